Background: an optimization exercise with open tools, aiming at small area, a short achievable clock period and few clock cycles. Do not read the settings as production practice.
RTL that was checked went through simulation tests only; none was proved equivalent to the original.
The runs stand in the order in which they began. Some may have run side by side, so a run need not build on the results above it, and the first need not be the original design.
Some runs may be left out. An edit can pass the tests and still lose a function that they never use.
For runs 2 to 9 and 11, only the layout was checked, not whether the RTL still works.
Power is estimated from default activity; no workload was simulated.

`design/flow/design.v`:
```
module half_adder(a,b,s,c); 
  input a,b;
  output s,c;
  xor x1(s,a,b);
  and a1(c,a,b);
endmodule
module full_adder(a,b,cin,cout,sum);
  input a,b,cin;
  output sum,cout;
  wire x,y,z;
  half_adder h1(.a(a),.b(b),.s(x),.c(y));
  half_adder h2(.a(x),.b(cin),.s(sum),.c(z));
  or o1(cout,y,z);
endmodule
module add32(
	input [31:0]A,
	input [31:0]B,
	input c_in,
	output c_out,
	output [31:0]R);
	wire [31:0]c;
	full_adder fa31(A[0],B[0],c_in,c[0],R[0]);
	full_adder fa30(A[1],B[1],c[0],c[1],R[1]);
	full_adder fa29(A[2],B[2],c[1],c[2],R[2]);
	full_adder fa28(A[3],B[3],c[2],c[3],R[3]);
	full_adder fa27(A[4],B[4],c[3],c[4],R[4]);
	full_adder fa26(A[5],B[5],c[4],c[5],R[5]);
	full_adder fa25(A[6],B[6],c[5],c[6],R[6]);
	full_adder fa24(A[7],B[7],c[6],c[7],R[7]);
	full_adder fa23(A[8],B[8],c[7],c[8],R[8]);
	full_adder fa22(A[9],B[9],c[8],c[9],R[9]);
	full_adder fa21(A[10],B[10],c[9],c[10],R[10]);
	full_adder fa20(A[11],B[11],c[10],c[11],R[11]);
	full_adder fa19(A[12],B[12],c[11],c[12],R[12]);
	full_adder fa18(A[13],B[13],c[12],c[13],R[13]);
	full_adder fa17(A[14],B[14],c[13],c[14],R[14]);
	full_adder fa16(A[15],B[15],c[14],c[15],R[15]);
	full_adder fa15(A[16],B[16],c[15],c[16],R[16]);
	full_adder fa14(A[17],B[17],c[16],c[17],R[17]);
	full_adder fa13(A[18],B[18],c[17],c[18],R[18]);
	full_adder fa12(A[19],B[19],c[18],c[19],R[19]);
	full_adder fa11(A[20],B[20],c[19],c[20],R[20]);
	full_adder fa10(A[21],B[21],c[20],c[21],R[21]);
	full_adder fa9(A[22],B[22],c[21],c[22],R[22]);
	full_adder fa8(A[23],B[23],c[22],c[23],R[23]);
	full_adder fa7(A[24],B[24],c[23],c[24],R[24]);
	full_adder fa6(A[25],B[25],c[24],c[25],R[25]);
	full_adder fa5(A[26],B[26],c[25],c[26],R[26]);
	full_adder fa4(A[27],B[27],c[26],c[27],R[27]);
	full_adder fa3(A[28],B[28],c[27],c[28],R[28]);
	full_adder fa2(A[29],B[29],c[28],c[29],R[29]);
	full_adder fa1(A[30],B[30],c[29],c[30],R[30]);
	full_adder fa0(A[31],B[31],c[30],c_out,R[31]);
endmodule
module sub32(A, B, R);
	input [31:0] A;
	input [31:0] B;
	output [31:0] R;
	wire [31:0]notB;
	wire [31:0]compB;
	wire tCout,tCout2;
	localparam zero = 1'b0;
	not not31(notB[31],B[31]);
	not not30(notB[30],B[30]);
	not not29(notB[29],B[29]);
	not not28(notB[28],B[28]);
	not not27(notB[27],B[27]);
	not not26(notB[26],B[26]);
	not not25(notB[25],B[25]);
	not not24(notB[24],B[24]);
	not not23(notB[23],B[23]);
	not not22(notB[22],B[22]);
	not not21(notB[21],B[21]);
	not not20(notB[20],B[20]);
	not not19(notB[19],B[19]);
	not not18(notB[18],B[18]);
	not not17(notB[17],B[17]);
	not not16(notB[16],B[16]);
	not not15(notB[15],B[15]);
	not not14(notB[14],B[14]);
	not not13(notB[13],B[13]);
	not not12(notB[12],B[12]);
	not not11(notB[11],B[11]);
	not not10(notB[10],B[10]);
	not not9(notB[9],B[9]);
	not not8(notB[8],B[8]);
	not not7(notB[7],B[7]);
	not not6(notB[6],B[6]);
	not not5(notB[5],B[5]);
	not not4(notB[4],B[4]);
	not not3(notB[3],B[3]);
	not not2(notB[2],B[2]);
	not not1(notB[1],B[1]);
	not not0(notB[0],B[0]);
	add32 compp1(notB,32'b1,zero,tCout,compB);
	add32 result(A,compB,zero,tCout2,R);
endmodule
module and32 (a, b, out);
input [31:0] a;
input [31:0] b;
output [31:0] out;
and and_0(out[0], b[0], a[0]);
and and_1(out[1], b[1], a[1]);
and and_2(out[2], b[2], a[2]);
and and_3(out[3], b[3], a[3]);
and and_4(out[4], b[4], a[4]);
and and_5(out[5], b[5], a[5]);
and and_6(out[6], b[6], a[6]);
and and_7(out[7], b[7], a[7]);
and and_8(out[8], b[8], a[8]);
and and_9(out[9], b[9], a[9]);
and and_10(out[10], b[10], a[10]);
and and_11(out[11], b[11], a[11]);
and and_12(out[12], b[12], a[12]);
and and_13(out[13], b[13], a[13]);
and and_14(out[14], b[14], a[14]);
and and_15(out[15], b[15], a[15]);
and and_16(out[16], b[16], a[16]);
and and_17(out[17], b[17], a[17]);
and and_18(out[18], b[18], a[18]);
and and_19(out[19], b[19], a[19]);
and and_20(out[20], b[20], a[20]);
and and_21(out[21], b[21], a[21]);
and and_22(out[22], b[22], a[22]);
and and_23(out[23], b[23], a[23]);
and and_24(out[24], b[24], a[24]);
and and_25(out[25], b[25], a[25]);
and and_26(out[26], b[26], a[26]);
and and_27(out[27], b[27], a[27]);
and and_28(out[28], b[28], a[28]);
and and_29(out[29], b[29], a[29]);
and and_30(out[30], b[30], a[30]);
and and_31(out[31], b[31], a[31]);
endmodule
module or32(a, b, out);
input [31:0] a;
input [31:0] b;
output [31:0] out;
or or_0(out[0], b[0], a[0]);
or or_1(out[1], b[1], a[1]);
or or_2(out[2], b[2], a[2]);
or or_3(out[3], b[3], a[3]);
or or_4(out[4], b[4], a[4]);
or or_5(out[5], b[5], a[5]);
or or_6(out[6], b[6], a[6]);
or or_7(out[7], b[7], a[7]);
or or_8(out[8], b[8], a[8]);
or or_9(out[9], b[9], a[9]);
or or_10(out[10], b[10], a[10]);
or or_11(out[11], b[11], a[11]);
or or_12(out[12], b[12], a[12]);
or or_13(out[13], b[13], a[13]);
or or_14(out[14], b[14], a[14]);
or or_15(out[15], b[15], a[15]);
or or_16(out[16], b[16], a[16]);
or or_17(out[17], b[17], a[17]);
or or_18(out[18], b[18], a[18]);
or or_19(out[19], b[19], a[19]);
or or_20(out[20], b[20], a[20]);
or or_21(out[21], b[21], a[21]);
or or_22(out[22], b[22], a[22]);
or or_23(out[23], b[23], a[23]);
or or_24(out[24], b[24], a[24]);
or or_25(out[25], b[25], a[25]);
or or_26(out[26], b[26], a[26]);
or or_27(out[27], b[27], a[27]);
or or_28(out[28], b[28], a[28]);
or or_29(out[29], b[29], a[29]);
or or_30(out[30], b[30], a[30]);
or or_31(out[31], b[31], a[31]);
endmodule
module xor32 (a, b, out);
input [31:0] a;
input [31:0] b;
output [31:0] out;
xor xor_0(out[0], b[0], a[0]);
xor xor_1(out[1], b[1], a[1]);
xor xor_2(out[2], b[2], a[2]);
xor xor_3(out[3], b[3], a[3]);
xor xor_4(out[4], b[4], a[4]);
xor xor_5(out[5], b[5], a[5]);
xor xor_6(out[6], b[6], a[6]);
xor xor_7(out[7], b[7], a[7]);
xor xor_8(out[8], b[8], a[8]);
xor xor_9(out[9], b[9], a[9]);
xor xor_10(out[10], b[10], a[10]);
xor xor_11(out[11], b[11], a[11]);
xor xor_12(out[12], b[12], a[12]);
xor xor_13(out[13], b[13], a[13]);
xor xor_14(out[14], b[14], a[14]);
xor xor_15(out[15], b[15], a[15]);
xor xor_16(out[16], b[16], a[16]);
xor xor_17(out[17], b[17], a[17]);
xor xor_18(out[18], b[18], a[18]);
xor xor_19(out[19], b[19], a[19]);
xor xor_20(out[20], b[20], a[20]);
xor xor_21(out[21], b[21], a[21]);
xor xor_22(out[22], b[22], a[22]);
xor xor_23(out[23], b[23], a[23]);
xor xor_24(out[24], b[24], a[24]);
xor xor_25(out[25], b[25], a[25]);
xor xor_26(out[26], b[26], a[26]);
xor xor_27(out[27], b[27], a[27]);
xor xor_28(out[28], b[28], a[28]);
xor xor_29(out[29], b[29], a[29]);
xor xor_30(out[30], b[30], a[30]);
xor xor_31(out[31], b[31], a[31]);
endmodule
module nor32(a, b, out);
input [31:0] a;
input [31:0] b;
output [31:0] out;
nor nor_0(out[0], b[0], a[0]);
nor nor_1(out[1], b[1], a[1]);
nor nor_2(out[2], b[2], a[2]);
nor nor_3(out[3], b[3], a[3]);
nor nor_4(out[4], b[4], a[4]);
nor nor_5(out[5], b[5], a[5]);
nor nor_6(out[6], b[6], a[6]);
nor nor_7(out[7], b[7], a[7]);
nor nor_8(out[8], b[8], a[8]);
nor nor_9(out[9], b[9], a[9]);
nor nor_10(out[10], b[10], a[10]);
nor nor_11(out[11], b[11], a[11]);
nor nor_12(out[12], b[12], a[12]);
nor nor_13(out[13], b[13], a[13]);
nor nor_14(out[14], b[14], a[14]);
nor nor_15(out[15], b[15], a[15]);
nor nor_16(out[16], b[16], a[16]);
nor nor_17(out[17], b[17], a[17]);
nor nor_18(out[18], b[18], a[18]);
nor nor_19(out[19], b[19], a[19]);
nor nor_20(out[20], b[20], a[20]);
nor nor_21(out[21], b[21], a[21]);
nor nor_22(out[22], b[22], a[22]);
nor nor_23(out[23], b[23], a[23]);
nor nor_24(out[24], b[24], a[24]);
nor nor_25(out[25], b[25], a[25]);
nor nor_26(out[26], b[26], a[26]);
nor nor_27(out[27], b[27], a[27]);
nor nor_28(out[28], b[28], a[28]);
nor nor_29(out[29], b[29], a[29]);
nor nor_30(out[30], b[30], a[30]);
nor nor_31(out[31], b[31], a[31]);
endmodule
module lessthan32 (a, b, out);
input [31:0] a;
input [31:0] b;
output [31:0] out;
wire [31:0] sub1_w;
localparam one = 1'b1;
sub32 sub_1(a, b, sub1_w);
and and_1(out[0], sub1_w[31], one);
assign out[31:1] = 31'b0;
endmodule
module mux8x1(a, b, c, d, e, f, g, h, S,out);
	input a, b, c, d, e, f, g, h;
	input [2:0] S;
	output out;
	wire sNot0;
	wire sNot1;
	wire sNot2;
	wire w1;
	wire w2;
	wire w3;
	wire w4;
	wire w5;
	wire w6;
	wire w7;
	wire w8;
	not (sNot2,S[2]);
	not (sNot1,S[1]);
	not (sNot0,S[0]);
	and (w1,sNot2,sNot1,sNot0,a);
	and (w2,S[2],sNot1,sNot0,b);
	and (w3,sNot2,S[1],sNot0,c);
	and (w4,S[2],S[1],sNot0,d);
	and (w5,sNot2,sNot1,S[0],e);
	and (w6,S[2],sNot1,S[0],f);
	and (w7,sNot2,S[1],S[0],g);
	and (w8,S[2],S[1],S[0],h);
	or (out,w1,w2,w3,w4,w5,w6,w7,w8);
endmodule
module mod_cu(
    input clk,
    input reset,
    input start,
    input less_than_B,   
    output reg save_A,   
    output reg subtract,  
    output reg done       
);
localparam [1:0] 
    first_s = 2'b00,
    secod_s = 2'b01,
    third_s = 2'b10,
    final_s = 2'b11;
reg [1:0] state;
always @(posedge clk or posedge reset) begin
    if (reset)
        state <= first_s;
    else begin
        case (state)
            first_s: state <= start ? secod_s : first_s;
            secod_s: state <= third_s;
            third_s: state <= less_than_B ? final_s : third_s;
            final_s: state <= first_s;
        endcase
    end
end
always @(*) begin
    save_A = (state == secod_s);
    subtract = (state == third_s) && !less_than_B;
    done = (state == final_s);
end
endmodule
module mod_dp(
    input clk,
    input [31:0] A,
    input [31:0] B,
    input save_A,        
    input subtract,      
    output reg [31:0] result,
    output less_than_B   
);
reg [31:0] TEMP;
always @(posedge clk) begin
    if (save_A) begin
        TEMP <= A;
    end
    else if (subtract) begin
        TEMP <= TEMP - B;
    end
end
assign less_than_B = TEMP < B;
always @(posedge clk) begin
    if (less_than_B) begin
        result <= TEMP;
    end
end
endmodule
module mod(
    input clk,
    input reset,
    input start,
    input [31:0] A,
    input [31:0] B,
    output [31:0] result,
    output done
);
wire save_A, subtract, less_than_B;
mod_cu control_unit(.clk(clk),.reset(reset),.start(start),.less_than_B(less_than_B),.save_A(save_A),.subtract(subtract),.done(done));
mod_dp datapath(.clk(clk),.A(A),.B(B),.save_A(save_A),.subtract(subtract),.result(result),.less_than_B(less_than_B));
endmodule
module alu32(clk,reset,start,a, b, aluop,out,done);
input wire clk;
input wire reset;
input wire start;
input [31:0] a;
input [31:0] b;
input [2:0] aluop;
output [31:0] out;
output wire done;
wire [31:0] w1, w2, w3, w4, w5, w6, w7, w8;
wire cout;
and32 op1(a,b,w1);
or32  op2(a,b,w2);
xor32 op3(a,b,w3);
nor32 op4(a,b,w4);
lessthan32 op5(a,b,w5);
add32 op6(a,b,1'b0,cout,w6);
sub32 op7(a,b,w7);
mod   op8(clk,reset,start,a,b,w8,done);
mux8x1 mux31(w1[31],w2[31],w3[31],w4[31],w5[31],w6[31],w7[31],w8[31],aluop,out[31]);
mux8x1 mux30(w1[30],w2[30],w3[30],w4[30],w5[30],w6[30],w7[30],w8[30],aluop,out[30]);
mux8x1 mux29(w1[29],w2[29],w3[29],w4[29],w5[29],w6[29],w7[29],w8[29],aluop,out[29]);
mux8x1 mux28(w1[28],w2[28],w3[28],w4[28],w5[28],w6[28],w7[28],w8[28],aluop,out[28]);
mux8x1 mux27(w1[27],w2[27],w3[27],w4[27],w5[27],w6[27],w7[27],w8[27],aluop,out[27]);
mux8x1 mux26(w1[26],w2[26],w3[26],w4[26],w5[26],w6[26],w7[26],w8[26],aluop,out[26]);
mux8x1 mux25(w1[25],w2[25],w3[25],w4[25],w5[25],w6[25],w7[25],w8[25],aluop,out[25]);
mux8x1 mux24(w1[24],w2[24],w3[24],w4[24],w5[24],w6[24],w7[24],w8[24],aluop,out[24]);
mux8x1 mux23(w1[23],w2[23],w3[23],w4[23],w5[23],w6[23],w7[23],w8[23],aluop,out[23]);
mux8x1 mux22(w1[22],w2[22],w3[22],w4[22],w5[22],w6[22],w7[22],w8[22],aluop,out[22]);
mux8x1 mux21(w1[21],w2[21],w3[21],w4[21],w5[21],w6[21],w7[21],w8[21],aluop,out[21]);
mux8x1 mux20(w1[20],w2[20],w3[20],w4[20],w5[20],w6[20],w7[20],w8[20],aluop,out[20]);
mux8x1 mux19(w1[19],w2[19],w3[19],w4[19],w5[19],w6[19],w7[19],w8[19],aluop,out[19]);
mux8x1 mux18(w1[18],w2[18],w3[18],w4[18],w5[18],w6[18],w7[18],w8[18],aluop,out[18]);
mux8x1 mux17(w1[17],w2[17],w3[17],w4[17],w5[17],w6[17],w7[17],w8[17],aluop,out[17]);
mux8x1 mux16(w1[16],w2[16],w3[16],w4[16],w5[16],w6[16],w7[16],w8[16],aluop,out[16]);
mux8x1 mux15(w1[15],w2[15],w3[15],w4[15],w5[15],w6[15],w7[15],w8[15],aluop,out[15]);
mux8x1 mux14(w1[14],w2[14],w3[14],w4[14],w5[14],w6[14],w7[14],w8[14],aluop,out[14]);
mux8x1 mux13(w1[13],w2[13],w3[13],w4[13],w5[13],w6[13],w7[13],w8[13],aluop,out[13]);
mux8x1 mux12(w1[12],w2[12],w3[12],w4[12],w5[12],w6[12],w7[12],w8[12],aluop,out[12]);
mux8x1 mux11(w1[11],w2[11],w3[11],w4[11],w5[11],w6[11],w7[11],w8[11],aluop,out[11]);
mux8x1 mux10(w1[10],w2[10],w3[10],w4[10],w5[10],w6[10],w7[10],w8[10],aluop,out[10]);
mux8x1 mux9(w1[9],w2[9],w3[9],w4[9],w5[9],w6[9],w7[9],w8[9],aluop,out[9]);
mux8x1 mux8(w1[8],w2[8],w3[8],w4[8],w5[8],w6[8],w7[8],w8[8],aluop,out[8]);
mux8x1 mux7(w1[7],w2[7],w3[7],w4[7],w5[7],w6[7],w7[7],w8[7],aluop,out[7]);
mux8x1 mux6(w1[6],w2[6],w3[6],w4[6],w5[6],w6[6],w7[6],w8[6],aluop,out[6]);
mux8x1 mux5(w1[5],w2[5],w3[5],w4[5],w5[5],w6[5],w7[5],w8[5],aluop,out[5]);
mux8x1 mux4(w1[4],w2[4],w3[4],w4[4],w5[4],w6[4],w7[4],w8[4],aluop,out[4]);
mux8x1 mux3(w1[3],w2[3],w3[3],w4[3],w5[3],w6[3],w7[3],w8[3],aluop,out[3]);
mux8x1 mux2(w1[2],w2[2],w3[2],w4[2],w5[2],w6[2],w7[2],w8[2],aluop,out[2]);
mux8x1 mux1(w1[1],w2[1],w3[1],w4[1],w5[1],w6[1],w7[1],w8[1],aluop,out[1]);
mux8x1 mux0(w1[0],w2[0],w3[0],w4[0],w5[0],w6[0],w7[0],w8[0],aluop,out[0]);
endmodule
```
`design/flow/run.sh`:
```
#!/bin/bash
# synth_recipe.tcl (not shown) runs the flow's synth.tcl, then flattens the netlist and writes it again
# the make line also repeats each setting of config.mk as NAME=value (left out here)
make -C /OpenROAD-flow-scripts/flow DESIGN_CONFIG=/design/flow/config.mk WORK_HOME=/design/flow/orfs CLKGATE_MAP_FILE= SYNTH_SCRIPT=/design/flow/synth_recipe.tcl finish
```
`design/flow/config.mk`:
```
export PLATFORM = sky130hd
export DESIGN_NAME = alu32
export DESIGN_NICKNAME = alu32
export VERILOG_FILES = /design/flow/design.v
export SDC_FILE = /design/flow/constraint.sdc
export NUM_CORES = 4
export LEC_CHECK = 0
export CAP_MARGIN = 20
export CORE_MARGIN = 2
export CORE_UTILIZATION = 40
export SLEW_MARGIN = 20
```
`design/flow/constraint.sdc`:
```
create_clock -name core_clock -period 23.0 [get_ports {clk}]
set_input_delay 4.6000 -clock core_clock [delete_from_list [all_inputs] [get_ports {clk}]]
set_output_delay 4.6000 -clock core_clock [all_outputs]
set_load 0.01 [all_outputs]
```
==> impl_metrics.env, run 1 <==
export IMPL_async_flop_share_pct=3.03
export IMPL_fin_cells=1313
export IMPL_drt_initial_drc_count=339
export IMPL_gr_total_overflow=0
export IMPL_hold_viol_final=0
export IMPL_multiInputGateArea_um2=6260
export IMPL_track_usage_pct=19.1
export IMPL_die_w_um=154
export IMPL_fin_crit_sh_pct=98.0
export IMPL_die_y_um=154
export IMPL_ys_seq_elements=66
export IMPL_status="no timing/DRC/antenna violations"
export IMPL_whs_ps=452
export IMPL_ys_flop_type="edfxtp_1"
export IMPL_cts_root_buf="clkbuf_16"
export IMPL_vdd_drop_max_uv=46.6
export IMPL_ys_seq_area_share_pct=22.1
export IMPL_whs_path_depth=0
export IMPL_crit_top_cell="fa_1"
export IMPL_drc=0
export IMPL_start_util_pct=40.8
export IMPL_antenna_found_initial=0
export IMPL_synth_area_leader_cell="edfxtp_1"
export IMPL_area_delta_synth_final_pct=15.3
export IMPL_grt_busiest_layer="met2"
export IMPL_grt_util_met2_pct=30.4
export IMPL_cts_sinks=66
export IMPL_numCtsBuffers=9
export IMPL_yosysUniqueCellTypes=61
export IMPL_crit_type="in -> out"
export IMPL_htree_levels=3
export IMPL_finalNetCount=1290
export IMPL_clockBufferDepth=2
export IMPL_boundaryPins=103
export IMPL_fmax_mhz=44.4
export IMPL_die_area_um2=23600
export IMPL_synthTopCellsByCount="130 x ha_1, 99 x nand2_1, 87 x inv_1"
export IMPL_cp_slowest_stage_delay_ps=500
export IMPL_reg2reg_to="op8.datapath.result[1]"
export IMPL_grt_pass1_wl_um=36600
export IMPL_critical_path_top_delay_family="adder cells"
export IMPL_hpwl_um=16700
export IMPL_place_gp_congestion=0.850
export IMPL_placed_cell_area_um2=9980
export IMPL_seq_area_um2=1970
export IMPL_start_kind="primary input"
export IMPL_wl_per_cell_um=16.7
export IMPL_clock_skew_ps=7.61
export IMPL_timing_final_ws_setup_ps=455
export IMPL_grt_pass1_vias=7002
export IMPL_port_buffers=102
export IMPL_rows=54
export IMPL_met1_usage_pct=27.4
export IMPL_drv_slew=0
export IMPL_core_um2=21900
export IMPL_hold_start="op8.datapath.TEMP[30]"
export IMPL_grt_max_degree=90
export IMPL_synth_fp_nets=1244
export IMPL_vias_per_cell=5.36
export IMPL_vias=7040
export IMPL_n_fill_cell=2151
export IMPL_post_synth_top_area_fraction_pct=21.5
export IMPL_r2r_start="op8.datapath.TEMP[0]"
export IMPL_placedCellCount=1297
export IMPL_synth_area_um2=8940
export IMPL_relSlewSlack_pct=41.2
export IMPL_yosys_top_cells_area="edfxtp_1 21%, ha_1 18%, fa_1 14%"
export IMPL_syn_area_per_cell_um2=9.10
export IMPL_total_power_uw=940
export IMPL_rrSetupSlack_ps=19180
export IMPL_insertion_delay_ps=330
export IMPL_r2r_cells=12
export IMPL_dr_pass1_iters=5
export IMPL_cts_tree="built"
export IMPL_synth_edf_count=64
export IMPL_leakage_nw=4.43
export IMPL_setup_viol=0
export IMPL_insertedDiodeCount=0
export IMPL_postSynthCellCount=983
export IMPL_cp_buffers_inverters=5
export IMPL_detailedPlace_worstSlack_ps=-475
export IMPL_end_kind="primary output"
export IMPL_hold_path_end="op8.datapath.result[30]"
export IMPL_yosysMostFrequentCell="ha_1"
export IMPL_clk_pin_slew_worst_paths_ps=50
export IMPL_drive_above_1_share_pct=6.49
export IMPL_grt_use_met3_pct=2.65
export IMPL_crit_path_max_fanout=2
export IMPL_wirelength_um=22000
export IMPL_antenna_left=0
export IMPL_ys_warn_count=2
export IMPL_maxCapViolCount=0
export IMPL_power_density_nw_per_um2=91.2
export IMPL_required_ps=18400
export IMPL_design_area_um2=10300
export IMPL_arrival_ps=17940
export IMPL_rsz0062_at_grt="no"
export IMPL_fin_crit_ps=22540
export IMPL_min_path_type="reg -> reg"
export IMPL_cp_slowest_cell="clkdlybuf4s50_1"
export IMPL_worstMarginPinSlew_ps=883
[cell type report]
class / instances / share of cell area, %
repair buffers: 118 / 10.9
clock inverters: 4 / 0.425
well taps: 280 / 3.40
flip-flops and latches: 66 / 19.1
inverters: 87 / 3.17
clock buffers: 11 / 2.26
multi-input cells: 747 / 60.7
[what timing repair did]
| action | in CTS | in global routing |
|---|---|---|
| endpoints found under the setup margin | 3 | 4 |
| gates resized for setup | 9 | 15 |
| pin swaps | 2 | 2 |
| setup buffers | 0 | 1 |
| hold buffers | 0 | 0 |
| cloned | 0 | 0 |
[layer usage]
metal / vias to the layer above / part of all wire, %
met5: - / 0
met2: 127 / 45
met4: 0 / 2.0
met3: 22 / 3.6
li1: 3521 / -
met1: 3370 / 49
[worst max path at each step]
stage / from / to / slack (ps) / cells past startpoint
global route: a[0] / out[30] / 2 / 39
detailed placement: b[0] / out[31] / -470 / 41
CTS: b[0] / out[31] / 30 / 41
finish: b[1] / out[31] / 460 / 41
global placement: b[0] / out[31] / -360 / 41
floorplan: b[0] / out[31] / 1250 / 40
[placed cells by master (no fill, tap or decap), types with 3 or more instances in the layout]
cell / netlist / layout
a211oi_1: 22 / 22
a21o_1: 18 / 17
a21oi_1: 70 / 70
a22oi_1: 24 / 24
a31oi_1: 8 / 8
and3_1: 6 / 6
buf_4: 32 / 17
clkbuf_16: 0 / 9
clkdlybuf4s50_1: 0 / 95
edfxtp_1: 64 / 64
fa_1: 61 / 45
fa_2: 0 / 16
ha_1: 130 / 128
inv_1: 87 / 87
mux2_2: 5 / 5
mux2i_1: 11 / 11
nand2_1: 99 / 99
nand2b_1: 6 / 6
nand3_1: 19 / 19
nand4_1: 3 / 3
nor2_1: 35 / 35
nor2b_1: 22 / 21
nor3_1: 5 / 5
nor3b_1: 4 / 4
o2111ai_1: 3 / 3
o211ai_1: 11 / 11
o21ai_0: 80 / 79
o21bai_1: 6 / 6
o22a_1: 4 / 4
o31ai_1: 10 / 10
xnor2_1: 22 / 22
xor2_1: 32 / 32
[where the power goes]
part	internal, mW	switching, mW
registers	0.246	0.0278
clock network	0.0826	0.0504
logic	0.217	0.316
total	0.545	0.394
[worst reg2reg max path, stage by stage (launching register included)]
cell,delay [ps]
edfxtp_1,380
inv_1,70
ha_1,210
fa_1,280
nor2b_4,50
o2111ai_1,290
a31oi_1,180
a211oi_2,410
o211ai_2,220
a31o_1,250
a21o_1,250
inv_1,490
buf_4,400
[logic make-up (layout without fill, tap and decap cells)]
family | count (synthesis) | in the layout | share of synthesized area (%)
compound gates | 282 | 282 | 20.0
flops | 66 | 66 | 22.1
xor+xnor | 54 | 54 | 5.29
simple gates | 204 | 204 | 10.4
mux | 16 | 16 | 1.86
fa+ha+maj | 191 | 191 | 31.8
buf+inv | 170 | 220 | 8.52
[sequential cells by signal, indices dropped and copies added (netlist names)]
signal and flops:
op8.datapath.TEMP 32, op8.control_unit.state 2, op8.datapath.result 32
[through the flow]
step	TNS, ps	utilization, %
2_1_floorplan	0	-
3_3_place_gp	-493	45.6
3_5_place_dp	-714	45.6
4_1_cts	0	46.9
5_1_grt	0	47.1
6_report	0	47.1
Testbench counts, summed over its fixed seeds: cycles 493,847.
==> run 2: changes to the inputs <==
--- a/design/flow/design.v
+++ b/design/flow/design.v
@@ -339,7 +339,7 @@
     end
 end
 endmodule
-module mod(
+module mod #(parameter M = 3) (
     input clk,
     input reset,
     input start,
@@ -348,9 +348,54 @@
     output [31:0] result,
     output done
 );
-wire save_A, subtract, less_than_B;
-mod_cu control_unit(.clk(clk),.reset(reset),.start(start),.less_than_B(less_than_B),.save_A(save_A),.subtract(subtract),.done(done));
-mod_dp datapath(.clk(clk),.A(A),.B(B),.save_A(save_A),.subtract(subtract),.result(result),.less_than_B(less_than_B));
+function [5:0] clz32(input [31:0] v);
+    integer i;
+    reg found;
+    begin
+        clz32 = 6'd32;
+        found = 1'b0;
+        for (i = 31; i >= 0; i = i - 1)
+            if (!found && v[i]) begin
+                clz32 = 31 - i;
+                found = 1'b1;
+            end
+    end
+endfunction
+reg busy;
+reg [4:0] k;
+reg [31:0] R;
+wire [5:0] lza = clz32(A);
+wire [5:0] lzb = clz32(B);
+wire [6:0] kd = {1'b0, lzb} - {1'b0, lza};
+wire [4:0] k0 = kd[6] ? 5'd0 : (kd[5] ? 5'd31 : kd[4:0]);
+wire [4:0] kin = busy ? k : k0;
+wire [31:0] rin = busy ? R : A;
+wire [31:0] X = B << kin;
+reg [31:0] r [0:M];
+reg [32:0] t [0:M-1];
+integer j;
+always @(*) begin
+    r[0] = rin;
+    for (j = 0; j < M; j = j + 1) begin
+        t[j] = {1'b0, r[j]} - {1'b0, X >> j};
+        r[j+1] = (kin >= j && !t[j][32]) ? t[j][31:0] : r[j];
+    end
+end
+wire last = kin < M;
+assign done = busy && last;
+assign result = r[M];
+always @(posedge clk or posedge reset) begin
+    if (reset)
+        busy <= 1'b0;
+    else if (busy)
+        busy <= !last;
+    else
+        busy <= start;
+end
+always @(posedge clk) begin
+    R <= r[M];
+    k <= last ? 5'd0 : kin - M;
+end
 endmodule
 module alu32(clk,reset,start,a, b, aluop,out,done);
 input wire clk;
@@ -359,48 +404,23 @@
 input [31:0] a;
 input [31:0] b;
 input [2:0] aluop;
-output [31:0] out;
+output reg [31:0] out;
 output wire done;
-wire [31:0] w1, w2, w3, w4, w5, w6, w7, w8;
-wire cout;
-and32 op1(a,b,w1);
-or32  op2(a,b,w2);
-xor32 op3(a,b,w3);
-nor32 op4(a,b,w4);
-lessthan32 op5(a,b,w5);
-add32 op6(a,b,1'b0,cout,w6);
-sub32 op7(a,b,w7);
-mod   op8(clk,reset,start,a,b,w8,done);
-mux8x1 mux31(w1[31],w2[31],w3[31],w4[31],w5[31],w6[31],w7[31],w8[31],aluop,out[31]);
-mux8x1 mux30(w1[30],w2[30],w3[30],w4[30],w5[30],w6[30],w7[30],w8[30],aluop,out[30]);
-mux8x1 mux29(w1[29],w2[29],w3[29],w4[29],w5[29],w6[29],w7[29],w8[29],aluop,out[29]);
-mux8x1 mux28(w1[28],w2[28],w3[28],w4[28],w5[28],w6[28],w7[28],w8[28],aluop,out[28]);
-mux8x1 mux27(w1[27],w2[27],w3[27],w4[27],w5[27],w6[27],w7[27],w8[27],aluop,out[27]);
-mux8x1 mux26(w1[26],w2[26],w3[26],w4[26],w5[26],w6[26],w7[26],w8[26],aluop,out[26]);
-mux8x1 mux25(w1[25],w2[25],w3[25],w4[25],w5[25],w6[25],w7[25],w8[25],aluop,out[25]);
-mux8x1 mux24(w1[24],w2[24],w3[24],w4[24],w5[24],w6[24],w7[24],w8[24],aluop,out[24]);
-mux8x1 mux23(w1[23],w2[23],w3[23],w4[23],w5[23],w6[23],w7[23],w8[23],aluop,out[23]);
-mux8x1 mux22(w1[22],w2[22],w3[22],w4[22],w5[22],w6[22],w7[22],w8[22],aluop,out[22]);
-mux8x1 mux21(w1[21],w2[21],w3[21],w4[21],w5[21],w6[21],w7[21],w8[21],aluop,out[21]);
-mux8x1 mux20(w1[20],w2[20],w3[20],w4[20],w5[20],w6[20],w7[20],w8[20],aluop,out[20]);
-mux8x1 mux19(w1[19],w2[19],w3[19],w4[19],w5[19],w6[19],w7[19],w8[19],aluop,out[19]);
-mux8x1 mux18(w1[18],w2[18],w3[18],w4[18],w5[18],w6[18],w7[18],w8[18],aluop,out[18]);
-mux8x1 mux17(w1[17],w2[17],w3[17],w4[17],w5[17],w6[17],w7[17],w8[17],aluop,out[17]);
-mux8x1 mux16(w1[16],w2[16],w3[16],w4[16],w5[16],w6[16],w7[16],w8[16],aluop,out[16]);
-mux8x1 mux15(w1[15],w2[15],w3[15],w4[15],w5[15],w6[15],w7[15],w8[15],aluop,out[15]);
-mux8x1 mux14(w1[14],w2[14],w3[14],w4[14],w5[14],w6[14],w7[14],w8[14],aluop,out[14]);
-mux8x1 mux13(w1[13],w2[13],w3[13],w4[13],w5[13],w6[13],w7[13],w8[13],aluop,out[13]);
-mux8x1 mux12(w1[12],w2[12],w3[12],w4[12],w5[12],w6[12],w7[12],w8[12],aluop,out[12]);
-mux8x1 mux11(w1[11],w2[11],w3[11],w4[11],w5[11],w6[11],w7[11],w8[11],aluop,out[11]);
-mux8x1 mux10(w1[10],w2[10],w3[10],w4[10],w5[10],w6[10],w7[10],w8[10],aluop,out[10]);
-mux8x1 mux9(w1[9],w2[9],w3[9],w4[9],w5[9],w6[9],w7[9],w8[9],aluop,out[9]);
-mux8x1 mux8(w1[8],w2[8],w3[8],w4[8],w5[8],w6[8],w7[8],w8[8],aluop,out[8]);
-mux8x1 mux7(w1[7],w2[7],w3[7],w4[7],w5[7],w6[7],w7[7],w8[7],aluop,out[7]);
-mux8x1 mux6(w1[6],w2[6],w3[6],w4[6],w5[6],w6[6],w7[6],w8[6],aluop,out[6]);
-mux8x1 mux5(w1[5],w2[5],w3[5],w4[5],w5[5],w6[5],w7[5],w8[5],aluop,out[5]);
-mux8x1 mux4(w1[4],w2[4],w3[4],w4[4],w5[4],w6[4],w7[4],w8[4],aluop,out[4]);
-mux8x1 mux3(w1[3],w2[3],w3[3],w4[3],w5[3],w6[3],w7[3],w8[3],aluop,out[3]);
-mux8x1 mux2(w1[2],w2[2],w3[2],w4[2],w5[2],w6[2],w7[2],w8[2],aluop,out[2]);
-mux8x1 mux1(w1[1],w2[1],w3[1],w4[1],w5[1],w6[1],w7[1],w8[1],aluop,out[1]);
-mux8x1 mux0(w1[0],w2[0],w3[0],w4[0],w5[0],w6[0],w7[0],w8[0],aluop,out[0]);
+wire [31:0] modres;
+wire sub = ~(aluop[2] & ~aluop[1]);
+wire [32:0] sum33 = {a, 1'b1} + {b ^ {32{sub}}, sub};
+wire [31:0] sum = sum33[32:1];
+mod op8(.clk(clk), .reset(reset), .start(start), .A(a), .B(b), .result(modres), .done(done));
+always @(*) begin
+    case (aluop)
+        3'b000: out = a & b;
+        3'b100: out = a | b;
+        3'b010: out = a ^ b;
+        3'b110: out = ~(a | b);
+        3'b001: out = {31'b0, sum[31]};
+        3'b101: out = sum;
+        3'b011: out = sum;
+        default: out = modres;
+    endcase
+end
 endmodule
==> run 2 against run 1 <==
Net effect: die area up 54%; sequential share of layout area down 15 points; still clean; highest routed layer is now met5; synthesized cell count up 100%; utilization up 3.6 points; via count up 130%; synthesized area up 56%.
==> impl_metrics.env, run 2 <==
export IMPL_synthTopCellsByCount="211 x nor2_1, 203 x a21oi_1, 197 x ha_1"
export IMPL_vias_per_cell=6.05
export IMPL_crit_type="in -> out"
export IMPL_arrival_ps=17900
export IMPL_hold_viol_final=0
export IMPL_cts_sinks=38
export IMPL_required_ps=18400
export IMPL_clock_skew_ps=6.49
export IMPL_post_synth_top_area_fraction_pct=17.7
export IMPL_yosys_top_cells_area="ha_1 18%, a21oi_1 7.3%, xnor2_1 6.7%"
export IMPL_die_area_um2=36400
export IMPL_fmax_mhz=44.4
export IMPL_dr_pass1_iters=6
export IMPL_final_cell_mix="208 x nor2_1, 191 x ha_1, 183 x buf_4"
export IMPL_clockBufferDepth=2
export IMPL_yosysMostFrequentCell="nor2_1"
export IMPL_min_path_type="reg -> reg"
export IMPL_htree_levels=2
export IMPL_setup_viol=0
export IMPL_gr_total_overflow=0
export IMPL_port_buffers=102
export IMPL_synth_area_um2=14000
export IMPL_status="no timing/DRC/antenna violations"
export IMPL_antenna_found_initial=1
export IMPL_async_flop_share_pct=2.63
export IMPL_whs_ps=816
export IMPL_die_y_um=191
export IMPL_cp_slowest_cell="clkdlybuf4s50_1"
export IMPL_finalNetCount=2455
export IMPL_rows=68
export IMPL_placed_cell_area_um2=16600
export IMPL_fin_crit_sh_pct=97.8
export IMPL_ys_flop_type="dfxtp_1"
export IMPL_wirelength_um=56900
export IMPL_hpwl_um=46500
export IMPL_grt_pass1_wl_um=86400
export IMPL_ys_warn_count=4
export IMPL_boundaryPins=103
export IMPL_die_w_um=191
export IMPL_clk_pin_slew_worst_paths_ps=70
export IMPL_numCtsBuffers=5
export IMPL_layout_commonest_cell="nor2_1"
export IMPL_design_area_um2=17500
export IMPL_synth_edf_count=0
export IMPL_place_gp_congestion=1.01
export IMPL_regMostFlops="op8.R"
export IMPL_worstMarginPinSlew_ps=978
export IMPL_end_kind="primary output"
export IMPL_postSynthCellCount=1969
export IMPL_cts_hold_fix_buffers=0
export IMPL_crit_path_max_fanout=26
export IMPL_relSlewSlack_pct=34.2
export IMPL_cp_slowest_stage_delay_ps=530
export IMPL_largest_reg_flops=32
export IMPL_area_delta_synth_final_pct=25.1
export IMPL_yosysUniqueCellTypes=82
export IMPL_top_regs="op8.R: 32 flops, op8.k: 5 flops, op8.busy: 1 flops"
export IMPL_maxCapViolCount=0
export IMPL_vias=16000
export IMPL_core_um2=34500
export IMPL_synth_fp_nets=2240
export IMPL_ys_seq_elements=38
export IMPL_antenna_left=0
export IMPL_ys_seq_area_share_pct=5.49
export IMPL_fin_crit_ps=22500
export IMPL_cts_tree="built"
export IMPL_drv_slew=0
export IMPL_drive_above_1_share_pct=17.2
export IMPL_start_util_pct=40.5
export IMPL_wl_per_cell_um=21.6
export IMPL_track_usage_pct=30.5
export IMPL_grt_pass1_vias=15400
export IMPL_synth_area_leader_cell="ha_1"
export IMPL_drt_initial_drc_count=1479
export IMPL_start_kind="primary input"
export IMPL_syn_area_per_cell_um2=7.09
export IMPL_grt_max_degree=75
export IMPL_drc=0
export IMPL_cts_root_buf="clkbuf_16"
export IMPL_insertion_delay_ps=300
[run 2: timing repair]
item | CTS | global route
pin swaps | 1 | 17
buffers inserted | 2 | 13
endpoints found under the setup margin | 32 | 32
resized for setup | 17 | 96
cloned | 0 | 3
[run 2: area by class of cell]
cell class / instances / area, µm²
sequential: 38 / 767
antenna: 1 / 2.50
clock inverter: 3 / 68.8
timing repair buffer: 297 / 2610
multi-input combinational: 1727 / 12900
fill: 3441 / 17000
tap: 455 / 569
clock buffer: 5 / 125
inverter: 115 / 432
[run 2: kinds of logic (layout without fill, tap and decap cells)]
logic type	count (synthesis)	after routing	synth area share, %
compound gates	676	676	31.6
xor+xnor	142	142	8.91
fa+ha+maj	203	203	18.4
buf+inv	204	420	5.75
flops	38	38	5.49
mux	150	150	11.8
other cells	0	1	0
simple gates	556	556	18.1
[run 2: path summary, 6_finish.rpt]
path	from	endpoint	slack, ps	depth (start not counted)
setup / recovery	a[28]	out[19]	500	62
hold / removal	op8.k[2]	op8.k[0]	820	3
setup reg to reg	op8.busy	op8.R[13]	12350	48
hold reg to reg	op8.k[2]	op8.k[0]	820	3
max in group asynchronous	reset	op8.busy	18470	2
min in group asynchronous	reset	op8.busy	4430	2
[run 2: layer usage]
| metal | vias to the layer above | GRT usage [%] | routed length, µm |
|---|---|---|---|
| met5 | - | 0 | 13 |
| met4 | 2 | 10.5 | 1940 |
| met3 | 108 | 2.54 | 3730 |
| met2 | 687 | 49.0 | 25300 |
| met1 | 7549 | 42.4 | 25900 |
| li1 | 7635 | - | - |
[run 2: critical path: cells and delay by family]
family | cells | cell delay (ps)
buffers and inverters | 13 | 2750
adders and majority gates | 5 | 1600
muxes | 5 | 1180
and+or+nand+nor | 15 | 2750
AOI/OAI and AO/OA | 24 | 4980
[run 2: stage by stage]
step	worst slack [ps]	utilization (%)	cells	TNS [ps]
floorplan	1180	-	1969	0
global placement	-668	48.2	2614	-17770
detailed placement	-813	48.2	2614	-20790
CTS	16.6	49.1	2624	0
global route	-39.3	50.7	2640	-125
finish	496	50.7	2641	0
Power of run 2 is left out: the tool's default activity adds up to more than one toggle a clock period on the data nets, which glitch-free logic cannot reach.
==> run 3: changes to the inputs <==
--- a/design/flow/design.v
+++ b/design/flow/design.v
@@ -361,27 +361,47 @@
             end
     end
 endfunction
+function [32:0] bksub(input [31:0] r, input [31:0] d);
+    reg [31:0] g0, p0, g, p;
+    integer i, l;
+    begin
+        g0 = r & ~d;
+        p0 = r ^ ~d;
+        g = g0;
+        p = p0;
+        g[0] = g0[0] | p0[0];
+        for (l = 1; l < 32; l = l * 2)
+            for (i = 2*l-1; i < 32; i = i + 2*l) begin
+                g[i] = g[i] | (p[i] & g[i-l]);
+                p[i] = p[i] & p[i-l];
+            end
+        for (l = 8; l >= 1; l = l / 2)
+            for (i = 3*l-1; i < 32; i = i + 2*l) begin
+                g[i] = g[i] | (p[i] & g[i-l]);
+                p[i] = p[i] & p[i-l];
+            end
+        bksub = {g[31], p0 ^ {g[30:0], 1'b1}};
+    end
+endfunction
 reg busy;
-reg [4:0] k;
+reg signed [5:0] kt;
 reg [31:0] R;
+reg [31:0] X;
 wire [5:0] lza = clz32(A);
 wire [5:0] lzb = clz32(B);
 wire [6:0] kd = {1'b0, lzb} - {1'b0, lza};
 wire [4:0] k0 = kd[6] ? 5'd0 : (kd[5] ? 5'd31 : kd[4:0]);
-wire [4:0] kin = busy ? k : k0;
-wire [31:0] rin = busy ? R : A;
-wire [31:0] X = B << kin;
 reg [31:0] r [0:M];
 reg [32:0] t [0:M-1];
 integer j;
 always @(*) begin
-    r[0] = rin;
+    r[0] = R;
     for (j = 0; j < M; j = j + 1) begin
-        t[j] = {1'b0, r[j]} - {1'b0, X >> j};
-        r[j+1] = (kin >= j && !t[j][32]) ? t[j][31:0] : r[j];
+        t[j] = bksub(r[j], X >> j);
+        r[j+1] = (kt >= j && t[j][32]) ? t[j][31:0] : r[j];
     end
 end
-wire last = kin < M;
+wire last = kt < M;
 assign done = busy && last;
 assign result = r[M];
 always @(posedge clk or posedge reset) begin
@@ -393,8 +413,15 @@
         busy <= start;
 end
 always @(posedge clk) begin
-    R <= r[M];
-    k <= last ? 5'd0 : kin - M;
+    if (!busy) begin
+        R <= A;
+        X <= B << k0;
+        kt <= {1'b0, k0};
+    end else begin
+        R <= r[M];
+        X <= X >> M;
+        kt <= kt - M;
+    end
 end
 endmodule
 module alu32(clk,reset,start,a, b, aluop,out,done);
@@ -408,8 +435,27 @@
 output wire done;
 wire [31:0] modres;
 wire sub = ~(aluop[2] & ~aluop[1]);
-wire [32:0] sum33 = {a, 1'b1} + {b ^ {32{sub}}, sub};
-wire [31:0] sum = sum33[32:1];
+wire [31:0] bx = b ^ {32{sub}};
+wire [31:0] g0 = a & bx;
+wire [31:0] p0 = a ^ bx;
+reg [31:0] g, p;
+integer i, l;
+always @(*) begin
+    g = g0;
+    p = p0;
+    g[0] = g0[0] | (p0[0] & sub);
+    for (l = 1; l < 32; l = l * 2)
+        for (i = 2*l-1; i < 32; i = i + 2*l) begin
+            g[i] = g[i] | (p[i] & g[i-l]);
+            p[i] = p[i] & p[i-l];
+        end
+    for (l = 8; l >= 1; l = l / 2)
+        for (i = 3*l-1; i < 32; i = i + 2*l) begin
+            g[i] = g[i] | (p[i] & g[i-l]);
+            p[i] = p[i] & p[i-l];
+        end
+end
+wire [31:0] sum = p0 ^ {g[30:0], sub};
 mod op8(.clk(clk), .reset(reset), .start(start), .A(a), .B(b), .result(modres), .done(done));
 always @(*) begin
     case (aluop)
--- a/design/flow/config.mk
+++ b/design/flow/config.mk
@@ -5,6 +5,7 @@
 export SDC_FILE = /design/flow/constraint.sdc
 export NUM_CORES = 4
 export LEC_CHECK = 0
+export ABC_AREA = 1
 export CAP_MARGIN = 20
 export CORE_MARGIN = 2
 export CORE_UTILIZATION = 40
==> run 3 against run 2 <==
Net effect: clock skew up 10 ps; die area down 2.5%; routed wire length down 11%; register-to-register slack better by 1300 ps; utilization down 5.0 points; global-route usage down 2.1 points; via count down 11%; flip-flop and latch count up 33; clock-buffer cell count up 4; non-clock buffer count down 178; critical path depth down 36; sequential share of layout area up 4.9 points; largest cell class unchanged.
==> impl_metrics.env, run 3 <==
export IMPL_whs_ps=513
export IMPL_drive_above_1_share_pct=4.87
export IMPL_die_y_um=188
export IMPL_start_util_pct=40.6
export IMPL_cts_tree="built"
export IMPL_yosysMostFrequentCell="nand2_1"
export IMPL_end_kind="primary output"
export IMPL_cp_slowest_stage_delay_ps=500
export IMPL_cts_sinks=71
export IMPL_yosys_top_cells_area="ha_1 18%, nand2_1 14%, dfxtp_1 10%"
export IMPL_grt_pass1_wl_um=78100
export IMPL_start_kind="primary input"
export IMPL_arrival_ps=10580
export IMPL_design_area_um2=15300
export IMPL_rsz0062_at_grt="no"
export IMPL_clockBufferDepth=2
export IMPL_place_gp_congestion=0.916
export IMPL_drv_slew=0
export IMPL_hpwl_um=40100
export IMPL_grt_busiest_layer="met2"
export IMPL_placed_cell_area_um2=15000
export IMPL_hold_start="op8.kt[4]"
export IMPL_r2r_start="op8.R[0]"
export IMPL_timing_final_ws_setup_ps=7820
export IMPL_post_synth_top_area_fraction_pct=17.8
export IMPL_layout_commonest_cell="nand2_1"
export IMPL_area_delta_synth_final_pct=12.5
export IMPL_dr_pass1_iters=7
export IMPL_critical_path_top_delay_family="compound AO/OA/AOI/OAI gates"
export IMPL_clock_skew_ps=16.5
export IMPL_core_um2=33500
export IMPL_cp_slowest_cell="clkdlybuf4s50_1"
export IMPL_vias_per_cell=5.59
export IMPL_post_cts_resized=0
export IMPL_antenna_found_initial=0
export IMPL_status="no timing/DRC/antenna violations"
export IMPL_n_fill_cell=3488
export IMPL_grt_util_met2_pct=47.4
export IMPL_clk_pin_slew_worst_paths_ps=60
export IMPL_insertion_delay_ps=350
export IMPL_relSlewSlack_pct=26.4
export IMPL_met1_usage_pct=37.9
export IMPL_synth_edf_count=0
export IMPL_multiInputGateArea_um2=10800
export IMPL_startpoint="aluop[2]"
export IMPL_ys_warn_count=4
export IMPL_top_regs="op8.R: 32 flops, op8.X: 32 flops, op8.kt: 6 flops"
export IMPL_grt_use_met3_pct=2.83
export IMPL_syn_area_per_cell_um2=6.69
export IMPL_fin_crit_sh_pct=66.0
export IMPL_cp_buffers_inverters=6
export IMPL_maxCapViolCount=0
export IMPL_finalNetCount=2418
export IMPL_synthTopCellsByCount="495 x nand2_1, 269 x inv_1, 194 x ha_1"
export IMPL_detailedPlace_worstSlack_ps=7760
export IMPL_track_usage_pct=28.4
export IMPL_seq_area_um2=1430
export IMPL_rows=67
export IMPL_cts_root_buf="clkbuf_16"
export IMPL_drc=0
export IMPL_vias=14200
export IMPL_boundaryPins=103
export IMPL_cts_hold_fix_buffers=0
export IMPL_synth_fp_nets=2363
export IMPL_async_flop_share_pct=1.41
export IMPL_hold_viol_final=0
export IMPL_port_buffers=102
export IMPL_grt_pass1_vias=13800
export IMPL_drt_initial_drc_count=1149
export IMPL_insertedDiodeCount=0
export IMPL_synth_area_leader_cell="ha_1"
export IMPL_required_ps=18400
export IMPL_crit_type="in -> out"
export IMPL_die_w_um=188
export IMPL_wirelength_um=50400
export IMPL_yosysUniqueCellTypes=60
export IMPL_synth_area_um2=13600
export IMPL_ys_flop_type="dfxtp_1"
export IMPL_ys_seq_elements=71
export IMPL_antenna_left=0
export IMPL_final_cell_mix="495 x nand2_1, 269 x inv_1, 194 x ha_1"
export IMPL_postSynthCellCount=2035
export IMPL_worstMarginPinSlew_ps=1100
export IMPL_htree_levels=3
export IMPL_fin_crit_ps=15180
export IMPL_grt_max_degree=64
export IMPL_setup_tns_ps=0
export IMPL_min_path_type="reg -> reg"
export IMPL_gr_total_overflow=0
export IMPL_die_area_um2=35500
export IMPL_ys_seq_area_share_pct=10.5
export IMPL_cts_setup_buffers=0
export IMPL_setup_viol=0
export IMPL_numCtsBuffers=9
export IMPL_crit_path_max_fanout=13
export IMPL_wl_per_cell_um=19.8
export IMPL_fmax_mhz=65.9
## run 3: layout make-up
cell class / count / share of cell area, %
multi-input cells: 1611 / 70.7
flip-flops and latches: 71 / 9.32
repair buffers: 119 / 7.58
inverters: 278 / 6.82
well taps: 448 / 3.66
clock buffers: 9 / 1.47
clock inverters: 7 / 0.474
## run 3: through the flow
stage | util (%) | instances
finish | 45.7 | 2543
global route | 45.7 | 2543
CTS | 45.7 | 2543
global placement | 44.7 | 2526
floorplan | - | 2035
detailed placement | 44.8 | 2527
## run 3: final timing paths
kind / slack, ps / cells after the start / end
worst min register to register: 510 / 2 / op8.kt[4]
worst max register to register: 13670 / 55 / op8.R[15]
max in group asynchronous: 18510 / 2 / op8.busy
min in group asynchronous: 4390 / 2 / op8.busy
worst max-delay path: 7820 / 26 / out[0]
worst min-delay path: 510 / 2 / op8.kt[4]
## run 3: per-layer routing
layer	share of wire, %	wire (µm)
met1	45	22700
met2	46	23000
met3	6.1	3080
met4	3.4	1700
met5	0	0
## run 3: logic make-up (layout without fill, tap and decap cells)
group	count (synthesis)	count (layout)	synth area share [%]
flip-flops	71	71	10.5
multiplexers	7	7	0.515
XOR/XNOR	84	84	5.46
AO/OA/AOI/OAI	429	429	19.3
adder cells (fa/ha/maj)	258	258	27.3
AND/OR/NAND/NOR	833	833	26.7
buffers and inverters	353	413	10.3
## run 3: tightest hold or removal path, delay by kind of cell, from the launching register on
kind / cells / cell delay, ps
AO/OA/AOI/OAI: 2 / 150
flip-flops: 1 / 310
Power of run 3 is left out for the same reason.
==> run 4: changes to the inputs <==
--- a/design/flow/design.v
+++ b/design/flow/design.v
@@ -349,16 +349,18 @@
     output done
 );
 function [5:0] clz32(input [31:0] v);
-    integer i;
-    reg found;
+    reg [31:0] x;
+    reg [5:0] n;
     begin
-        clz32 = 6'd32;
-        found = 1'b0;
-        for (i = 31; i >= 0; i = i - 1)
-            if (!found && v[i]) begin
-                clz32 = 31 - i;
-                found = 1'b1;
-            end
+        n = 6'd0;
+        x = v;
+        if (x[31:16] == 16'b0) begin n[4] = 1'b1; x = {x[15:0], 16'b0}; end
+        if (x[31:24] == 8'b0) begin n[3] = 1'b1; x = {x[23:0], 8'b0}; end
+        if (x[31:28] == 4'b0) begin n[2] = 1'b1; x = {x[27:0], 4'b0}; end
+        if (x[31:30] == 2'b0) begin n[1] = 1'b1; x = {x[29:0], 2'b0}; end
+        if (!x[31]) n[0] = 1'b1;
+        if (!x[31] && !x[30]) n = 6'd32;
+        clz32 = n;
     end
 endfunction
 function [32:0] bksub(input [31:0] r, input [31:0] d);
==> run 4 against run 3 <==
Net effect: sequential share of layout area hardly changed; flip-flop and latch count stayed put; register-to-register slack better by 30 ps; via count is 0.65% lower; routed wire length is 3.4% lower; die area is 0.14% lower; hold slack worse by 4.0 ps; clock skew is 10 ps lower; global-route usage is 0.74 points lower; first-iteration DRC count is 3.5% lower; synthesized cell count is 1.9% higher; critical path type unchanged.
==> impl_metrics.env, run 4 <==
export IMPL_r2r_cells=48
export IMPL_ys_warn_count=4
export IMPL_relSlewSlack_pct=39.9
export IMPL_yosysMostFrequentCell="nand2_1"
export IMPL_fin_crit_sh_pct=64.5
export IMPL_hold_start="op8.X[22]"
export IMPL_yosysUniqueCellTypes=55
export IMPL_start_util_pct=40.6
export IMPL_status="no timing/DRC/antenna violations"
export IMPL_rsz0062_at_grt="no"
export IMPL_grt_pass1_vias=13600
export IMPL_htree_levels=3
export IMPL_maxCapViolCount=0
export IMPL_die_area_um2=35500
export IMPL_die_y_um=188
export IMPL_syn_area_per_cell_um2=6.55
export IMPL_fin_crit_ps=14830
export IMPL_cts_sinks=71
export IMPL_wl_per_cell_um=18.9
export IMPL_setup_tns_ps=0
export IMPL_insertedDiodeCount=0
export IMPL_gr_total_overflow=0
export IMPL_hpwl_um=39600
export IMPL_rrSetupSlack_ps=13700
export IMPL_vias=14100
export IMPL_synth_area_um2=13600
export IMPL_ys_seq_elements=71
export IMPL_worstMarginPinSlew_ps=879
export IMPL_post_cts_resized=0
export IMPL_grt_pass1_wl_um=76500
export IMPL_yosys_top_cells_area="ha_1 18%, nand2_1 14%, dfxtp_1 10%"
export IMPL_area_delta_synth_final_pct=12.6
export IMPL_layout_commonest_cell="nand2_1"
export IMPL_synth_edf_count=0
export IMPL_cts_tree="built"
export IMPL_finalNetCount=2454
export IMPL_whs_path_depth=2
export IMPL_clock_skew_ps=6.05
export IMPL_crit_path_max_fanout=13
export IMPL_fmax_mhz=67.4
export IMPL_die_w_um=188
export IMPL_arrival_ps=10230
export IMPL_design_area_um2=15300
export IMPL_end_kind="primary output"
export IMPL_final_cell_mix="520 x nand2_1, 291 x inv_1, 194 x ha_1"
export IMPL_setup_viol=0
export IMPL_start_kind="primary input"
export IMPL_antenna_left=0
export IMPL_drv_slew=0
export IMPL_hold_viol_final=0
export IMPL_post_synth_top_area_fraction_pct=17.9
export IMPL_top_regs="op8.R: 32 flops, op8.X: 32 flops, op8.kt: 6 flops"
export IMPL_antenna_found_initial=0
export IMPL_track_usage_pct=27.6
export IMPL_vias_per_cell=5.48
export IMPL_cts_hold_fix_buffers=0
export IMPL_synth_area_leader_cell="ha_1"
export IMPL_hold_path_end="op8.X[19]"
export IMPL_async_flop_share_pct=1.41
export IMPL_min_path_type="reg -> reg"
export IMPL_dr_pass1_iters=5
export IMPL_crit_type="in -> out"
export IMPL_required_ps=18400
export IMPL_drt_initial_drc_count=1109
export IMPL_synth_fp_nets=2401
export IMPL_port_buffers=102
export IMPL_reg2reg_to="op8.R[21]"
export IMPL_cts_root_buf="clkbuf_16"
export IMPL_postSynthCellCount=2073
export IMPL_numCtsBuffers=9
export IMPL_boundaryPins=103
export IMPL_r2r_start="op8.R[0]"
export IMPL_synthTopCellsByCount="520 x nand2_1, 291 x inv_1, 194 x ha_1"
export IMPL_grt_max_degree=64
export IMPL_place_gp_congestion=0.954
export IMPL_drc=0
export IMPL_drive_above_1_share_pct=4.50
export IMPL_core_um2=33400
export IMPL_placed_cell_area_um2=15000
export IMPL_insertion_delay_ps=350
export IMPL_clockBufferDepth=2
export IMPL_wirelength_um=48700
export IMPL_clk_pin_slew_worst_paths_ps=60
export IMPL_ys_seq_area_share_pct=10.5
export IMPL_ys_flop_type="dfxtp_1"
export IMPL_rows=67
export IMPL_cts_setup_buffers=0
## run 4: area by class of cell
cell class                 instances  area [µm²]
multi-input combinational       1624       10700
sequential                        71        1430
timing repair buffer             120        1180
clock buffer                       9         225
fill                            3461       18200
tap                              448         561
inverter                         300        1130
clock inverter                     7        73.8
## run 4: cell families after synthesis
logic type | count (synthesis) | share of synthesized area [%]
and+or+nand+nor | 874 | 27.3
DFF | 71 | 10.5
adders and majority gates | 258 | 27.3
buffers and inverters | 378 | 10.9
xor gates and xnor gates | 85 | 5.48
AOI/OAI and AO/OA | 404 | 18.3
muxes | 3 | 0.221
## run 4: per-stage QoR
stage / utilization (%) / worst slack [ps] / hold WS [ps] / cells
3_3_place_gp: 44.7 / 7750 / 477 / 2561
3_5_place_dp: 44.7 / 7610 / 495 / 2561
5_1_grt: 45.7 / 7300 / 523 / 2579
6_report: 45.7 / 8170 / 509 / 2579
4_1_cts: 45.6 / 7590 / 511 / 2577
2_1_floorplan: - / 9990 / 453 / 2073
## run 4: worst max-delay path by stage
stage | startpoint | end | slack [ps] | cells past startpoint
finish | aluop[2] | out[0] | 8170 | 24
global placement | aluop[2] | out[0] | 7750 | 24
detailed placement | aluop[2] | out[0] | 7610 | 24
CTS | aluop[2] | out[0] | 7590 | 24
global route | op8.R[0] | out[19] | 7300 | 52
floorplan | aluop[2] | out[0] | 9990 | 23
## run 4: worst max-delay path, cell delays in order
cell	delay (ps)
clkdlybuf4s50_1	520
inv_1	110
nor2_4	420
o21ai_0	200
fa_1	460
a31oi_1	290
inv_1	100
a221o_1	360
nand2_1	90
a21oi_1	60
nor2_1	170
o21ai_0	300
nand3_1	170
nand2_1	80
nand2_1	70
nand2_1	90
nand3_1	90
nand2_1	70
fa_1	410
xnor2_1	190
xor2_1	520
a311oi_1	190
nand2_1	110
clkdlybuf4s50_1	550
## run 4: per-layer routing
metal / GRT usage (%) / vias to the layer above / share of wire (%)
met2: 44.2 / 484 / 44
met5: 0 / - / 0
met3: 2.44 / 92 / 5.9
met4: 11.0 / 0 / 4.0
li1: - / 6963 / -
met1: 38.4 / 6586 / 46
Power of run 4 is left out for the same reason.
==> run 5: changes to the inputs <==
==> design/flow/flow/run.sh (new file) <==
#!/bin/bash
set -euo pipefail
bash standard.sh SETUP_SLACK_MARGIN=10 finish > standard.log 2>&1
==> design/flow/standard.sh (new file) <==
#!/bin/bash
# synth_recipe.tcl (not shown) runs the flow's synth.tcl, then flattens the netlist and writes it again
# the make line also repeats each setting of config.mk as NAME=value (left out here)
make -C /OpenROAD-flow-scripts/flow DESIGN_CONFIG=/design/flow/config.mk WORK_HOME=/design/flow/orfs CLKGATE_MAP_FILE= SYNTH_SCRIPT=/design/flow/synth_recipe.tcl "${@:-finish}"
removed: design/flow/run.sh
==> run 5 against run 4 <==
Net effect: still clean on timing, DRC and antenna; final cell count grew 1.7%; utilization grew 2.5 points; register-to-register slack better by 1800 ps; synthesized area unchanged; clock-buffer cell count did not move; highest routed layer is now met5.
==> impl_metrics.env, run 5 <==
export IMPL_die_y_um=188
export IMPL_hpwl_um=39400
export IMPL_ys_flop_type="dfxtp_1"
export IMPL_ys_warn_count=4
export IMPL_setup_viol=0
export IMPL_syn_area_per_cell_um2=6.55
export IMPL_status="no timing/DRC/antenna violations"
export IMPL_yosys_top_cells_area="ha_1 18%, nand2_1 14%, dfxtp_1 10%"
export IMPL_min_path_type="reg -> reg"
export IMPL_synth_xor_area_share_pct=5.48
export IMPL_track_usage_pct=28.3
export IMPL_start_util_pct=40.6
export IMPL_die_w_um=188
export IMPL_insertedDiodeCount=0
export IMPL_antenna_found_initial=1
export IMPL_synth_compound_area_share_pct=18.3
export IMPL_drt_initial_drc_count=1348
export IMPL_drc=0
export IMPL_yosys_area_share_adder_pct=27.3
export IMPL_wl_per_cell_um=19.6
export IMPL_multiInputGateArea_um2=11200
export IMPL_clk_pin_slew_worst_paths_ps=60
export IMPL_final_cell_mix="508 x nand2_1, 278 x inv_1, 193 x ha_1"
export IMPL_core_um2=33400
export IMPL_arrival_ps=8350
export IMPL_rows=67
export IMPL_yosysMostFrequentCell="nand2_1"
export IMPL_grt_max_degree=61
export IMPL_synthTopCellsByCount="520 x nand2_1, 291 x inv_1, 194 x ha_1"
export IMPL_required_ps=18400
export IMPL_ys_seq_elements=71
export IMPL_vias=14600
export IMPL_port_buffers=102
export IMPL_setup_tns_ps=0
export IMPL_place_gp_congestion=0.956
export IMPL_maxCapViolCount=0
export IMPL_drv_slew=0
export IMPL_fin_crit_ps=12950
export IMPL_hold_viol_final=0
export IMPL_crit_type="in -> out"
export IMPL_async_flop_share_pct=1.41
export IMPL_vias_per_cell=5.56
export IMPL_seq_area_um2=1430
export IMPL_end_kind="primary output"
export IMPL_timing_final_ws_setup_ps=10050
export IMPL_clockBufferDepth=2
export IMPL_cts_root_buf="clkbuf_16"
export IMPL_ys_seq_area_share_pct=10.5
export IMPL_drive_above_1_share_pct=9.84
export IMPL_layout_commonest_cell="nand2_1"
export IMPL_top_regs="op8.R: 32 flops, op8.X: 32 flops, op8.kt: 6 flops"
export IMPL_htree_levels=3
export IMPL_gr_total_overflow=0
export IMPL_relSlewSlack_pct=34.4
export IMPL_rsz0062_at_grt="yes"
export IMPL_die_area_um2=35500
export IMPL_detailedPlace_worstSlack_ps=7700
export IMPL_rrSetupSlack_ps=15530
export IMPL_synth_mux_area_share_pct=0.221
export IMPL_synth_top_family_by_area="simple AND/OR/NAND/NOR gates"
export IMPL_fmax_mhz=77.2
export IMPL_synth_area_um2=13600
export IMPL_area_delta_synth_final_pct=18.8
export IMPL_start_kind="primary input"
export IMPL_worstMarginPinSlew_ps=977
export IMPL_synth_area_leader_cell="ha_1"
export IMPL_grt_pass1_vias=13800
export IMPL_crit_path_max_fanout=4
export IMPL_synth_fp_nets=2401
export IMPL_dr_pass1_iters=8
export IMPL_cts_tree="built"
export IMPL_synthSimpleGateAreaFrac_pct=27.3
export IMPL_yosysUniqueCellTypes=55
export IMPL_post_synth_top_area_fraction_pct=17.9
export IMPL_numCtsBuffers=9
export IMPL_synth_edf_count=0
export IMPL_finalNetCount=2497
export IMPL_boundaryPins=103
export IMPL_grt_pass1_wl_um=78100
export IMPL_antenna_left=0
export IMPL_clock_skew_ps=7.96
export IMPL_n_fill_cell=3414
export IMPL_fin_crit_sh_pct=56.3
export IMPL_wirelength_um=51300
export IMPL_postSynthCellCount=2073
export IMPL_insertion_delay_ps=350
export IMPL_whs_ps=512
export IMPL_cts_sinks=71
## run 5: cell counts after synthesis
Identical to the previous run, type by type.
## run 5: cells by family after synthesis
kind of cell	after synthesis
and+or+nand+nor	874
DFF	71
adders and majority gates	258
xor gates and xnor gates	85
buffers and inverters	378
muxes	3
AOI/OAI and AO/OA	404
## run 5: layer usage
metal  global-route usage, %  share of wire (%)  routed length, µm  vias to the layer above
li1                        -                  -                  -                     7052
met1                    38.1                 43              22200                     6846
met2                    45.9                 45              23300                      578
met3                    3.17                7.0               3600                       97
met4                    12.3                4.3               2210                        2
met5                       0              0.023                 12                        -
## run 5: layout make-up
class,instances,area share (%)
flip-flops and latches,71,8.84
well taps,448,3.47
clock inverters,7,0.744
repair buffers,157,9.42
clock buffers,9,1.40
multi-input cells,1630,69.1
inverters,300,7.02
## run 5: stage by stage
step,std cells,utilization (%),area [µm²]
final,2622,48.3,16100
after global placement,2561,44.7,15000
after floorplan,2073,-,13600
after CTS,2606,47.1,15700
after detailed placement,2561,44.7,15000
after global routing,2622,48.3,16100
## run 5: critical path: stages
cell and delay (ps):
clkdlybuf4s15_1 260, inv_2 110, xor2_1 200, fa_2 400, a31oi_4 200, inv_2 60, a221o_1 360, nand2_2 100
a21oi_2 70, nor2_4 130, o21ai_4 100, buf_4 160, a21oi_2 200, o31ai_2 110, fa_1 380, or2_2 310
a311oi_2 310, nand2_1 120, buf_2 160
## run 5: worst paths after layout
kind	cells past startpoint	start	end
max reg2reg	53	op8.R[0]	op8.R[21]
min reg2reg	2	op8.X[22]	op8.X[19]
min	2	op8.X[22]	op8.X[19]
min in group asynchronous	2	reset	op8.busy
max	19	b[1]	out[23]
max in group asynchronous	2	reset	op8.busy
## run 5: repair_timing
item	4_1_cts	5_1_grt
resized for setup	98	82
pin swaps	27	29
gates cloned	4	2
hold buffers	0	0
setup endpoints to repair	32	32
buffers inserted	25	13
endpoints found under the hold margin	0	0
Power of run 5 is left out for the same reason.
==> run 6: changes to the inputs <==
--- a/design/flow/design.v
+++ b/design/flow/design.v
@@ -436,7 +436,7 @@
 output reg [31:0] out;
 output wire done;
 wire [31:0] modres;
-wire sub = ~(aluop[2] & ~aluop[1]);
+wire sub = ~aluop[2];
 wire [31:0] bx = b ^ {32{sub}};
 wire [31:0] g0 = a & bx;
 wire [31:0] p0 = a ^ bx;
==> design/flow/flow/run.sh (replaced) <==
#!/bin/bash
set -euo pipefail
bash standard.sh SETUP_SLACK_MARGIN=12 finish > standard.log 2>&1
==> run 6 against run 5 <==
Net effect: still clean on timing, DRC and antenna; synthesized cell count increased by 1.8%; worst setup slack got worse by 77 ps; sequential share of layout area decreased by 1.5 points; final area increased by 21%; utilization increased by 9.9 points; hold slack got worse by 3.9 ps; maximum frequency decreased by 0.59%; global-route usage increased by 3.1 points; critical path depth increased by 7; clock skew increased by 5.7 ps; routed wire length increased by 19%.
==> impl_metrics.env, run 6 <==
export IMPL_synth_area_um2=13800
export IMPL_n_fill_cell=3110
export IMPL_yosys_top_cells_area="ha_1 18%, nand2_1 14%, dfxtp_1 10%"
export IMPL_drv_slew=0
export IMPL_startpoint="aluop[2]"
export IMPL_synth_area_leader_cell="ha_1"
export IMPL_whs_path_depth=2
export IMPL_grt_max_degree=63
export IMPL_top_regs="op8.R: 32 flops, op8.X: 32 flops, op8.kt: 6 flops"
export IMPL_htree_levels=3
export IMPL_setup_tns_ps=0
export IMPL_boundaryPins=103
export IMPL_wirelength_um=61000
export IMPL_gr_total_overflow=0
export IMPL_crit_top_cell="buf_6"
export IMPL_min_path_type="reg -> reg"
export IMPL_cts_root_buf="clkbuf_16"
export IMPL_fin_crit_ps=13030
export IMPL_clock_skew_ps=13.6
export IMPL_cp_slowest_stage_delay_ps=450
export IMPL_start_kind="primary input"
export IMPL_required_ps=18400
export IMPL_die_w_um=190
export IMPL_yosysUniqueCellTypes=55
export IMPL_r2r_cells=98
export IMPL_wl_per_cell_um=21.6
export IMPL_r2r_start="op8.X[2]"
export IMPL_crit_type="in -> out"
export IMPL_die_y_um=190
export IMPL_status="no timing/DRC/antenna violations"
export IMPL_end_kind="primary output"
export IMPL_reg2reg_to="op8.R[5]"
export IMPL_setup_viol=0
export IMPL_rsz0062_at_grt="yes"
export IMPL_area_delta_synth_final_pct=42.1
export IMPL_rrSetupSlack_ps=11520
export IMPL_synth_edf_count=0
export IMPL_place_gp_congestion=1.01
export IMPL_insertion_delay_ps=360
export IMPL_yosysMostFrequentCell="nand2_1"
export IMPL_port_buffers=102
export IMPL_ys_seq_elements=71
export IMPL_ys_warn_count=4
export IMPL_cts_hold_fix_buffers=0
export IMPL_synthTopCellsByCount="505 x nand2_1, 302 x inv_1, 200 x nand3_1"
export IMPL_maxCapViolCount=0
export IMPL_core_um2=33700
export IMPL_start_util_pct=40.9
export IMPL_die_area_um2=36000
export IMPL_vias_per_cell=5.76
export IMPL_dr_pass1_iters=8
export IMPL_postSynthCellCount=2111
export IMPL_numCtsBuffers=9
export IMPL_crit_end="out[7]"
export IMPL_worstMarginPinSlew_ps=822
export IMPL_insertedDiodeCount=0
export IMPL_arrival_ps=8430
export IMPL_antenna_found_initial=1
export IMPL_multiInputGateArea_um2=12900
export IMPL_cts_tree="built"
export IMPL_antenna_left=0
export IMPL_crit_path_max_fanout=4
export IMPL_hold_viol_final=0
export IMPL_cp_slowest_cell="a2111oi_4"
export IMPL_fin_crit_sh_pct=56.6
export IMPL_track_usage_pct=31.4
export IMPL_clk_pin_slew_worst_paths_ps=70
export IMPL_fmax_mhz=76.8
export IMPL_ys_seq_area_share_pct=10.3
export IMPL_synth_fp_nets=2439
export IMPL_relSlewSlack_pct=45.0
export IMPL_post_synth_top_area_fraction_pct=17.6
export IMPL_rows=67
export IMPL_hpwl_um=41100
export IMPL_drc=0
export IMPL_clockBufferDepth=2
export IMPL_hold_start="op8.kt[4]"
export IMPL_seq_area_um2=1440
export IMPL_final_cell_mix="449 x nand2_1, 262 x inv_1, 189 x nand3_1"
export IMPL_ys_flop_type="dfxtp_1"
export IMPL_syn_area_per_cell_um2=6.53
export IMPL_finalNetCount=2696
export IMPL_async_flop_share_pct=1.41
export IMPL_drt_initial_drc_count=1604
export IMPL_grt_pass1_wl_um=87200
export IMPL_grt_pass1_vias=15300
export IMPL_layout_commonest_cell="nand2_1"
export IMPL_vias=16300
export IMPL_cts_sinks=71
export IMPL_drive_above_1_share_pct=27.7
run 6: logic make-up (layout without fill, tap and decap cells):
| group | after synthesis | in the layout | share of synthesized area (%) |
|---|---|---|---|
| AND/OR/NAND/NOR | 895 | 903 | 28.1 |
| AO/OA/AOI/OAI | 403 | 403 | 17.8 |
| buffers and inverters | 396 | 650 | 11.3 |
| adder cells (fa/ha/maj) | 258 | 258 | 26.9 |
| XOR/XNOR | 85 | 85 | 5.40 |
| flip-flops | 71 | 71 | 10.3 |
| multiplexers | 3 | 3 | 0.218 |
run 6: cell type report:
type	instances	share of cell area (%)
Inverter	314	6.22
Clock buffer	9	1.15
Timing Repair Buffer	320	16.4
Tap cell	448	2.86
Sequential cell	71	7.36
Clock inverter	7	0.370
Multi-Input combinational cell	1652	65.6
run 6: critical path: cells and delay by family:
family          cells  cell delay (ps)
fa+ha+maj           2              740
buf+inv            17             1760
compound gates      4              900
xor+xnor            1              180
simple gates        2              220
run 6: worst min path at each step:
stage | end | slack [ps]
final | op8.kt[4] | 510
after global routing | op8.kt[4] | 550
after CTS | op8.kt[4] | 500
after detailed placement | op8.kt[4] | 490
after floorplan | op8.X[19] | 450
after global placement | op8.kt[4] | 490
run 6: repair_timing:
item	CTS	global route
endpoints found under the setup margin	60	65
pin swaps	81	135
resized for setup	384	359
setup buffers	121	72
gates cloned	11	2
run 6: through the flow:
step | hold slack (ps) | utilization (%) | area, µm² | setup WS (ps) | std cells
final | 508 | 58.1 | 19600 | 9970 | 2821
after global routing | 545 | 58.1 | 19600 | 9890 | 2821
after CTS | 503 | 52.1 | 17600 | 10000 | 2746
after detailed placement | 493 | 45.1 | 15200 | 8770 | 2598
after global placement | 495 | 45.1 | 15200 | 8820 | 2598
after floorplan | 453 | - | 13900 | 10420 | 2111
run 6: per-layer routing:
metal | vias up | share of wire, % | track usage (%)
li1 | 7496 | - | -
met1 | 7727 | 39 | 40.3
met2 | 807 | 46 | 52.5
met3 | 223 | 7.5 | 3.39
met4 | 2 | 6.6 | 15.6
met5 | - | 0.016 | 0
Power of run 6 is left out for the same reason.
==> run 7: changes to the inputs <==
==> design/flow/flow/run.sh (replaced) <==
#!/bin/bash
set -euo pipefail
bash standard.sh SETUP_SLACK_MARGIN=11 finish > standard.log 2>&1
==> run 7 against run 6 <==
Net effect: routed wire length shrank 3.7%; clock skew increased by 2.2 ps; global-route usage fell by 0.44 points; largest cell class unchanged; synthesized area did not move; utilization is 2.6 points lower; still clean; highest routed layer unchanged; worst setup slack better by 370 ps; final area down 4.5%.
==> impl_metrics.env, run 7 <==
export IMPL_path_cells="buf_2, xnor2_1, ha_4, a21o_1, a221o_1, nand2_1, a21oi_2, nor2_2, o21ai_2, nand3_1, nand2_2, nand2_2, nand2_2, nand3_2, nand2_2, fa_2, xor2_2, xnor2_2, buf_6, nor2_1, a2111oi_2, nand2_1, buf_2"
export IMPL_r2r_start="op8.R[0]"
export IMPL_cp_buffers_inverters=3
export IMPL_placedCellCount=2599
export IMPL_grt_pass1_wl_um=85700
export IMPL_port_buffers=102
export IMPL_antenna_left=0
export IMPL_wl_per_cell_um=21.0
export IMPL_clk_pin_slew_worst_paths_ps=60
export IMPL_die_y_um=190
export IMPL_arrival_ps=8060
export IMPL_critical_path_top_delay_family="compound AO/OA/AOI/OAI gates"
export IMPL_hold_start="op8.kt[4]"
export IMPL_ys_warn_count=4
export IMPL_drive_above_1_share_pct=24.6
export IMPL_rows=67
export IMPL_fin_crit_sh_pct=55.0
export IMPL_crit_path_max_fanout=4
export IMPL_status="no timing/DRC/antenna violations"
export IMPL_synth_fp_nets=2439
export IMPL_startpoint="b[5]"
export IMPL_postSynthCellCount=2111
export IMPL_ys_seq_elements=71
export IMPL_wirelength_um=58700
export IMPL_vias_per_cell=5.71
export IMPL_worstMarginPinSlew_ps=998
export IMPL_ys_flop_type="dfxtp_1"
export IMPL_rrSetupSlack_ps=11080
export IMPL_required_ps=18400
export IMPL_cp_slowest_cell="fa_2"
export IMPL_synth_edf_count=0
export IMPL_cp_slowest_stage_delay_ps=370
export IMPL_boundaryPins=103
export IMPL_dr_pass1_iters=6
export IMPL_htree_levels=3
export IMPL_drv_slew=0
export IMPL_crit_top_cell="nand2_2"
export IMPL_post_synth_top_area_fraction_pct=17.6
export IMPL_insertedDiodeCount=0
export IMPL_syn_area_per_cell_um2=6.53
export IMPL_crit_type="in -> out"
export IMPL_area_delta_synth_final_pct=35.8
export IMPL_ys_seq_area_share_pct=10.3
export IMPL_cts_tree="built"
export IMPL_finalNetCount=2665
export IMPL_place_gp_congestion=0.963
export IMPL_drt_initial_drc_count=1540
export IMPL_vias=15900
export IMPL_synth_area_leader_cell="ha_1"
export IMPL_yosys_top_cells_area="ha_1 18%, nand2_1 14%, dfxtp_1 10%"
export IMPL_core_um2=33700
export IMPL_fin_crit_ps=12660
export IMPL_relSlewSlack_pct=33.4
export IMPL_die_area_um2=36000
export IMPL_track_usage_pct=31.0
export IMPL_grt_max_degree=63
export IMPL_insertion_delay_ps=370
export IMPL_grt_pass1_vias=14900
export IMPL_hpwl_um=41000
export IMPL_timing_final_ws_setup_ps=10340
export IMPL_setup_tns_ps=0
export IMPL_top_regs="op8.R: 32 flops, op8.X: 32 flops, op8.kt: 6 flops"
export IMPL_fin_cells=2790
export IMPL_setup_viol=0
export IMPL_cts_sinks=71
export IMPL_cts_root_buf="clkbuf_16"
export IMPL_synth_area_um2=13800
export IMPL_clockBufferDepth=2
export IMPL_gr_total_overflow=0
export IMPL_yosysUniqueCellTypes=55
export IMPL_start_kind="primary input"
export IMPL_synthTopCellsByCount="505 x nand2_1, 302 x inv_1, 200 x nand3_1"
export IMPL_rsz0062_at_grt="yes"
export IMPL_fmax_mhz=79.0
export IMPL_final_cell_mix="439 x nand2_1, 280 x inv_1, 183 x nand3_1"
export IMPL_maxCapViolCount=0
export IMPL_end_kind="primary output"
export IMPL_yosysMostFrequentCell="nand2_1"
export IMPL_hold_viol_final=0
export IMPL_async_flop_share_pct=1.41
export IMPL_die_w_um=190
export IMPL_layout_commonest_cell="nand2_1"
export IMPL_antenna_found_initial=1
export IMPL_detailedPlace_worstSlack_ps=8420
export IMPL_drc=0
export IMPL_start_util_pct=40.9
export IMPL_numCtsBuffers=9
export IMPL_min_path_type="reg -> reg"
export IMPL_clock_skew_ps=15.9
## run 7: cell counts after synthesis
No cell type changed its count.
## run 7: timing repair
action | in CTS | in global routing
resized for setup | 341 | 294
pin swaps | 60 | 119
setup endpoints to repair | 32 | 35
hold buffers | 0 | 0
buffers inserted | 107 | 57
cloned | 10 | 1
## run 7: per-layer routing
metal | part of all wire [%] | GRT usage [%] | vias up
met5 | 0.020 | 0 | -
met4 | 5.6 | 14.8 | 2
met3 | 7.1 | 2.86 | 185
met2 | 46 | 50.8 | 764
met1 | 41 | 41.0 | 7546
li1 | - | - | 7429
## run 7: worst paths after layout
| kind | to | depth (start not counted) |
|---|---|---|
| setup / recovery | out[31] | 23 |
| hold / removal | op8.kt[4] | 2 |
| setup reg to reg | op8.R[13] | 95 |
| hold reg to reg | op8.kt[4] | 2 |
| max in group asynchronous | op8.busy | 2 |
| min in group asynchronous | op8.busy | 2 |
## run 7: logic make-up after synthesis
kind of cell | count (synthesis) | share of synthesized area (%)
buffers and inverters | 396 | 11.3
AND/OR/NAND/NOR | 895 | 28.1
adder cells (fa/ha/maj) | 258 | 26.9
XOR/XNOR | 85 | 5.40
multiplexers | 3 | 0.218
AO/OA/AOI/OAI | 403 | 17.8
flip-flops | 71 | 10.3
## run 7: layout make-up
cell class,instances,area (µm²)
flip-flops and latches,71,1430
clock buffers,9,225
well taps,448,561
inverters,314,1200
clock inverters,7,72.6
fillers,3143,15000
multi-input cells,1647,12400
repair buffers,294,2880
## run 7: worst min-delay path, stage by stage (launching register included)
cell	delay, ps
dfxtp_1	310
o21ai_0	70
a31oi_1	80
## run 7: through the flow
step | util [%] | hold slack (ps) | instance area (µm²)
finish | 55.6 | 506 | 18700
CTS | 51.1 | 511 | 17200
detailed placement | 45.1 | 502 | 15200
global route | 55.6 | 529 | 18700
global placement | 45.1 | 491 | 15200
floorplan | - | 453 | 13900
Power of run 7 is left out for the same reason.
==> run 8: changes to the inputs <==
--- a/design/flow/design.v
+++ b/design/flow/design.v
@@ -404,6 +404,7 @@
     end
 end
 wire last = kt < M;
+wire [4:0] kn = busy ? kt[4:0] - M : k0;
 assign done = busy && last;
 assign result = r[M];
 always @(posedge clk or posedge reset) begin
@@ -417,13 +418,12 @@
 always @(posedge clk) begin
     if (!busy) begin
         R <= A;
-        X <= B << k0;
         kt <= {1'b0, k0};
     end else begin
         R <= r[M];
-        X <= X >> M;
         kt <= kt - M;
     end
+    X <= B << kn;
 end
 endmodule
 module alu32(clk,reset,start,a, b, aluop,out,done);
==> design/flow/flow/run.sh (replaced) <==
#!/bin/bash
set -euo pipefail
bash standard.sh "BUFFER_PORTS_ARGS=-buffer_cell sky130_fd_sc_hd__buf_1" SETUP_SLACK_MARGIN=10 finish > standard.log 2>&1
==> run 8 against run 7 <==
Net effect: routed wire length shrank 14%; maximum frequency shrank 1.6%; still clean; first-iteration DRC count shrank 27%; die area shrank 1.6%; via count shrank 10%; critical path depth shrank 3; global-route usage shrank 3.0 points; non-clock buffer count shrank 153; register-to-register slack gained 4500 ps.
==> impl_metrics.env, run 8 <==
export IMPL_die_area_um2=35400
export IMPL_hpwl_um=39400
export IMPL_n_fill_cell=3475
export IMPL_ys_warn_count=4
export IMPL_rows=67
export IMPL_min_path_type="reg -> reg"
export IMPL_antenna_left=0
export IMPL_crit_type="in -> out"
export IMPL_synthTopCellsByCount="500 x nand2_1, 301 x inv_1, 194 x ha_1"
export IMPL_cts_root_buf="clkbuf_16"
export IMPL_setup_viol=0
export IMPL_rsz0062_at_grt="yes"
export IMPL_placedCellCount=2555
export IMPL_reg2reg_to="op8.R[10]"
export IMPL_drc=0
export IMPL_ys_seq_elements=71
export IMPL_start_kind="primary input"
export IMPL_area_delta_synth_final_pct=11.9
export IMPL_status="no timing/DRC/antenna violations"
export IMPL_clockBufferDepth=2
export IMPL_cts_tree="built"
export IMPL_whs_ps=656
export IMPL_synth_fp_nets=2401
export IMPL_layout_commonest_cell="nand2_1"
export IMPL_end_kind="primary output"
export IMPL_finalNetCount=2472
export IMPL_fmax_mhz=77.7
export IMPL_utilization_pct=45.4
export IMPL_required_ps=18400
export IMPL_cp_slowest_cell="fa_1"
export IMPL_grt_pass1_vias=13600
export IMPL_ys_flop_type="dfxtp_1"
export IMPL_fin_crit_ps=12870
export IMPL_antenna_found_initial=0
export IMPL_track_usage_pct=28.0
export IMPL_yosysMostFrequentCell="nand2_1"
export IMPL_port_buffers=102
export IMPL_arrival_ps=8270
export IMPL_rrSetupSlack_ps=15540
export IMPL_synth_edf_count=0
export IMPL_setup_tns_ps=0
export IMPL_post_synth_top_area_fraction_pct=17.9
export IMPL_async_flop_share_pct=1.41
export IMPL_clock_skew_ps=9.58
export IMPL_numCtsBuffers=9
export IMPL_cts_hold_fix_buffers=0
export IMPL_crit_top_cell="nand2_1"
export IMPL_syn_area_per_cell_um2=6.54
export IMPL_worstMarginPinSlew_ps=1130
export IMPL_relSlewSlack_pct=22.8
export IMPL_r2r_cells=52
export IMPL_yosysUniqueCellTypes=56
export IMPL_cp_slowest_stage_delay_ps=420
export IMPL_grt_pass1_wl_um=77300
export IMPL_place_gp_congestion=0.943
export IMPL_final_cell_mix="489 x nand2_1, 299 x inv_1, 194 x ha_1"
export IMPL_start_util_pct=40.5
export IMPL_r2r_start="op8.R[0]"
export IMPL_vias=14300
export IMPL_top_regs="op8.R: 32 flops, op8.X: 32 flops, op8.kt: 6 flops"
export IMPL_die_y_um=188
export IMPL_dr_pass1_iters=5
export IMPL_clk_pin_slew_worst_paths_ps=60
export IMPL_whs_path_depth=2
export IMPL_yosys_top_cells_area="ha_1 18%, nand2_1 14%, dfxtp_1 10%"
export IMPL_hold_viol_final=0
export IMPL_synth_area_leader_cell="ha_1"
export IMPL_vias_per_cell=5.51
export IMPL_htree_levels=3
export IMPL_insertedDiodeCount=0
export IMPL_crit_path_max_fanout=6
export IMPL_gr_total_overflow=0
export IMPL_postSynthCellCount=2073
export IMPL_die_w_um=188
export IMPL_wirelength_um=50500
export IMPL_hold_start="op8.kt[5]"
export IMPL_boundaryPins=103
export IMPL_ys_seq_area_share_pct=10.5
export IMPL_drt_initial_drc_count=1120
export IMPL_cts_sinks=71
export IMPL_insertion_delay_ps=350
export IMPL_fin_cells=2597
export IMPL_path_cells="clkbuf_16, xnor2_2, ha_1, nand2_1, nand2_1, a31oi_4, inv_2, a221o_1, nand2_1, a21oi_1, nor2_2, o21ai_2, buf_4, a21oi_1, o31ai_1, fa_1, or2_2, a311oi_2, nand2_1, buf_1"
export IMPL_fin_crit_sh_pct=55.9
export IMPL_drive_above_1_share_pct=8.70
export IMPL_grt_max_degree=64
export IMPL_maxCapViolCount=0
export IMPL_drv_slew=0
export IMPL_wl_per_cell_um=19.5
export IMPL_hold_path_end="op8.kt[5]"
export IMPL_synth_area_um2=13600
export IMPL_core_um2=33400
## run 8: final cells by class
type	count	area, µm²	area share [%]
tap	448	561	3.69
timing repair buffer	141	823	5.43
clock inverter	7	62.6	0.412
clock buffer	9	225	1.48
multi-input combinational	1613	10900	72.0
inverter	308	1160	7.62
sequential	71	1430	9.40
## run 8: logic make-up after synthesis
| family | synth area share, % |
|---|---|
| flops | 10.5 |
| compound gates | 18.0 |
| mux | 0.148 |
| fa+ha+maj | 27.4 |
| simple gates | 27.2 |
| buf+inv | 11.3 |
| xor+xnor | 5.55 |
## run 8: worst max path at each step
stage / start / endpoint / cells past startpoint
after global routing: op8.R[0] / out[23] / 44
after CTS: aluop[2] / out[0] / 24
after detailed placement: aluop[2] / out[0] / 23
after floorplan: aluop[2] / out[0] / 23
after global placement: aluop[2] / out[0] / 23
final: aluop[2] / out[23] / 20
## run 8: what timing repair did
| action | 4_1_cts | 5_1_grt |
|---|---|---|
| hold endpoints to repair | 0 | 0 |
| endpoints found under the setup margin | 32 | 32 |
| setup buffers | 13 | 7 |
| gates cloned | 3 | 3 |
| resized for setup | 42 | 52 |
| pin swaps | 17 | 20 |
## run 8: metrics by stage
step                cell area, µm²  worst slack, ps
global route                 15200             9950
global placement             14300             8110
CTS                          14900            10010
finish                       15200            10130
floorplan                    13600            10010
detailed placement           14300             7880
## run 8: metal layers
layer | vias to the layer above | share of wire (%) | GRT usage [%]
met1 | 6755 | 46 | 38.9
met4 | 0 | 3.0 | 8.60
met2 | 514 | 45 | 45.9
li1 | 6965 | - | -
met3 | 78 | 5.7 | 2.30
met5 | - | 0 | 0
## run 8: worst max-delay path, delay by kind of cell
family | cells | cell delay (ps)
AND/OR/NAND/NOR | 6 | 840
AO/OA/AOI/OAI | 7 | 1450
adder cells (fa/ha/maj) | 2 | 720
buffers and inverters | 4 | 510
XOR/XNOR | 1 | 130
Power of run 8 is left out for the same reason.
==> run 9: changes to the inputs <==
==> design/flow/flow/run.sh (replaced) <==
#!/bin/bash
set -euo pipefail
bash standard.sh "BUFFER_PORTS_ARGS=-buffer_cell sky130_fd_sc_hd__buf_2" SETUP_SLACK_MARGIN=10 finish > standard.log 2>&1
==> run 9 against run 8 <==
Net effect: worst setup slack worse by 73 ps; routed wire length is 0.42% higher; via count up 1.1%; critical path depth up 4; register-to-register slack got worse by 110 ps; still clean; non-clock buffer count up 20; final cell count up 0.69%; hold slack better by 8.9 ps; critical endpoint is now out[6]; synthesized cell count stayed put; first-iteration DRC count increased by 12%; flip-flop and latch count unchanged.
==> impl_metrics.env, run 9 <==
export IMPL_status="no timing/DRC/antenna violations"
export IMPL_arrival_ps=8340
export IMPL_relSlewSlack_pct=25.1
export IMPL_dr_pass1_iters=5
export IMPL_drt_initial_drc_count=1252
export IMPL_ys_seq_area_share_pct=10.5
export IMPL_synthTopCellsByCount="500 x nand2_1, 301 x inv_1, 194 x ha_1"
export IMPL_area_delta_synth_final_pct=14.9
export IMPL_die_y_um=188
export IMPL_drv_slew=0
export IMPL_port_buffers=102
export IMPL_die_w_um=188
export IMPL_cts_tree="built"
export IMPL_top_regs="op8.R: 32 flops, op8.X: 32 flops, op8.kt: 6 flops"
export IMPL_die_area_um2=35400
export IMPL_clockBufferDepth=2
export IMPL_wirelength_um=50700
export IMPL_gr_total_overflow=0
export IMPL_insertedDiodeCount=0
export IMPL_yosysMostFrequentCell="nand2_1"
export IMPL_track_usage_pct=28.1
export IMPL_drc=0
export IMPL_critical_path_top_delay_family="buffers and inverters"
export IMPL_drive_above_1_share_pct=14.0
export IMPL_vias_per_cell=5.53
export IMPL_yosys_top_cells_area="ha_1 18%, nand2_1 14%, dfxtp_1 10%"
export IMPL_setup_viol=0
export IMPL_grt_pass1_vias=13900
export IMPL_cts_hold_fix_buffers=0
export IMPL_seq_area_um2=1430
export IMPL_path_cells="buf_4, nand2_2, o21ai_2, fa_2, a31oi_4, inv_2, buf_4, buf_4, buf_4, buf_4, buf_4, buf_4, buf_4, buf_4, buf_4, buf_4, buf_4, buf_4, buf_4, a31o_2, fa_2, a211oi_2, nand2_1, buf_2"
export IMPL_start_kind="primary input"
export IMPL_crit_path_max_fanout=7
export IMPL_synth_fp_nets=2401
export IMPL_timing_final_ws_setup_ps=10060
export IMPL_place_gp_congestion=0.995
export IMPL_detailedPlace_worstSlack_ps=7930
export IMPL_n_fill_cell=3483
export IMPL_core_um2=33400
export IMPL_boundaryPins=103
export IMPL_ys_flop_type="dfxtp_1"
export IMPL_ys_seq_elements=71
export IMPL_synth_edf_count=0
export IMPL_rows=67
export IMPL_grt_pass1_wl_um=78100
export IMPL_worstMarginPinSlew_ps=1120
export IMPL_setup_tns_ps=0
export IMPL_fin_crit_ps=12940
export IMPL_required_ps=18400
export IMPL_syn_area_per_cell_um2=6.54
export IMPL_htree_levels=3
export IMPL_wl_per_cell_um=19.4
export IMPL_cts_sinks=71
export IMPL_yosysUniqueCellTypes=56
export IMPL_rsz0062_at_grt="yes"
export IMPL_crit_type="in -> out"
export IMPL_clk_pin_slew_worst_paths_ps=60
export IMPL_antenna_found_initial=0
export IMPL_async_flop_share_pct=1.41
export IMPL_numCtsBuffers=9
export IMPL_cp_slowest_stage_delay_ps=460
export IMPL_fmax_mhz=77.3
export IMPL_maxCapViolCount=0
export IMPL_cts_root_buf="clkbuf_16"
export IMPL_hpwl_um=39200
export IMPL_cp_buffers_inverters=16
export IMPL_post_synth_top_area_fraction_pct=17.9
export IMPL_antenna_left=0
export IMPL_start_util_pct=40.5
export IMPL_r2r_start="op8.X[3]"
export IMPL_placedCellCount=2555
export IMPL_synth_area_leader_cell="ha_1"
export IMPL_hold_viol_final=0
export IMPL_fin_crit_sh_pct=56.3
export IMPL_startpoint="b[0]"
export IMPL_layout_commonest_cell="nand2_1"
export IMPL_insertion_delay_ps=360
export IMPL_final_cell_mix="485 x nand2_1, 300 x inv_1, 192 x ha_1"
export IMPL_fin_cells=2615
export IMPL_end_kind="primary output"
export IMPL_crit_top_cell="buf_4"
export IMPL_grt_max_degree=64
export IMPL_finalNetCount=2490
export IMPL_cp_slowest_cell="fa_2"
export IMPL_synth_area_um2=13600
export IMPL_vias=14500
export IMPL_min_path_type="reg -> reg"
export IMPL_hold_start="op8.kt[5]"
export IMPL_clock_skew_ps=11.8
export IMPL_multiInputGateArea_um2=11000
export IMPL_ys_warn_count=4
export IMPL_postSynthCellCount=2073
-- run 9: cell counts after synthesis --
No cell type changed its count.
-- run 9: logic make-up after synthesis --
logic type      share of synthesized area [%]
fa+ha+maj                                27.4
compound gates                           18.0
xor+xnor                                 5.55
simple gates                             27.2
flops                                    10.5
mux                                     0.148
buf+inv                                  11.3
-- run 9: worst min-delay path: stages, from the launching register on --
cell	delay, ps
dfxtp_1	330
inv_1	200
a21oi_1	90
-- run 9: final timing paths --
path                              to  slack [ps]  cells after the start
setup / recovery              out[6]       10060                     24
hold / removal             op8.kt[5]         660                      2
setup reg to reg           op8.R[29]       15430                     51
hold reg to reg            op8.kt[5]         660                      2
max in group asynchronous   op8.busy       18840                      2
min in group asynchronous   op8.busy        4070                      2
-- run 9: layer usage --
metal  track usage (%)  vias up  share of wire, %
li1                  -     6999                 -
met1              39.4     6828                45
met2              45.6      564                45
met3              2.92       77               6.7
met4              8.27        0               2.9
met5                 0        -                 0
-- run 9: final cells by class --
class	count	area share [%]
clock buffer	9	1.45
sequential	71	9.17
inverter	308	7.42
clock inverter	7	0.546
multi-input combinational	1611	70.4
tap	448	3.60
timing repair buffer	161	7.41
-- run 9: repair_timing --
| action | CTS | global route |
|---|---|---|
| pin swaps | 22 | 24 |
| endpoints found under the setup margin | 32 | 32 |
| gates resized for setup | 49 | 45 |
| buffers inserted | 25 | 12 |
| cloned | 3 | 4 |
-- run 9: stage by stage --
stage          hold slack (ps)  cell area [µm²]  utilization, %
2_1_floorplan              529            13600               -
5_1_grt                    709            15600            46.6
3_5_place_dp               614            14400            43.1
3_3_place_gp               602            14400            43.1
4_1_cts                    625            15200            45.4
6_report                   665            15600            46.6
Power of run 9 is left out for the same reason.
==> run 10: changes to the inputs <==
--- a/design/flow/design.v
+++ b/design/flow/design.v
@@ -348,19 +348,30 @@
     output [31:0] result,
     output done
 );
-function [5:0] clz32(input [31:0] v);
-    reg [31:0] x;
-    reg [5:0] n;
+function [4:0] clz32(input [31:0] v);
+    reg [15:0] c1; reg [15:0] v1;
+    reg [15:0] c2; reg [7:0] v2;
+    reg [11:0] c3; reg [3:0] v3;
+    reg [7:0] c4; reg [1:0] v4;
+    integer i;
     begin
-        n = 6'd0;
-        x = v;
-        if (x[31:16] == 16'b0) begin n[4] = 1'b1; x = {x[15:0], 16'b0}; end
-        if (x[31:24] == 8'b0) begin n[3] = 1'b1; x = {x[23:0], 8'b0}; end
-        if (x[31:28] == 4'b0) begin n[2] = 1'b1; x = {x[27:0], 4'b0}; end
-        if (x[31:30] == 2'b0) begin n[1] = 1'b1; x = {x[29:0], 2'b0}; end
-        if (!x[31]) n[0] = 1'b1;
-        if (!x[31] && !x[30]) n = 6'd32;
-        clz32 = n;
+        for (i = 0; i < 16; i = i + 1) begin
+            v1[i] = v[2*i+1] | v[2*i];
+            c1[i] = ~v[2*i+1];
+        end
+        for (i = 0; i < 8; i = i + 1) begin
+            v2[i] = v1[2*i+1] | v1[2*i];
+            c2[2*i+1 -: 2] = v1[2*i+1] ? {1'b0, c1[2*i+1]} : {1'b1, c1[2*i]};
+        end
+        for (i = 0; i < 4; i = i + 1) begin
+            v3[i] = v2[2*i+1] | v2[2*i];
+            c3[3*i+2 -: 3] = v2[2*i+1] ? {1'b0, c2[4*i+3 -: 2]} : {1'b1, c2[4*i+1 -: 2]};
+        end
+        for (i = 0; i < 2; i = i + 1) begin
+            v4[i] = v3[2*i+1] | v3[2*i];
+            c4[4*i+3 -: 4] = v3[2*i+1] ? {1'b0, c3[6*i+5 -: 3]} : {1'b1, c3[6*i+2 -: 3]};
+        end
+        clz32 = v4[1] ? {1'b0, c4[7:4]} : {1'b1, c4[3:0]};
     end
 endfunction
 function [32:0] bksub(input [31:0] r, input [31:0] d);
@@ -389,10 +400,10 @@
 reg signed [5:0] kt;
 reg [31:0] R;
 reg [31:0] X;
-wire [5:0] lza = clz32(A);
-wire [5:0] lzb = clz32(B);
-wire [6:0] kd = {1'b0, lzb} - {1'b0, lza};
-wire [4:0] k0 = kd[6] ? 5'd0 : (kd[5] ? 5'd31 : kd[4:0]);
+wire [4:0] lza = clz32(A);
+wire [4:0] lzb = clz32(B);
+wire [5:0] kd = {1'b0, lzb} - {1'b0, lza};
+wire [4:0] k0 = kd[5] ? 5'd0 : kd[4:0];
 reg [31:0] r [0:M];
 reg [32:0] t [0:M-1];
 integer j;
==> design/flow/flow/run.sh (replaced) <==
#!/bin/bash
set -euo pipefail
bash standard.sh "BUFFER_PORTS_ARGS=-buffer_cell sky130_fd_sc_hd__buf_1" SETUP_SLACK_MARGIN=11 finish > standard.log 2>&1
==> run 10 against run 9 <==
Net effect: synthesized cell count fell by 2.4%; maximum frequency is 1.9% higher; still clean on timing, DRC and antenna; flip-flop and latch count unchanged; non-clock buffer count grew 19; via count down 3.8%; critical endpoint is now out[23]; routed wire length fell by 11%; clock-buffer cell count is 1 higher.
==> impl_metrics.env, run 10 <==
export IMPL_numCtsBuffers=9
export IMPL_final_cell_mix="468 x nand2_1, 304 x inv_1, 189 x ha_1"
export IMPL_cts_tree="built"
export IMPL_rows=66
export IMPL_grt_max_degree=66
export IMPL_start_kind="primary input"
export IMPL_area_delta_synth_final_pct=21.6
export IMPL_fin_crit_ps=12700
export IMPL_syn_area_per_cell_um2=6.53
export IMPL_met1_usage_pct=35.2
export IMPL_clockBufferDepth=2
export IMPL_ys_seq_elements=71
export IMPL_die_area_um2=34500
export IMPL_placed_cell_area_um2=14000
export IMPL_fin_crit_sh_pct=55.2
export IMPL_setup_tns_ps=0
export IMPL_relSlewSlack_pct=34.3
export IMPL_drv_slew=0
export IMPL_layout_commonest_cell="nand2_1"
export IMPL_die_y_um=186
export IMPL_synthTopCellsByCount="509 x nand2_1, 312 x inv_1, 193 x ha_1"
export IMPL_finalNetCount=2470
export IMPL_crit_type="in -> out"
export IMPL_ys_flop_type="dfxtp_1"
export IMPL_async_flop_share_pct=1.41
export IMPL_vias=13900
export IMPL_placedCellCount=2507
export IMPL_rsz0062_at_grt="yes"
export IMPL_port_buffers=102
export IMPL_drive_above_1_share_pct=14.9
export IMPL_vias_per_cell=5.37
export IMPL_crit_path_max_fanout=4
export IMPL_ys_seq_area_share_pct=10.8
export IMPL_fmax_mhz=78.8
export IMPL_grt_pass1_vias=12900
export IMPL_grt_busiest_layer="met2"
export IMPL_cts_sinks=71
export IMPL_synth_area_leader_cell="ha_1"
export IMPL_synth_area_um2=13200
export IMPL_end_kind="primary output"
export IMPL_grt_util_met2_pct=42.1
export IMPL_min_path_type="reg -> reg"
export IMPL_drt_initial_drc_count=979
export IMPL_place_gp_congestion=0.915
export IMPL_ys_warn_count=4
export IMPL_arrival_ps=8100
export IMPL_synth_fp_nets=2350
export IMPL_design_area_um2=16100
export IMPL_setup_viol=0
export IMPL_yosys_top_cells_area="ha_1 18%, nand2_1 14%, dfxtp_1 11%"
export IMPL_antenna_left=0
export IMPL_synth_edf_count=0
export IMPL_grt_pass1_wl_um=68600
export IMPL_dr_pass1_iters=7
export IMPL_start_util_pct=40.6
export IMPL_yosysMostFrequentCell="nand2_1"
export IMPL_cts_root_buf="clkbuf_16"
export IMPL_top_regs="op8.R: 32 flops, op8.X: 32 flops, op8.kt: 6 flops"
export IMPL_clock_skew_ps=9.30
export IMPL_status="no timing/DRC/antenna violations"
export IMPL_required_ps=18400
export IMPL_hpwl_um=33700
export IMPL_core_um2=32500
export IMPL_die_w_um=186
export IMPL_track_usage_pct=25.4
export IMPL_yosysUniqueCellTypes=56
export IMPL_htree_levels=3
export IMPL_maxCapViolCount=0
export IMPL_post_synth_top_area_fraction_pct=18.3
export IMPL_hold_viol_final=0
export IMPL_antenna_found_initial=0
export IMPL_worstMarginPinSlew_ps=986
export IMPL_grt_use_met3_pct=1.94
export IMPL_clk_pin_slew_worst_paths_ps=60
export IMPL_postSynthCellCount=2023
export IMPL_insertion_delay_ps=350
export IMPL_drc=0
export IMPL_insertedDiodeCount=0
export IMPL_wirelength_um=45100
export IMPL_wl_per_cell_um=17.4
export IMPL_n_fill_cell=3296
export IMPL_fin_cells=2590
export IMPL_boundaryPins=103
export IMPL_gr_total_overflow=0
[run 10: cell count changes in the layout (fill, tap and decap cells not counted), sizes merged, moves of 7 or more]
cell / change
a221oi: +8
o211ai: -8
or2: -15
o21a: +11
nand3: -38
clkbuf: +7
nand2: +7
buf: +13
[run 10: path summary, 6_finish.rpt]
| kind | start | end | slack, ps | cells after the start |
|---|---|---|---|---|
| setup / recovery | aluop[2] | out[23] | 10300 | 21 |
| hold / removal | op8.kt[5] | op8.kt[5] | 680 | 2 |
| setup reg to reg | op8.R[0] | op8.R[29] | 16080 | 48 |
| hold reg to reg | op8.kt[5] | op8.kt[5] | 680 | 2 |
| max in group asynchronous | reset | op8.busy | 18860 | 2 |
| min in group asynchronous | reset | op8.busy | 4050 | 2 |
[run 10: cell type report]
| type | count | area (µm²) | share of cell area, % |
|---|---|---|---|
| clock inverters | 6 | 93.8 | 0.584 |
| well taps | 442 | 553 | 3.44 |
| clock buffers | 10 | 229 | 1.42 |
| flip-flops and latches | 71 | 1430 | 8.89 |
| repair buffers | 180 | 1230 | 7.65 |
| inverters | 318 | 1210 | 7.51 |
| multi-input cells | 1563 | 11300 | 70.5 |
[run 10: worst max-delay path, cell delays in order]
cell       delay (ps)
clkbuf_16         140
buf_16            140
xnor2_2           140
fa_2              390
a31oi_4           190
o21a_1            200
nor2_2             60
nand2_1            70
nand3_2            90
nand2_2           100
nand3_4            80
a21oi_4           210
buf_4             140
buf_6              80
buf_6              90
o21ai_2            60
fa_2              390
or2_4             240
a311oi_4          380
nand2_1           140
buf_2             170
[run 10: stage by stage]
step,hold WS (ps),util [%],worst slack [ps]
3_5_place_dp,639,43.2,9300
5_1_grt,728,49.4,10170
4_1_cts,660,47.1,10390
2_1_floorplan,511,-,10650
6_report,684,49.4,10300
3_3_place_gp,629,43.2,9380
[run 10: routing by layer]
layer	vias to the layer above	routed length, µm
met5	-	0
met4	0	1430
met3	77	2530
met2	449	20800
met1	6511	20300
li1	6884	-
[run 10: kinds of logic (layout without fill, tap and decap cells)]
group / Yosys count / count (layout) / synth area share, %
simple gates: 804 / 812 / 25.4
compound gates: 408 / 408 / 18.5
buf+inv: 397 / 514 / 11.6
fa+ha+maj: 257 / 257 / 28.0
xor+xnor: 84 / 84 / 5.57
flops: 71 / 71 / 10.8
mux: 2 / 2 / 0.151
[run 10: repair_timing]
| action | in CTS | in global routing |
|---|---|---|
| gates resized for setup | 138 | 129 |
| cloned | 7 | 5 |
| pin swaps | 53 | 66 |
| hold buffers | 0 | 0 |
| buffers inserted | 30 | 25 |
| setup endpoints to repair | 32 | 32 |
Testbench counts for the RTL of run 10, summed over its fixed seeds: cycles 4,027.
Power of run 10 is left out for the same reason.
==> run 11: changes to the inputs <==
--- a/design/flow/design.v
+++ b/design/flow/design.v
@@ -470,16 +470,11 @@
 end
 wire [31:0] sum = p0 ^ {g[30:0], sub};
 mod op8(.clk(clk), .reset(reset), .start(start), .A(a), .B(b), .result(modres), .done(done));
-always @(*) begin
-    case (aluop)
-        3'b000: out = a & b;
-        3'b100: out = a | b;
-        3'b010: out = a ^ b;
-        3'b110: out = ~(a | b);
-        3'b001: out = {31'b0, sum[31]};
-        3'b101: out = sum;
-        3'b011: out = sum;
-        default: out = modres;
-    endcase
-end
+wire sumsel = aluop[0] & (aluop[2] ^ aluop[1]);
+wire sltsel = aluop[0] & ~aluop[2] & ~aluop[1];
+wire [31:0] logic_ab = aluop[1] ? (aluop[2] ? ~(a | b) : a ^ b)
+                                : (aluop[2] ? a | b : a & b);
+wire [31:0] other = aluop[0] ? ((aluop[2] & aluop[1]) ? modres : 32'b0) : logic_ab;
+wire [31:0] sumbits = {{32{sumsel}} & sum} | {31'b0, sltsel & sum[31]};
+always @(*) out = other | sumbits;
 endmodule
==> design/flow/flow/run.sh (replaced) <==
#!/bin/bash
set -euo pipefail
bash standard.sh "BUFFER_PORTS_ARGS=-buffer_cell sky130_fd_sc_hd__buf_1" SETUP_SLACK_MARGIN=10 finish > standard.log 2>&1
==> run 11 against run 10 <==
Net effect: utilization fell by 4.1 points; via count grew 0.93%; die area increased by 1.9%; routed wire length is 1.0% lower; hold slack worse by 21 ps; register-to-register slack got worse by 430 ps; clock skew is essentially flat; worst setup slack worse by 170 ps; critical endpoint is now out[0].
==> impl_metrics.env, run 11 <==
export IMPL_track_usage_pct=24.6
export IMPL_ys_seq_elements=71
export IMPL_antenna_left=0
export IMPL_wirelength_um=44600
export IMPL_start_kind="primary input"
export IMPL_status="no timing/DRC/antenna violations"
export IMPL_synth_fp_nets=2414
export IMPL_rrSetupSlack_ps=15650
export IMPL_cts_sinks=71
export IMPL_fmax_mhz=77.7
export IMPL_die_area_um2=35200
export IMPL_synth_area_um2=13500
export IMPL_ys_flop_type="dfxtp_1"
export IMPL_design_area_um2=15100
export IMPL_rows=67
export IMPL_vias_per_cell=5.39
export IMPL_postSynthCellCount=2086
export IMPL_yosysMostFrequentCell="nand2_1"
export IMPL_ys_warn_count=4
export IMPL_cts_tree="built"
export IMPL_die_y_um=188
export IMPL_setup_viol=0
export IMPL_area_delta_synth_final_pct=12.2
export IMPL_start_util_pct=40.4
export IMPL_crit_path_max_fanout=8
export IMPL_synthTopCellsByCount="547 x nand2_1, 298 x inv_1, 194 x ha_1, 194 x nand3_1, 179 x o21ai_0"
export IMPL_placed_cell_area_um2=14200
export IMPL_port_buffers=102
export IMPL_ys_seq_area_share_pct=10.6
export IMPL_relSlewSlack_pct=36.5
export IMPL_cts_root_buf="clkbuf_16"
export IMPL_grt_max_degree=67
export IMPL_cp_buffers_inverters=5
export IMPL_post_synth_top_area_fraction_pct=18.0
export IMPL_vias=14100
export IMPL_fin_crit_sh_pct=55.9
export IMPL_core_um2=33400
export IMPL_setup_tns_ps=0
export IMPL_min_path_type="reg -> reg"
export IMPL_final_cell_mix="536 x nand2_1, 295 x inv_1, 192 x nand3_1"
export IMPL_maxCapViolCount=0
export IMPL_worstMarginPinSlew_ps=951
export IMPL_cp_slowest_cell="a221o_1"
export IMPL_yosysUniqueCellTypes=52
export IMPL_cp_slowest_stage_delay_ps=390
export IMPL_cts_hold_fix_buffers=0
export IMPL_required_ps=18400
export IMPL_drv_slew=0
export IMPL_path_cells="clkbuf_16, buf_12, xnor2_2, ha_1, nand2_1, inv_1, a221o_1, a21oi_2, nand3b_1, o21ai_2, nand2_1, nand2_2, nand2_2, nand2_4, nand2_2, nand2_2, fa_2, xnor2_2, xnor2_1, inv_1, nor4_4, a221oi_2, nand2_1, buf_2"
export IMPL_fin_crit_ps=12860
export IMPL_clock_skew_ps=9.13
export IMPL_antenna_found_initial=0
export IMPL_dr_pass1_iters=6
export IMPL_clk_pin_slew_worst_paths_ps=60
export IMPL_utilization_pct=45.3
export IMPL_syn_area_per_cell_um2=6.46
export IMPL_synth_area_leader_cell="ha_1"
export IMPL_insertedDiodeCount=0
export IMPL_drc=0
export IMPL_hpwl_um=34200
export IMPL_boundaryPins=103
export IMPL_rsz0062_at_grt="yes"
export IMPL_yosys_top_cells_area="ha_1 18%, nand2_1 15%, dfxtp_1 10%"
export IMPL_grt_pass1_wl_um=69800
export IMPL_gr_total_overflow=0
export IMPL_end_kind="primary output"
export IMPL_insertion_delay_ps=350
export IMPL_critical_path_top_delay_family="simple AND/OR/NAND/NOR gates"
export IMPL_wl_per_cell_um=17.1
export IMPL_numCtsBuffers=9
export IMPL_drt_initial_drc_count=900
export IMPL_die_w_um=188
export IMPL_hold_viol_final=0
export IMPL_arrival_ps=8260
export IMPL_drive_above_1_share_pct=7.28
export IMPL_async_flop_share_pct=1.41
export IMPL_grt_pass1_vias=13300
export IMPL_crit_type="in -> out"
export IMPL_layout_commonest_cell="nand2_1"
export IMPL_whs_ps=662
export IMPL_htree_levels=3
export IMPL_synth_edf_count=0
export IMPL_place_gp_congestion=0.955
export IMPL_top_regs="op8.R: 32 flops, op8.X: 32 flops, op8.kt: 6 flops"
export IMPL_finalNetCount=2480
export IMPL_crit_top_cell="nand2_2"
export IMPL_clockBufferDepth=2
-- run 11: changes by cell type in the layout (fill, tap and decap cells not counted), moves of 18 or more --
cell and delta:
buf_2 -18, nand3_1 +73, buf_4 -33, o21ai_0 +25, nand2_1 +68, nand2_2 -20
buf_1 +21
-- run 11: worst paths after layout --
check / from / end / depth (start not counted)
max: aluop[2] / out[0] / 24
min in group asynchronous: reset / op8.busy / 2
max in group asynchronous: reset / op8.busy / 2
min: op8.kt[4] / op8.kt[5] / 3
min reg2reg: op8.kt[4] / op8.kt[5] / 3
max reg2reg: op8.X[7] / op8.R[29] / 44
-- run 11: worst min-delay path, cell delays in order (launching register included) --
cell	delay (ps)
dfxtp_1	360
nor2_1	90
o21ai_0	100
a21oi_1	70
-- run 11: cells by family after synthesis --
group | after synthesis | synth area share (%)
mux | 4 | 0.297
simple gates | 904 | 28.5
compound gates | 378 | 16.5
flops | 71 | 10.6
buf+inv | 392 | 11.4
fa+ha+maj | 258 | 27.5
xor+xnor | 79 | 5.14
-- run 11: per-layer routing --
| metal | vias to the layer above | track usage (%) | wire length, µm |
|---|---|---|---|
| li1 | 6950 | - | - |
| met1 | 6559 | 34.6 | 20600 |
| met2 | 462 | 40.7 | 20600 |
| met3 | 79 | 1.46 | 2220 |
| met4 | 0 | 7.12 | 1220 |
| met5 | - | 0 | 0 |
-- run 11: layout make-up --
cell class	count	area (µm²)
timing repair buffer	139	798
clock inverter	6	51.3
clock buffer	10	239
sequential	71	1430
fill	3557	18200
tap	448	561
multi-input combinational	1628	10900
inverter	303	1140
-- run 11: repair_timing --
item                                   4_1_cts  5_1_grt
resized for setup                           26       55
buffers inserted                             7       11
pin swaps                                   12       21
setup endpoints to repair                   32       32
endpoints found under the hold margin        0        0
cloned                                       4        4
-- run 11: metrics by stage --
step           worst slack, ps  cells
2_1_floorplan            10020   2086
3_3_place_gp              8840   2563
3_5_place_dp              8780   2563
4_1_cts                   9940   2590
5_1_grt                   9920   2605
6_report                 10140   2605
Power of run 11 is left out for the same reason.
==> run 12: changes to the inputs <==
--- a/design/flow/design.v
+++ b/design/flow/design.v
@@ -448,33 +448,19 @@
 output wire done;
 wire [31:0] modres;
 wire sub = ~aluop[2];
-wire [31:0] bx = b ^ {32{sub}};
-wire [31:0] g0 = a & bx;
-wire [31:0] p0 = a ^ bx;
-reg [31:0] g, p;
-integer i, l;
+wire [32:0] sum33 = {a, 1'b1} + {b ^ {32{sub}}, sub};
+wire [31:0] sum = sum33[32:1];
+mod op8(.clk(clk), .reset(reset), .start(start), .A(a), .B(b), .result(modres), .done(done));
 always @(*) begin
-    g = g0;
-    p = p0;
-    g[0] = g0[0] | (p0[0] & sub);
-    for (l = 1; l < 32; l = l * 2)
-        for (i = 2*l-1; i < 32; i = i + 2*l) begin
-            g[i] = g[i] | (p[i] & g[i-l]);
-            p[i] = p[i] & p[i-l];
-        end
-    for (l = 8; l >= 1; l = l / 2)
-        for (i = 3*l-1; i < 32; i = i + 2*l) begin
-            g[i] = g[i] | (p[i] & g[i-l]);
-            p[i] = p[i] & p[i-l];
-        end
+    case (aluop)
+        3'b000: out = a & b;
+        3'b100: out = a | b;
+        3'b010: out = a ^ b;
+        3'b110: out = ~(a | b);
+        3'b001: out = {31'b0, sum[31]};
+        3'b101: out = sum;
+        3'b011: out = sum;
+        default: out = modres;
+    endcase
 end
-wire [31:0] sum = p0 ^ {g[30:0], sub};
-mod op8(.clk(clk), .reset(reset), .start(start), .A(a), .B(b), .result(modres), .done(done));
-wire sumsel = aluop[0] & (aluop[2] ^ aluop[1]);
-wire sltsel = aluop[0] & ~aluop[2] & ~aluop[1];
-wire [31:0] logic_ab = aluop[1] ? (aluop[2] ? ~(a | b) : a ^ b)
-                                : (aluop[2] ? a | b : a & b);
-wire [31:0] other = aluop[0] ? ((aluop[2] & aluop[1]) ? modres : 32'b0) : logic_ab;
-wire [31:0] sumbits = {{32{sumsel}} & sum} | {31'b0, sltsel & sum[31]};
-always @(*) out = other | sumbits;
 endmodule
==> run 12 against run 11 <==
Net effect: final area down 1.1%; still clean on timing, DRC and antenna; routed wire length grew 6.9%; utilization fell by 0.63 points; critical path type unchanged; synthesized cell count up 2.6%; via count rose by 3.7%; non-clock buffer count down 6; global-route usage grew 1.9 points.
==> impl_metrics.env, run 12 <==
export IMPL_vias_per_cell=5.47
export IMPL_vias=14600
export IMPL_drive_above_1_share_pct=5.15
export IMPL_clk_pin_slew_worst_paths_ps=60
export IMPL_cts_hold_fix_buffers=0
export IMPL_synth_xor_area_share_pct=5.87
export IMPL_track_usage_pct=26.5
export IMPL_maxCapViolCount=0
export IMPL_port_buffers=102
export IMPL_start_kind="primary input"
export IMPL_syn_area_per_cell_um2=6.34
export IMPL_clock_skew_ps=6.52
export IMPL_insertion_delay_ps=340
export IMPL_antenna_found_initial=0
export IMPL_numCtsBuffers=9
export IMPL_wirelength_um=47700
export IMPL_grt_pass1_wl_um=74600
export IMPL_setup_viol=0
export IMPL_wl_per_cell_um=17.9
export IMPL_r2r_start="op8.X[12]"
export IMPL_yosys_area_share_adder_pct=25.1
export IMPL_clockBufferDepth=2
export IMPL_setup_tns_ps=0
export IMPL_finalNetCount=2523
export IMPL_r2r_cells=49
export IMPL_cts_sinks=71
export IMPL_crit_path_max_fanout=39
export IMPL_post_synth_top_area_fraction_pct=18.1
export IMPL_rows=67
export IMPL_fmax_mhz=78.9
export IMPL_arrival_ps=8070
export IMPL_place_gp_congestion=0.974
export IMPL_fin_crit_sh_pct=55.1
export IMPL_final_cell_mix="515 x nand2_1, 297 x inv_1, 212 x nand3_1"
export IMPL_required_ps=18400
export IMPL_ys_seq_elements=71
export IMPL_hold_viol_final=0
export IMPL_antenna_left=0
export IMPL_synth_area_um2=13600
export IMPL_postSynthCellCount=2140
export IMPL_reg2reg_to="op8.R[9]"
export IMPL_gr_total_overflow=0
export IMPL_n_fill_cell=3610
export IMPL_drc=0
export IMPL_synthSimpleGateAreaFrac_pct=28.7
export IMPL_synth_fp_nets=2454
export IMPL_hpwl_um=37600
export IMPL_dr_pass1_iters=8
export IMPL_relSlewSlack_pct=20.6
export IMPL_worstMarginPinSlew_ps=1190
export IMPL_ys_seq_area_share_pct=10.5
export IMPL_crit_type="in -> out"
export IMPL_top_regs="op8.R: 32 flops, op8.X: 32 flops, op8.kt: 6 flops"
export IMPL_area_delta_synth_final_pct=10.1
export IMPL_synth_mux_area_share_pct=0.221
export IMPL_boundaryPins=103
export IMPL_yosysMostFrequentCell="nand2_1"
export IMPL_htree_levels=3
export IMPL_yosys_top_cells_area="ha_1 18%, nand2_1 14%, dfxtp_1 10%"
export IMPL_start_util_pct=40.6
export IMPL_synth_area_leader_cell="ha_1"
export IMPL_core_um2=33400
export IMPL_drv_slew=0
export IMPL_cts_tree="built"
export IMPL_layout_commonest_cell="nand2_1"
export IMPL_cts_root_buf="clkbuf_16"
export IMPL_die_area_um2=35400
export IMPL_drt_initial_drc_count=1354
export IMPL_whs_ps=664
export IMPL_end_kind="primary output"
export IMPL_ys_warn_count=4
export IMPL_grt_max_degree=65
export IMPL_grt_pass1_vias=13800
export IMPL_async_flop_share_pct=1.41
export IMPL_fin_crit_ps=12670
export IMPL_die_w_um=188
export IMPL_die_y_um=188
export IMPL_insertedDiodeCount=0
export IMPL_status="no timing/DRC/antenna violations"
export IMPL_yosysUniqueCellTypes=58
export IMPL_rrSetupSlack_ps=15560
export IMPL_synth_top_family_by_area="simple AND/OR/NAND/NOR gates"
export IMPL_synthTopCellsByCount="521 x nand2_1, 299 x inv_1, 212 x nand3_1"
export IMPL_synth_compound_area_share_pct=18.4
export IMPL_ys_flop_type="dfxtp_1"
export IMPL_rsz0062_at_grt="no"
export IMPL_crit_end="out[24]"
export IMPL_startpoint="aluop[2]"
export IMPL_synth_edf_count=0
export IMPL_min_path_type="reg -> reg"
==> run 12: cell types whose count changed after synthesis, sizes merged, moves of 14 or more <==
cell / delta
nand2: -25
o211ai: -19
a21oi: +42
nand3: +19
a32o: -14
a31oi: +16
nor2: +27
fa: -16
==> run 12: worst min-delay path by stage <==
stage	startpoint	to	slack (ps)	cells past startpoint
after global placement	op8.kt[4]	op8.kt[5]	630	3
after detailed placement	op8.kt[4]	op8.kt[5]	660	3
final	op8.kt[4]	op8.kt[5]	660	3
after CTS	op8.kt[4]	op8.kt[5]	660	3
after global routing	op8.kt[4]	op8.kt[5]	750	3
after floorplan	op8.kt[5]	op8.kt[5]	530	2
==> run 12: area by class of cell <==
type	instances	area [µm²]	area share (%)
sequential	71	1430	9.54
tap	448	561	3.75
timing repair inverter	1	7.51	0.0502
inverter	308	1160	7.76
clock buffer	12	236	1.58
timing repair buffer	133	674	4.51
multi-input combinational	1685	10800	72.5
clock inverter	4	47.5	0.318
==> run 12: worst max-delay path, cell delays in order <==
cell	delay, ps
clkbuf_2	90
buf_8	320
xnor2_1	170
ha_1	300
a21oi_1	160
nand2_1	100
a21oi_1	270
o21ai_1	160
a21oi_1	230
inv_1	60
nand2_1	60
nand2_1	130
a21boi_1	260
o21ai_0	210
nand2_1	130
nand3b_1	80
nand3_1	90
nand2_1	70
nor2_1	270
nand2_1	130
buf_1	140
==> run 12: kinds of logic after synthesis <==
logic type / after synthesis
flops: 71
simple gates: 916
fa+ha+maj: 244
buf+inv: 388
compound gates: 427
mux: 3
xor+xnor: 91
==> run 12: through the flow <==
stage | instance area (µm²) | std cells | util, % | setup WS [ps]
floorplan | 13600 | 2140 | - | 10910
detailed placement | 14300 | 2627 | 42.9 | 9020
global route | 14900 | 2662 | 44.7 | 10010
global placement | 14300 | 2627 | 42.9 | 9170
finish | 14900 | 2662 | 44.7 | 10330
CTS | 14800 | 2653 | 44.1 | 10070
==> run 12: what timing repair did <==
item | in CTS | in global routing
setup buffers | 7 | 6
gates resized for setup | 7 | 25
cloned | 3 | 3
endpoints found under the setup margin | 32 | 32
pin swaps | 3 | 7
==> run 12: routing by layer <==
layer | part of all wire, % | track usage (%) | vias up | routed length, µm
li1 | - | - | 7224 | -
met1 | 45 | 36.9 | 6742 | 21700
met2 | 45 | 42.8 | 497 | 21300
met3 | 5.8 | 1.73 | 101 | 2760
met4 | 4.0 | 10.7 | 0 | 1920
met5 | 0 | 0 | - | 0
Testbench counts for the RTL of run 12, summed over its fixed seeds: cycles 4,027.
Power of run 12 is left out for the same reason.
==> run 13: changes to the inputs <==
--- a/design/flow/design.v
+++ b/design/flow/design.v
@@ -448,8 +448,27 @@
 output wire done;
 wire [31:0] modres;
 wire sub = ~aluop[2];
-wire [32:0] sum33 = {a, 1'b1} + {b ^ {32{sub}}, sub};
-wire [31:0] sum = sum33[32:1];
+wire [31:0] bx = b ^ {32{sub}};
+wire [31:0] g0 = a & bx;
+wire [31:0] p0 = a ^ bx;
+reg [31:0] g, p;
+integer i, l;
+always @(*) begin
+    g = g0;
+    p = p0;
+    g[0] = g0[0] | (p0[0] & sub);
+    for (l = 1; l < 32; l = l * 2)
+        for (i = 2*l-1; i < 32; i = i + 2*l) begin
+            g[i] = g[i] | (p[i] & g[i-l]);
+            p[i] = p[i] & p[i-l];
+        end
+    for (l = 8; l >= 1; l = l / 2)
+        for (i = 3*l-1; i < 32; i = i + 2*l) begin
+            g[i] = g[i] | (p[i] & g[i-l]);
+            p[i] = p[i] & p[i-l];
+        end
+end
+wire [31:0] sum = p0 ^ {g[30:0], sub};
 mod op8(.clk(clk), .reset(reset), .start(start), .A(a), .B(b), .result(modres), .done(done));
 always @(*) begin
     case (aluop)
==> run 13 against run 12 <==
Net effect: final cell count down 4.5%; final area down 1.3%; register-to-register slack about the same; first-iteration DRC count down 32%; critical path type unchanged; critical endpoint is now out[23]; largest cell class unchanged.
==> impl_metrics.env, run 13 <==
export IMPL_syn_area_per_cell_um2=6.53
export IMPL_wirelength_um=42400
export IMPL_rsz0062_at_grt="no"
export IMPL_yosysMostFrequentCell="nand2_1"
export IMPL_status="no timing/DRC/antenna violations"
export IMPL_vias_per_cell=5.29
export IMPL_fin_crit_ps=12830
export IMPL_relSlewSlack_pct=31.7
export IMPL_die_w_um=186
export IMPL_cts_tree="built"
export IMPL_cts_hold_fix_buffers=0
export IMPL_startpoint="aluop[2]"
export IMPL_clock_skew_ps=11.6
export IMPL_final_cell_mix="503 x nand2_1, 310 x inv_1, 192 x ha_1"
export IMPL_n_fill_cell=3498
export IMPL_drc=0
export IMPL_min_path_type="reg -> reg"
export IMPL_synth_edf_count=0
export IMPL_rows=66
export IMPL_vias=13400
export IMPL_worstMarginPinSlew_ps=999
export IMPL_cts_sinks=71
export IMPL_ys_flop_type="dfxtp_1"
export IMPL_yosys_top_cells_area="ha_1 18%, nand2_1 14%, dfxtp_1 11%"
export IMPL_start_util_pct=40.6
export IMPL_top_regs="op8.R: 32 flops, op8.X: 32 flops, op8.kt: 6 flops"
export IMPL_async_flop_share_pct=1.41
export IMPL_yosysUniqueCellTypes=56
export IMPL_clk_pin_slew_worst_paths_ps=70
export IMPL_grt_pass1_vias=12700
export IMPL_setup_tns_ps=0
export IMPL_hold_viol_final=0
export IMPL_die_y_um=186
export IMPL_antenna_found_initial=1
export IMPL_dr_pass1_iters=7
export IMPL_fmax_mhz=77.9
export IMPL_end_kind="primary output"
export IMPL_synthTopCellsByCount="509 x nand2_1, 312 x inv_1, 193 x ha_1"
export IMPL_gr_total_overflow=0
export IMPL_die_area_um2=34500
export IMPL_port_buffers=102
export IMPL_synth_area_leader_cell="ha_1"
export IMPL_drt_initial_drc_count=926
export IMPL_setup_viol=0
export IMPL_wl_per_cell_um=16.7
export IMPL_drive_above_1_share_pct=6.29
export IMPL_place_gp_congestion=0.901
export IMPL_post_synth_top_area_fraction_pct=18.3
export IMPL_ys_warn_count=4
export IMPL_r2r_start="op8.R[0]"
export IMPL_crit_type="in -> out"
export IMPL_core_um2=32500
export IMPL_required_ps=18400
export IMPL_finalNetCount=2421
export IMPL_start_kind="primary input"
export IMPL_track_usage_pct=25.1
export IMPL_synth_area_um2=13200
export IMPL_grt_max_degree=66
export IMPL_area_delta_synth_final_pct=11.6
export IMPL_fin_crit_sh_pct=55.8
export IMPL_ys_seq_elements=71
export IMPL_synth_fp_nets=2350
export IMPL_ys_seq_area_share_pct=10.8
export IMPL_grt_pass1_wl_um=67600
export IMPL_clockBufferDepth=2
export IMPL_insertion_delay_ps=360
export IMPL_antenna_left=0
export IMPL_r2r_cells=54
export IMPL_hpwl_um=34000
export IMPL_postSynthCellCount=2023
export IMPL_boundaryPins=103
export IMPL_htree_levels=3
export IMPL_drv_slew=0
export IMPL_hold_start="op8.busy"
export IMPL_arrival_ps=8230
export IMPL_layout_commonest_cell="nand2_1"
export IMPL_whs_path_depth=3
export IMPL_maxCapViolCount=0
export IMPL_crit_path_max_fanout=9
export IMPL_insertedDiodeCount=0
export IMPL_numCtsBuffers=9
export IMPL_cts_root_buf="clkbuf_16"
[run 13: timing repair]
action,4_1_cts,5_1_grt
pin swaps,7,6
resized for setup,24,33
cloned,3,0
endpoints found under the setup margin,32,32
setup buffers,11,3
endpoints found under the hold margin,0,0
[run 13: final cells by class]
type	instances	area, µm²	share of cell area [%]
clock inverters	7	77.6	0.526
flip-flops and latches	71	1430	9.67
multi-input cells	1557	10600	71.5
repair buffers	137	724	4.91
inverters	318	1200	8.11
well taps	442	553	3.75
clock buffers	9	225	1.53
[run 13: per-layer routing]
metal  global-route usage (%)  vias to the layer above  part of all wire, %
li1                         -                     6758                    -
met1                     34.8                     6281                   47
met2                     41.1                      342                   46
met3                     2.21                       53                  5.1
met4                     7.69                        0                  2.3
met5                        0                        -                    0
[run 13: worst paths after layout]
check / to / slack [ps]
setup reg to reg: op8.R[31] / 15550
max in group asynchronous: op8.busy / 18870
min in group asynchronous: op8.busy / 4040
hold reg to reg: op8.busy / 660
hold / removal: op8.busy / 660
setup / recovery: out[23] / 10170
[run 13: critical path: stages]
cell	delay (ps)
clkbuf_2	150
buf_12	170
xnor2_1	120
ha_1	320
nand2_1	80
nand2_1	80
a31oi_4	210
o21a_1	180
nor2_1	60
nand2_1	60
nand3_1	100
nand2_1	100
nand3_2	120
a21oi_4	200
buf_4	150
o21ai_0	100
fa_1	430
or2_2	330
a311oi_4	350
nand2_1	150
buf_1	150
[run 13: logic make-up after synthesis]
family / count (synthesis) / share of synthesized area [%]
buf+inv: 397 / 11.6
simple gates: 804 / 25.4
mux: 2 / 0.151
compound gates: 408 / 18.5
flops: 71 / 10.8
fa+ha+maj: 257 / 28.0
xor+xnor: 84 / 5.57
[run 13: through the flow]
| stage | hold WS (ps) | std cells | cell area, µm² | setup WS [ps] | util (%) |
|---|---|---|---|---|---|
| 2_1_floorplan | 511 | 2023 | 13200 | 10010 | - |
| 3_3_place_gp | 636 | 2508 | 14000 | 8870 | 43.0 |
| 3_5_place_dp | 650 | 2508 | 14000 | 8790 | 43.0 |
| 4_1_cts | 664 | 2538 | 14600 | 10020 | 44.8 |
| 5_1_grt | 693 | 2541 | 14800 | 9970 | 45.4 |
| 6_report | 664 | 2541 | 14800 | 10170 | 45.4 |
Testbench counts for the RTL of run 13, summed over its fixed seeds: cycles 4,027.
Power of run 13 is left out for the same reason.
==> run 14: changes to the inputs <==
==> design/flow/flow/run.sh (replaced) <==
#!/bin/bash
set -euo pipefail
bash standard.sh "BUFFER_PORTS_ARGS=-buffer_cell sky130_fd_sc_hd__buf_1" SETUP_SLACK_MARGIN=9 finish > standard.log 2>&1
==> run 14 against run 13 <==
Net effect: synthesized cell count did not move; worst setup slack got worse by 720 ps; first-iteration DRC count rose by 2.3%; critical endpoint is now out[31]; still clean; synthesized area did not move; maximum frequency fell by 5.3%; utilization fell by 0.98 points; critical path depth rose by 4; global-route usage fell by 0.59 points; final area fell by 2.2%.
==> impl_metrics.env, run 14 <==
export IMPL_maxCapViolCount=0
export IMPL_die_w_um=186
export IMPL_cts_tree="built"
export IMPL_fmax_mhz=73.8
export IMPL_crit_type="in -> out"
export IMPL_crit_path_max_fanout=37
export IMPL_timing_final_ws_setup_ps=9450
export IMPL_setup_tns_ps=0
export IMPL_hpwl_um=34100
export IMPL_clk_pin_slew_worst_paths_ps=70
export IMPL_gr_total_overflow=0
export IMPL_start_kind="primary input"
export IMPL_place_gp_congestion=0.901
export IMPL_wirelength_um=42400
export IMPL_fin_crit_ps=13550
export IMPL_n_fill_cell=3506
export IMPL_yosysMostFrequentCell="nand2_1"
export IMPL_synth_area_um2=13200
export IMPL_yosysUniqueCellTypes=56
export IMPL_fin_crit_sh_pct=58.9
export IMPL_wl_per_cell_um=16.7
export IMPL_worstMarginPinSlew_ps=997
export IMPL_setup_viol=0
export IMPL_required_ps=18400
export IMPL_async_flop_share_pct=1.41
export IMPL_cts_hold_fix_buffers=0
export IMPL_drive_above_1_share_pct=4.54
export IMPL_vias_per_cell=5.34
export IMPL_track_usage_pct=24.5
export IMPL_ys_seq_elements=71
export IMPL_antenna_left=0
export IMPL_ys_flop_type="dfxtp_1"
export IMPL_drc=0
export IMPL_core_um2=32500
export IMPL_die_y_um=186
export IMPL_clockBufferDepth=2
export IMPL_utilization_pct=44.4
export IMPL_rows=66
export IMPL_grt_pass1_vias=12500
export IMPL_numCtsBuffers=9
export IMPL_area_delta_synth_final_pct=9.23
export IMPL_grt_pass1_wl_um=66500
export IMPL_rsz0062_at_grt="no"
export IMPL_arrival_ps=8950
export IMPL_synthTopCellsByCount="509 x nand2_1, 312 x inv_1, 193 x ha_1"
export IMPL_cts_sinks=71
export IMPL_grt_max_degree=66
export IMPL_hold_viol_final=0
export IMPL_synth_fp_nets=2350
export IMPL_yosys_top_cells_area="ha_1 18%, nand2_1 14%, dfxtp_1 11%"
export IMPL_postSynthCellCount=2023
export IMPL_final_cell_mix="509 x nand2_1, 311 x inv_1, 193 x ha_1"
export IMPL_cts_root_buf="clkbuf_16"
export IMPL_min_path_type="reg -> reg"
export IMPL_synth_edf_count=0
export IMPL_layout_commonest_cell="nand2_1"
export IMPL_status="no timing/DRC/antenna violations"
export IMPL_start_util_pct=40.6
export IMPL_vias=13500
export IMPL_clock_skew_ps=9.62
export IMPL_insertion_delay_ps=350
export IMPL_finalNetCount=2415
export IMPL_drt_initial_drc_count=947
export IMPL_boundaryPins=103
export IMPL_synth_area_leader_cell="ha_1"
export IMPL_port_buffers=102
export IMPL_drv_slew=0
export IMPL_post_synth_top_area_fraction_pct=18.3
export IMPL_end_kind="primary output"
export IMPL_dr_pass1_iters=6
export IMPL_die_area_um2=34500
export IMPL_relSlewSlack_pct=31.8
export IMPL_syn_area_per_cell_um2=6.53
export IMPL_detailedPlace_worstSlack_ps=8860
export IMPL_ys_seq_area_share_pct=10.8
export IMPL_ys_warn_count=4
export IMPL_antenna_found_initial=1
export IMPL_htree_levels=3
export IMPL_top_regs="op8.R: 32 flops, op8.X: 32 flops, op8.kt: 6 flops"
==> run 14: changes by cell type in the layout (fill, tap and decap cells not counted), sizes merged <==
cell,previous run,this run
bufbuf,1,0
diode,0,1
buf,133,129
clkinvlp,2,3
inv,319,317
clkbuf,12,11
==> run 14: stage by stage <==
stage | hold WS (ps) | instances | instance area [µm²]
floorplan | 511 | 2023 | 13200
global placement | 628 | 2509 | 14000
detailed placement | 633 | 2509 | 14000
CTS | 644 | 2524 | 14300
global route | 723 | 2534 | 14400
finish | 659 | 2535 | 14400
==> run 14: metal layers <==
metal	part of all wire [%]	vias up	wire [µm]	global-route usage, %
met4	2.5	0	1060	6.39
met3	5.7	66	2430	2.93
met2	45	395	19200	39.6
met1	47	6314	19800	34.3
met5	0	-	0	0
li1	-	6751	-	-
==> run 14: cells by family after synthesis <==
| logic type | after synthesis | synth area share (%) |
|---|---|---|
| xor+xnor | 84 | 5.57 |
| buf+inv | 397 | 11.6 |
| compound gates | 408 | 18.5 |
| simple gates | 804 | 25.4 |
| flops | 71 | 10.8 |
| mux | 2 | 0.151 |
| fa+ha+maj | 257 | 28.0 |
==> run 14: cell type report <==
type | instances | area [µm²] | area share, %
well taps | 442 | 553 | 3.83
flip-flops and latches | 71 | 1430 | 9.88
clock inverters | 6 | 71.3 | 0.494
inverters | 318 | 1200 | 8.29
clock buffers | 9 | 225 | 1.56
diodes | 1 | 2.50 | 0.0173
repair buffers | 131 | 608 | 4.21
multi-input cells | 1557 | 10400 | 71.7
==> run 14: worst paths after layout <==
path,start,end,slack [ps],cells after the start
setup / recovery,aluop[2],out[31],9450,25
hold / removal,op8.kt[5],op8.kt[5],660,2
setup reg to reg,op8.R[0],op8.R[22],14760,50
hold reg to reg,op8.kt[5],op8.kt[5],660,2
max in group asynchronous,reset,op8.busy,18870,2
min in group asynchronous,reset,op8.busy,4040,2
==> run 14: repair_timing <==
action | in CTS | in global routing
setup endpoints to repair | 2 | 32
gates resized for setup | 1 | 9
cloned | 0 | 2
buffers inserted | 0 | 8
pin swaps | 0 | 2
==> run 14: worst max-delay path, stage by stage <==
cell       delay, ps
clkbuf_2          80
clkbuf_8         350
o21ai_0          180
fa_1             490
a31oi_2          330
o21a_1           210
nor2_1            70
nand2_1           50
nand3_1          100
nand2_1           80
nand3_1          120
a21oi_2          250
o221ai_1         200
inv_1            130
o21ai_0          160
nand2_1          100
nand2_1           70
fa_1             410
xnor2_1          170
xnor2_2          350
nand2_1           90
o2111ai_1        100
inv_1             70
nand2_1           60
buf_1            140
Power of run 14 is left out for the same reason.
==> run 15: changes to the inputs <==
==> design/flow/flow/run.sh (replaced) <==
#!/bin/bash
set -euo pipefail
bash standard.sh "BUFFER_PORTS_ARGS=-buffer_cell sky130_fd_sc_hd__buf_1" SETUP_SLACK_MARGIN=10 finish > standard.log 2>&1
--- a/design/flow/config.mk
+++ b/design/flow/config.mk
@@ -9,4 +9,5 @@
 export CAP_MARGIN = 20
 export CORE_MARGIN = 2
 export CORE_UTILIZATION = 40
+export CTS_BUF_LIST = sky130_fd_sc_hd__clkbuf_4 sky130_fd_sc_hd__clkbuf_8
 export SLEW_MARGIN = 20
==> run 15 against run 14 <==
Net effect: still clean; critical path depth is 4 lower; first-iteration DRC count is 2.7% lower; final cell count is 0.28% higher; final area is 1.7% higher; via count is 0.60% lower; non-clock buffer count is 7 higher; worst setup slack better by 710 ps; maximum frequency is 5.5% higher; highest routed layer unchanged.
==> impl_metrics.env, run 15 <==
export IMPL_status="no timing/DRC/antenna violations"
export IMPL_cts_tree="built"
export IMPL_core_um2=32500
export IMPL_die_w_um=186
export IMPL_async_flop_share_pct=1.41
export IMPL_fmax_mhz=77.9
export IMPL_clk_pin_slew_worst_paths_ps=90
export IMPL_hold_viol_final=0
export IMPL_layout_commonest_cell="nand2_1"
export IMPL_yosys_top_cells_area="ha_1 18%, nand2_1 14%, dfxtp_1 11%"
export IMPL_antenna_left=0
export IMPL_crit_path_max_fanout=9
export IMPL_drive_above_1_share_pct=6.43
export IMPL_drv_slew=0
export IMPL_yosysMostFrequentCell="nand2_1"
export IMPL_area_delta_synth_final_pct=11.0
export IMPL_dr_pass1_iters=5
export IMPL_wirelength_um=42500
export IMPL_ys_flop_type="dfxtp_1"
export IMPL_ys_warn_count=4
export IMPL_synth_area_um2=13200
export IMPL_cts_hold_fix_buffers=0
export IMPL_port_buffers=102
export IMPL_die_area_um2=34500
export IMPL_crit_type="in -> out"
export IMPL_arrival_ps=8240
export IMPL_setup_viol=0
export IMPL_grt_max_degree=66
export IMPL_cts_sinks=71
export IMPL_insertion_delay_ps=370
export IMPL_htree_levels=3
export IMPL_numCtsBuffers=9
export IMPL_synth_fp_nets=2350
export IMPL_track_usage_pct=25.0
export IMPL_gr_total_overflow=0
export IMPL_hpwl_um=34000
export IMPL_top_regs="op8.R: 32 flops, op8.X: 32 flops, op8.kt: 6 flops"
export IMPL_finalNetCount=2422
export IMPL_required_ps=18400
export IMPL_setup_tns_ps=0
export IMPL_final_cell_mix="503 x nand2_1, 310 x inv_1, 191 x ha_1"
export IMPL_place_gp_congestion=0.901
export IMPL_synth_edf_count=0
export IMPL_end_kind="primary output"
export IMPL_wl_per_cell_um=16.7
export IMPL_start_kind="primary input"
export IMPL_fin_crit_ps=12840
export IMPL_grt_pass1_vias=12700
export IMPL_start_util_pct=40.6
export IMPL_min_path_type="reg -> reg"
export IMPL_vias_per_cell=5.29
export IMPL_boundaryPins=103
export IMPL_postSynthCellCount=2023
export IMPL_cts_root_buf="clkbuf_8"
export IMPL_synth_area_leader_cell="ha_1"
export IMPL_n_fill_cell=3508
export IMPL_antenna_found_initial=1
export IMPL_rsz0062_at_grt="no"
export IMPL_synthTopCellsByCount="509 x nand2_1, 312 x inv_1, 193 x ha_1"
export IMPL_worstMarginPinSlew_ps=997
export IMPL_insertedDiodeCount=0
export IMPL_yosysUniqueCellTypes=56
export IMPL_ys_seq_area_share_pct=10.8
export IMPL_vias=13400
export IMPL_maxCapViolCount=0
export IMPL_ys_seq_elements=71
export IMPL_utilization_pct=45.1
export IMPL_post_synth_top_area_fraction_pct=18.3
export IMPL_relSlewSlack_pct=31.8
export IMPL_rows=66
export IMPL_die_y_um=186
export IMPL_syn_area_per_cell_um2=6.53
export IMPL_clockBufferDepth=2
export IMPL_drc=0
export IMPL_drt_initial_drc_count=921
export IMPL_grt_pass1_wl_um=67600
export IMPL_fin_crit_sh_pct=55.8
export IMPL_clock_skew_ps=15.1
[run 15: cell counts after synthesis]
Identical to the previous run, type by type.
[run 15: layout make-up]
class | instances | area [µm²] | area share [%]
multi-input cells | 1557 | 10600 | 72.0
flip-flops and latches | 71 | 1430 | 9.72
inverters | 318 | 1200 | 8.16
repair buffers | 138 | 732 | 4.99
well taps | 442 | 553 | 3.77
clock buffers | 9 | 124 | 0.844
clock inverters | 7 | 77.6 | 0.529
[run 15: path summary, 6_finish.rpt]
kind | from | endpoint | slack [ps] | cells past startpoint
min | op8.kt[4] | op8.kt[5] | 670 | 3
min reg2reg | op8.kt[4] | op8.kt[5] | 670 | 3
max reg2reg | op8.R[0] | op8.R[29] | 15560 | 45
min in group asynchronous | reset | op8.busy | 4020 | 2
max in group asynchronous | reset | op8.busy | 18900 | 2
max | aluop[2] | out[23] | 10160 | 21
[run 15: cells by family after synthesis]
| logic type | after synthesis | share of synthesized area (%) |
|---|---|---|
| compound gates | 408 | 18.5 |
| xor+xnor | 84 | 5.57 |
| fa+ha+maj | 257 | 28.0 |
| buf+inv | 397 | 11.6 |
| flops | 71 | 10.8 |
| mux | 2 | 0.151 |
| simple gates | 804 | 25.4 |
[run 15: through the flow]
| step | cell area (µm²) | instances | setup WS, ps | hold slack, ps |
|---|---|---|---|---|
| CTS | 14500 | 2538 | 10000 | 667 |
| global route | 14700 | 2542 | 9970 | 700 |
| detailed placement | 14000 | 2508 | 8790 | 650 |
| floorplan | 13200 | 2023 | 10010 | 511 |
| finish | 14700 | 2542 | 10160 | 669 |
| global placement | 14000 | 2508 | 8870 | 636 |
[run 15: timing repair]
item                                    4_1_cts  5_1_grt
cloned                                        3        0
buffers inserted                             11        4
resized for setup                            24       35
pin swaps                                     7        7
endpoints found under the setup margin       32       32
[run 15: worst max-delay path, stage by stage]
cell	delay, ps
clkbuf_2	160
buf_12	180
xnor2_1	120
ha_1	320
nand2_1	80
nand2_1	90
a31oi_4	210
o21a_1	180
nor2_1	60
nand2_1	60
nand3_1	100
nand2_1	100
nand3_2	120
a21oi_4	200
buf_4	150
o21ai_0	100
fa_1	430
or2_2	330
a311oi_4	350
nand2_1	150
buf_1	150
[run 15: metal layers]
metal / track usage, % / wire length [µm] / up-vias
met3: 2.02 / 2320 / 51
met2: 41.2 / 19500 / 342
met5: 0 / 0 / -
li1: - / - / 6759
met4: 7.24 / 935 / 0
met1: 34.8 / 19700 / 6293
Power of run 15 is left out for the same reason.
==> run 16: changes to the inputs <==
==> design/flow/config.mk (replaced) <==
export PLATFORM = sky130hd
export DESIGN_NAME = alu32
export DESIGN_NICKNAME = alu32
export VERILOG_FILES = /design/flow/design.v
export SDC_FILE = /design/flow/constraint.sdc
export NUM_CORES = 4
export LEC_CHECK = 0
export ABC_AREA = 1
export CAP_MARGIN = 0
export CORE_MARGIN = 2
export CORE_UTILIZATION = 40
export SLEW_MARGIN = 0
==> run 16 against run 15 <==
Net effect: routed wire length shrank 0.14%; flip-flop and latch count stayed put; first-iteration DRC count up 0.54%; non-clock buffer count shrank 1; via count hardly changed; clock-buffer cell count is the same; critical path depth is the same; die area did not move; synthesized cell count stayed put; still clean on timing, DRC and antenna.
==> impl_metrics.env, run 16 <==
export IMPL_status="no timing/DRC/antenna violations"
export IMPL_rows=66
export IMPL_yosysMostFrequentCell="nand2_1"
export IMPL_rsz0062_at_grt="no"
export IMPL_final_cell_mix="503 x nand2_1, 310 x inv_1, 192 x ha_1"
export IMPL_synth_compound_area_share_pct=18.5
export IMPL_vias_per_cell=5.29
export IMPL_ys_warn_count=4
export IMPL_post_synth_top_area_fraction_pct=18.3
export IMPL_syn_area_per_cell_um2=6.53
export IMPL_drc=0
export IMPL_detailedPlace_worstSlack_ps=8790
export IMPL_cts_tree="built"
export IMPL_synth_area_um2=13200
export IMPL_synth_area_leader_cell="ha_1"
export IMPL_yosysUniqueCellTypes=56
export IMPL_end_kind="primary output"
export IMPL_antenna_left=0
export IMPL_synthTopCellsByCount="509 x nand2_1, 312 x inv_1, 193 x ha_1"
export IMPL_timing_final_ws_setup_ps=10170
export IMPL_place_gp_congestion=0.901
export IMPL_setup_tns_ps=0
export IMPL_cts_root_buf="clkbuf_16"
export IMPL_insertedDiodeCount=0
export IMPL_ys_seq_area_share_pct=10.8
export IMPL_cts_hold_fix_buffers=0
export IMPL_wirelength_um=42400
export IMPL_grt_pass1_wl_um=67600
export IMPL_crit_type="in -> out"
export IMPL_postSynthCellCount=2023
export IMPL_finalNetCount=2421
export IMPL_yosys_area_share_adder_pct=28.0
export IMPL_track_usage_pct=25.1
export IMPL_drv_slew=0
export IMPL_crit_path_max_fanout=9
export IMPL_vias=13400
export IMPL_die_area_um2=34500
export IMPL_cts_sinks=71
export IMPL_yosys_top_cells_area="ha_1 18%, nand2_1 14%, dfxtp_1 11%"
export IMPL_ys_seq_elements=71
export IMPL_maxCapViolCount=0
export IMPL_relSlewSlack_pct=31.7
export IMPL_boundaryPins=103
export IMPL_grt_pass1_vias=12700
export IMPL_layout_commonest_cell="nand2_1"
export IMPL_area_delta_synth_final_pct=11.6
export IMPL_hpwl_um=34000
export IMPL_synth_fp_nets=2350
export IMPL_fmax_mhz=77.9
export IMPL_core_um2=32500
export IMPL_worstMarginPinSlew_ps=999
export IMPL_start_kind="primary input"
export IMPL_whs_ps=664
export IMPL_drive_above_1_share_pct=6.29
export IMPL_ys_flop_type="dfxtp_1"
export IMPL_synthSimpleGateAreaFrac_pct=25.4
export IMPL_port_buffers=102
export IMPL_grt_max_degree=66
export IMPL_wl_per_cell_um=16.7
export IMPL_die_y_um=186
export IMPL_synth_xor_area_share_pct=5.57
export IMPL_synth_top_family_by_area="adder cells"
export IMPL_n_fill_cell=3498
export IMPL_insertion_delay_ps=360
export IMPL_fin_crit_ps=12830
export IMPL_antenna_found_initial=1
export IMPL_numCtsBuffers=9
export IMPL_clk_pin_slew_worst_paths_ps=70
export IMPL_hold_viol_final=0
export IMPL_synth_mux_area_share_pct=0.151
export IMPL_fin_crit_sh_pct=55.8
export IMPL_setup_viol=0
export IMPL_gr_total_overflow=0
export IMPL_clockBufferDepth=2
export IMPL_clock_skew_ps=11.6
export IMPL_arrival_ps=8230
export IMPL_required_ps=18400
export IMPL_htree_levels=3
export IMPL_top_regs="op8.R: 32 flops, op8.X: 32 flops, op8.kt: 6 flops"
export IMPL_synth_edf_count=0
export IMPL_die_w_um=186
export IMPL_drt_initial_drc_count=926
export IMPL_async_flop_share_pct=1.41
export IMPL_dr_pass1_iters=7
export IMPL_start_util_pct=40.6
export IMPL_min_path_type="reg -> reg"
run 16: cell count changes in the layout (fill, tap and decap cells not counted):
cell | previous run | this run
buf_4 | 31 | 30
clkbuf_16 | 0 | 9
clkbuf_8 | 9 | 0
fa_1 | 60 | 61
fa_2 | 4 | 3
ha_1 | 191 | 192
ha_4 | 2 | 1
run 16: what timing repair did:
item,CTS,global route
setup endpoints to repair,32,32
pin swaps,7,6
resized for setup,24,34
cloned,3,0
setup buffers,11,3
run 16: metrics by stage:
| step | util [%] | std cells | instance area, µm² |
|---|---|---|---|
| CTS | 44.8 | 2538 | 14600 |
| finish | 45.4 | 2541 | 14800 |
| global placement | 43.0 | 2508 | 14000 |
| global route | 45.4 | 2541 | 14800 |
| floorplan | - | 2023 | 13200 |
| detailed placement | 43.0 | 2508 | 14000 |
run 16: final timing paths:
kind	start	endpoint	slack, ps	cells after the start
setup reg to reg	op8.R[0]	op8.R[31]	15550	54
hold / removal	op8.busy	op8.busy	660	3
hold reg to reg	op8.busy	op8.busy	660	3
max in group asynchronous	reset	op8.busy	18870	2
min in group asynchronous	reset	op8.busy	4040	2
setup / recovery	aluop[2]	out[23]	10170	21
run 16: cell families after synthesis:
kind of cell             Yosys count
AO/OA/AOI/OAI                    408
XOR/XNOR                          84
adder cells (fa/ha/maj)          257
buffers and inverters            397
flip-flops                        71
multiplexers                       2
AND/OR/NAND/NOR                  804
run 16: critical path, cell delays in order:
cell	delay [ps]
clkbuf_2	150
buf_12	170
xnor2_1	120
ha_1	320
nand2_1	80
nand2_1	80
a31oi_4	210
o21a_1	180
nor2_1	60
nand2_1	60
nand3_1	100
nand2_1	100
nand3_2	120
a21oi_4	200
buf_4	150
o21ai_0	100
fa_1	430
or2_2	330
a311oi_4	350
nand2_1	150
buf_1	150
run 16: layer usage:
layer	vias to the layer above	routed length [µm]	track usage, %
li1	6758	-	-
met1	6281	19800	34.8
met2	342	19500	41.1
met3	53	2160	2.21
met4	0	968	7.69
met5	-	0	0
run 16: area by class of cell:
cell class,instances,area (µm²),area share (%)
Inverter,318,1200,8.11
Timing Repair Buffer,137,724,4.91
Clock buffer,9,225,1.53
Multi-Input combinational cell,1557,10600,71.5
Clock inverter,7,77.6,0.526
Sequential cell,71,1430,9.67
Tap cell,442,553,3.75
Power of run 16 is left out for the same reason.
==> run 17: changes to the inputs <==
==> design/flow/config.mk (replaced) <==
export PLATFORM = sky130hd
export DESIGN_NAME = alu32
export DESIGN_NICKNAME = alu32
export VERILOG_FILES = /design/flow/design.v
export SDC_FILE = /design/flow/constraint.sdc
export NUM_CORES = 4
export LEC_CHECK = 0
export CAP_MARGIN = 20
export CORE_MARGIN = 2
export CORE_UTILIZATION = 40
export SLEW_MARGIN = 20
==> run 17 against run 16 <==
Net effect: via count is 2.8% higher; flip-flop and latch count is the same; non-clock buffer count up 51; sequential share of layout area is 1.1 points lower; register-to-register slack got worse by 1400 ps; synthesized cell count shrank 16%; global-route usage is 4.1 points higher; final cell count is 11% lower; clock-buffer cell count stayed put; critical endpoint is now out[13].
==> impl_metrics.env, run 17 <==
export IMPL_clock_skew_ps=13.0
export IMPL_cts_root_buf="clkbuf_16"
export IMPL_relSlewSlack_pct=35.7
export IMPL_synth_edf_count=0
export IMPL_start_util_pct=40.7
export IMPL_cts_tree="built"
export IMPL_cp_slowest_stage_delay_ps=460
export IMPL_start_kind="flop"
export IMPL_drt_initial_drc_count=1319
export IMPL_n_fill_cell=3226
export IMPL_async_flop_share_pct=1.41
export IMPL_core_um2=33500
export IMPL_wirelength_um=54200
export IMPL_placedCellCount=2181
export IMPL_placed_cell_area_um2=14400
export IMPL_postSynthCellCount=1703
export IMPL_fin_cells=2266
export IMPL_die_y_um=189
export IMPL_port_buffers=102
export IMPL_htree_levels=3
export IMPL_seq_area_um2=1430
export IMPL_synth_fp_nets=2030
export IMPL_clockBufferDepth=2
export IMPL_hold_start="op8.kt[5]"
export IMPL_vias=13800
export IMPL_die_area_um2=35600
export IMPL_startpoint="op8.R[0]"
export IMPL_setup_tns_ps=0
export IMPL_min_path_type="reg -> reg"
export IMPL_layout_commonest_cell="ha_1"
export IMPL_synth_area_leader_cell="ha_1"
export IMPL_place_gp_congestion=0.946
export IMPL_wl_per_cell_um=23.9
export IMPL_hpwl_um=38400
export IMPL_synthTopCellsByCount="193 x ha_1, 173 x inv_1, 120 x mux2i_1"
export IMPL_crit_top_cell="a21o_1"
export IMPL_fmax_mhz=72.2
export IMPL_yosysMostFrequentCell="ha_1"
export IMPL_antenna_left=0
export IMPL_drc=0
export IMPL_clk_pin_slew_worst_paths_ps=60
export IMPL_drive_above_1_share_pct=18.8
export IMPL_synth_area_um2=13600
export IMPL_ys_seq_area_share_pct=10.5
export IMPL_die_w_um=189
export IMPL_yosysUniqueCellTypes=84
export IMPL_cp_slowest_cell="fa_2"
export IMPL_fin_crit_sh_pct=60.2
export IMPL_boundaryPins=103
export IMPL_required_ps=18400
export IMPL_worstMarginPinSlew_ps=964
export IMPL_vias_per_cell=6.09
export IMPL_final_cell_mix="179 x ha_1, 168 x inv_1, 108 x mux2i_1"
export IMPL_rsz0062_at_grt="yes"
export IMPL_yosys_top_cells_area="ha_1 18%, dfxtp_1 10%, fa_1 9.4%"
export IMPL_setup_viol=0
export IMPL_design_area_um2=16700
export IMPL_grt_max_degree=73
export IMPL_finalNetCount=2139
export IMPL_post_synth_top_area_fraction_pct=17.7
export IMPL_ys_seq_elements=71
export IMPL_status="no timing/DRC/antenna violations"
export IMPL_rows=67
export IMPL_cts_sinks=71
export IMPL_numCtsBuffers=9
export IMPL_fin_crit_ps=13850
export IMPL_gr_total_overflow=0
export IMPL_ys_flop_type="dfxtp_1"
export IMPL_maxCapViolCount=0
export IMPL_hold_viol_final=0
export IMPL_rrSetupSlack_ps=14110
export IMPL_arrival_ps=9250
export IMPL_r2r_start="op8.R[0]"
export IMPL_syn_area_per_cell_um2=8.01
export IMPL_drv_slew=0
export IMPL_dr_pass1_iters=5
export IMPL_insertion_delay_ps=360
export IMPL_crit_path_max_fanout=18
export IMPL_ys_warn_count=4
export IMPL_end_kind="primary output"
export IMPL_multiInputGateArea_um2=12100
export IMPL_track_usage_pct=29.2
export IMPL_area_delta_synth_final_pct=22.3
export IMPL_crit_type="reg -> out"
export IMPL_grt_pass1_wl_um=79800
export IMPL_grt_pass1_vias=13300
export IMPL_antenna_found_initial=2
export IMPL_cts_hold_fix_buffers=0
export IMPL_top_regs="op8.R: 32 flops, op8.X: 32 flops, op8.kt: 6 flops"
run 17: changes by cell type after synthesis, moves of 34 or more:
cell     change
inv_1      -139
a21o_1      +41
a31oi_1     +34
o21ai_0    -105
nand3_1     -80
nand2_1    -413
mux2i_1    +118
run 17: logic make-up (layout without fill, tap and decap cells):
logic type,count (synthesis),count (layout),share of synthesized area [%]
other,0,1,0
XOR/XNOR,98,98,6.29
multiplexers,152,152,11.6
buffers and inverters,268,382,7.71
AO/OA/AOI/OAI,488,488,23.8
flip-flops,71,71,10.5
adder cells (fa/ha/maj),265,265,27.7
AND/OR/NAND/NOR,361,361,12.6
run 17: final cells by class:
| class | count | area share [%] |
|---|---|---|
| inverters | 178 | 4.00 |
| repair buffers | 188 | 9.40 |
| clock inverters | 7 | 0.577 |
| well taps | 448 | 3.36 |
| multi-input cells | 1364 | 72.7 |
| flip-flops and latches | 71 | 8.58 |
| diodes | 1 | 0.0150 |
| clock buffers | 9 | 1.35 |
run 17: final timing paths:
path	depth (start not counted)	endpoint
max	47	out[13]
min	2	op8.kt[5]
max reg2reg	47	op8.R[0]
min reg2reg	2	op8.kt[5]
max in group asynchronous	2	op8.busy
min in group asynchronous	2	op8.busy
run 17: per-layer routing:
metal	routed length, µm	GRT usage, %	vias to the layer above
met2	24300	46.3	588
met4	2920	15.5	2
li1	-	-	6352
met3	3870	4.17	119
met5	18	0	-
met1	23000	38.3	6747
run 17: stage by stage:
stage / utilization, % / worst slack [ps] / hold WS [ps]
after detailed placement: 42.9 / 8660 / 648
after floorplan: - / 9800 / 672
after global placement: 42.9 / 8710 / 651
final: 49.8 / 9150 / 666
after global routing: 49.8 / 9010 / 693
after CTS: 47.6 / 9240 / 659
run 17: critical path, delay by kind of cell, from the launching register on:
family,cells,cell delay [ps]
AOI/OAI and AO/OA,22,4240
buffers and inverters,13,1510
adders and majority gates,5,1450
and+or+nand+nor,6,1150
DFF,1,320
muxes,1,190
run 17: what timing repair did:
item,in CTS,in global routing
buffers inserted,35,19
gates cloned,8,6
pin swaps,78,59
setup endpoints to repair,32,32
resized for setup,179,77
Power of run 17 is left out for the same reason.
==> run 18: changes to the inputs <==
--- a/design/flow/design.v
+++ b/design/flow/design.v
@@ -448,27 +448,8 @@
 output wire done;
 wire [31:0] modres;
 wire sub = ~aluop[2];
-wire [31:0] bx = b ^ {32{sub}};
-wire [31:0] g0 = a & bx;
-wire [31:0] p0 = a ^ bx;
-reg [31:0] g, p;
-integer i, l;
-always @(*) begin
-    g = g0;
-    p = p0;
-    g[0] = g0[0] | (p0[0] & sub);
-    for (l = 1; l < 32; l = l * 2)
-        for (i = 2*l-1; i < 32; i = i + 2*l) begin
-            g[i] = g[i] | (p[i] & g[i-l]);
-            p[i] = p[i] & p[i-l];
-        end
-    for (l = 8; l >= 1; l = l / 2)
-        for (i = 3*l-1; i < 32; i = i + 2*l) begin
-            g[i] = g[i] | (p[i] & g[i-l]);
-            p[i] = p[i] & p[i-l];
-        end
-end
-wire [31:0] sum = p0 ^ {g[30:0], sub};
+wire [32:0] sum33 = {a, 1'b1} + {b ^ {32{sub}}, sub};
+wire [31:0] sum = sum33[32:1];
 mod op8(.clk(clk), .reset(reset), .start(start), .A(a), .B(b), .result(modres), .done(done));
 always @(*) begin
     case (aluop)
==> design/flow/flow/run.sh (replaced) <==
#!/bin/bash
set -euo pipefail
bash standard.sh "BUFFER_PORTS_ARGS=-buffer_cell sky130_fd_sc_hd__buf_1" SETUP_SLACK_MARGIN=10.5 finish > standard.log 2>&1
--- a/design/flow/config.mk
+++ b/design/flow/config.mk
@@ -5,6 +5,7 @@
 export SDC_FILE = /design/flow/constraint.sdc
 export NUM_CORES = 4
 export LEC_CHECK = 0
+export ABC_AREA = 1
 export CAP_MARGIN = 20
 export CORE_MARGIN = 2
 export CORE_UTILIZATION = 40
==> run 18 against run 17 <==
Net effect: maximum frequency rose by 11%; synthesized area fell by 0.51%; synthesized cell count rose by 26%; utilization fell by 4.2 points; highest routed layer is now met4; flip-flop and latch count did not move; critical path type is now in -> out.
==> impl_metrics.env, run 18 <==
export IMPL_r2r_cells=43
export IMPL_fin_crit_ps=12500
export IMPL_ys_flop_type="dfxtp_1"
export IMPL_cts_sinks=71
export IMPL_clk_pin_slew_worst_paths_ps=60
export IMPL_synth_edf_count=0
export IMPL_multiInputGateArea_um2=10900
export IMPL_post_synth_top_area_fraction_pct=18.1
export IMPL_final_cell_mix="513 x nand2_1, 294 x inv_1, 209 x nand3_1"
export IMPL_cts_root_buf="clkbuf_16"
export IMPL_synth_top_family_by_area="simple AND/OR/NAND/NOR gates"
export IMPL_drive_above_1_share_pct=7.04
export IMPL_insertedDiodeCount=0
export IMPL_vias=14700
export IMPL_ys_warn_count=4
export IMPL_relSlewSlack_pct=18.0
export IMPL_yosys_area_share_adder_pct=25.1
export IMPL_top_regs="op8.R: 32 flops, op8.X: 32 flops, op8.kt: 6 flops"
export IMPL_design_area_um2=15200
export IMPL_vias_per_cell=5.50
export IMPL_drt_initial_drc_count=1359
export IMPL_detailedPlace_worstSlack_ps=9020
export IMPL_port_buffers=102
export IMPL_insertion_delay_ps=340
export IMPL_setup_viol=0
export IMPL_boundaryPins=103
export IMPL_core_um2=33400
export IMPL_place_gp_congestion=0.974
export IMPL_drc=0
export IMPL_clock_skew_ps=11.5
export IMPL_ys_seq_area_share_pct=10.5
export IMPL_die_area_um2=35400
export IMPL_fin_crit_sh_pct=54.4
export IMPL_timing_final_ws_setup_ps=10500
export IMPL_start_util_pct=40.6
export IMPL_wl_per_cell_um=18.2
export IMPL_required_ps=18400
export IMPL_arrival_ps=7900
export IMPL_grt_pass1_vias=13900
export IMPL_synth_xor_area_share_pct=5.87
export IMPL_rrSetupSlack_ps=15910
export IMPL_dr_pass1_iters=7
export IMPL_numCtsBuffers=9
export IMPL_clockBufferDepth=2
export IMPL_area_delta_synth_final_pct=12.3
export IMPL_cts_hold_fix_buffers=0
export IMPL_rsz0062_at_grt="yes"
export IMPL_n_fill_cell=3569
export IMPL_crit_type="in -> out"
export IMPL_layout_commonest_cell="nand2_1"
export IMPL_htree_levels=3
export IMPL_worstMarginPinSlew_ps=1230
export IMPL_antenna_found_initial=0
export IMPL_synthTopCellsByCount="521 x nand2_1, 299 x inv_1, 212 x nand3_1"
export IMPL_yosysMostFrequentCell="nand2_1"
export IMPL_wirelength_um=48600
export IMPL_grt_max_degree=65
export IMPL_placed_cell_area_um2=14300
export IMPL_gr_total_overflow=0
export IMPL_synth_area_leader_cell="ha_1"
export IMPL_antenna_left=0
export IMPL_ys_seq_elements=71
export IMPL_status="no timing/DRC/antenna violations"
export IMPL_finalNetCount=2539
export IMPL_cts_tree="built"
export IMPL_drv_slew=0
export IMPL_seq_area_um2=1430
export IMPL_setup_tns_ps=0
export IMPL_track_usage_pct=26.8
export IMPL_reg2reg_to="op8.R[9]"
export IMPL_synthSimpleGateAreaFrac_pct=28.7
export IMPL_yosys_top_cells_area="ha_1 18%, nand2_1 14%, dfxtp_1 10%"
export IMPL_crit_path_max_fanout=10
export IMPL_maxCapViolCount=0
export IMPL_min_path_type="reg -> reg"
export IMPL_hpwl_um=37600
export IMPL_r2r_start="op8.R[0]"
export IMPL_synth_mux_area_share_pct=0.221
export IMPL_end_kind="primary output"
export IMPL_start_kind="primary input"
export IMPL_die_y_um=188
export IMPL_synth_area_um2=13600
export IMPL_synth_fp_nets=2454
export IMPL_yosysUniqueCellTypes=58
export IMPL_rows=67
export IMPL_hold_start="op8.kt[4]"
export IMPL_fmax_mhz=80.0
export IMPL_hold_viol_final=0
export IMPL_grt_pass1_wl_um=75100
export IMPL_synth_compound_area_share_pct=18.4
export IMPL_async_flop_share_pct=1.41
export IMPL_crit_end="out[10]"
export IMPL_die_w_um=188
export IMPL_startpoint="aluop[2]"
export IMPL_postSynthCellCount=2140
export IMPL_syn_area_per_cell_um2=6.34
## run 18: final cells by class
type                    instances  area share [%]
multi-input cells            1685            71.7
flip-flops and latches         71            9.37
inverters                     308            7.61
repair buffers                149            5.70
well taps                     448            3.68
clock buffers                  12            1.55
clock inverters                 4           0.312
repair inverters                1          0.0493
## run 18: how the worst min path moves through the flow
stage                      to  slack (ps)  cells after the start
floorplan           op8.kt[5]         530                      2
CTS                 op8.kt[5]         660                      3
detailed placement  op8.kt[5]         660                      3
global placement    op8.kt[5]         630                      3
finish              op8.kt[5]         660                      3
global route        op8.kt[5]         750                      3
## run 18: routing by layer
metal  share of wire [%]  up-vias  global-route usage, %
met5                   0        -                      0
met4                 4.3        0                   11.5
met3                 5.9      113                   1.96
met2                  45      532                   43.0
met1                  45     6838                   36.9
li1                    -     7252                      -
## run 18: critical path, cell delays in order
cell and delay [ps]:
clkbuf_2 180, buf_12 200, xnor2_1 130, ha_1 350, a21oi_1 170, nand2_1 110, a21oi_2 240, o21ai_2 120
a21boi_2 200, buf_4 140, xor2_1 150, nor2_1 60, a2111oi_1 970, nand2_1 120, buf_1 170
## run 18: what timing repair did
action                                  CTS  global route
gates resized for setup                  23            48
endpoints found under the setup margin   32            32
setup buffers                            14            12
cloned                                    5             4
endpoints found under the hold margin     0             0
pin swaps                                 5            16
## run 18: stage by stage
stage | util (%) | cells | hold slack [ps]
2_1_floorplan | - | 2140 | 528
3_3_place_gp | 42.9 | 2627 | 633
3_5_place_dp | 42.9 | 2627 | 662
4_1_cts | 44.6 | 2662 | 664
5_1_grt | 45.6 | 2678 | 751
6_report | 45.6 | 2678 | 661
## run 18: cell families (layout without fill, tap and decap cells)
group	count (synthesis)	count (layout)
simple gates	916	920
mux	3	3
xor+xnor	91	91
compound gates	427	427
buf+inv	388	474
flops	71	71
fa+ha+maj	244	244
Testbench counts for the RTL of run 18, summed over its fixed seeds: cycles 4,027.
Power of run 18 is left out for the same reason.
==> run 19: changes to the inputs <==
--- a/design/flow/design.v
+++ b/design/flow/design.v
@@ -448,8 +448,27 @@
 output wire done;
 wire [31:0] modres;
 wire sub = ~aluop[2];
-wire [32:0] sum33 = {a, 1'b1} + {b ^ {32{sub}}, sub};
-wire [31:0] sum = sum33[32:1];
+wire [31:0] bx = b ^ {32{sub}};
+wire [31:0] g0 = a & bx;
+wire [31:0] p0 = a ^ bx;
+reg [31:0] g, p;
+integer i, l;
+always @(*) begin
+    g = g0;
+    p = p0;
+    g[0] = g0[0] | (p0[0] & sub);
+    for (l = 1; l < 32; l = l * 2)
+        for (i = 2*l-1; i < 32; i = i + 2*l) begin
+            g[i] = g[i] | (p[i] & g[i-l]);
+            p[i] = p[i] & p[i-l];
+        end
+    for (l = 8; l >= 1; l = l / 2)
+        for (i = 3*l-1; i < 32; i = i + 2*l) begin
+            g[i] = g[i] | (p[i] & g[i-l]);
+            p[i] = p[i] & p[i-l];
+        end
+end
+wire [31:0] sum = p0 ^ {g[30:0], sub};
 mod op8(.clk(clk), .reset(reset), .start(start), .A(a), .B(b), .result(modres), .done(done));
 always @(*) begin
     case (aluop)
==> design/flow/flow/run.sh (replaced) <==
#!/bin/bash
set -euo pipefail
bash standard.sh "BUFFER_PORTS_ARGS=-buffer_cell sky130_fd_sc_hd__buf_1" SETUP_SLACK_MARGIN=10 finish > standard.log 2>&1
--- a/design/flow/config.mk
+++ b/design/flow/config.mk
@@ -8,5 +8,6 @@
 export ABC_AREA = 1
 export CAP_MARGIN = 20
 export CORE_MARGIN = 2
-export CORE_UTILIZATION = 40
+export CORE_UTILIZATION = 65
+export CTS_BUF_LIST = sky130_fd_sc_hd__clkbuf_4 sky130_fd_sc_hd__clkbuf_8
 export SLEW_MARGIN = 20
==> run 19 against run 18 <==
Net effect: still clean; flip-flop and latch count unchanged; hold slack improved by 21 ps; utilization increased by 26 points; sequential share of layout area increased by 0.58 points; via count decreased by 5.6%; routed wire length decreased by 17%; clock skew increased by 3.4 ps; critical path depth increased by 10; worst setup slack got worse by 280 ps; largest cell class unchanged; highest routed layer unchanged.
==> impl_metrics.env, run 19 <==
export IMPL_layout_commonest_cell="nand2_1"
export IMPL_port_buffers=102
export IMPL_synth_area_leader_cell="ha_1"
export IMPL_synth_fp_nets=2350
export IMPL_r2r_cells=52
export IMPL_yosys_top_cells_area="ha_1 18%, nand2_1 14%, dfxtp_1 11%"
export IMPL_drv_slew=0
export IMPL_final_cell_mix="505 x nand2_1, 311 x inv_1, 193 x ha_1"
export IMPL_start_util_pct=65.7
export IMPL_die_w_um=147
export IMPL_yosysMostFrequentCell="nand2_1"
export IMPL_timing_final_ws_setup_ps=10210
export IMPL_hold_start="op8.kt[4]"
export IMPL_cts_root_buf="clkbuf_8"
export IMPL_insertion_delay_ps=360
export IMPL_hold_viol_final=0
export IMPL_crit_type="in -> out"
export IMPL_multiInputGateArea_um2=10500
export IMPL_hold_path_end="op8.kt[5]"
export IMPL_post_synth_top_area_fraction_pct=18.3
export IMPL_ys_seq_elements=71
export IMPL_utilization_pct=71.3
export IMPL_drc=0
export IMPL_numCtsBuffers=9
export IMPL_n_fill_cell=1765
export IMPL_maxCapViolCount=0
export IMPL_boundaryPins=103
export IMPL_die_y_um=147
export IMPL_cts_sinks=71
export IMPL_syn_area_per_cell_um2=6.53
export IMPL_clk_pin_slew_worst_paths_ps=90
export IMPL_rows=52
export IMPL_gr_total_overflow=0
export IMPL_grt_max_degree=66
export IMPL_fin_crit_ps=12790
export IMPL_rrSetupSlack_ps=15490
export IMPL_detailedPlace_worstSlack_ps=9010
export IMPL_finalNetCount=2419
export IMPL_worstMarginPinSlew_ps=931
export IMPL_core_um2=20100
export IMPL_synthTopCellsByCount="509 x nand2_1, 312 x inv_1, 193 x ha_1"
export IMPL_synth_edf_count=0
export IMPL_fin_cells=2366
export IMPL_clock_skew_ps=14.9
export IMPL_antenna_left=0
export IMPL_place_gp_congestion=0.948
export IMPL_antenna_found_initial=1
export IMPL_vias=13900
export IMPL_required_ps=18400
export IMPL_crit_path_max_fanout=19
export IMPL_min_path_type="reg -> reg"
export IMPL_async_flop_share_pct=1.41
export IMPL_wl_per_cell_um=17.2
export IMPL_postSynthCellCount=2023
export IMPL_hpwl_um=31500
export IMPL_ys_warn_count=4
export IMPL_status="no timing/DRC/antenna violations"
export IMPL_rsz0062_at_grt="yes"
export IMPL_vias_per_cell=5.88
export IMPL_ys_seq_area_share_pct=10.8
export IMPL_die_area_um2=21500
export IMPL_r2r_start="op8.R[0]"
export IMPL_synth_area_um2=13200
export IMPL_cts_hold_fix_buffers=0
export IMPL_reg2reg_to="op8.R[9]"
export IMPL_dr_pass1_iters=6
export IMPL_setup_viol=0
export IMPL_top_regs="op8.R: 32 flops, op8.X: 32 flops, op8.kt: 6 flops"
export IMPL_area_delta_synth_final_pct=8.52
export IMPL_wirelength_um=40600
export IMPL_clockBufferDepth=2
export IMPL_grt_pass1_vias=12600
export IMPL_placedCellCount=2332
export IMPL_whs_path_depth=3
export IMPL_end_kind="primary output"
export IMPL_cts_tree="built"
export IMPL_seq_area_um2=1430
export IMPL_relSlewSlack_pct=36.3
export IMPL_setup_tns_ps=0
export IMPL_grt_pass1_wl_um=64200
export IMPL_fin_crit_sh_pct=55.6
export IMPL_drive_above_1_share_pct=5.58
export IMPL_track_usage_pct=37.0
export IMPL_insertedDiodeCount=0
export IMPL_yosysUniqueCellTypes=56
export IMPL_arrival_ps=8190
export IMPL_start_kind="primary input"
export IMPL_htree_levels=3
export IMPL_drt_initial_drc_count=1372
export IMPL_fmax_mhz=78.2
export IMPL_ys_flop_type="dfxtp_1"
run 19: stage by stage:
step	area (µm²)	hold slack [ps]
CTS	14200	662
global placement	13700	636
detailed placement	13700	651
finish	14300	682
global route	14300	701
floorplan	13200	511
run 19: cells by family (layout without fill, tap and decap cells):
group	after synthesis	in the layout	synth area share [%]
AND/OR/NAND/NOR	804	807	25.4
buffers and inverters	397	467	11.6
AO/OA/AOI/OAI	408	408	18.5
adder cells (fa/ha/maj)	257	257	28.0
XOR/XNOR	84	84	5.57
multiplexers	2	2	0.151
flip-flops	71	71	10.8
run 19: critical path, cell delays in order:
cell      delay [ps]
clkbuf_2         120
buf_12           170
xnor2_1          140
ha_1             350
a21o_1           210
a21boi_1         130
o21a_1           160
nor2_1            60
nand2_1           50
nand3_1           90
nand2_1           70
nand3_1          100
a21oi_2          210
o221ai_2         150
inv_2            100
o21ai_2           80
nand2_1           90
nand2_1           70
fa_2             360
xnor2_2          160
xnor2_2          150
buf_4            160
a21oi_1          150
nand2_1          100
buf_1            130
run 19: layout make-up:
class                   instances  share of cell area (%)
repair buffers                134                    4.95
inverters                     318                    8.32
clock inverters                 3                   0.323
flip-flops and latches         71                    9.95
multi-input cells            1558                    73.1
clock buffers                  12                    1.02
well taps                     270                    2.36
run 19: layer usage:
layer	share of wire, %	track usage, %
met3	9.2	3.19
met1	44	54.1
met4	2.5	9.95
met5	0	0
met2	44	58.6
run 19: how the worst max path moves through the flow:
stage	startpoint	endpoint	cells after the start
6_report	aluop[2]	out[0]	25
5_1_grt	aluop[2]	out[0]	25
4_1_cts	aluop[2]	out[18]	20
3_5_place_dp	aluop[2]	out[31]	25
3_3_place_gp	aluop[2]	out[31]	25
2_1_floorplan	aluop[2]	out[31]	25
run 19: timing repair:
item,in CTS,in global routing
gates cloned,3,2
pin swaps,7,10
buffers inserted,8,6
endpoints found under the setup margin,32,32
gates resized for setup,21,34
Testbench counts for the RTL of run 19, summed over its fixed seeds: cycles 4,027.
Power of run 19 is left out for the same reason.
==> run 20: changes to the inputs <==
--- a/design/flow/design.v
+++ b/design/flow/design.v
@@ -448,27 +448,8 @@
 output wire done;
 wire [31:0] modres;
 wire sub = ~aluop[2];
-wire [31:0] bx = b ^ {32{sub}};
-wire [31:0] g0 = a & bx;
-wire [31:0] p0 = a ^ bx;
-reg [31:0] g, p;
-integer i, l;
-always @(*) begin
-    g = g0;
-    p = p0;
-    g[0] = g0[0] | (p0[0] & sub);
-    for (l = 1; l < 32; l = l * 2)
-        for (i = 2*l-1; i < 32; i = i + 2*l) begin
-            g[i] = g[i] | (p[i] & g[i-l]);
-            p[i] = p[i] & p[i-l];
-        end
-    for (l = 8; l >= 1; l = l / 2)
-        for (i = 3*l-1; i < 32; i = i + 2*l) begin
-            g[i] = g[i] | (p[i] & g[i-l]);
-            p[i] = p[i] & p[i-l];
-        end
-end
-wire [31:0] sum = p0 ^ {g[30:0], sub};
+wire [32:0] sum33 = {a, 1'b1} + {b ^ {32{sub}}, sub};
+wire [31:0] sum = sum33[32:1];
 mod op8(.clk(clk), .reset(reset), .start(start), .A(a), .B(b), .result(modres), .done(done));
 always @(*) begin
     case (aluop)
==> design/flow/flow/run.sh (replaced) <==
#!/bin/bash
set -euo pipefail
bash standard.sh "BUFFER_PORTS_ARGS=-buffer_cell sky130_fd_sc_hd__buf_1" SETUP_SLACK_MARGIN=11 finish > standard.log 2>&1
--- a/design/flow/config.mk
+++ b/design/flow/config.mk
@@ -8,6 +8,6 @@
 export ABC_AREA = 1
 export CAP_MARGIN = 20
 export CORE_MARGIN = 2
-export CORE_UTILIZATION = 65
+export CORE_UTILIZATION = 70
 export CTS_BUF_LIST = sky130_fd_sc_hd__clkbuf_4 sky130_fd_sc_hd__clkbuf_8
 export SLEW_MARGIN = 20
==> run 20 against run 19 <==
Net effect: maximum frequency down 8.5%; final area increased by 12%; utilization up 13 points; flip-flop and latch count unchanged.
==> impl_metrics.env, run 20 <==
export IMPL_status="no timing/DRC/antenna violations"
export IMPL_die_w_um=143
export IMPL_synth_edf_count=0
export IMPL_dr_pass1_iters=12
export IMPL_start_util_pct=71.8
export IMPL_die_y_um=143
export IMPL_final_cell_mix="496 x nand2_1, 286 x inv_1, 204 x nand3_1"
export IMPL_drive_above_1_share_pct=14.1
export IMPL_startpoint="op8.X[23]"
export IMPL_ys_seq_area_share_pct=10.5
export IMPL_cp_slowest_stage_delay_ps=920
export IMPL_finalNetCount=2573
export IMPL_postSynthCellCount=2140
export IMPL_yosys_top_cells_area="ha_1 18%, nand2_1 14%, dfxtp_1 10%"
export IMPL_cts_root_buf="clkbuf_8"
export IMPL_rows=50
export IMPL_grt_pass1_wl_um=72800
export IMPL_vias=17600
export IMPL_antenna_left=0
export IMPL_cts_tree="built"
export IMPL_async_flop_share_pct=1.41
export IMPL_cts_hold_fix_buffers=0
export IMPL_synth_fp_nets=2454
export IMPL_numCtsBuffers=9
export IMPL_syn_area_per_cell_um2=6.34
export IMPL_crit_top_cell="nand2_1"
export IMPL_arrival_ps=9380
export IMPL_insertion_delay_ps=380
export IMPL_vias_per_cell=6.96
export IMPL_setup_tns_ps=0
export IMPL_rsz0062_at_grt="yes"
export IMPL_clock_skew_ps=17.3
export IMPL_required_ps=18400
export IMPL_grt_max_degree=65
export IMPL_worstMarginPinSlew_ps=1420
export IMPL_hold_viol_final=0
export IMPL_cts_sinks=71
export IMPL_synth_area_um2=13600
export IMPL_timing_final_ws_setup_ps=9020
export IMPL_hold_start="op8.kt[4]"
export IMPL_boundaryPins=103
export IMPL_die_area_um2=20500
export IMPL_area_delta_synth_final_pct=17.8
export IMPL_port_buffers=102
export IMPL_wirelength_um=60400
export IMPL_post_synth_top_area_fraction_pct=18.1
export IMPL_clockBufferDepth=2
export IMPL_drt_initial_drc_count=3238
export IMPL_htree_levels=3
export IMPL_setup_viol=0
export IMPL_yosysMostFrequentCell="nand2_1"
export IMPL_crit_path_max_fanout=17
export IMPL_r2r_start="op8.X[23]"
export IMPL_yosysUniqueCellTypes=58
export IMPL_wl_per_cell_um=23.9
export IMPL_maxCapViolCount=0
export IMPL_ys_warn_count=4
export IMPL_drc=0
export IMPL_antenna_found_initial=4
export IMPL_critical_path_top_delay_family="compound AO/OA/AOI/OAI gates"
export IMPL_synth_area_leader_cell="ha_1"
export IMPL_drv_slew=0
export IMPL_gr_total_overflow=0
export IMPL_ys_seq_elements=71
export IMPL_cp_buffers_inverters=7
export IMPL_clk_pin_slew_worst_paths_ps=90
export IMPL_core_um2=18900
export IMPL_cp_slowest_cell="o21ai_0"
export IMPL_track_usage_pct=44.8
export IMPL_layout_commonest_cell="nand2_1"
export IMPL_fin_crit_sh_pct=60.8
export IMPL_grt_pass1_vias=14400
export IMPL_fin_crit_ps=13980
export IMPL_ys_flop_type="dfxtp_1"
export IMPL_relSlewSlack_pct=4.95
export IMPL_crit_type="reg -> out"
export IMPL_fmax_mhz=71.5
export IMPL_synthTopCellsByCount="521 x nand2_1, 299 x inv_1, 212 x nand3_1"
export IMPL_start_kind="flop"
export IMPL_place_gp_congestion=1.03
export IMPL_end_kind="primary output"
export IMPL_min_path_type="reg -> reg"
export IMPL_top_regs="op8.R: 32 flops, op8.X: 32 flops, op8.kt: 6 flops"
export IMPL_hpwl_um=34800
export IMPL_detailedPlace_worstSlack_ps=9770
==> run 20: area by class of cell <==
cell class	instances	area (µm²)
repair buffers	180	1160
inverters	308	1170
well taps	260	325
flip-flops and latches	71	1430
clock buffers	10	138
multi-input cells	1687	11600
diodes	3	7.51
fillers	1137	2900
clock inverters	6	115
repair inverters	2	15.0
==> run 20: metal layers <==
layer	share of wire [%]	vias to the layer above	track usage, %
li1	-	7344	-
met1	33	7827	59.7
met2	40	1799	70.2
met3	17	608	8.95
met4	8.8	20	19.6
met5	0.66	-	0
==> run 20: final timing paths <==
kind	endpoint	slack (ps)	depth (start not counted)
hold reg to reg	op8.kt[5]	740	3
min in group asynchronous	op8.busy	4020	2
hold / removal	op8.kt[5]	740	3
setup / recovery	out[3]	9020	40
max in group asynchronous	op8.busy	18890	2
setup reg to reg	op8.R[29]	13920	39
==> run 20: kinds of logic after synthesis <==
family,share of synthesized area (%)
simple gates,28.7
fa+ha+maj,25.1
xor+xnor,5.87
buf+inv,11.1
mux,0.221
flops,10.5
compound gates,18.4
==> run 20: worst reg2reg max path, delay by kind of cell, from the launching register on <==
kind,cells,cell delay [ps]
buffers and inverters,6,1140
adders and majority gates,3,1130
and+or+nand+nor,22,3150
DFF,1,380
AOI/OAI and AO/OA,8,3130
==> run 20: timing repair <==
item | in CTS | in global routing
resized for setup | 73 | 181
endpoints found under the setup margin | 32 | 32
buffers inserted | 24 | 36
pin swaps | 18 | 60
cloned | 9 | 3
==> run 20: metrics by stage <==
step	std cells	util, %	instance area (µm²)	hold slack (ps)
floorplan	2140	-	13600	528
global placement	2436	74.5	14100	625
detailed placement	2436	74.5	14100	635
CTS	2485	79.0	14900	646
global route	2524	84.6	16000	771
finish	2527	84.7	16000	745
Testbench counts for the RTL of run 20, summed over its fixed seeds: cycles 4,027.
Power of run 20 is left out for the same reason.
==> run 21: changes to the inputs <==
==> design/flow/flow/run.sh (replaced) <==
#!/bin/bash
set -euo pipefail
bash standard.sh "BUFFER_PORTS_ARGS=-buffer_cell sky130_fd_sc_hd__buf_1" SETUP_SLACK_MARGIN=10.5 finish > standard.log 2>&1
--- a/design/flow/config.mk
+++ b/design/flow/config.mk
@@ -8,6 +8,6 @@
 export ABC_AREA = 1
 export CAP_MARGIN = 20
 export CORE_MARGIN = 2
-export CORE_UTILIZATION = 70
+export CORE_UTILIZATION = 75
 export CTS_BUF_LIST = sky130_fd_sc_hd__clkbuf_4 sky130_fd_sc_hd__clkbuf_8
 export SLEW_MARGIN = 20
==> run 21 against run 20 <==
Net effect: still clean; worst setup slack better by 1700 ps; synthesized cell count stayed put; maximum frequency is 13% higher; hold slack worse by 69 ps; register-to-register slack better by 1700 ps; clock skew is 2.9 ps lower; critical path depth is 5 higher; clock-buffer cell count is 1 lower; first-iteration DRC count is 31% lower; critical path type unchanged; largest cell class unchanged.
==> impl_metrics.env, run 21 <==
export IMPL_htree_levels=3
export IMPL_async_flop_share_pct=1.41
export IMPL_postSynthCellCount=2140
export IMPL_synth_fp_nets=2454
export IMPL_start_kind="flop"
export IMPL_drv_slew=0
export IMPL_layout_commonest_cell="nand2_1"
export IMPL_grt_max_degree=65
export IMPL_drt_initial_drc_count=2232
export IMPL_vias=15800
export IMPL_worstMarginPinSlew_ps=1250
export IMPL_hpwl_um=34400
export IMPL_synth_edf_count=0
export IMPL_status="no timing/DRC/antenna violations"
export IMPL_setup_viol=0
export IMPL_relSlewSlack_pct=16.2
export IMPL_port_buffers=102
export IMPL_antenna_found_initial=1
export IMPL_synthTopCellsByCount="521 x nand2_1, 299 x inv_1, 212 x nand3_1"
export IMPL_yosys_top_cells_area="ha_1 18%, nand2_1 14%, dfxtp_1 10%"
export IMPL_numCtsBuffers=9
export IMPL_fin_crit_ps=12320
export IMPL_core_um2=17800
export IMPL_rsz0062_at_grt="yes"
export IMPL_crit_path_max_fanout=34
export IMPL_drc=0
export IMPL_synth_area_leader_cell="ha_1"
export IMPL_grt_pass1_vias=14300
export IMPL_crit_type="reg -> out"
export IMPL_clk_pin_slew_worst_paths_ps=90
export IMPL_place_gp_congestion=1.06
export IMPL_finalNetCount=2523
export IMPL_min_path_type="reg -> reg"
export IMPL_ys_seq_area_share_pct=10.5
export IMPL_yosysUniqueCellTypes=58
export IMPL_required_ps=18400
export IMPL_insertion_delay_ps=370
export IMPL_fmax_mhz=81.2
export IMPL_maxCapViolCount=0
export IMPL_fin_crit_sh_pct=53.6
export IMPL_n_fill_cell=1305
export IMPL_cts_tree="built"
export IMPL_clock_skew_ps=14.4
export IMPL_yosysMostFrequentCell="nand2_1"
export IMPL_start_util_pct=76.1
export IMPL_drive_above_1_share_pct=5.74
export IMPL_synth_area_um2=13600
export IMPL_die_y_um=139
export IMPL_area_delta_synth_final_pct=7.58
export IMPL_cts_root_buf="clkbuf_8"
export IMPL_insertedDiodeCount=0
export IMPL_top_regs="op8.R: 32 flops, op8.X: 32 flops, op8.kt: 6 flops"
export IMPL_die_area_um2=19200
export IMPL_ys_seq_elements=71
export IMPL_rows=49
export IMPL_antenna_left=0
export IMPL_die_w_um=139
export IMPL_cts_sinks=71
export IMPL_ys_warn_count=4
export IMPL_end_kind="primary output"
export IMPL_wl_per_cell_um=19.0
export IMPL_clockBufferDepth=2
export IMPL_track_usage_pct=45.2
export IMPL_post_synth_top_area_fraction_pct=18.1
export IMPL_final_cell_mix="514 x nand2_1, 297 x inv_1, 211 x nand3_1"
export IMPL_cts_hold_fix_buffers=0
export IMPL_syn_area_per_cell_um2=6.34
export IMPL_dr_pass1_iters=9
export IMPL_setup_tns_ps=0
export IMPL_wirelength_um=46400
export IMPL_grt_pass1_wl_um=71300
export IMPL_cp_slowest_stage_delay_ps=470
export IMPL_vias_per_cell=6.47
export IMPL_hold_viol_final=0
export IMPL_arrival_ps=7720
export IMPL_boundaryPins=103
export IMPL_crit_top_cell="nand2_1"
export IMPL_ys_flop_type="dfxtp_1"
export IMPL_cp_slowest_cell="o21ai_0"
export IMPL_gr_total_overflow=0
## run 21: worst paths after layout
| check | from | endpoint | slack [ps] | cells past startpoint |
|---|---|---|---|---|
| setup reg to reg | op8.R[0] | op8.R[19] | 15640 | 44 |
| setup / recovery | op8.R[0] | out[13] | 10680 | 45 |
| hold reg to reg | op8.kt[4] | op8.kt[5] | 680 | 3 |
| max in group asynchronous | reset | op8.busy | 18880 | 2 |
| hold / removal | op8.kt[4] | op8.kt[5] | 680 | 3 |
| min in group asynchronous | reset | op8.busy | 4030 | 2 |
## run 21: stage by stage
step	area, µm²	util (%)	worst slack (ps)	hold WS [ps]	cells
2_1_floorplan	13600	-	10910	528	2140
3_3_place_gp	14100	78.8	10300	615	2408
5_1_grt	14600	81.8	10360	699	2443
3_5_place_dp	14100	78.8	10100	651	2408
6_report	14600	81.8	10680	675	2443
4_1_cts	14400	80.5	10500	670	2432
## run 21: timing repair
action                                  CTS  global route
gates cloned                              3             3
endpoints found under the setup margin   32            32
buffers inserted                          5             8
pin swaps                                 4             9
resized for setup                        11            42
## run 21: final cells by class
cell class | count | area, µm² | share of cell area (%)
inverter | 308 | 1160 | 7.93
sequential | 71 | 1430 | 9.78
timing repair buffer | 133 | 661 | 4.52
tap | 229 | 287 | 1.96
multi-input combinational | 1686 | 10900 | 74.6
clock buffer | 9 | 124 | 0.848
clock inverter | 7 | 56.3 | 0.386
## run 21: per-layer routing
layer / GRT usage, % / wire length (µm)
met2: 71.3 / 20000
met1: 61.1 / 17400
met3: 8.83 / 6370
met4: 17.8 / 2580
met5: 0 / 12
## run 21: worst max-delay path, delay by kind of cell, from the launching register on
kind,cells,cell delay [ps]
adders and majority gates,5,1650
AOI/OAI and AO/OA,10,2020
and+or+nand+nor,21,2190
buffers and inverters,8,910
xor gates and xnor gates,1,260
DFF,1,320
## run 21: cell families after synthesis
| kind of cell | synth area share (%) |
|---|---|
| flops | 10.5 |
| compound gates | 18.4 |
| xor+xnor | 5.87 |
| simple gates | 28.7 |
| mux | 0.221 |
| buf+inv | 11.1 |
| fa+ha+maj | 25.1 |
Power of run 21 is left out for the same reason.
==> run 22: changes to the inputs <==
--- a/design/flow/config.mk
+++ b/design/flow/config.mk
@@ -8,6 +8,6 @@
 export ABC_AREA = 1
 export CAP_MARGIN = 20
 export CORE_MARGIN = 2
-export CORE_UTILIZATION = 75
+export CORE_UTILIZATION = 65
 export CTS_BUF_LIST = sky130_fd_sc_hd__clkbuf_4 sky130_fd_sc_hd__clkbuf_8
 export SLEW_MARGIN = 20
==> run 22 against run 21 <==
Net effect: still clean on timing, DRC and antenna; utilization decreased by 9.5 points; maximum frequency is 0.21% lower; non-clock buffer count fell by 2; worst setup slack worse by 26 ps; first-iteration DRC count shrank 32%; hold slack got worse by 19 ps; final area grew 0.90%; die area up 15%; synthesized area unchanged; via count decreased by 4.5%; flip-flop and latch count did not move; clock-buffer cell count stayed put; critical path type is now in -> out; critical endpoint is now out[24]; largest cell class unchanged.
==> impl_metrics.env, run 22 <==
export IMPL_status="no timing/DRC/antenna violations"
export IMPL_hpwl_um=34700
export IMPL_routed_wl_met3_um=5060
export IMPL_die_y_um=149
export IMPL_wirelength_um=45100
export IMPL_crit_path_max_fanout=10
export IMPL_worstMarginPinSlew_ps=1220
export IMPL_whs_path_depth=3
export IMPL_clockBufferDepth=2
export IMPL_clock_skew_ps=16.0
export IMPL_setup_tns_ps=0
export IMPL_grt_pass1_wl_um=69200
export IMPL_seq_area_um2=1430
export IMPL_area_delta_synth_final_pct=8.55
export IMPL_rows=52
export IMPL_maxCapViolCount=0
export IMPL_yosysMostFrequentCell="nand2_1"
export IMPL_cts_sinks=71
export IMPL_wl_met1_um=18400
export IMPL_detailedPlace_worstSlack_ps=10070
export IMPL_r2r_cells=45
export IMPL_cp_buffers_inverters=4
export IMPL_multiInputGateArea_um2=10900
export IMPL_wl_per_cell_um=18.2
export IMPL_crit_type="in -> out"
export IMPL_cts_hold_fix_buffers=0
export IMPL_crit_top_cell="nand2_1"
export IMPL_fin_crit_ps=12350
export IMPL_ys_seq_area_share_pct=10.5
export IMPL_die_area_um2=22100
export IMPL_antenna_left=0
export IMPL_synth_area_leader_cell="ha_1"
export IMPL_vias_per_cell=6.08
export IMPL_insertedDiodeCount=0
export IMPL_cts_root_buf="clkbuf_8"
export IMPL_r2r_start="op8.R[0]"
export IMPL_synth_fp_nets=2454
export IMPL_arrival_ps=7750
export IMPL_rsz0062_at_grt="no"
export IMPL_synthTopCellsByCount="521 x nand2_1, 299 x inv_1, 212 x nand3_1"
export IMPL_htree_levels=3
export IMPL_hold_start="op8.kt[4]"
export IMPL_numCtsBuffers=9
export IMPL_end_kind="primary output"
export IMPL_grt_max_degree=65
export IMPL_dr_wl_met2_um=20000
export IMPL_path_cells="clkbuf_2, buf_12, xnor2_1, ha_1, nand3_1, nand2_1, a21oi_2, o21ai_1, a21oi_2, inv_1, nand2_1, nand2_1, a21boi_2, o21ai_1, nand2_1, nand2_1, nand2_1, nand3_1, nand2_1, nor2_1, nand2_1, buf_1"
export IMPL_layout_commonest_cell="nand2_1"
export IMPL_ys_flop_type="dfxtp_1"
export IMPL_drv_slew=0
export IMPL_synth_area_um2=13600
export IMPL_insertion_delay_ps=370
export IMPL_timing_final_ws_setup_ps=10650
export IMPL_dr_pass1_iters=6
export IMPL_async_flop_share_pct=1.41
export IMPL_boundaryPins=103
export IMPL_grt_pass1_vias=13700
export IMPL_worst_path_stages=22
export IMPL_hold_viol_final=0
export IMPL_start_kind="primary input"
export IMPL_final_cell_mix="512 x nand2_1, 298 x inv_1, 211 x nand3_1"
export IMPL_drt_initial_drc_count=1523
export IMPL_routed_top_layer="met4"
export IMPL_cp_slowest_cell="ha_1"
export IMPL_startpoint="aluop[2]"
export IMPL_fmax_mhz=81.0
export IMPL_postSynthCellCount=2140
export IMPL_min_path_type="reg -> reg"
export IMPL_core_um2=20400
export IMPL_drive_above_1_share_pct=5.83
export IMPL_track_usage_pct=39.3
export IMPL_setup_viol=0
export IMPL_syn_area_per_cell_um2=6.34
export IMPL_start_util_pct=66.7
export IMPL_ys_warn_count=4
export IMPL_critical_path_top_delay_family="simple AND/OR/NAND/NOR gates"
export IMPL_ys_seq_elements=71
export IMPL_port_buffers=102
export IMPL_yosysUniqueCellTypes=58
export IMPL_cp_slowest_stage_delay_ps=360
export IMPL_relSlewSlack_pct=18.2
export IMPL_finalNetCount=2522
export IMPL_yosys_top_cells_area="ha_1 18%, nand2_1 14%, dfxtp_1 10%"
export IMPL_fin_crit_sh_pct=53.7
export IMPL_gr_total_overflow=0
export IMPL_clk_pin_slew_worst_paths_ps=80
export IMPL_die_w_um=149
export IMPL_vias=15100
export IMPL_n_fill_cell=1874
export IMPL_post_synth_top_area_fraction_pct=18.1
export IMPL_required_ps=18400
export IMPL_place_gp_congestion=1.03
export IMPL_antenna_found_initial=0
export IMPL_drc=0
export IMPL_top_regs="op8.R: 32 flops, op8.X: 32 flops, op8.kt: 6 flops"
export IMPL_synth_edf_count=0
export IMPL_cts_tree="built"
-- run 22: cell counts after synthesis --
No cell type changed its count.
-- run 22: layout make-up --
class                      count  area share (%)
multi-input combinational   1687            73.9
sequential                    71            9.69
inverter                     308            7.88
timing repair buffer         131            4.56
tap                          270            2.29
clock buffer                   9           0.841
clock inverter                 7           0.815
-- run 22: per-layer routing --
metal | vias up | track usage, %
li1 | 7219 | -
met2 | 880 | 63.1
met3 | 126 | 5.86
met5 | - | 0
met4 | 0 | 12.0
met1 | 6883 | 54.6
-- run 22: what timing repair did --
action | in CTS | in global routing
setup endpoints to repair | 32 | 32
resized for setup | 12 | 46
gates cloned | 3 | 5
pin swaps | 4 | 13
hold endpoints to repair | 0 | 0
buffers inserted | 5 | 7
-- run 22: stage by stage --
| stage | hold slack, ps | util, % | instances | area [µm²] |
|---|---|---|---|---|
| 6_report | 657 | 72.3 | 2483 | 14700 |
| 5_1_grt | 761 | 72.3 | 2483 | 14700 |
| 4_1_cts | 651 | 71.1 | 2471 | 14500 |
| 3_5_place_dp | 654 | 69.2 | 2447 | 14100 |
| 3_3_place_gp | 636 | 69.2 | 2447 | 14100 |
| 2_1_floorplan | 528 | - | 2140 | 13600 |
-- run 22: kinds of logic after synthesis --
| logic type | synth area share, % |
|---|---|
| adder cells (fa/ha/maj) | 25.1 |
| AO/OA/AOI/OAI | 18.4 |
| buffers and inverters | 11.1 |
| AND/OR/NAND/NOR | 28.7 |
| flip-flops | 10.5 |
| XOR/XNOR | 5.87 |
| multiplexers | 0.221 |
-- run 22: worst reg2reg max path: cells and delay by family, from the launching register on --
family,cells,cell delay [ps]
DFF,1,320
adders and majority gates,6,1910
buffers and inverters,8,710
AOI/OAI and AO/OA,7,1650
and+or+nand+nor,24,2520
-- run 22: final timing paths --
kind	endpoint	slack (ps)
setup / recovery	out[24]	10650
hold / removal	op8.kt[5]	660
setup reg to reg	op8.R[15]	15710
hold reg to reg	op8.kt[5]	660
max in group asynchronous	op8.busy	18890
min in group asynchronous	op8.busy	4020
Power of run 22 is left out for the same reason.
==> run 23: changes to the inputs <==
--- a/design/flow/config.mk
+++ b/design/flow/config.mk
@@ -8,6 +8,6 @@
 export ABC_AREA = 1
 export CAP_MARGIN = 20
 export CORE_MARGIN = 2
-export CORE_UTILIZATION = 65
+export CORE_UTILIZATION = 58
 export CTS_BUF_LIST = sky130_fd_sc_hd__clkbuf_4 sky130_fd_sc_hd__clkbuf_8
 export SLEW_MARGIN = 20
==> run 23 against run 22 <==
Net effect: still clean; utilization down 7.1 points; non-clock buffer count up 2; clock skew decreased by 3.5 ps; global-route usage shrank 3.0 points; synthesized cell count stayed put; first-iteration DRC count fell by 7.0%; die area increased by 12%; flip-flop and latch count did not move; routed wire length increased by 1.9%; largest cell class unchanged.
==> impl_metrics.env, run 23 <==
export IMPL_core_um2=22800
export IMPL_rrSetupSlack_ps=15920
export IMPL_postSynthCellCount=2140
export IMPL_relSlewSlack_pct=25.1
export IMPL_vias=14800
export IMPL_clk_pin_slew_worst_paths_ps=80
export IMPL_vias_per_cell=5.86
export IMPL_htree_levels=3
export IMPL_rsz0062_at_grt="yes"
export IMPL_layout_commonest_cell="nand2_1"
export IMPL_grt_max_degree=65
export IMPL_post_synth_top_area_fraction_pct=18.1
export IMPL_status="no timing/DRC/antenna violations"
export IMPL_fin_crit_ps=12370
export IMPL_grt_pass1_wl_um=70600
export IMPL_clockBufferDepth=2
export IMPL_drive_above_1_share_pct=6.72
export IMPL_rows=55
export IMPL_drv_slew=0
export IMPL_fin_crit_sh_pct=53.8
export IMPL_wirelength_um=45900
export IMPL_hold_path_end="op8.kt[5]"
export IMPL_synth_area_um2=13600
export IMPL_die_area_um2=24600
export IMPL_hold_start="op8.kt[4]"
export IMPL_reg2reg_to="op8.R[19]"
export IMPL_drc=0
export IMPL_setup_viol=0
export IMPL_die_y_um=157
export IMPL_ys_flop_type="dfxtp_1"
export IMPL_maxCapViolCount=0
export IMPL_clock_skew_ps=12.5
export IMPL_crit_type="in -> out"
export IMPL_start_util_pct=59.6
export IMPL_async_flop_share_pct=1.41
export IMPL_whs_path_depth=3
export IMPL_start_kind="primary input"
export IMPL_yosys_top_cells_area="ha_1 18%, nand2_1 14%, dfxtp_1 10%"
export IMPL_ys_seq_area_share_pct=10.5
export IMPL_drt_initial_drc_count=1416
export IMPL_end_kind="primary output"
export IMPL_worstMarginPinSlew_ps=1120
export IMPL_min_path_type="reg -> reg"
export IMPL_antenna_left=0
export IMPL_cts_root_buf="clkbuf_8"
export IMPL_hpwl_um=35600
export IMPL_final_cell_mix="511 x nand2_1, 295 x inv_1, 210 x nand3_1"
export IMPL_numCtsBuffers=9
export IMPL_port_buffers=102
export IMPL_cts_hold_fix_buffers=0
export IMPL_finalNetCount=2526
export IMPL_place_gp_congestion=0.972
export IMPL_ys_warn_count=4
export IMPL_syn_area_per_cell_um2=6.34
export IMPL_hold_viol_final=0
export IMPL_track_usage_pct=36.3
export IMPL_required_ps=18400
export IMPL_antenna_found_initial=1
export IMPL_synth_edf_count=0
export IMPL_die_w_um=157
export IMPL_top_regs="op8.R: 32 flops, op8.X: 32 flops, op8.kt: 6 flops"
export IMPL_synth_fp_nets=2454
export IMPL_wl_per_cell_um=18.2
export IMPL_fmax_mhz=80.8
export IMPL_grt_pass1_vias=13800
export IMPL_yosysMostFrequentCell="nand2_1"
export IMPL_dr_pass1_iters=6
export IMPL_boundaryPins=103
export IMPL_cts_tree="built"
export IMPL_cts_sinks=71
export IMPL_gr_total_overflow=0
export IMPL_synth_area_leader_cell="ha_1"
export IMPL_crit_path_max_fanout=10
export IMPL_area_delta_synth_final_pct=9.57
export IMPL_r2r_start="op8.X[12]"
export IMPL_arrival_ps=7770
export IMPL_ys_seq_elements=71
export IMPL_synthTopCellsByCount="521 x nand2_1, 299 x inv_1, 212 x nand3_1"
export IMPL_insertion_delay_ps=370
export IMPL_setup_tns_ps=0
export IMPL_r2r_cells=44
export IMPL_yosysUniqueCellTypes=58
## run 23: worst max path at each step
| stage | from | end | slack, ps | cells past startpoint |
|---|---|---|---|---|
| after floorplan | aluop[2] | out[26] | 10910 | 20 |
| after global placement | op8.R[0] | out[11] | 9830 | 51 |
| after detailed placement | op8.R[0] | out[9] | 9660 | 51 |
| after CTS | aluop[2] | out[0] | 10510 | 16 |
| after global routing | aluop[2] | out[22] | 10440 | 22 |
| final | aluop[2] | out[28] | 10630 | 19 |
## run 23: metrics by stage
step	instances	util, %	setup WS [ps]	hold slack (ps)	area, µm²
finish	2531	65.3	10630	690	14900
global route	2530	65.3	10440	751	14900
CTS	2517	63.7	10510	676	14500
detailed placement	2490	62.1	9660	654	14100
global placement	2490	62.1	9830	625	14100
floorplan	2140	-	10910	528	13600
## run 23: final cells by class
cell class | count | area (µm²)
Multi-Input combinational cell | 1688 | 11000
Fill cell | 2197 | 7910
Sequential cell | 71 | 1430
Inverter | 308 | 1160
Timing Repair Buffer | 133 | 702
Tap cell | 313 | 392
Clock buffer | 9 | 124
Clock inverter | 7 | 72.6
Timing Repair inverter | 1 | 7.51
Antenna cell | 1 | 2.50
## run 23: cells by family after synthesis
kind of cell             Yosys count  share of synthesized area (%)
buffers and inverters            388                           11.1
flip-flops                        71                           10.5
AO/OA/AOI/OAI                    427                           18.4
AND/OR/NAND/NOR                  916                           28.7
multiplexers                       3                          0.221
XOR/XNOR                          91                           5.87
adder cells (fa/ha/maj)          244                           25.1
## run 23: what timing repair did
item                                    in CTS  in global routing
pin swaps                                    4                 10
endpoints found under the setup margin      32                 32
resized for setup                           11                 65
buffers inserted                             6                  8
cloned                                       5                  5
## run 23: per-layer routing
| layer | share of wire (%) | up-vias | track usage [%] |
|---|---|---|---|
| li1 | - | 7242 | - |
| met3 | 8.6 | 95 | 4.71 |
| met5 | 0 | - | 0 |
| met2 | 44 | 677 | 56.4 |
| met4 | 3.2 | 0 | 11.4 |
| met1 | 44 | 6813 | 52.2 |
## run 23: worst max-delay path, cell delays in order
cell       delay, ps
clkbuf_2         190
buf_12           200
xnor2_1          120
ha_1             340
a21oi_1          170
nand2_1          120
a21oi_2          190
o21ai_1          160
a21oi_2          190
inv_1             50
nand2_1           50
nand2_1          140
nand4_1          190
nand2_1           90
o21ai_0          450
o2111ai_1        210
inv_1            110
nand2_1           50
buf_1            120
Power of run 23 is left out for the same reason.
==> run 24: changes to the inputs <==
==> design/flow/flow/run.sh (replaced) <==
#!/bin/bash
set -euo pipefail
bash standard.sh "BUFFER_PORTS_ARGS=-buffer_cell sky130_fd_sc_hd__buf_1" SETUP_SLACK_MARGIN=10.75 finish > standard.log 2>&1
--- a/design/flow/config.mk
+++ b/design/flow/config.mk
@@ -8,6 +8,6 @@
 export ABC_AREA = 1
 export CAP_MARGIN = 20
 export CORE_MARGIN = 2
-export CORE_UTILIZATION = 58
+export CORE_UTILIZATION = 65
 export CTS_BUF_LIST = sky130_fd_sc_hd__clkbuf_4 sky130_fd_sc_hd__clkbuf_8
 export SLEW_MARGIN = 20
==> run 24 against run 23 <==
Net effect: utilization rose by 8.4 points; global-route usage rose by 3.7 points; synthesized cell count did not move; flip-flop and latch count unchanged; first-iteration DRC count grew 20%; die area decreased by 11%; clock skew is 3.0 ps higher; hold slack worse by 21 ps; via count grew 2.8%; synthesized area unchanged; worst setup slack better by 220 ps; maximum frequency is 1.8% higher.
==> impl_metrics.env, run 24 <==
export IMPL_rows=52
export IMPL_fin_crit_sh_pct=52.8
export IMPL_post_synth_top_area_fraction_pct=18.1
export IMPL_hpwl_um=34700
export IMPL_cp_slowest_cell="a2111oi_1"
export IMPL_finalNetCount=2536
export IMPL_ys_seq_elements=71
export IMPL_n_fill_cell=1816
export IMPL_postSynthCellCount=2140
export IMPL_clock_skew_ps=15.5
export IMPL_die_w_um=149
export IMPL_insertion_delay_ps=370
export IMPL_clk_pin_slew_worst_paths_ps=80
export IMPL_maxCapViolCount=0
export IMPL_crit_type="in -> out"
export IMPL_relSlewSlack_pct=19.2
export IMPL_min_path_type="reg -> reg"
export IMPL_drv_slew=0
export IMPL_grt_pass1_wl_um=70300
export IMPL_place_gp_congestion=1.03
export IMPL_cts_sinks=71
export IMPL_layout_commonest_cell="nand2_1"
export IMPL_required_ps=18400
export IMPL_grt_max_degree=65
export IMPL_top_regs="op8.R: 32 flops, op8.X: 32 flops, op8.kt: 6 flops"
export IMPL_gr_total_overflow=0
export IMPL_antenna_found_initial=0
export IMPL_numCtsBuffers=9
export IMPL_crit_path_max_fanout=10
export IMPL_synth_edf_count=0
export IMPL_drt_initial_drc_count=1701
export IMPL_cts_tree="built"
export IMPL_drc=0
export IMPL_fin_crit_ps=12150
export IMPL_grt_pass1_vias=13900
export IMPL_cp_slowest_stage_delay_ps=750
export IMPL_hold_viol_final=0
export IMPL_fmax_mhz=82.3
export IMPL_setup_viol=0
export IMPL_cts_root_buf="clkbuf_8"
export IMPL_core_um2=20400
export IMPL_synth_fp_nets=2454
export IMPL_vias=15200
export IMPL_wirelength_um=45900
export IMPL_die_area_um2=22100
export IMPL_htree_levels=3
export IMPL_synth_area_um2=13600
export IMPL_path_cells="clkbuf_2, buf_12, xnor2_1, ha_1, a21oi_1, nand2_1, a21oi_2, o21ai_2, a21boi_2, xor2_1, nor2_1, a2111oi_1, nand2_1, buf_1"
export IMPL_worstMarginPinSlew_ps=1210
export IMPL_die_y_um=149
export IMPL_final_cell_mix="511 x nand2_1, 298 x inv_1, 208 x nand3_1"
export IMPL_drive_above_1_share_pct=7.41
export IMPL_vias_per_cell=6.10
export IMPL_ys_seq_area_share_pct=10.5
export IMPL_synthTopCellsByCount="521 x nand2_1, 299 x inv_1, 212 x nand3_1"
export IMPL_design_area_um2=15000
export IMPL_port_buffers=102
export IMPL_ys_warn_count=4
export IMPL_crit_top_cell="nand2_1"
export IMPL_insertedDiodeCount=0
export IMPL_syn_area_per_cell_um2=6.34
export IMPL_area_delta_synth_final_pct=10.6
export IMPL_boundaryPins=103
export IMPL_rsz0062_at_grt="yes"
export IMPL_status="no timing/DRC/antenna violations"
export IMPL_track_usage_pct=40.1
export IMPL_start_util_pct=66.7
export IMPL_dr_pass1_iters=6
export IMPL_synth_area_leader_cell="ha_1"
export IMPL_end_kind="primary output"
export IMPL_start_kind="primary input"
export IMPL_yosys_top_cells_area="ha_1 18%, nand2_1 14%, dfxtp_1 10%"
export IMPL_async_flop_share_pct=1.41
export IMPL_antenna_left=0
export IMPL_wl_per_cell_um=18.4
export IMPL_yosysUniqueCellTypes=58
export IMPL_clockBufferDepth=2
export IMPL_arrival_ps=7550
export IMPL_setup_tns_ps=0
export IMPL_yosysMostFrequentCell="nand2_1"
export IMPL_placed_cell_area_um2=14100
export IMPL_ys_flop_type="dfxtp_1"
-- run 24: final timing paths --
path                       startpoint         to  slack [ps]  depth (start not counted)
setup reg to reg             op8.R[0]  op8.R[19]       15960                         48
hold / removal              op8.kt[4]  op8.kt[5]         670                          3
hold reg to reg             op8.kt[4]  op8.kt[5]         670                          3
min in group asynchronous       reset   op8.busy        4020                          2
max in group asynchronous       reset   op8.busy       18890                          2
setup / recovery             aluop[2]    out[10]       10850                         14
-- run 24: layout make-up --
class / count / area [µm²] / area share, %
inverter: 308 / 1170 / 7.77
sequential: 71 / 1430 / 9.51
multi-input combinational: 1688 / 11000 / 73.3
clock buffer: 9 / 124 / 0.825
timing repair buffer: 144 / 837 / 5.58
clock inverter: 7 / 120 / 0.800
tap: 270 / 338 / 2.25
-- run 24: kinds of logic after synthesis --
family	share of synthesized area (%)
and+or+nand+nor	28.7
muxes	0.221
buffers and inverters	11.1
AOI/OAI and AO/OA	18.4
xor gates and xnor gates	5.87
adders and majority gates	25.1
DFF	10.5
-- run 24: layer usage --
metal  wire, µm  part of all wire (%)  track usage (%)
met1      18900                    41             55.1
met2      20400                    44             64.2
met3       4720                    10             6.10
met4       1900                   4.1             13.8
met5          0                     0                0
-- run 24: timing repair --
item,in CTS,in global routing
setup endpoints to repair,32,32
gates cloned,6,4
gates resized for setup,22,70
buffers inserted,9,15
hold buffers,0,0
pin swaps,6,21
-- run 24: worst max-delay path: cells and delay by family --
kind | cells | cell delay, ps
buffers and inverters | 3 | 520
adders and majority gates | 1 | 340
AOI/OAI and AO/OA | 5 | 1430
xor gates and xnor gates | 2 | 320
and+or+nand+nor | 3 | 320
-- run 24: stage by stage --
step	util, %	hold slack (ps)	worst slack (ps)	instances
global route	73.7	758	10660	2497
CTS	71.7	651	10740	2478
finish	73.7	669	10850	2497
floorplan	-	528	10910	2140
detailed placement	69.2	654	10070	2447
global placement	69.2	636	10300	2447
Power of run 24 is left out for the same reason.
==> run 25: changes to the inputs <==
==> design/flow/flow/run.sh (replaced) <==
#!/bin/bash
set -euo pipefail
bash standard.sh "BUFFER_PORTS_ARGS=-buffer_cell sky130_fd_sc_hd__buf_1" SETUP_SLACK_MARGIN=10.5 finish > standard.log 2>&1
--- a/design/flow/config.mk
+++ b/design/flow/config.mk
@@ -11,3 +11,5 @@
 export CORE_UTILIZATION = 65
 export CTS_BUF_LIST = sky130_fd_sc_hd__clkbuf_4 sky130_fd_sc_hd__clkbuf_8
 export SLEW_MARGIN = 20
+export SYNTH_HIERARCHICAL = 1
+export SYNTH_MINIMUM_KEEP_SIZE = 0
==> run 25 against run 24 <==
Net effect: still clean on timing, DRC and antenna; routed wire length grew 20%; die area grew 8.1%; critical path depth grew 30; non-clock buffer count shrank 6; synthesized cell count grew 12%; utilization shrank 2.4 points; first-iteration DRC count grew 34%; maximum frequency shrank 0.82%; via count grew 11%.
==> impl_metrics.env, run 25 <==
export IMPL_status="no timing/DRC/antenna violations"
export IMPL_cp_slowest_stage_delay_ps=460
export IMPL_cts_sinks=71
export IMPL_synth_area_leader_cell="ha_1"
export IMPL_vias=17000
export IMPL_setup_tns_ps=0
export IMPL_worstMarginPinSlew_ps=1050
export IMPL_min_path_type="reg -> reg"
export IMPL_drive_above_1_share_pct=7.64
export IMPL_fin_crit_sh_pct=53.2
export IMPL_relSlewSlack_pct=29.8
export IMPL_antenna_left=0
export IMPL_grt_max_degree=50
export IMPL_start_util_pct=65.5
export IMPL_insertion_delay_ps=400
export IMPL_synth_xor_area_share_pct=4.89
export IMPL_cts_root_buf="clkbuf_8"
export IMPL_drv_slew=0
export IMPL_yosys_area_share_adder_pct=23.5
export IMPL_yosys_top_cells_area="ha_1 17%, nand2_1 15%, inv_1 10%"
export IMPL_port_buffers=102
export IMPL_insertedDiodeCount=0
export IMPL_final_cell_mix="569 x nand2_1, 390 x inv_1, 189 x ha_1"
export IMPL_vias_per_cell=6.18
export IMPL_boundaryPins=103
export IMPL_synth_top_family_by_area="simple AND/OR/NAND/NOR gates"
export IMPL_setup_viol=0
export IMPL_async_flop_share_pct=1.41
export IMPL_rsz0062_at_grt="yes"
export IMPL_die_y_um=154
export IMPL_numCtsBuffers=9
export IMPL_yosysUniqueCellTypes=63
export IMPL_cp_slowest_cell="o21ai_0"
export IMPL_synth_area_um2=14700
export IMPL_hpwl_um=41600
export IMPL_detailedPlace_worstSlack_ps=9820
export IMPL_fmax_mhz=81.7
export IMPL_wl_per_cell_um=20.0
export IMPL_finalNetCount=2773
export IMPL_top_regs="op8.R: 32 flops, op8.X: 32 flops, op8.kt: 6 flops"
export IMPL_crit_path_max_fanout=16
export IMPL_ys_seq_elements=71
export IMPL_wirelength_um=54800
export IMPL_synthTopCellsByCount="581 x nand2_1, 394 x inv_1, 199 x ha_1"
export IMPL_fin_crit_ps=12250
export IMPL_synth_mux_area_share_pct=0.204
export IMPL_rows=55
export IMPL_utilization_pct=71.3
export IMPL_gr_total_overflow=0
export IMPL_die_area_um2=23800
export IMPL_dr_pass1_iters=6
export IMPL_yosysMostFrequentCell="nand2_1"
export IMPL_grt_pass1_vias=15500
export IMPL_synth_edf_count=0
export IMPL_synthSimpleGateAreaFrac_pct=30.5
export IMPL_ys_flop_type="dfxtp_1"
export IMPL_drt_initial_drc_count=2278
export IMPL_crit_top_cell="nand2_2"
export IMPL_timing_final_ws_setup_ps=10750
export IMPL_drc=0
export IMPL_ys_warn_count=10
export IMPL_ys_seq_area_share_pct=9.70
export IMPL_area_delta_synth_final_pct=8.84
export IMPL_hold_viol_final=0
export IMPL_layout_commonest_cell="nand2_1"
export IMPL_end_kind="primary output"
export IMPL_post_synth_top_area_fraction_pct=16.9
export IMPL_cts_tree="built"
export IMPL_grt_pass1_wl_um=82500
export IMPL_clk_pin_slew_worst_paths_ps=80
export IMPL_postSynthCellCount=2388
export IMPL_arrival_ps=7650
export IMPL_track_usage_pct=44.3
export IMPL_start_kind="flop"
export IMPL_maxCapViolCount=0
export IMPL_crit_type="reg -> out"
export IMPL_antenna_found_initial=2
export IMPL_htree_levels=3
export IMPL_clockBufferDepth=2
export IMPL_die_w_um=154
export IMPL_place_gp_congestion=1.06
export IMPL_required_ps=18400
export IMPL_core_um2=22400
export IMPL_syn_area_per_cell_um2=6.16
export IMPL_clock_skew_ps=29.0
export IMPL_synth_fp_nets=2705
export IMPL_synth_compound_area_share_pct=18.1
run 25: what timing repair did:
action | 4_1_cts | 5_1_grt
setup endpoints to repair | 32 | 32
setup buffers | 4 | 13
gates cloned | 5 | 1
gates resized for setup | 20 | 73
hold buffers | 0 | 0
pin swaps | 6 | 16
run 25: final timing paths:
kind / start / end / slack (ps) / cells after the start
worst min register to register: op8.kt[4] / op8.kt[5] / 620 / 3
worst max register to register: op8.X[11] / op8.R[29] / 15820 / 41
worst max-delay path: op8.X[11] / out[24] / 10750 / 44
min in group asynchronous: reset / op8.busy / 3980 / 2
max in group asynchronous: reset / op8.busy / 18930 / 2
worst min-delay path: op8.kt[4] / op8.kt[5] / 620 / 3
run 25: area by class of cell:
class                   instances  area (µm²)
multi-input cells            1826       11700
fillers                      1974        6440
inverters                     410        1560
flip-flops and latches         71        1430
repair buffers                138         756
well taps                     285         357
clock buffers                  10         138
clock inverters                 6        36.3
run 25: metrics by stage:
| step | instances | instance area [µm²] | hold slack (ps) |
|---|---|---|---|
| after CTS | 2732 | 15600 | 607 |
| after floorplan | 2388 | 14700 | 527 |
| final | 2746 | 16000 | 618 |
| after global placement | 2707 | 15200 | 588 |
| after global routing | 2746 | 16000 | 673 |
| after detailed placement | 2707 | 15200 | 592 |
run 25: cell families after synthesis:
family | after synthesis
and+or+nand+nor | 1040
buffers and inverters | 494
AOI/OAI and AO/OA | 451
adders and majority gates | 247
xor gates and xnor gates | 82
DFF | 71
muxes | 3
run 25: Yosys stat by module, one instance, submodules excluded:
module	copies in the design	flip-flops and latches	area [µm²]
alu32	1	0	5010
mod	1	71	9690
run 25: critical path, delay by kind of cell (launching register included):
| family | cells | cell delay (ps) |
|---|---|---|
| DFF | 1 | 390 |
| adders and majority gates | 3 | 930 |
| buffers and inverters | 7 | 1160 |
| AOI/OAI and AO/OA | 5 | 1420 |
| and+or+nand+nor | 29 | 3310 |
run 25: per-layer routing:
layer / wire [µm] / vias up / GRT usage (%)
li1: - / 7896 / -
met1: 21400 / 7735 / 59.8
met2: 23300 / 1099 / 68.5
met3: 6750 / 229 / 7.68
met4: 3390 / 4 / 21.8
met5: 26 / - / 0
Power of run 25 is left out for the same reason.
==> run 26: changes to the inputs <==
--- a/design/flow/design.v
+++ b/design/flow/design.v
@@ -448,8 +448,27 @@
 output wire done;
 wire [31:0] modres;
 wire sub = ~aluop[2];
-wire [32:0] sum33 = {a, 1'b1} + {b ^ {32{sub}}, sub};
-wire [31:0] sum = sum33[32:1];
+wire [31:0] bx = b ^ {32{sub}};
+wire [31:0] g0 = a & bx;
+wire [31:0] p0 = a ^ bx;
+reg [31:0] g, p;
+integer i, l;
+always @(*) begin
+    g = g0;
+    p = p0;
+    g[0] = g0[0] | (p0[0] & sub);
+    for (l = 1; l < 32; l = l * 2)
+        for (i = 2*l-1; i < 32; i = i + 2*l) begin
+            g[i] = g[i] | (p[i] & g[i-l]);
+            p[i] = p[i] & p[i-l];
+        end
+    for (l = 8; l >= 1; l = l / 2)
+        for (i = 3*l-1; i < 32; i = i + 2*l) begin
+            g[i] = g[i] | (p[i] & g[i-l]);
+            p[i] = p[i] & p[i-l];
+        end
+end
+wire [31:0] sum = p0 ^ {g[30:0], sub};
 mod op8(.clk(clk), .reset(reset), .start(start), .A(a), .B(b), .result(modres), .done(done));
 always @(*) begin
     case (aluop)
--- a/design/flow/config.mk
+++ b/design/flow/config.mk
@@ -11,5 +11,3 @@
 export CORE_UTILIZATION = 65
 export CTS_BUF_LIST = sky130_fd_sc_hd__clkbuf_4 sky130_fd_sc_hd__clkbuf_8
 export SLEW_MARGIN = 20
-export SYNTH_HIERARCHICAL = 1
-export SYNTH_MINIMUM_KEEP_SIZE = 0
==> run 26 against run 25 <==
Net effect: still clean; final cell count decreased by 13%; synthesized cell count shrank 15%; clock skew is 11 ps lower; routed wire length down 26%.
==> impl_metrics.env, run 26 <==
export IMPL_fin_crit_ps=12580
export IMPL_setup_viol=0
export IMPL_place_gp_congestion=0.968
export IMPL_fmax_mhz=79.5
export IMPL_die_w_um=147
export IMPL_ys_seq_elements=71
export IMPL_status="no timing/DRC/antenna violations"
export IMPL_seq_area_um2=1430
export IMPL_grt_max_degree=66
export IMPL_min_path_type="reg -> reg"
export IMPL_port_buffers=102
export IMPL_clock_skew_ps=17.9
export IMPL_synthTopCellsByCount="509 x nand2_1, 312 x inv_1, 193 x ha_1"
export IMPL_fin_crit_sh_pct=54.7
export IMPL_area_delta_synth_final_pct=11.6
export IMPL_design_area_um2=14700
export IMPL_drv_slew=0
export IMPL_track_usage_pct=36.7
export IMPL_rows=52
export IMPL_antenna_left=0
export IMPL_syn_area_per_cell_um2=6.53
export IMPL_antenna_found_initial=0
export IMPL_async_flop_share_pct=1.41
export IMPL_required_ps=18400
export IMPL_ys_warn_count=4
export IMPL_arrival_ps=7980
export IMPL_yosys_top_cells_area="ha_1 18%, nand2_1 14%, dfxtp_1 11%"
export IMPL_ys_flop_type="dfxtp_1"
export IMPL_boundaryPins=103
export IMPL_core_um2=20100
export IMPL_crit_top_cell="nand2_1"
export IMPL_hold_viol_final=0
export IMPL_critical_path_top_delay_family="compound AO/OA/AOI/OAI gates"
export IMPL_cp_slowest_cell="fa_2"
export IMPL_whs_path_depth=2
export IMPL_r2r_start="op8.X[3]"
export IMPL_setup_tns_ps=0
export IMPL_die_area_um2=21500
export IMPL_wirelength_um=40800
export IMPL_crit_type="in -> out"
export IMPL_insertedDiodeCount=0
export IMPL_cts_tree="built"
export IMPL_hold_start="op8.kt[5]"
export IMPL_drt_initial_drc_count=1326
export IMPL_cp_slowest_stage_delay_ps=350
export IMPL_final_cell_mix="498 x nand2_1, 310 x inv_1, 189 x ha_1"
export IMPL_rsz0062_at_grt="yes"
export IMPL_vias_per_cell=5.81
export IMPL_wl_per_cell_um=17.1
export IMPL_postSynthCellCount=2023
export IMPL_die_y_um=147
export IMPL_dr_pass1_iters=6
export IMPL_clockBufferDepth=2
export IMPL_synth_edf_count=0
export IMPL_yosysMostFrequentCell="nand2_1"
export IMPL_insertion_delay_ps=360
export IMPL_grt_pass1_wl_um=63800
export IMPL_end_kind="primary output"
export IMPL_grt_pass1_vias=12500
export IMPL_finalNetCount=2434
export IMPL_ys_seq_area_share_pct=10.8
export IMPL_post_synth_top_area_fraction_pct=18.3
export IMPL_drc=0
export IMPL_fin_cells=2382
export IMPL_top_regs="op8.R: 32 flops, op8.X: 32 flops, op8.kt: 6 flops"
export IMPL_multiInputGateArea_um2=10700
export IMPL_rrSetupSlack_ps=15850
export IMPL_cts_hold_fix_buffers=0
export IMPL_r2r_cells=46
export IMPL_synth_area_um2=13200
export IMPL_yosysUniqueCellTypes=56
export IMPL_placedCellCount=2332
export IMPL_cts_sinks=71
export IMPL_worstMarginPinSlew_ps=976
export IMPL_synth_fp_nets=2350
export IMPL_worst_path_stages=25
export IMPL_numCtsBuffers=9
export IMPL_drive_above_1_share_pct=8.81
export IMPL_hpwl_um=31100
export IMPL_synth_area_leader_cell="ha_1"
export IMPL_start_util_pct=65.7
export IMPL_clk_pin_slew_worst_paths_ps=90
export IMPL_hold_path_end="op8.kt[5]"
export IMPL_htree_levels=3
export IMPL_reg2reg_to="op8.R[29]"
export IMPL_relSlewSlack_pct=34.9
export IMPL_crit_path_max_fanout=5
export IMPL_placed_cell_area_um2=13800
export IMPL_n_fill_cell=1755
export IMPL_cts_root_buf="clkbuf_8"
export IMPL_start_kind="primary input"
export IMPL_gr_total_overflow=0
export IMPL_maxCapViolCount=0
export IMPL_layout_commonest_cell="nand2_1"
export IMPL_cp_buffers_inverters=4
export IMPL_vias=13900
run 26: cell types whose count changed after synthesis, sizes merged, moves of 16 or more:
cell,delta
nor2,-52
nand3,-50
inv,-90
and2,-18
clkbuf,+23
fa,+16
nand2,-96
a21oi,-44
buf,-28
run 26: logic make-up after synthesis:
kind of cell               synth area share, %
muxes                                    0.151
buffers and inverters                     11.6
and+or+nand+nor                           25.4
DFF                                       10.8
AOI/OAI and AO/OA                         18.5
adders and majority gates                 28.0
xor gates and xnor gates                  5.57
run 26: repair_timing:
action                     4_1_cts  5_1_grt
gates resized for setup         37       80
pin swaps                       10       20
setup buffers                   10       16
setup endpoints to repair       32       32
gates cloned                     3        5
run 26: stage by stage:
step	worst slack, ps	util (%)	hold slack (ps)
after CTS	10510	70.8	652
final	10420	73.3	684
after detailed placement	8970	68.4	640
after global placement	9010	68.4	613
after floorplan	10500	-	511
after global routing	10280	73.3	678
run 26: per-layer routing:
layer	vias up	share of wire [%]	GRT usage [%]
met1	6371	44	54.8
met3	73	8.8	3.88
met2	615	44	57.0
met4	0	2.8	8.40
met5	-	0	0
li1	6791	-	-
run 26: worst register-to-register path: cells and delay by family (launching register included):
family                   cells  cell delay [ps]
flip-flops                   1              370
buffers and inverters        6              870
AND/OR/NAND/NOR             30             3200
AO/OA/AOI/OAI                6             1320
adder cells (fa/ha/maj)      4             1310
run 26: final cells by class:
cell class | instances | share of cell area [%]
multi-input cells | 1558 | 72.7
flip-flops and latches | 71 | 9.69
inverters | 318 | 8.10
repair buffers | 149 | 5.92
clock buffers | 11 | 1.03
clock inverters | 5 | 0.280
well taps | 270 | 2.29
run 26: worst max path at each step:
stage | startpoint | end | slack (ps)
floorplan | aluop[2] | out[31] | 10500
global placement | aluop[2] | out[31] | 9010
detailed placement | aluop[2] | out[31] | 8970
CTS | op8.R[0] | out[10] | 10510
global route | aluop[2] | out[0] | 10280
finish | aluop[2] | out[0] | 10420
Testbench counts for the RTL of run 26, summed over its fixed seeds: cycles 4,027.
Power of run 26 is left out for the same reason.
==> run 27: changes to the inputs <==
--- a/design/flow/design.v
+++ b/design/flow/design.v
@@ -339,7 +339,7 @@
     end
 end
 endmodule
-module mod #(parameter M = 3) (
+module mod (
     input clk,
     input reset,
     input start,
@@ -397,27 +397,30 @@
     end
 endfunction
 reg busy;
-reg signed [5:0] kt;
+reg [3:0] c;
 reg [31:0] R;
-reg [31:0] X;
+reg [33:0] X;
 wire [4:0] lza = clz32(A);
 wire [4:0] lzb = clz32(B);
 wire [5:0] kd = {1'b0, lzb} - {1'b0, lza};
 wire [4:0] k0 = kd[5] ? 5'd0 : kd[4:0];
-reg [31:0] r [0:M];
-reg [32:0] t [0:M-1];
-integer j;
-always @(*) begin
-    r[0] = R;
-    for (j = 0; j < M; j = j + 1) begin
-        t[j] = bksub(r[j], X >> j);
-        r[j+1] = (kt >= j && t[j][32]) ? t[j][31:0] : r[j];
-    end
-end
-wire last = kt < M;
-wire [4:0] kn = busy ? kt[4:0] - M : k0;
+wire [3:0] c0 = k0 / 5'd3;
+wire [31:0] r1, r2, r3;
+wire [32:0] t0 = bksub(R, X[31:0]);
+assign r1 = (X[33:32] == 2'b00 && t0[32]) ? t0[31:0] : R;
+wire [32:0] t1 = bksub(r1, X[32:1]);
+assign r2 = (!X[33] && t1[32]) ? t1[31:0] : r1;
+wire [32:0] t2 = bksub(r2, X[33:2]);
+assign r3 = t2[32] ? t2[31:0] : r2;
+wire last = c == 4'd0;
+wire [3:0] cn = busy ? c - 4'd1 : c0;
+wire [33:0] b2 = {B, 2'b00};
+wire [33:0] x1 = cn[0] ? {b2[30:0], 3'b0} : b2;
+wire [33:0] x2 = cn[1] ? {x1[27:0], 6'b0} : x1;
+wire [33:0] x3 = cn[2] ? {x2[21:0], 12'b0} : x2;
+wire [33:0] x4 = cn[3] ? {x3[9:0], 24'b0} : x3;
 assign done = busy && last;
-assign result = r[M];
+assign result = r3;
 always @(posedge clk or posedge reset) begin
     if (reset)
         busy <= 1'b0;
@@ -429,12 +432,12 @@
 always @(posedge clk) begin
     if (!busy) begin
         R <= A;
-        kt <= {1'b0, k0};
+        c <= c0;
     end else begin
-        R <= r[M];
-        kt <= kt - M;
+        R <= r3;
+        c <= c - 4'd1;
     end
-    X <= B << kn;
+    X <= x4;
 end
 endmodule
 module alu32(clk,reset,start,a, b, aluop,out,done);
@@ -448,27 +451,8 @@
 output wire done;
 wire [31:0] modres;
 wire sub = ~aluop[2];
-wire [31:0] bx = b ^ {32{sub}};
-wire [31:0] g0 = a & bx;
-wire [31:0] p0 = a ^ bx;
-reg [31:0] g, p;
-integer i, l;
-always @(*) begin
-    g = g0;
-    p = p0;
-    g[0] = g0[0] | (p0[0] & sub);
-    for (l = 1; l < 32; l = l * 2)
-        for (i = 2*l-1; i < 32; i = i + 2*l) begin
-            g[i] = g[i] | (p[i] & g[i-l]);
-            p[i] = p[i] & p[i-l];
-        end
-    for (l = 8; l >= 1; l = l / 2)
-        for (i = 3*l-1; i < 32; i = i + 2*l) begin
-            g[i] = g[i] | (p[i] & g[i-l]);
-            p[i] = p[i] & p[i-l];
-        end
-end
-wire [31:0] sum = p0 ^ {g[30:0], sub};
+wire [32:0] sum33 = {a, 1'b1} + {b ^ {32{sub}}, sub};
+wire [31:0] sum = sum33[32:1];
 mod op8(.clk(clk), .reset(reset), .start(start), .A(a), .B(b), .result(modres), .done(done));
 always @(*) begin
     case (aluop)
==> run 27 against run 26 <==
Net effect: synthesized area grew 2.3%; die area grew 2.3%; flip-flop and latch count shrank 2; critical endpoint is now out[30]; final cell count grew 4.0%; utilization shrank 1.4 points; still clean; critical path depth grew 17; routed wire length grew 18%; sequential share of layout area shrank 0.19 points; via count grew 11%; global-route usage grew 4.8 points; non-clock buffer count shrank 24; worst setup slack gained 320 ps.
==> impl_metrics.env, run 27 <==
export IMPL_ys_warn_count=2
export IMPL_syn_area_per_cell_um2=6.33
export IMPL_cts_tree="built"
export IMPL_insertedDiodeCount=0
export IMPL_wirelength_um=48100
export IMPL_worstMarginPinSlew_ps=1030
export IMPL_post_synth_top_area_fraction_pct=18.1
export IMPL_synth_area_leader_cell="ha_1"
export IMPL_rsz0062_at_grt="yes"
export IMPL_ys_seq_area_share_pct=10.2
export IMPL_clk_pin_slew_worst_paths_ps=90
export IMPL_dr_pass1_iters=6
export IMPL_drc=0
export IMPL_ys_seq_elements=69
export IMPL_grt_pass1_vias=14200
export IMPL_cts_sinks=69
export IMPL_cts_root_buf="clkbuf_8"
export IMPL_htree_levels=3
export IMPL_antenna_left=0
export IMPL_wl_per_cell_um=19.4
export IMPL_die_y_um=148
export IMPL_die_w_um=148
export IMPL_yosys_top_cells_area="ha_1 18%, nand2_1 15%, nand3_1 11%"
export IMPL_finalNetCount=2515
export IMPL_port_buffers=102
export IMPL_async_flop_share_pct=1.45
export IMPL_synth_fp_nets=2449
export IMPL_clockBufferDepth=2
export IMPL_clock_skew_ps=13.8
export IMPL_layout_commonest_cell="nand2_1"
export IMPL_min_path_type="reg -> reg"
export IMPL_track_usage_pct=41.5
export IMPL_cp_slowest_cell="fa_1"
export IMPL_final_cell_mix="540 x nand2_1, 289 x nand3_1, 280 x inv_1"
export IMPL_insertion_delay_ps=370
export IMPL_core_um2=20300
export IMPL_grt_pass1_wl_um=72900
export IMPL_area_delta_synth_final_pct=8.02
export IMPL_maxCapViolCount=0
export IMPL_drt_initial_drc_count=1800
export IMPL_top_regs="op8.R: 32 flops, op8.X: 32 flops, op8.c: 4 flops"
export IMPL_gr_total_overflow=0
export IMPL_status="no timing/DRC/antenna violations"
export IMPL_synth_edf_count=0
export IMPL_start_kind="flop"
export IMPL_place_gp_congestion=1.04
export IMPL_cp_slowest_stage_delay_ps=450
export IMPL_routed_top_layer="met4"
export IMPL_synthTopCellsByCount="546 x nand2_1, 290 x nand3_1, 281 x inv_1"
export IMPL_vias=15400
export IMPL_dr_wl_met2_um=21400
export IMPL_postSynthCellCount=2137
export IMPL_yosysMostFrequentCell="nand2_1"
export IMPL_fin_crit_ps=12260
export IMPL_arrival_ps=7660
export IMPL_fin_crit_sh_pct=53.3
export IMPL_hpwl_um=37200
export IMPL_crit_top_cell="nand2_1"
export IMPL_vias_per_cell=6.23
export IMPL_end_kind="primary output"
export IMPL_rows=52
export IMPL_required_ps=18400
export IMPL_synth_area_um2=13500
export IMPL_hold_viol_final=0
export IMPL_die_area_um2=22000
export IMPL_boundaryPins=103
export IMPL_placedCellCount=2454
export IMPL_antenna_found_initial=0
export IMPL_drv_slew=0
export IMPL_setup_tns_ps=0
export IMPL_numCtsBuffers=9
export IMPL_relSlewSlack_pct=31.5
export IMPL_fin_cells=2478
export IMPL_drive_above_1_share_pct=6.02
export IMPL_crit_path_max_fanout=16
export IMPL_routed_wl_met3_um=5250
export IMPL_grt_max_degree=44
export IMPL_ys_flop_type="dfxtp_1"
export IMPL_yosysUniqueCellTypes=59
export IMPL_wl_met1_um=19300
export IMPL_crit_type="reg -> out"
export IMPL_setup_viol=0
export IMPL_start_util_pct=66.6
export IMPL_fmax_mhz=81.6
==> run 27: worst max-delay path: cells and delay by family, from the launching register on <==
family | cells | cell delay [ps]
DFF | 1 | 380
xor gates and xnor gates | 1 | 170
AOI/OAI and AO/OA | 11 | 1960
and+or+nand+nor | 18 | 2030
buffers and inverters | 7 | 850
adders and majority gates | 5 | 1850
==> run 27: cell families after synthesis <==
group,count (synthesis),share of synthesized area (%)
and+or+nand+nor,1036,33.6
adders and majority gates,242,24.9
AOI/OAI and AO/OA,332,14.8
xor gates and xnor gates,86,5.57
DFF,69,10.2
buffers and inverters,372,10.8
==> run 27: metrics by stage <==
stage | hold WS (ps) | instance area [µm²] | utilization, % | setup slack (ps)
after floorplan | 517 | 13500 | - | 11240
after global placement | 551 | 14000 | 69.2 | 10630
after detailed placement | 562 | 14000 | 69.2 | 10290
after CTS | 577 | 14300 | 70.5 | 10500
after global routing | 615 | 14600 | 72.0 | 10410
final | 604 | 14600 | 72.0 | 10740
==> run 27: path summary, 6_finish.rpt <==
check / start / endpoint / slack, ps / cells after the start
hold reg to reg: op8.c[3] / op8.busy / 600 / 2
setup reg to reg: op8.X[11] / op8.R[30] / 15730 / 41
setup / recovery: op8.X[11] / out[30] / 10740 / 42
hold / removal: op8.c[3] / op8.busy / 600 / 2
min in group asynchronous: reset / op8.busy / 4040 / 2
max in group asynchronous: reset / op8.busy / 18870 / 2
==> run 27: area by class of cell <==
class / count / area (µm²)
Clock inverter: 7 / 58.8
Clock buffer: 9 / 124
Sequential cell: 69 / 1390
Inverter: 302 / 1140
Timing Repair Buffer: 125 / 637
Tap cell: 270 / 338
Fill cell: 1766 / 5690
Multi-Input combinational cell: 1696 / 10900
==> run 27: what timing repair did <==
action / in CTS / in global routing
resized for setup: 16 / 51
hold buffers: 0 / 0
pin swaps: 1 / 8
cloned: 0 / 2
setup endpoints to repair: 32 / 32
setup buffers: 2 / 4
==> run 27: per-layer routing <==
| metal | vias up | GRT usage, % |
|---|---|---|
| li1 | 7234 | - |
| met1 | 7063 | 57.3 |
| met2 | 979 | 65.3 |
| met3 | 160 | 6.13 |
| met4 | 0 | 16.3 |
| met5 | - | 0 |
Testbench counts for the RTL of run 27, summed over its fixed seeds: cycles 4,027.
Power of run 27 is left out for the same reason.
==> run 28: changes to the inputs <==
==> design/flow/flow/run.sh (replaced) <==
#!/bin/bash
set -euo pipefail
bash standard.sh "BUFFER_PORTS_ARGS=-buffer_cell sky130_fd_sc_hd__buf_1" SETUP_SLACK_MARGIN=10.75 finish > standard.log 2>&1
==> run 28 against run 27 <==
Net effect: routed wire length up 8.2%; clock-buffer cell count unchanged; utilization up 2.0 points; worst setup slack worse by 130 ps; synthesized cell count unchanged; hold slack worse by 12 ps; non-clock buffer count up 12; still clean; final area up 2.8%; final cell count up 0.48%; global-route usage up 0.47 points; die area unchanged; critical path depth down 4.
==> impl_metrics.env, run 28 <==
export IMPL_synth_area_leader_cell="ha_1"
export IMPL_yosysUniqueCellTypes=59
export IMPL_htree_levels=3
export IMPL_die_w_um=148
export IMPL_grt_use_met3_pct=6.04
export IMPL_cp_slowest_cell="fa_1"
export IMPL_setup_tns_ps=0
export IMPL_postSynthCellCount=2137
export IMPL_boundaryPins=103
export IMPL_insertedDiodeCount=0
export IMPL_synth_fp_nets=2449
export IMPL_gr_total_overflow=0
export IMPL_arrival_ps=7780
export IMPL_cp_slowest_stage_delay_ps=450
export IMPL_layout_commonest_cell="nand2_1"
export IMPL_maxCapViolCount=0
export IMPL_grt_busiest_layer="met2"
export IMPL_final_cell_mix="535 x nand2_1, 288 x nand3_1, 277 x inv_1"
export IMPL_reg2reg_to="op8.R[30]"
export IMPL_grt_pass1_wl_um=73600
export IMPL_min_path_type="reg -> reg"
export IMPL_cts_hold_fix_buffers=0
export IMPL_die_area_um2=22000
export IMPL_start_util_pct=66.6
export IMPL_drt_initial_drc_count=2022
export IMPL_relSlewSlack_pct=32.4
export IMPL_hold_viol_final=0
export IMPL_numCtsBuffers=9
export IMPL_grt_max_degree=44
export IMPL_area_delta_synth_final_pct=11.0
export IMPL_fin_crit_ps=12380
export IMPL_synthTopCellsByCount="546 x nand2_1, 290 x nand3_1, 281 x inv_1"
export IMPL_end_kind="primary output"
export IMPL_dr_pass1_iters=7
export IMPL_post_synth_top_area_fraction_pct=18.1
export IMPL_drive_above_1_share_pct=8.38
export IMPL_antenna_found_initial=0
export IMPL_rsz0062_at_grt="yes"
export IMPL_rrSetupSlack_ps=15610
export IMPL_clk_pin_slew_worst_paths_ps=90
export IMPL_crit_top_cell="nand2_1"
export IMPL_yosysMostFrequentCell="nand2_1"
export IMPL_grt_pass1_vias=14300
export IMPL_top_regs="op8.R: 32 flops, op8.X: 32 flops, op8.c: 4 flops"
export IMPL_core_um2=20300
export IMPL_r2r_cells=37
export IMPL_insertion_delay_ps=370
export IMPL_async_flop_share_pct=1.45
export IMPL_r2r_start="op8.X[17]"
export IMPL_startpoint="op8.X[17]"
export IMPL_yosys_top_cells_area="ha_1 18%, nand2_1 15%, nand3_1 11%"
export IMPL_drv_slew=0
export IMPL_fmax_mhz=80.7
export IMPL_rows=52
export IMPL_syn_area_per_cell_um2=6.33
export IMPL_crit_path_max_fanout=30
export IMPL_die_y_um=148
export IMPL_vias_per_cell=6.50
export IMPL_setup_viol=0
export IMPL_crit_type="reg -> out"
export IMPL_vias=16200
export IMPL_ys_flop_type="dfxtp_1"
export IMPL_port_buffers=102
export IMPL_ys_seq_elements=69
export IMPL_grt_util_met2_pct=66.4
export IMPL_synth_area_um2=13500
export IMPL_ys_seq_area_share_pct=10.2
export IMPL_fin_cells=2490
export IMPL_drc=0
export IMPL_utilization_pct=74.0
export IMPL_placedCellCount=2454
export IMPL_start_kind="flop"
export IMPL_clock_skew_ps=14.7
export IMPL_cts_sinks=69
export IMPL_hpwl_um=37200
export IMPL_finalNetCount=2527
export IMPL_required_ps=18400
export IMPL_cts_root_buf="clkbuf_8"
export IMPL_place_gp_congestion=1.04
export IMPL_crit_end="out[30]"
export IMPL_wirelength_um=52000
export IMPL_wl_per_cell_um=20.9
export IMPL_track_usage_pct=41.9
export IMPL_cts_tree="built"
export IMPL_antenna_left=0
export IMPL_fin_crit_sh_pct=53.8
export IMPL_ys_warn_count=2
export IMPL_clockBufferDepth=2
export IMPL_synth_edf_count=0
export IMPL_met1_usage_pct=57.4
export IMPL_status="no timing/DRC/antenna violations"
export IMPL_worstMarginPinSlew_ps=1010
==> run 28: cell counts after synthesis <==
No cell type changed its count.
==> run 28: worst min path at each step <==
| stage | start | depth (start not counted) | end |
|---|---|---|---|
| 2_1_floorplan | op8.c[3] | 2 | op8.busy |
| 3_3_place_gp | op8.c[3] | 2 | op8.busy |
| 3_5_place_dp | op8.c[3] | 2 | op8.busy |
| 4_1_cts | op8.c[3] | 2 | op8.busy |
| 5_1_grt | op8.c[3] | 2 | op8.busy |
| 6_report | op8.c[3] | 2 | op8.busy |
==> run 28: layer usage <==
layer	share of wire, %	vias to the layer above
met3	12	297
met2	44	1249
met4	6.3	0
met5	0	-
li1	-	7254
met1	38	7377
==> run 28: logic make-up (layout without fill, tap and decap cells) <==
| group | after synthesis | count (layout) | synth area share (%) |
|---|---|---|---|
| AND/OR/NAND/NOR | 1036 | 1036 | 33.6 |
| buffers and inverters | 372 | 455 | 10.8 |
| AO/OA/AOI/OAI | 332 | 332 | 14.8 |
| adder cells (fa/ha/maj) | 242 | 242 | 24.9 |
| XOR/XNOR | 86 | 86 | 5.57 |
| flip-flops | 69 | 69 | 10.2 |
==> run 28: area by class of cell <==
class / instances / area (µm²)
clock buffer: 9 / 124
sequential: 69 / 1390
fill: 1643 / 5280
tap: 270 / 338
timing repair buffer: 137 / 762
multi-input combinational: 1696 / 11200
inverter: 302 / 1140
clock inverter: 7 / 58.8
==> run 28: what timing repair did <==
| item | CTS | global route |
|---|---|---|
| cloned | 1 | 2 |
| endpoints found under the setup margin | 32 | 32 |
| buffers inserted | 6 | 10 |
| pin swaps | 5 | 20 |
| resized for setup | 32 | 88 |
==> run 28: critical path, delay by kind of cell (launching register included) <==
kind / cells / cell delay (ps)
compound gates: 14 / 2610
xor+xnor: 1 / 190
fa+ha+maj: 5 / 1900
buf+inv: 4 / 580
flops: 1 / 310
simple gates: 14 / 1830
==> run 28: metrics by stage <==
step	instance area, µm²	setup slack (ps)	hold slack [ps]
5_1_grt	15000	10340	615
4_1_cts	14400	10760	577
3_5_place_dp	14000	10290	562
2_1_floorplan	13500	11240	517
6_report	15000	10620	592
3_3_place_gp	14000	10630	551
Power of run 28 is left out for the same reason.
==> run 29: changes to the inputs <==
==> design/flow/flow/run.sh (replaced) <==
#!/bin/bash
set -euo pipefail
bash standard.sh "BUFFER_PORTS_ARGS=-buffer_cell sky130_fd_sc_hd__buf_1" SETUP_SLACK_MARGIN=10.25 finish > standard.log 2>&1
==> run 29 against run 28 <==
Net effect: utilization down 2.5 points; synthesized area stayed put; first-iteration DRC count fell by 18%; die area unchanged; largest cell class unchanged.
==> impl_metrics.env, run 29 <==
export IMPL_status="no timing/DRC/antenna violations"
export IMPL_layout_commonest_cell="nand2_1"
export IMPL_cp_slowest_stage_delay_ps=500
export IMPL_crit_type="in -> out"
export IMPL_postSynthCellCount=2137
export IMPL_hpwl_um=37200
export IMPL_antenna_left=0
export IMPL_ys_flop_type="dfxtp_1"
export IMPL_place_gp_congestion=1.04
export IMPL_drt_initial_drc_count=1665
export IMPL_rows=52
export IMPL_grt_max_degree=44
export IMPL_fin_crit_sh_pct=54.1
export IMPL_rrSetupSlack_ps=15610
export IMPL_hold_viol_final=0
export IMPL_die_w_um=148
export IMPL_cts_tree="built"
export IMPL_track_usage_pct=41.3
export IMPL_rsz0062_at_grt="no"
export IMPL_clock_skew_ps=11.1
export IMPL_yosys_area_share_adder_pct=24.9
export IMPL_ys_warn_count=2
export IMPL_synthTopCellsByCount="546 x nand2_1, 290 x nand3_1, 281 x inv_1"
export IMPL_finalNetCount=2514
export IMPL_critical_path_top_delay_family="compound AO/OA/AOI/OAI gates"
export IMPL_drv_slew=0
export IMPL_wirelength_um=47200
export IMPL_synth_xor_area_share_pct=5.57
export IMPL_n_fill_cell=1779
export IMPL_drc=0
export IMPL_core_um2=20300
export IMPL_arrival_ps=7840
export IMPL_yosys_top_cells_area="ha_1 18%, nand2_1 15%, nand3_1 11%"
export IMPL_port_buffers=102
export IMPL_maxCapViolCount=0
export IMPL_wl_per_cell_um=19.1
export IMPL_worstMarginPinSlew_ps=996
export IMPL_yosysMostFrequentCell="nand2_1"
export IMPL_grt_pass1_vias=14100
export IMPL_relSlewSlack_pct=33.5
export IMPL_timing_final_ws_setup_ps=10560
export IMPL_synth_edf_count=0
export IMPL_required_ps=18400
export IMPL_multiInputGateArea_um2=10900
export IMPL_numCtsBuffers=9
export IMPL_synth_mux_area_share_pct=0
export IMPL_vias_per_cell=6.23
export IMPL_crit_path_max_fanout=39
export IMPL_path_cells="clkbuf_2, buf_4, xnor2_1, ha_1, nand3_1, nand2_1, inv_1, o21bai_1, a21oi_1, inv_1, a21oi_1, o21ai_0, a21oi_1, o21ai_0, nand2_1, nor2_1, nand2_1, buf_1"
export IMPL_start_kind="primary input"
export IMPL_yosysUniqueCellTypes=59
export IMPL_die_y_um=148
export IMPL_insertedDiodeCount=0
export IMPL_whs_path_depth=2
export IMPL_gr_total_overflow=0
export IMPL_min_path_type="reg -> reg"
export IMPL_clk_pin_slew_worst_paths_ps=80
export IMPL_detailedPlace_worstSlack_ps=10290
export IMPL_synth_area_leader_cell="ha_1"
export IMPL_synth_area_um2=13500
export IMPL_ys_seq_elements=69
export IMPL_cp_buffers_inverters=5
export IMPL_vias=15400
export IMPL_synth_compound_area_share_pct=14.8
export IMPL_dr_pass1_iters=5
export IMPL_utilization_pct=71.5
export IMPL_fmax_mhz=80.4
export IMPL_grt_pass1_wl_um=72500
export IMPL_post_synth_top_area_fraction_pct=18.1
export IMPL_end_kind="primary output"
export IMPL_fin_crit_ps=12440
export IMPL_seq_area_um2=1390
export IMPL_setup_tns_ps=0
export IMPL_top_regs="op8.R: 32 flops, op8.X: 32 flops, op8.c: 4 flops"
export IMPL_area_delta_synth_final_pct=7.30
export IMPL_synthSimpleGateAreaFrac_pct=33.6
export IMPL_syn_area_per_cell_um2=6.33
export IMPL_drive_above_1_share_pct=5.21
export IMPL_synth_top_family_by_area="simple AND/OR/NAND/NOR gates"
export IMPL_final_cell_mix="544 x nand2_1, 290 x nand3_1, 281 x inv_1"
export IMPL_synth_fp_nets=2449
export IMPL_cts_sinks=69
export IMPL_antenna_found_initial=1
export IMPL_cp_slowest_cell="buf_4"
export IMPL_insertion_delay_ps=360
export IMPL_worst_path_stages=18
export IMPL_boundaryPins=103
export IMPL_clockBufferDepth=2
export IMPL_die_area_um2=22000
export IMPL_htree_levels=3
export IMPL_r2r_cells=43
export IMPL_setup_viol=0
export IMPL_ys_seq_area_share_pct=10.2
export IMPL_start_util_pct=66.6
export IMPL_cts_root_buf="clkbuf_8"
export IMPL_async_flop_share_pct=1.45
## run 29: final cells by class
| class | count | area share [%] |
|---|---|---|
| Multi-Input combinational cell | 1696 | 74.8 |
| Timing Repair Buffer | 124 | 4.22 |
| Inverter | 302 | 7.84 |
| Sequential cell | 69 | 9.55 |
| Clock inverter | 7 | 0.405 |
| Clock buffer | 9 | 0.853 |
| Tap cell | 270 | 2.33 |
## run 29: metal layers
| layer | track usage (%) | wire, µm |
|---|---|---|
| met4 | 16.7 | 2180 |
| met3 | 6.01 | 5320 |
| met5 | 0 | 13 |
| met2 | 64.9 | 20600 |
| met1 | 57.1 | 19100 |
## run 29: cell families (layout without fill, tap and decap cells)
| family | Yosys count | after routing |
|---|---|---|
| AO/OA/AOI/OAI | 332 | 332 |
| AND/OR/NAND/NOR | 1036 | 1036 |
| XOR/XNOR | 86 | 86 |
| buffers and inverters | 372 | 442 |
| flip-flops | 69 | 69 |
| adder cells (fa/ha/maj) | 242 | 242 |
## run 29: worst paths after layout
kind                        endpoint     start
min reg2reg                 op8.busy  op8.c[3]
min in group asynchronous   op8.busy     reset
max in group asynchronous   op8.busy     reset
max                          out[18]  aluop[2]
min                         op8.busy  op8.c[3]
max reg2reg                op8.R[30]  op8.X[3]
## run 29: through the flow
step                cells  hold WS [ps]  cell area [µm²]
CTS                  2471           577            14300
floorplan            2137           517            13500
global placement     2454           551            14000
detailed placement   2454           562            14000
global route         2477           615            14500
finish               2477           598            14500
## run 29: timing repair
| item | in CTS | in global routing |
|---|---|---|
| endpoints found under the setup margin | 32 | 32 |
| hold buffers | 0 | 0 |
| cloned | 0 | 2 |
| setup buffers | 1 | 4 |
| resized for setup | 7 | 32 |
| pin swaps | 1 | 5 |
| hold endpoints to repair | 0 | 0 |
## run 29: tightest hold or removal path, cell delays in order, from the launching register on
cell	delay, ps
dfxtp_1	370
nor3_1	110
nor2_1	90
Power of run 29 is left out for the same reason.

==> afterwards: timing with drivers on the ports <==
The results above use ideal ports. As a check the final layouts listed here were re-extracted and re-timed, cells and wires unchanged. Step 1, drivers: a clkbuf_16 drives clk and a buf_2 each remaining input, both assumed. Step 2 adds t to the input delays and takes it off the output delays; t is the mean of the earliest and latest rising clock arrival at the registers after step 1. Input paths then give back, and output paths get back, about the clock's delay inside the block. Three values: ideal, step 1, step 2; two values: the first two.
run	shift t [ns]	slack for setup (ns)	hold WS [ns]	clock arrival spread, ns
run 1	0.381	0.455 / 0.428 / 0.428	0.452 / 0.452 / 0.452	0.008 / 0.008
run 2	0.351	0.496 / 0.472 / 0.472	0.816 / 0.816 / 0.816	0.006 / 0.006
run 3	0.393	7.823 / 7.802 / 7.802	0.513 / 0.513 / 0.513	0.017 / 0.017
run 4	0.390	8.173 / 8.150 / 8.150	0.509 / 0.509 / 0.509	0.006 / 0.006
run 5	0.392	10.052 / 10.006 / 10.006	0.512 / 0.512 / 0.512	0.009 / 0.008
run 6	0.399	9.975 / 9.911 / 9.911	0.508 / 0.508 / 0.508	0.014 / 0.015
run 7	0.402	10.342 / 10.178 / 10.178	0.506 / 0.506 / 0.506	0.015 / 0.016
run 8	0.398	10.135 / 10.057 / 10.057	0.656 / 0.656 / 0.656	0.010 / 0.010
run 9	0.401	10.062 / 9.989 / 9.989	0.665 / 0.665 / 0.665	0.012 / 0.012
run 10	0.390	10.303 / 10.264 / 10.264	0.684 / 0.684 / 0.684	0.009 / 0.009
run 11	0.394	10.136 / 10.043 / 10.043	0.662 / 0.662 / 0.662	0.010 / 0.009
run 12	0.381	10.326 / 10.303 / 10.303	0.664 / 0.664 / 0.664	0.007 / 0.007
run 13	0.394	10.171 / 10.150 / 10.150	0.664 / 0.664 / 0.664	0.012 / 0.012
run 14	0.387	9.446 / 9.423 / 9.423	0.659 / 0.659 / 0.659	0.010 / 0.010
run 15	0.403	10.156 / 10.136 / 10.136	0.669 / 0.669 / 0.669	0.015 / 0.015
run 16	0.394	10.171 / 10.150 / 10.150	0.664 / 0.664 / 0.664	0.012 / 0.012
run 17	0.403	9.146 / 9.101 / 9.281	0.666 / 0.666 / 0.666	0.013 / 0.013
run 18	0.380	10.496 / 10.475 / 10.475	0.661 / 0.661 / 0.661	0.012 / 0.011
run 19	0.396	10.214 / 10.193 / 10.193	0.682 / 0.682 / 0.682	0.015 / 0.015
run 20	0.410	9.020 / 8.978 / 9.389	0.745 / 0.745 / 0.745	0.018 / 0.017
run 21	0.399	10.679 / 10.645 / 10.682	0.675 / 0.675 / 0.675	0.015 / 0.015
run 22	0.399	10.653 / 10.630 / 10.630	0.657 / 0.657 / 0.657	0.016 / 0.016
run 23	0.406	10.630 / 10.603 / 10.603	0.690 / 0.690 / 0.690	0.012 / 0.012
run 24	0.408	10.854 / 10.830 / 10.830	0.669 / 0.669 / 0.669	0.015 / 0.015
run 25	0.435	10.754 / 10.705 / 10.837	0.618 / 0.618 / 0.618	0.029 / 0.029
run 26	0.384	10.424 / 10.290 / 10.290	0.684 / 0.684 / 0.684	0.018 / 0.018
run 27	0.400	10.742 / 10.702 / 10.727	0.604 / 0.604 / 0.604	0.014 / 0.014
run 28	0.400	10.616 / 10.578 / 10.857	0.592 / 0.592 / 0.592	0.016 / 0.015
run 29	0.397	10.561 / 10.532 / 10.532	0.598 / 0.598 / 0.598	0.012 / 0.011
After both steps setup and hold are still met in every run listed. The setup slack of run 7, which loses most, moves by -0.164 ns with the drivers and by -0.164 ns with both steps.
